Source: an optimization exercise on an open RTL-to-GDS flow (aim: small area). Production flows keep margins and buffers that such runs may drop.
Where RTL was checked, it was by simulation tests only, not by an equivalence proof against the original.
The runs stand in the order in which they began. Some may have run side by side, so a run need not build on the results above it, and the first need not be the original design.
The series may have gaps, and a smaller design here may also do less where the tests do not look.
For run 4, only the layout was checked, not whether the RTL still works.

==> design/flow/design.v <==
module CORE_FIR(clk, rst_n, sequencing, smpl_in, smpl_out, cff_ptr, cff_out);
parameter NUM_COEFF = 1021;
input clk, rst_n, sequencing;
input signed [15:0] smpl_in;
input signed [15:0] cff_out;
reg inc_smpl, clr_accum;
output reg [9:0] cff_ptr;
reg [31:0] accum;
output reg [15:0] smpl_out;
wire flt_done;
wire signed [31:0] mult;
typedef enum reg [1:0] {IDLE, MAC} state;
state st, nxt_st;
always@(posedge clk, negedge rst_n) 
  if(!rst_n)
    cff_ptr <= 10'h0;
  else 
    if(inc_smpl)
      cff_ptr <= cff_ptr + 1;
    else
      cff_ptr <= 10'h0;  
assign flt_done = (cff_ptr == 1022) ? 1'b1 : 1'b0;
assign mult = cff_out*smpl_in;
always@(posedge clk, negedge rst_n) 
  if(!rst_n) 
    accum <= 32'h0;
  else
    if(clr_accum)
      accum <= 32'h0;
    else if(inc_smpl)
      accum <= accum + mult;
always@(posedge clk, negedge rst_n) 
  if(!rst_n) 
    smpl_out <= 16'h0;
  else if(flt_done) 
    smpl_out <= accum[30:15];
always@(posedge clk, negedge rst_n) 
  if(!rst_n) 
    st <= IDLE;
  else 
    st <= nxt_st;
always_comb begin
  clr_accum = 1'b0;
  inc_smpl = 1'b0;
  nxt_st = IDLE;
  case(st)
    IDLE:
      if(sequencing) begin
        clr_accum = 1'b1;
        inc_smpl = 1'b1;  
        nxt_st = MAC; 
      end else 
        nxt_st = IDLE;
    MAC:
      if(sequencing) begin
        inc_smpl = 1'b1;
        nxt_st = MAC;
      end else
        nxt_st = IDLE;
  endcase
end
endmodule
module ROM_LP(clk,addr,dout);
input clk;				 
input [9:0] addr;		 
output reg [15:0] dout;	 
  reg [15:0] rom[1023:0];
  initial
    $readmemh("Coeff_LP.hex",rom);		 
  always @(posedge clk)
    dout <= rom[addr];
endmodule
module ROM_B1(clk,addr,dout);
input clk;				 
input [9:0] addr;		 
output reg [15:0] dout;	 
  reg [15:0] rom[1023:0];
  initial
    $readmemh("Coeff_B1.hex",rom);		 
  always @(posedge clk)
    dout <= rom[addr];
endmodule
module ROM_B2(clk,addr,dout);
input clk;				 
input [9:0] addr;		 
output reg [15:0] dout;	 
  reg [15:0] rom[1023:0];
  initial
    $readmemh("Coeff_B2.hex",rom);		 
  always @(posedge clk)
    dout <= rom[addr];
endmodule
module ROM_B3(clk,addr,dout);
input clk;				 
input [9:0] addr;		 
output reg [15:0] dout;	 
  reg [15:0] rom[1023:0];
  initial
    $readmemh("Coeff_B3.hex",rom);		 
  always @(posedge clk)
    dout <= rom[addr];
endmodule
module ROM_HP(clk,addr,dout);
input clk;				 
input [9:0] addr;		 
output reg [15:0] dout;	 
  reg [15:0] rom[1023:0];
  initial
    $readmemh("Coeff_HP.hex",rom);		 
  always @(posedge clk)
    dout <= rom[addr];
endmodule
module LP_FIR(clk, rst_n, sequencing, smpl_in, smpl_out);
input clk, rst_n, sequencing;
input signed [15:0] smpl_in;
wire [9:0] cff_ptr;
wire signed [15:0] cff_out;
output wire [15:0] smpl_out;
ROM_LP rom_lp(.clk(clk), .addr(cff_ptr), .dout(cff_out));
CORE_FIR filter(.clk(clk),
                .rst_n(rst_n),
                .sequencing(sequencing),
                .smpl_in(smpl_in),
                .smpl_out(smpl_out),
                .cff_ptr(cff_ptr),
                .cff_out(cff_out)
                );
endmodule
module B1_FIR(clk, rst_n, sequencing, smpl_in, smpl_out);
input clk, rst_n, sequencing;
input signed [15:0] smpl_in;
wire [9:0] cff_ptr;
wire signed [15:0] cff_out;
output wire [15:0] smpl_out;
ROM_B1 rom_b1(.clk(clk), .addr(cff_ptr), .dout(cff_out));
CORE_FIR filter(.clk(clk),
                .rst_n(rst_n),
                .sequencing(sequencing),
                .smpl_in(smpl_in),
                .smpl_out(smpl_out),
                .cff_ptr(cff_ptr),
                .cff_out(cff_out)
                );
endmodule
module B2_FIR(clk, rst_n, sequencing, smpl_in, smpl_out);
input clk, rst_n, sequencing;
input signed [15:0] smpl_in;
wire [9:0] cff_ptr;
wire signed [15:0] cff_out;
output wire [15:0] smpl_out;
ROM_B2 rom_b2(.clk(clk), .addr(cff_ptr), .dout(cff_out));
CORE_FIR filter(.clk(clk),
                .rst_n(rst_n),
                .sequencing(sequencing),
                .smpl_in(smpl_in),
                .smpl_out(smpl_out),
                .cff_ptr(cff_ptr),
                .cff_out(cff_out)
                );
endmodule
module B3_FIR(clk, rst_n, sequencing, smpl_in, smpl_out);
input clk, rst_n, sequencing;
input signed [15:0] smpl_in;
wire [9:0] cff_ptr;
wire signed [15:0] cff_out;
output wire [15:0] smpl_out;
ROM_B3 rom_b3(.clk(clk), .addr(cff_ptr), .dout(cff_out));
CORE_FIR filter(.clk(clk),
                .rst_n(rst_n),
                .sequencing(sequencing),
                .smpl_in(smpl_in),
                .smpl_out(smpl_out),
                .cff_ptr(cff_ptr),
                .cff_out(cff_out)
                );
endmodule
module HP_FIR(clk, rst_n, sequencing, smpl_in, smpl_out);
input clk, rst_n, sequencing;
input signed [15:0] smpl_in;
wire [9:0] cff_ptr;
wire signed [15:0] cff_out;
output wire [15:0] smpl_out;
ROM_HP rom_hp(.clk(clk), .addr(cff_ptr), .dout(cff_out));
CORE_FIR filter(.clk(clk),
                .rst_n(rst_n),
                .sequencing(sequencing),
                .smpl_in(smpl_in),
                .smpl_out(smpl_out),
                .cff_ptr(cff_ptr),
                .cff_out(cff_out)
                );
endmodule
module band_scale(clk, pot, audio, scaled);
input clk;
input [11:0] pot;
input signed [15:0] audio;
output wire [15:0] scaled;
wire [23:0] mult_pot;
reg signed [12:0] signed_mult_pot;
reg signed [28:0] signed_audio_scaled;
wire [3:0] sat_bits;
wire sat_pos, sat_neg;
assign mult_pot = pot*pot;
always@(posedge clk)
  signed_mult_pot <= {1'b0, mult_pot[23:12]};
always@(posedge clk) 
  signed_audio_scaled <= signed_mult_pot*audio;
assign sat_bits = signed_audio_scaled[28:25];
assign sat_pos = ((sat_bits[3] == 1'b0) && (sat_bits[2:0] > 3'b000)) ? 1'b1 : 1'b0;
assign sat_neg = ((sat_bits[3] == 1'b1) && (sat_bits[2:0] < 3'b111)) ? 1'b1 : 1'b0;
assign scaled = (sat_pos == 1'b1) ? 16'h7fff :
                (sat_neg == 1'b1) ? 16'h8000 : signed_audio_scaled[25:10];
endmodule
module band_scale_sum(LP_scl, B1_scl, B2_scl, B3_scl, HP_scl, out);
input signed [15:0] LP_scl, B1_scl, B2_scl, B3_scl, HP_scl;
output wire [15:0] out;
wire signed [18:0] sum_out;
wire [2:0] sat_bits;
wire sat_pos, sat_neg;
assign sum_out = LP_scl + B1_scl + B2_scl + B3_scl + HP_scl;
assign sat_bits = sum_out[18:16];
assign sat_pos = ((sat_bits[2] == 1'b0) && (sat_bits[1:0] > 2'b00)) ? 1'b1 : 1'b0;
assign sat_neg = ((sat_bits[2] == 1'b1) && (sat_bits[1:0] < 2'b11)) ? 1'b1 : 1'b0;
assign out = (sat_pos == 1'b1) ? 16'h7fff :
                (sat_neg == 1'b1) ? 16'h8000 : sum_out[15:0];
endmodule
module vol_scale(clk, pot, audio, scaled);
input clk;
input [11:0] pot;
input signed [15:0] audio;
output wire [15:0] scaled;
wire signed [12:0] signed_pot;
reg signed [28:0] signed_audio_scaled;
assign signed_pot = {1'b0, pot[11:0]};
always@(posedge clk) 
  signed_audio_scaled <= signed_pot*audio;
assign scaled = signed_audio_scaled[27:12];
endmodule
module eq_channel(clk, rst_n, seq_lo, smpl_lo, seq_hi, smpl_hi,
                  LP_pot, B1_pot, B2_pot, B3_pot, HP_pot, VOL_pot, aud_out);
input clk, rst_n;
input seq_lo, seq_hi;                  
input [15:0] smpl_lo, smpl_hi;         
input [11:0] LP_pot, B1_pot, B2_pot, B3_pot, HP_pot, VOL_pot;
output [15:0] aud_out;
wire [15:0] LP_out, B1_out, B2_out, B3_out, HP_out;
wire signed [15:0] LP_scl, B1_scl, B2_scl, B3_scl, HP_scl;
wire [15:0] sum_out;
reg [15:0] sum_out_buf;
LP_FIR iLP(.clk(clk), .rst_n(rst_n), .sequencing(seq_lo), .smpl_in(smpl_lo), .smpl_out(LP_out));
B1_FIR iB1(.clk(clk), .rst_n(rst_n), .sequencing(seq_lo), .smpl_in(smpl_lo), .smpl_out(B1_out));
B2_FIR iB2(.clk(clk), .rst_n(rst_n), .sequencing(seq_lo), .smpl_in(smpl_lo), .smpl_out(B2_out));
B3_FIR iB3(.clk(clk), .rst_n(rst_n), .sequencing(seq_hi), .smpl_in(smpl_hi), .smpl_out(B3_out));
HP_FIR iHP(.clk(clk), .rst_n(rst_n), .sequencing(seq_hi), .smpl_in(smpl_hi), .smpl_out(HP_out));
band_scale scale_LP(.pot(LP_pot), .clk(clk), .audio(LP_out), .scaled(LP_scl));
band_scale scale_B1(.pot(B1_pot), .clk(clk), .audio(B1_out), .scaled(B1_scl));
band_scale scale_B2(.pot(B2_pot), .clk(clk), .audio(B2_out), .scaled(B2_scl));
band_scale scale_B3(.pot(B3_pot), .clk(clk), .audio(B3_out), .scaled(B3_scl));
band_scale scale_HP(.pot(HP_pot), .clk(clk), .audio(HP_out), .scaled(HP_scl));
band_scale_sum sum(.LP_scl(LP_scl), .B1_scl(B1_scl), .B2_scl(B2_scl), .B3_scl(B3_scl),
                   .HP_scl(HP_scl), .out(sum_out));
always@(posedge clk, negedge rst_n)
  if(!rst_n)
    sum_out_buf <= 16'h0;
  else
    sum_out_buf <= sum_out;
vol_scale scale_vol(.pot(VOL_pot), .clk(clk), .audio(sum_out_buf), .scaled(aud_out));
endmodule
==> design/flow/Coeff_B1.hex <==
21C
FB0C
FE42
FF73
FFE3
D
1B
20
21
20
1F
1D
1B
19
17
15
13
10
E
C
9
7
4
1
FFFF
FFFC
FFFA
FFF7
FFF5
FFF2
FFF0
FFED
FFEB
FFE9
FFE6
FFE4
FFE2
FFE0
FFDE
FFDD
FFDB
FFD9
FFD8
FFD7
FFD5
FFD4
FFD3
FFD2
FFD2
FFD1
FFD1
FFD0
FFD0
FFD0
FFD0
FFD0
FFD1
FFD1
FFD2
FFD2
FFD3
FFD4
FFD5
FFD6
FFD7
FFD8
FFDA
FFDB
FFDD
FFDE
FFE0
FFE2
FFE3
FFE5
FFE7
FFE9
FFEB
FFED
FFEE
FFF0
FFF2
FFF4
FFF6
FFF8
FFFA
FFFC
FFFE
FFFF
1
3
4
6
7
9
A
B
C
D
E
F
10
10
11
11
12
12
12
12
12
12
12
11
11
11
F
10
D
E
D
B
B
A
8
7
6
5
3
2
1
0
FFFE
FFFD
FFFB
FFFB
FFFA
FFF8
FFF7
FFF6
FFF5
FFF4
FFF3
FFF3
FFF2
FFF1
FFF0
FFF0
FFF0
FFEF
FFEF
FFEF
FFEF
FFEF
FFEF
FFEF
FFF0
FFF1
FFF2
FFF2
FFF3
FFF4
FFF5
FFF6
FFF7
FFF9
FFFA
FFFC
FFFE
0
2
4
6
8
A
C
E
10
12
14
16
19
1B
1D
1F
21
23
25
27
29
2B
2D
2F
30
32
33
35
36
37
38
39
39
3A
3A
3B
3B
3B
3B
3A
3A
3A
39
38
37
36
35
34
33
31
30
2E
2C
2B
29
27
25
23
21
1F
1D
1B
19
17
15
13
11
F
D
B
9
8
7
5
4
3
2
0
0
FFFF
FFFE
FFFE
FFFE
FFFE
FFFE
FFFE
FFFE
FFFF
FFFF
0
1
2
3
4
6
7
9
B
D
E
10
12
15
17
19
1B
1E
20
22
25
27
29
2B
2D
2F
31
33
35
36
38
39
3A
3B
3C
3D
3D
3E
3E
3E
3D
3D
3C
3B
3A
39
38
36
34
32
2F
2D
2A
27
24
21
1E
1A
17
13
F
B
7
3
FFFE
FFFA
FFF6
FFF1
FFED
FFE9
FFE4
FFE0
FFDC
FFD8
FFD4
FFD0
FFCC
FFC8
FFC5
FFC1
FFBE
FFBB
FFB8
FFB6
FFB3
FFB1
FFAF
FFAD
FFAC
FFAA
FFA9
FFA9
FFA8
FFA8
FFA8
FFA8
FFA9
FFAA
FFAB
FFAC
FFAE
FFAF
FFB1
FFB3
FFB6
FFB8
FFBB
FFBE
FFC1
FFC4
FFC8
FFCB
FFCF
FFD2
FFD6
FFD9
FFDD
FFE0
FFE4
FFE7
FFEB
FFEE
FFF1
FFF4
FFF7
FFF9
FFFC
FFFE
0
2
3
4
5
5
5
5
4
4
2
1
FFFE
FFFC
FFF9
FFF6
FFF2
FFEE
FFEA
FFE5
FFE0
FFDA
FFD5
FFCE
FFC8
FFC1
FFBA
FFB3
FFAB
FFA3
FF9B
FF93
FF8B
FF82
FF7A
FF71
FF68
FF60
FF57
FF4E
FF46
FF3E
FF35
FF2D
FF26
FF1E
FF17
FF10
FF0A
FF03
FEFE
FEF8
FEF4
FEEF
FEEC
FEE9
FEE6
FEE4
FEE3
FEE2
FEE2
FEE3
FEE4
FEE6
FEE9
FEED
FEF1
FEF6
FEFC
FF03
FF0A
FF12
FF1B
FF25
FF2F
FF3A
FF46
FF53
FF60
FF6E
FF7C
FF8B
FF9A
FFAA
FFBB
FFCC
FFDD
FFEF
1
14
26
39
4D
60
73
87
9A
AD
C1
D4
E7
F9
10C
11E
12F
140
151
161
171
180
18F
19C
1A9
1B6
1C1
1CC
1D6
1DF
1E7
1EE
1F5
1FA
1FF
202
204
206
206
206
204
202
1FF
1FA
1F5
1EE
1E7
1DF
1D6
1CC
1C1
1B6
1A9
19C
18F
180
171
161
151
140
12F
11E
10C
F9
E7
D4
C1
AD
9A
87
73
60
4D
39
26
14
1
FFEF
FFDD
FFCC
FFBB
FFAA
FF9A
FF8B
FF7C
FF6E
FF60
FF53
FF46
FF3A
FF2F
FF25
FF1B
FF12
FF0A
FF03
FEFC
FEF6
FEF1
FEED
FEE9
FEE6
FEE4
FEE3
FEE2
FEE2
FEE3
FEE4
FEE6
FEE9
FEEC
FEEF
FEF4
FEF8
FEFE
FF03
FF0A
FF10
FF17
FF1E
FF26
FF2D
FF35
FF3E
FF46
FF4E
FF57
FF60
FF68
FF71
FF7A
FF82
FF8B
FF93
FF9B
FFA3
FFAB
FFB3
FFBA
FFC1
FFC8
FFCE
FFD5
FFDA
FFE0
FFE5
FFEA
FFEE
FFF2
FFF6
FFF9
FFFC
FFFE
1
2
4
4
5
5
5
5
4
3
2
0
FFFE
FFFC
FFF9
FFF7
FFF4
FFF1
FFEE
FFEB
FFE7
FFE4
FFE0
FFDD
FFD9
FFD6
FFD2
FFCF
FFCB
FFC8
FFC4
FFC1
FFBE
FFBB
FFB8
FFB6
FFB3
FFB1
FFAF
FFAE
FFAC
FFAB
FFAA
FFA9
FFA8
FFA8
FFA8
FFA8
FFA9
FFA9
FFAA
FFAC
FFAD
FFAF
FFB1
FFB3
FFB6
FFB8
FFBB
FFBE
FFC1
FFC5
FFC8
FFCC
FFD0
FFD4
FFD8
FFDC
FFE0
FFE4
FFE9
FFED
FFF1
FFF6
FFFA
FFFE
3
7
B
F
13
17
1A
1E
21
24
27
2A
2D
2F
32
34
36
38
39
3A
3B
3C
3D
3D
3E
3E
3E
3D
3D
3C
3B
3A
39
38
36
35
33
31
2F
2D
2B
29
27
25
22
20
1E
1B
19
17
15
12
10
E
D
B
9
7
6
4
3
2
1
0
FFFF
FFFF
FFFE
FFFE
FFFE
FFFE
FFFE
FFFE
FFFE
FFFF
0
0
2
3
4
5
7
8
9
B
D
F
11
13
15
17
19
1B
1D
1F
21
23
25
27
29
2B
2C
2E
30
31
33
34
35
36
37
38
39
3A
3A
3A
3B
3B
3B
3B
3A
3A
39
39
38
37
36
35
33
32
30
2F
2D
2B
29
27
25
23
21
1F
1D
1B
19
16
14
12
10
E
C
A
8
6
4
2
0
FFFE
FFFC
FFFA
FFF9
FFF7
FFF6
FFF5
FFF4
FFF3
FFF2
FFF2
FFF1
FFF0
FFEF
FFEF
FFEF
FFEF
FFEF
FFEF
FFEF
FFF0
FFF0
FFF0
FFF1
FFF2
FFF3
FFF3
FFF4
FFF5
FFF6
FFF7
FFF8
FFFA
FFFB
FFFB
FFFD
FFFE
0
1
2
3
5
6
7
8
A
B
B
D
E
D
10
F
11
11
11
12
12
12
12
12
12
12
11
11
10
10
F
E
D
C
B
A
9
7
6
4
3
1
FFFF
FFFE
FFFC
FFFA
FFF8
FFF6
FFF4
FFF2
FFF0
FFEE
FFED
FFEB
FFE9
FFE7
FFE5
FFE3
FFE2
FFE0
FFDE
FFDD
FFDB
FFDA
FFD8
FFD7
FFD6
FFD5
FFD4
FFD3
FFD2
FFD2
FFD1
FFD1
FFD0
FFD0
FFD0
FFD0
FFD0
FFD1
FFD1
FFD2
FFD2
FFD3
FFD4
FFD5
FFD7
FFD8
FFD9
FFDB
FFDD
FFDE
FFE0
FFE2
FFE4
FFE6
FFE9
FFEB
FFED
FFF0
FFF2
FFF5
FFF7
FFFA
FFFC
FFFF
1
4
7
9
C
E
10
13
15
17
19
1B
1D
1F
20
21
20
1B
D
FFE3
FF73
FE42
FB0C
21C
0
0
0
==> design/flow/Coeff_B2.hex <==
1A7
FDF0
FEE5
FF6F
FFBC
FFE4
FFF8
0
1
FFFD
FFF8
FFF2
FFEC
FFE6
FFE2
FFDF
FFDE
FFDF
FFE1
FFE4
FFE9
FFEE
FFF3
FFF9
FFFE
3
6
9
A
A
9
7
5
1
FFFE
FFFB
FFF8
FFF6
FFF5
FFF5
FFF6
FFF8
FFFB
FFFF
3
8
C
11
15
18
1B
1C
1D
1C
1A
17
14
10
C
9
5
3
1
FFFF
FFFF
0
2
4
7
A
D
10
12
14
15
14
13
11
E
A
5
0
FFFB
FFF7
FFF2
FFEF
FFEC
FFEA
FFEA
FFEA
FFEB
FFED
FFF0
FFF3
FFF6
FFF9
FFFB
FFFD
FFFE
FFFE
FFFE
FFFC
FFF9
FFF6
FFF2
FFEE
FFEA
FFE6
FFE3
FFE1
FFE0
FFE0
FFE1
FFE3
FFE6
FFEA
FFEE
FFF3
FFF8
FFFD
2
5
8
A
A
A
8
6
4
1
FFFE
FFFB
FFF9
FFF8
FFF7
FFF9
FFFA
FFFE
1
6
C
11
16
1B
20
23
25
26
26
24
22
1E
1A
15
10
C
8
5
3
2
2
4
6
9
D
11
15
18
1B
1C
1C
1B
18
15
F
9
3
FFFC
FFF5
FFEE
FFE9
FFE4
FFE1
FFE0
FFDF
FFE1
FFE3
FFE6
FFEA
FFEF
FFF3
FFF7
FFFA
FFFC
FFFD
FFFC
FFFA
FFF7
FFF2
FFED
FFE7
FFE1
FFDB
FFD6
FFD2
FFD0
FFCF
FFD0
FFD2
FFD6
FFDC
FFE3
FFEA
FFF2
FFFA
1
7
C
F
10
10
E
B
7
2
FFFD
FFF9
FFF5
FFF3
FFF2
FFF2
FFF5
FFF9
FFFF
6
E
17
20
28
30
36
3A
3C
3D
3B
37
31
2A
23
1B
13
C
7
3
1
1
3
7
C
13
19
20
26
2B
2E
2F
2E
2B
25
1D
13
8
FFFC
FFF1
FFE6
FFDC
FFD4
FFCE
FFCB
FFCA
FFCC
FFCF
FFD5
FFDC
FFE4
FFEC
FFF3
FFF8
FFFD
FFFF
FFFE
FFFB
FFF6
FFEE
FFE5
FFDB
FFD0
FFC6
FFBC
FFB5
FFAF
FFAD
FFAD
FFB1
FFB7
FFC0
FFCC
FFD8
FFE6
FFF3
0
B
14
1A
1D
1D
1B
15
E
6
FFFD
FFF4
FFEC
FFE7
FFE4
FFE4
FFE7
FFEE
FFF7
4
12
22
32
42
50
5C
64
6A
6B
68
62
59
4D
3F
30
22
15
B
3
FFFE
FFFE
1
7
11
1D
2A
37
43
4E
55
59
58
53
4A
3C
2A
16
0
FFEA
FFD5
FFC1
FFB1
FFA4
FF9C
FF99
FF9B
FFA2
FFAC
FFB9
FFC9
FFD8
FFE7
FFF4
FFFD
2
3
FFFE
FFF4
FFE6
FFD4
FFBF
FFA9
FF93
FF7E
FF6D
FF60
FF58
FF56
FF5B
FF67
FF78
FF8E
FFA7
FFC3
FFE0
FFFB
13
28
36
3F
41
3D
32
23
10
FFFC
FFE7
FFD5
FFC6
FFBD
FFBA
FFBF
FFCB
FFE0
FFFB
1B
40
67
8D
B1
D0
E9
F9
101
FF
F3
DF
C4
A3
80
5C
3A
1D
6
FFF8
FFF4
FFFA
A
23
43
68
8F
B6
D8
F4
105
10A
102
EC
C8
97
5B
18
FFD0
FF88
FF43
FF06
FED3
FEAF
FE9A
FE97
FEA5
FEC2
FEED
FF22
FF5C
FF96
FFCB
FFF6
12
1B
C
FFE5
FFA5
FF4D
FEE0
FE63
FDDB
FD4F
FCC9
FC50
FBEC
FBA5
FB84
FB8C
FBC3
FC29
FCBF
FD82
FE6E
FF7A
9E
1D0
303
42E
542
636
6FF
795
7F2
811
7F2
795
6FF
636
542
42E
303
1D0
9E
FF7A
FE6E
FD82
FCBF
FC29
FBC3
FB8C
FB84
FBA5
FBEC
FC50
FCC9
FD4F
FDDB
FE63
FEE0
FF4D
FFA5
FFE5
C
1B
12
FFF6
FFCB
FF96
FF5C
FF22
FEED
FEC2
FEA5
FE97
FE9A
FEAF
FED3
FF06
FF43
FF88
FFD0
18
5B
97
C8
EC
102
10A
105
F4
D8
B6
8F
68
43
23
A
FFFA
FFF4
FFF8
6
1D
3A
5C
80
A3
C4
DF
F3
FF
101
F9
E9
D0
B1
8D
67
40
1B
FFFB
FFE0
FFCB
FFBF
FFBA
FFBD
FFC6
FFD5
FFE7
FFFC
10
23
32
3D
41
3F
36
28
13
FFFB
FFE0
FFC3
FFA7
FF8E
FF78
FF67
FF5B
FF56
FF58
FF60
FF6D
FF7E
FF93
FFA9
FFBF
FFD4
FFE6
FFF4
FFFE
3
2
FFFD
FFF4
FFE7
FFD8
FFC9
FFB9
FFAC
FFA2
FF9B
FF99
FF9C
FFA4
FFB1
FFC1
FFD5
FFEA
0
16
2A
3C
4A
53
58
59
55
4E
43
37
2A
1D
11
7
1
FFFE
FFFE
3
B
15
22
30
3F
4D
59
62
68
6B
6A
64
5C
50
42
32
22
12
4
FFF7
FFEE
FFE7
FFE4
FFE4
FFE7
FFEC
FFF4
FFFD
6
E
15
1B
1D
1D
1A
14
B
0
FFF3
FFE6
FFD8
FFCC
FFC0
FFB7
FFB1
FFAD
FFAD
FFAF
FFB5
FFBC
FFC6
FFD0
FFDB
FFE5
FFEE
FFF6
FFFB
FFFE
FFFF
FFFD
FFF8
FFF3
FFEC
FFE4
FFDC
FFD5
FFCF
FFCC
FFCA
FFCB
FFCE
FFD4
FFDC
FFE6
FFF1
FFFC
8
13
1D
25
2B
2E
2F
2E
2B
26
20
19
13
C
7
3
1
1
3
7
C
13
1B
23
2A
31
37
3B
3D
3C
3A
36
30
28
20
17
E
6
FFFF
FFF9
FFF5
FFF2
FFF2
FFF3
FFF5
FFF9
FFFD
2
7
B
E
10
10
F
C
7
1
FFFA
FFF2
FFEA
FFE3
FFDC
FFD6
FFD2
FFD0
FFCF
FFD0
FFD2
FFD6
FFDB
FFE1
FFE7
FFED
FFF2
FFF7
FFFA
FFFC
FFFD
FFFC
FFFA
FFF7
FFF3
FFEF
FFEA
FFE6
FFE3
FFE1
FFDF
FFE0
FFE1
FFE4
FFE9
FFEE
FFF5
FFFC
3
9
F
15
18
1B
1C
1C
1B
18
15
11
D
9
6
4
2
2
3
5
8
C
10
15
1A
1E
22
24
26
26
25
23
20
1B
16
11
C
6
1
FFFE
FFFA
FFF9
FFF7
FFF8
FFF9
FFFB
FFFE
1
4
6
8
A
A
A
8
5
2
FFFD
FFF8
FFF3
FFEE
FFEA
FFE6
FFE3
FFE1
FFE0
FFE0
FFE1
FFE3
FFE6
FFEA
FFEE
FFF2
FFF6
FFF9
FFFC
FFFE
FFFE
FFFE
FFFD
FFFB
FFF9
FFF6
FFF3
FFF0
FFED
FFEB
FFEA
FFEA
FFEA
FFEC
FFEF
FFF2
FFF7
FFFB
0
5
A
E
11
13
14
15
14
12
10
D
A
7
4
2
0
FFFF
FFFF
1
3
5
9
C
10
14
17
1A
1C
1D
1C
1B
18
15
11
C
8
3
FFFF
FFFB
FFF8
FFF6
FFF5
FFF5
FFF6
FFF8
FFFB
FFFE
1
5
7
9
A
A
9
6
3
FFFE
FFF9
FFF3
FFEE
FFE9
FFE4
FFE1
FFDF
FFDE
FFDF
FFE2
FFE6
FFEC
FFF2
FFF8
FFFD
1
0
FFF8
FFE4
FFBC
FF6F
FEE5
FDF0
1A7
0
0
0
==> design/flow/Coeff_B3.hex <==
549
FF30
FF50
FF75
FF99
FFB7
FFCC
FFD7
FFD8
FFD0
FFC4
FFB7
FFAD
FFA7
FFA7
FFAB
FFB3
FFBB
FFC2
FFC6
FFC6
FFC3
FFBE
FFBA
FFB7
FFB7
FFBB
FFC2
FFCB
FFD4
FFDC
FFE2
FFE4
FFE4
FFE3
FFE2
FFE2
FFE4
FFE9
FFF0
FFF9
0
6
9
9
7
3
FFFE
FFFB
FFFA
FFFC
FFFF
3
6
8
7
3
FFFD
FFF5
FFEE
FFE9
FFE7
FFE7
FFEA
FFED
FFF1
FFF3
FFF3
FFF0
FFEB
FFE6
FFE2
FFE0
FFE1
FFE5
FFEB
FFF3
FFFA
FFFF
2
2
0
FFFD
FFFB
FFFB
FFFD
2
A
11
18
1C
1D
1B
16
10
A
6
5
7
B
F
12
13
10
A
1
FFF8
FFF0
FFEA
FFE8
FFE9
FFED
FFF2
FFF6
FFF7
FFF6
FFF0
FFED
FFE5
FFDF
FFDE
FFE0
FFE7
FFEF
FFF8
0
6
8
7
3
FFFF
FFFC
FFFC
0
7
10
1A
22
26
25
21
19
11
A
6
6
9
F
15
18
18
13
9
FFFE
FFF2
FFE9
FFE3
FFE2
FFE6
FFEC
FFF3
FFF7
FFF8
FFF5
FFEE
FFE5
FFDD
FFD7
FFD6
FFDB
FFE4
FFF0
FFFC
6
B
C
8
2
FFFC
FFF9
FFFA
1
B
18
24
2D
30
2D
25
1A
F
8
4
7
D
15
1C
20
1D
15
7
FFF8
FFE9
FFDF
FFDA
FFDC
FFE2
FFEC
FFF4
FFF9
FFF9
FFF2
FFE7
FFDB
FFD1
FFCB
FFCD
FFD5
FFE3
FFF3
2
D
11
F
7
FFFE
FFF7
FFF5
FFF9
4
13
24
33
3A
3C
35
28
19
D
5
3
9
13
1F
27
29
23
15
2
FFEE
FFDD
FFD2
FFD0
FFD5
FFE0
FFED
FFF7
FFFB
FFF7
FFEC
FFDC
FFCC
FFC0
FFBC
FFC2
FFD0
FFE4
FFF9
A
15
16
10
4
FFF8
FFF0
FFF0
FFF9
A
20
36
46
4D
4A
3D
2B
17
8
1
4
F
1F
2D
36
35
29
13
FFF9
FFDF
FFCB
FFC1
FFC3
FFCE
FFDF
FFF0
FFFB
FFFC
FFF2
FFE0
FFC9
FFB5
FFA9
FFA8
FFB4
FFCB
FFE7
2
16
1F
1C
F
FFFD
FFEE
FFE6
FFEB
FFFC
17
35
51
62
66
5C
47
2C
13
3
FFFF
9
1C
32
44
4C
44
2E
D
FFE8
FFC7
FFB1
FFAA
FFB3
FFC8
FFE0
FFF5
FFFF
FFFA
FFE7
FFC9
FFAA
FF91
FF85
FF8B
FFA3
FFC7
FFEF
11
27
2C
20
A
FFF0
FFDD
FFD9
FFE7
5
2F
5A
7D
8F
8C
76
53
2D
D
FFFD
0
15
35
55
6B
6E
5A
32
FFFE
FFC9
FF9D
FF86
FF86
FF9C
FFBE
FFE2
FFFC
2
FFF1
FFCC
FF9C
FF6E
FF4E
FF47
FF5B
FF87
FFC2
FFFE
2C
43
3F
24
FFFC
FFD6
FFC0
FFC4
FFE5
1F
65
A7
D6
E6
D5
A8
6A
2E
4
FFF7
A
36
6F
A2
BC
B3
84
35
FFD8
FF80
FF41
FF28
FF38
FF69
FFAA
FFE6
7
1
FFD1
FF81
FF24
FED4
FEA6
FEAA
FEE3
FF44
FFB9
25
6F
88
6B
26
FFD1
FF8B
FF70
FF90
FFEE
7B
118
1A3
1F9
207
1C8
150
BE
3C
FFF0
FFF1
41
CD
16A
1E9
21A
1DF
136
37
FF15
FE0D
FD5C
FD2A
FD7F
FE3D
FF27
FFEB
36
FFCE
FE9F
FCCA
FAA2
F8A0
F749
F713
F84C
FAFE
FEED
39B
85A
C6E
F2E
1027
F2E
C6E
85A
39B
FEED
FAFE
F84C
F713
F749
F8A0
FAA2
FCCA
FE9F
FFCE
36
FFEB
FF27
FE3D
FD7F
FD2A
FD5C
FE0D
FF15
37
136
1DF
21A
1E9
16A
CD
41
FFF1
FFF0
3C
BE
150
1C8
207
1F9
1A3
118
7B
FFEE
FF90
FF70
FF8B
FFD1
26
6B
88
6F
25
FFB9
FF44
FEE3
FEAA
FEA6
FED4
FF24
FF81
FFD1
1
7
FFE6
FFAA
FF69
FF38
FF28
FF41
FF80
FFD8
35
84
B3
BC
A2
6F
36
A
FFF7
4
2E
6A
A8
D5
E6
D6
A7
65
1F
FFE5
FFC4
FFC0
FFD6
FFFC
24
3F
43
2C
FFFE
FFC2
FF87
FF5B
FF47
FF4E
FF6E
FF9C
FFCC
FFF1
2
FFFC
FFE2
FFBE
FF9C
FF86
FF86
FF9D
FFC9
FFFE
32
5A
6E
6B
55
35
15
0
FFFD
D
2D
53
76
8C
8F
7D
5A
2F
5
FFE7
FFD9
FFDD
FFF0
A
20
2C
27
11
FFEF
FFC7
FFA3
FF8B
FF85
FF91
FFAA
FFC9
FFE7
FFFA
FFFF
FFF5
FFE0
FFC8
FFB3
FFAA
FFB1
FFC7
FFE8
D
2E
44
4C
44
32
1C
9
FFFF
3
13
2C
47
5C
66
62
51
35
17
FFFC
FFEB
FFE6
FFEE
FFFD
F
1C
1F
16
2
FFE7
FFCB
FFB4
FFA8
FFA9
FFB5
FFC9
FFE0
FFF2
FFFC
FFFB
FFF0
FFDF
FFCE
FFC3
FFC1
FFCB
FFDF
FFF9
13
29
35
36
2D
1F
F
4
1
8
17
2B
3D
4A
4D
46
36
20
A
FFF9
FFF0
FFF0
FFF8
4
10
16
15
A
FFF9
FFE4
FFD0
FFC2
FFBC
FFC0
FFCC
FFDC
FFEC
FFF7
FFFB
FFF7
FFED
FFE0
FFD5
FFD0
FFD2
FFDD
FFEE
2
15
23
29
27
1F
13
9
3
5
D
19
28
35
3C
3A
33
24
13
4
FFF9
FFF5
FFF7
FFFE
7
F
11
D
2
FFF3
FFE3
FFD5
FFCD
FFCB
FFD1
FFDB
FFE7
FFF2
FFF9
FFF9
FFF4
FFEC
FFE2
FFDC
FFDA
FFDF
FFE9
FFF8
7
15
1D
20
1C
15
D
7
4
8
F
1A
25
2D
30
2D
24
18
B
1
FFFA
FFF9
FFFC
2
8
C
B
6
FFFC
FFF0
FFE4
FFDB
FFD6
FFD7
FFDD
FFE5
FFEE
FFF5
FFF8
FFF7
FFF3
FFEC
FFE6
FFE2
FFE3
FFE9
FFF2
FFFE
9
13
18
18
15
F
9
6
6
A
11
19
21
25
26
22
1A
10
7
0
FFFC
FFFC
FFFF
3
7
8
6
0
FFF8
FFEF
FFE7
FFE0
FFDE
FFDF
FFE5
FFED
FFF0
FFF6
FFF7
FFF6
FFF2
FFED
FFE9
FFE8
FFEA
FFF0
FFF8
1
A
10
13
12
F
B
7
5
6
A
10
16
1B
1D
1C
18
11
A
2
FFFD
FFFB
FFFB
FFFD
0
2
2
FFFF
FFFA
FFF3
FFEB
FFE5
FFE1
FFE0
FFE2
FFE6
FFEB
FFF0
FFF3
FFF3
FFF1
FFED
FFEA
FFE7
FFE7
FFE9
FFEE
FFF5
FFFD
3
7
8
6
3
FFFF
FFFC
FFFA
FFFB
FFFE
3
7
9
9
6
0
FFF9
FFF0
FFE9
FFE4
FFE2
FFE2
FFE3
FFE4
FFE4
FFE2
FFDC
FFD4
FFCB
FFC2
FFBB
FFB7
FFB7
FFBA
FFBE
FFC3
FFC6
FFC6
FFC2
FFBB
FFB3
FFAB
FFA7
FFA7
FFAD
FFB7
FFC4
FFD0
FFD8
FFD7
FFCC
FFB7
FF99
FF75
FF50
FF30
549
0
0
0
==> design/flow/Coeff_HP.hex <==
E1
FFF5
FFF1
FFEA
FFE3
FFDD
FFDA
FFDB
FFDE
FFE4
FFEB
FFF1
FFF5
FFF7
FFF6
FFF4
FFF0
FFED
FFEC
FFED
FFF0
FFF5
FFFA
FFFF
1
1
FFFF
FFFB
FFF7
FFF4
FFF3
FFF4
FFF7
FFFC
1
4
6
6
3
FFFE
FFFA
FFF6
FFF5
FFF6
FFF9
FFFE
3
7
9
8
4
FFFF
FFFA
FFF6
FFF5
FFF7
FFFA
0
5
9
A
9
4
FFFF
FFFA
FFF6
FFF5
FFF7
FFFB
1
6
A
B
9
5
FFFF
FFF9
FFF5
FFF4
FFF6
FFFB
1
7
B
C
A
5
FFFE
FFF8
FFF4
FFF3
FFF6
FFFB
2
8
C
D
A
4
FFFD
FFF7
FFF3
FFF3
FFF6
FFFC
3
9
D
E
A
4
FFFD
FFF6
FFF2
FFF2
FFF5
FFFC
4
B
F
F
B
4
FFFC
FFF5
FFF1
FFF1
FFF5
FFFC
5
C
10
10
B
3
FFFB
FFF4
FFF0
FFF0
FFF5
FFFD
6
D
11
10
B
3
FFFA
FFF2
FFEE
FFEF
FFF5
FFFD
7
E
12
11
B
2
FFF9
FFF1
FFED
FFEE
FFF4
FFFE
8
10
14
12
C
2
FFF7
FFEF
FFEC
FFED
FFF4
FFFF
9
12
15
13
C
1
FFF6
FFEE
FFEA
FFED
FFF4
FFFF
B
13
17
14
C
0
FFF5
FFEC
FFE9
FFEC
FFF4
0
C
15
18
15
C
FFFF
FFF3
FFEA
FFE7
FFEB
FFF4
1
E
17
1A
16
C
FFFE
FFF1
FFE8
FFE5
FFEA
FFF4
2
10
19
1C
17
B
FFFD
FFEF
FFE6
FFE4
FFE9
FFF5
4
12
1B
1D
17
B
FFFC
FFED
FFE4
FFE2
FFE8
FFF5
5
14
1E
1F
18
B
FFFA
FFEB
FFE1
FFE0
FFE7
FFF6
7
17
20
21
19
A
FFF8
FFE8
FFDE
FFDE
FFE6
FFF6
9
19
23
23
1A
9
FFF6
FFE5
FFDC
FFDC
FFE6
FFF7
B
1C
26
26
1B
9
FFF4
FFE2
FFD8
FFD9
FFE5
FFF8
D
20
29
28
1C
8
FFF1
FFDF
FFD5
FFD7
FFE4
FFF9
10
23
2D
2A
1C
6
FFEE
FFDB
FFD1
FFD4
FFE3
FFFA
13
27
31
2D
1D
5
FFEB
FFD7
FFCD
FFD2
FFE3
FFFC
17
2C
35
30
1E
3
FFE7
FFD2
FFC9
FFCE
FFE2
FFFE
1B
31
3A
33
1E
1
FFE3
FFCC
FFC3
FFCB
FFE1
0
20
37
3F
37
1F
FFFE
FFDE
FFC6
FFBE
FFC7
FFE1
3
25
3D
46
3B
20
FFFB
FFD8
FFBF
FFB7
FFC3
FFE0
6
2B
45
4D
3F
20
FFF8
FFD1
FFB6
FFAF
FFBE
FFE0
A
33
4F
55
44
21
FFF3
FFC9
FFAC
FFA6
FFB9
FFDF
F
3C
5A
5F
4B
21
FFEE
FFBE
FFA0
FF9B
FFB2
FFDF
16
48
68
6C
52
22
FFE7
FFB1
FF90
FF8D
FFA9
FFDE
1E
57
79
7B
5C
22
FFDD
FFA0
FF7C
FF7B
FF9E
FFDE
29
6A
91
90
68
22
FFD0
FF89
FF60
FF62
FF90
FFDE
38
86
B2
AE
7A
22
FFBE
FF68
FF38
FF3E
FF7A
FFDD
4F
AF
E4
DB
95
23
FFA1
FF33
FEF8
FF04
FF57
FFDD
75
F5
139
129
C5
23
FF6C
FED1
FE80
FE95
FF12
FFDD
C3
187
1EF
1D3
130
23
FEEC
FDDE
FD4A
FD6A
FE51
FFDD
1BB
375
486
47A
307
23
FC0C
F740
F26C
EE4A
EB83
6A88
EB83
EE4A
F26C
F740
FC0C
23
307
47A
486
375
1BB
FFDD
FE51
FD6A
FD4A
FDDE
FEEC
23
130
1D3
1EF
187
C3
FFDD
FF12
FE95
FE80
FED1
FF6C
23
C5
129
139
F5
75
FFDD
FF57
FF04
FEF8
FF33
FFA1
23
95
DB
E4
AF
4F
FFDD
FF7A
FF3E
FF38
FF68
FFBE
22
7A
AE
B2
86
38
FFDE
FF90
FF62
FF60
FF89
FFD0
22
68
90
91
6A
29
FFDE
FF9E
FF7B
FF7C
FFA0
FFDD
22
5C
7B
79
57
1E
FFDE
FFA9
FF8D
FF90
FFB1
FFE7
22
52
6C
68
48
16
FFDF
FFB2
FF9B
FFA0
FFBE
FFEE
21
4B
5F
5A
3C
F
FFDF
FFB9
FFA6
FFAC
FFC9
FFF3
21
44
55
4F
33
A
FFE0
FFBE
FFAF
FFB6
FFD1
FFF8
20
3F
4D
45
2B
6
FFE0
FFC3
FFB7
FFBF
FFD8
FFFB
20
3B
46
3D
25
3
FFE1
FFC7
FFBE
FFC6
FFDE
FFFE
1F
37
3F
37
20
0
FFE1
FFCB
FFC3
FFCC
FFE3
1
1E
33
3A
31
1B
FFFE
FFE2
FFCE
FFC9
FFD2
FFE7
3
1E
30
35
2C
17
FFFC
FFE3
FFD2
FFCD
FFD7
FFEB
5
1D
2D
31
27
13
FFFA
FFE3
FFD4
FFD1
FFDB
FFEE
6
1C
2A
2D
23
10
FFF9
FFE4
FFD7
FFD5
FFDF
FFF1
8
1C
28
29
20
D
FFF8
FFE5
FFD9
FFD8
FFE2
FFF4
9
1B
26
26
1C
B
FFF7
FFE6
FFDC
FFDC
FFE5
FFF6
9
1A
23
23
19
9
FFF6
FFE6
FFDE
FFDE
FFE8
FFF8
A
19
21
20
17
7
FFF6
FFE7
FFE0
FFE1
FFEB
FFFA
B
18
1F
1E
14
5
FFF5
FFE8
FFE2
FFE4
FFED
FFFC
B
17
1D
1B
12
4
FFF5
FFE9
FFE4
FFE6
FFEF
FFFD
B
17
1C
19
10
2
FFF4
FFEA
FFE5
FFE8
FFF1
FFFE
C
16
1A
17
E
1
FFF4
FFEB
FFE7
FFEA
FFF3
FFFF
C
15
18
15
C
0
FFF4
FFEC
FFE9
FFEC
FFF5
0
C
14
17
13
B
FFFF
FFF4
FFED
FFEA
FFEE
FFF6
1
C
13
15
12
9
FFFF
FFF4
FFED
FFEC
FFEF
FFF7
2
C
12
14
10
8
FFFE
FFF4
FFEE
FFED
FFF1
FFF9
2
B
11
12
E
7
FFFD
FFF5
FFEF
FFEE
FFF2
FFFA
3
B
10
11
D
6
FFFD
FFF5
FFF0
FFF0
FFF4
FFFB
3
B
10
10
C
5
FFFC
FFF5
FFF1
FFF1
FFF5
FFFC
4
B
F
F
B
4
FFFC
FFF5
FFF2
FFF2
FFF6
FFFD
4
A
E
D
9
3
FFFC
FFF6
FFF3
FFF3
FFF7
FFFD
4
A
D
C
8
2
FFFB
FFF6
FFF3
FFF4
FFF8
FFFE
5
A
C
B
7
1
FFFB
FFF6
FFF4
FFF5
FFF9
FFFF
5
9
B
A
6
1
FFFB
FFF7
FFF5
FFF6
FFFA
FFFF
4
9
A
9
5
0
FFFA
FFF7
FFF5
FFF6
FFFA
FFFF
4
8
9
7
3
FFFE
FFF9
FFF6
FFF5
FFF6
FFFA
FFFE
3
6
6
4
1
FFFC
FFF7
FFF4
FFF3
FFF4
FFF7
FFFB
FFFF
1
1
FFFF
FFFA
FFF5
FFF0
FFED
FFEC
FFED
FFF0
FFF4
FFF6
FFF7
FFF5
FFF1
FFEB
FFE4
FFDE
FFDB
FFDA
FFDD
FFE3
FFEA
FFF1
FFF5
E1
0
0
0
==> design/flow/Coeff_LP.hex <==
FA2A
93
8C
86
7F
79
74
6F
69
65
60
5C
58
54
50
4D
4A
47
44
41
3E
3C
3A
37
35
33
32
30
2E
2D
2B
2A
28
27
26
25
24
23
22
21
20
1F
1E
1D
1D
1C
1B
1B
1A
1A
19
19
18
18
17
17
16
16
15
15
15
14
16
13
12
13
13
13
13
12
12
11
11
10
10
10
10
10
10
F
F
F
F
E
E
E
D
D
D
C
C
C
C
C
B
B
B
B
A
A
A
9
9
9
8
8
8
7
7
7
6
6
6
5
5
5
4
4
4
4
3
3
2
2
1
2
1
1
0
0
FFFF
FFFF
FFFF
FFFE
FFFE
FFFD
FFFD
FFFD
FFFC
FFFC
FFFC
FFFB
FFFB
FFFA
FFFA
FFF9
FFF9
FFF9
FFF8
FFF8
FFF7
FFF7
FFF7
FFF6
FFF6
FFF6
FFF5
FFF5
FFF4
FFF4
FFF3
FFF3
FFF2
FFF2
FFF2
FFF1
FFF1
FFF0
FFF0
FFF0
FFEF
FFEF
FFEE
FFEE
FFEE
FFED
FFED
FFEC
FFEC
FFEC
FFEB
FFEB
FFEA
FFEA
FFEA
FFE9
FFE9
FFE9
FFE8
FFE8
FFE8
FFE7
FFE7
FFE7
FFE6
FFE6
FFE6
FFE5
FFE5
FFE5
FFE4
FFE4
FFE4
FFE3
FFE3
FFE3
FFE3
FFE2
FFE2
FFE2
FFE1
FFE1
FFE1
FFE1
FFE1
FFE0
FFE0
FFE0
FFE0
FFE0
FFDF
FFDF
FFDF
FFDF
FFDF
FFDF
FFDE
FFDE
FFDE
FFDE
FFDE
FFDE
FFDE
FFDE
FFDE
FFDE
FFDE
FFDE
FFDE
FFDE
FFDE
FFDE
FFDE
FFDE
FFDE
FFDE
FFDE
FFDE
FFDE
FFDE
FFDE
FFDE
FFDE
FFDE
FFDE
FFDF
FFDF
FFDF
FFDF
FFDF
FFDF
FFE0
FFE0
FFE0
FFE0
FFE1
FFE1
FFE1
FFE1
FFE2
FFE2
FFE2
FFE3
FFE3
FFE3
FFE4
FFE4
FFE4
FFE5
FFE5
FFE6
FFE6
FFE7
FFE7
FFE8
FFE8
FFE9
FFE9
FFEA
FFEA
FFEB
FFEB
FFEC
FFEC
FFED
FFEE
FFEE
FFEF
FFEF
FFF0
FFF1
FFF1
FFF2
FFF3
FFF3
FFF4
FFF5
FFF5
FFF6
FFF7
FFF8
FFF9
FFF9
FFFA
FFFB
FFFC
FFFC
FFFD
FFFE
FFFF
0
1
2
3
3
4
5
6
7
8
9
A
B
C
D
E
F
10
11
12
13
14
15
16
17
19
1A
1B
1C
1D
1E
1F
20
21
23
24
25
26
27
28
2A
2B
2C
2D
2E
2F
31
32
33
34
36
37
38
39
3A
3C
3D
3E
3F
41
42
43
44
46
47
48
49
4A
4C
4D
4E
4F
51
52
53
54
56
57
58
59
5B
5C
5D
5E
5F
61
62
63
64
66
67
68
69
6A
6B
6D
6E
6F
70
71
72
74
75
76
77
78
79
7A
7B
7C
7E
7F
80
81
82
83
84
85
86
87
88
89
8A
8B
8C
8D
8D
8E
8F
90
91
92
93
94
94
95
96
97
98
98
99
9A
9B
9B
9C
9D
9D
9E
9F
9F
A0
A1
A1
A2
A2
A3
A3
A4
A4
A5
A5
A6
A6
A7
A7
A8
A8
A8
A9
A9
A9
AA
AA
AA
AA
AB
AB
AB
AB
AC
AC
AC
AC
AC
AC
AC
AC
AC
AC
AC
AC
AC
AC
AC
AC
AC
AC
AC
AC
AC
AC
AC
AB
AB
AB
AB
AA
AA
AA
AA
A9
A9
A9
A8
A8
A8
A7
A7
A6
A6
A5
A5
A4
A4
A3
A3
A2
A2
A1
A1
A0
9F
9F
9E
9D
9D
9C
9B
9B
9A
99
98
98
97
96
95
94
94
93
92
91
90
8F
8E
8D
8D
8C
8B
8A
89
88
87
86
85
84
83
82
81
80
7F
7E
7C
7B
7A
79
78
77
76
75
74
72
71
70
6F
6E
6D
6B
6A
69
68
67
66
64
63
62
61
5F
5E
5D
5C
5B
59
58
57
56
54
53
52
51
4F
4E
4D
4C
4A
49
48
47
46
44
43
42
41
3F
3E
3D
3C
3A
39
38
37
36
34
33
32
31
2F
2E
2D
2C
2B
2A
28
27
26
25
24
23
21
20
1F
1E
1D
1C
1B
1A
19
17
16
15
14
13
12
11
10
F
E
D
C
B
A
9
8
7
6
5
4
3
3
2
1
0
FFFF
FFFE
FFFD
FFFC
FFFC
FFFB
FFFA
FFF9
FFF9
FFF8
FFF7
FFF6
FFF5
FFF5
FFF4
FFF3
FFF3
FFF2
FFF1
FFF1
FFF0
FFEF
FFEF
FFEE
FFEE
FFED
FFEC
FFEC
FFEB
FFEB
FFEA
FFEA
FFE9
FFE9
FFE8
FFE8
FFE7
FFE7
FFE6
FFE6
FFE5
FFE5
FFE4
FFE4
FFE4
FFE3
FFE3
FFE3
FFE2
FFE2
FFE2
FFE1
FFE1
FFE1
FFE1
FFE0
FFE0
FFE0
FFE0
FFDF
FFDF
FFDF
FFDF
FFDF
FFDF
FFDE
FFDE
FFDE
FFDE
FFDE
FFDE
FFDE
FFDE
FFDE
FFDE
FFDE
FFDE
FFDE
FFDE
FFDE
FFDE
FFDE
FFDE
FFDE
FFDE
FFDE
FFDE
FFDE
FFDE
FFDE
FFDE
FFDE
FFDE
FFDE
FFDF
FFDF
FFDF
FFDF
FFDF
FFDF
FFE0
FFE0
FFE0
FFE0
FFE0
FFE1
FFE1
FFE1
FFE1
FFE1
FFE2
FFE2
FFE2
FFE3
FFE3
FFE3
FFE3
FFE4
FFE4
FFE4
FFE5
FFE5
FFE5
FFE6
FFE6
FFE6
FFE7
FFE7
FFE7
FFE8
FFE8
FFE8
FFE9
FFE9
FFE9
FFEA
FFEA
FFEA
FFEB
FFEB
FFEC
FFEC
FFEC
FFED
FFED
FFEE
FFEE
FFEE
FFEF
FFEF
FFF0
FFF0
FFF0
FFF1
FFF1
FFF2
FFF2
FFF2
FFF3
FFF3
FFF4
FFF4
FFF5
FFF5
FFF6
FFF6
FFF6
FFF7
FFF7
FFF7
FFF8
FFF8
FFF9
FFF9
FFF9
FFFA
FFFA
FFFB
FFFB
FFFC
FFFC
FFFC
FFFD
FFFD
FFFD
FFFE
FFFE
FFFF
FFFF
FFFF
0
0
1
1
2
1
2
2
3
3
4
4
4
4
5
5
5
6
6
6
7
7
7
8
8
8
9
9
9
A
A
A
B
B
B
B
C
C
C
C
C
D
D
D
E
E
E
F
F
F
F
10
10
10
10
10
10
11
11
12
12
13
13
13
13
12
13
16
14
15
15
15
16
16
17
17
18
18
19
19
1A
1A
1B
1B
1C
1D
1D
1E
1F
20
21
22
23
24
25
26
27
28
2A
2B
2D
2E
30
32
33
35
37
3A
3C
3E
41
44
47
4A
4D
50
54
58
5C
60
65
69
6F
74
79
7F
86
8C
93
FA2A
0
0
0
==> design/flow/run.sh <==
#!/bin/bash
# synth_recipe.tcl (not shown) runs the flow's synth.tcl, then flattens the netlist and writes it again
# the make line also repeats each setting of config.mk as NAME=value (left out here)
make -C /OpenROAD-flow-scripts/flow DESIGN_CONFIG=/design/flow/config.mk WORK_HOME=/design/flow/orfs CLKGATE_MAP_FILE= SYNTH_SCRIPT=/design/flow/synth_recipe.tcl finish
==> design/flow/config.mk <==
export PLATFORM = sky130hd
export DESIGN_NAME = eq_channel
export DESIGN_NICKNAME = eq_channel
export VERILOG_FILES = /design/flow/design.v
export SDC_FILE = /design/flow/constraint.sdc
export NUM_CORES = 4
export LEC_CHECK = 0
export CAP_MARGIN = 20
export CORE_MARGIN = 2
export CORE_UTILIZATION = 45
export SLEW_MARGIN = 20
export SYNTH_MEMORY_MAX_BITS = 65536
==> design/flow/constraint.sdc <==
create_clock -name core_clock -period 10.0 [get_ports {clk}]
set_input_delay 2.0000 -clock core_clock [delete_from_list [all_inputs] [get_ports {clk}]]
set_output_delay 2.0000 -clock core_clock [all_outputs]
set_load 0.01 [all_outputs]
==> flow_summary.json, run 1 <==
{
  "hpwlAfterDp_um": 493200,
  "grt_use_total_pct": 35.53,
  "antenna_found_initial": 54,
  "path_common_cell": "sky130_fd_sc_hd__fa_1",
  "dieWidth_um": 606.1,
  "htreeDepth": 3,
  "proportion_of_register_bits_with_asynchronous_set_or_reset_after_synthesis_pct": 56.32,
  "detail_route.wl_per_cell_um": 27.29,
  "first_iter_violations": 17230,
  "worst_setup_path_start_kind": "input port",
  "number_of_enable_type_register_cells_in_the_synthesized_netlist": 0,
  "clock_sinks": 538,
  "maxSlewViolCount": 0,
  "quantity_of_i_o_buffers_inserted_on_ports": 123,
  "clockRootBuffer": "sky130_fd_sc_hd__clkbuf_16",
  "cts_hold_buf": 0,
  "resized_cells_post_cts": 0,
  "synth.cell_area_sq_um": 163100,
  "routed_via_density": 6.112,
  "final_layout_size_suffix_gt1_share_pct": 4.508,
  "nNetsFinal": 23270,
  "detailed_routing_iteration_count_for_the_pre_antenna_repair_pass": 10,
  "slowest_stage_cell_crit_path": "sky130_fd_sc_hd__clkdlybuf4s50_1",
  "grt_pass1_wl_um": 982500,
  "synthesis.area_per_instance_sq_um": 8.233,
  "setup.worst_path.class": "input port to flop",
  "mostFrequentLayoutCell": "sky130_fd_sc_hd__inv_1",
  "die-area_sq_um": 367400,
  "cap_viol_max_count": 0,
  "share_of_the_synthesized_area_in_the_top_cell_type_pct": 34.27,
  "start_util_pct": 45.11,
  "synth.largest_area_cell": "sky130_fd_sc_hd__fa_1",
  "grt_overflow": 0,
  "finalSetupViolCount": 0,
  "finalClockSkew_ns": 0.07350,
  "core_area_sq_um": 361700,
  "clock_tree.buffer_depth": 4,
  "synth.yosys.seq_area_share_pct": 7.531,
  "ys.warnings.count": 9,
  "ys_ff_latch": 538,
  "cp_data_arrival_time_ns": 9.50,
  "finalWirelength_um": 654100,
  "ys.flop_type": "sky130_fd_sc_hd__dfrtp_1",
  "timing.final.crit_period_ns": 8.747,
  "area.growth.synth_to_final_pct": 4.986,
  "timing.critical_path.required_ns": 10.76,
  "netlist_instances": 19820,
  "maximum_number_of_pins_on_one_net_before_global_route_repair": 169,
  "crit_path_max_fanout": 17,
  "insertion_delay_ns": 0.87,
  "netlist_top_cells_area": "sky130_fd_sc_hd__fa_1 34%, sky130_fd_sc_hd__ha_1 9.9%, sky130_fd_sc_hd__inv_1 7.3%",
  "path_category_of_the_worst_min_delay_check": "flop to flop",
  "yosysUniqueCellTypes": 97,
  "post_cts_repair_timing_setup_buffer_count": 0,
  "hold_viol_final": 0,
  "endpoint_kind": "flop",
  "floorplan.io_pins": 124,
  "tritoncts": "built",
  "max_slew.worst_pin.slew_ns": 1.225,
  "cp_cell_sequence": "clkdlybuf4s50_1 -> nand2_1 -> fa_1 -> inv_1 -> fa_1 -> inv_1 -> fa_1 -> fa_1 -> inv_1 -> fa_1 -> fa_1 -> ha_1 -> nand2_1 -> o31ai_1 -> a311oi_2 -> a2111oi_0 -> o31ai_1 -> o21ai_1 -> xnor2_1 -> a22o_1",
  "number_of_filler_instances_in_the_final_layout": 36010,
  "mostFrequentLayoutCells": "3,185 x sky130_fd_sc_hd__inv_1, 2,793 x sky130_fd_sc_hd__fa_1, 2,166 x sky130_fd_sc_hd__nand2_1, 1,301 x sky130_fd_sc_hd__and2_1, 1,292 x sky130_fd_sc_hd__ha_1",
  "cpPeakStageDelay_ns": 1.01,
  "grt_setup_unrepaired": "no",
  "fmax_mhz": 114.3,
  "route.vias.total": 146500,
  "fin_tns_setup_ns": 0,
  "place_congestion": 1.067,
  "clk_transition_reported_paths_ns": 0.07,
  "max-slew-margin-rel_pct": 17.71,
  "final_min_period_over_clock_period_pct": 87.47,
  "cts-buffers-inserted": 84,
  "rows": 221,
  "antenna_violating_nets_post_route": 0,
  "outcome": "timing/DRC/antenna clean",
  "floorplan.die.height_um": 606.1,
  "vias_in_the_first_global_route": 148800,
  "drt_drc_violations_left": 0
}
synth_stat cells, types with 235 or more instances:
cell type,n
sky130_fd_sc_hd__nand2_1,2168
sky130_fd_sc_hd__xnor2_1,328
sky130_fd_sc_hd__nor3_1,302
sky130_fd_sc_hd__nand3_1,288
sky130_fd_sc_hd__clkbuf_1,1003
sky130_fd_sc_hd__dfrtp_1,303
sky130_fd_sc_hd__inv_1,3191
sky130_fd_sc_hd__fa_1,2793
sky130_fd_sc_hd__o21ai_0,1066
sky130_fd_sc_hd__a21oi_1,1182
sky130_fd_sc_hd__dfxtp_1,235
sky130_fd_sc_hd__nor2_1,1032
sky130_fd_sc_hd__and2_1,1303
sky130_fd_sc_hd__ha_1,1294
cells by family (layout without fill, tap and decap cells):
group                      Yosys count  count (layout)  share of synthesized area (%)
adders and majority gates         4088            4088                          44.20
AOI/OAI and AO/OA                 4311            4311                          16.98
other                                0              29                              0
buffers and inverters             4536            3861                          10.55
muxes                              195             195                          1.795
and+or+nand+nor                   5716            5716                          16.62
xor gates and xnor gates           433             433                          2.324
DFF                                538             538                          7.531
final cells by class:
cell class	instances	area, sq um	area share [%]
multi-input combinational	14740	133800	78.09
clock buffer	101	2256	1.317
tap	4794	5998	3.502
sequential	538	12370	7.221
timing repair buffer	504	4210	2.458
antenna	29	72.57	0.04237
inverter	3208	12040	7.032
clock inverter	48	575.6	0.3360
worst paths after layout:
path / from / endpoint / slack [ns] / cells after the start
worst max-delay path: smpl_hi[1] / iHP.filter.accum[30] / 1.25 / 20
worst min-delay path: iHP.filter.accum[10] / iHP.filter.accum[10] / 0.51 / 1
worst max register to register: scale_LP.signed_audio_scaled[28] / sum_out_buf[15] / 2.21 / 25
worst min register to register: iHP.filter.accum[10] / iHP.filter.accum[10] / 0.51 / 1
max in group asynchronous: rst_n / iB2.filter.cff_ptr[4] / 6.90 / 3
min in group asynchronous: rst_n / iB1.filter.cff_ptr[3] / 1.13 / 1
routing by layer:
metal	wire, um	part of all wire, %	vias up	track usage, %
met4	40960	6.3	32	18.48
met2	282400	43	7850	53.82
li1	-	-	63200	-
met1	267100	41	73270	47.53
met3	63400	9.7	2115	7.914
met5	199	0.030	-	0
stage by stage:
stage / utilization, % / area (sq um) / hold WS, ns / cells / setup WS [ns]
after floorplan: - / 163100 / 0.4612 / 19820 / 1.799
after global placement: 46.54 / 168300 / 0.4834 / 23780 / 0.3314
after detailed placement: 46.54 / 168300 / 0.4845 / 23780 / 0.3634
after CTS: 47.32 / 171100 / 0.5008 / 23930 / 1.250
after global routing: 47.35 / 171200 / 0.5282 / 23950 / 0.7673
final: 47.36 / 171300 / 0.5086 / 23970 / 1.253
flip-flops by register name, indices dropped and copies added, names as in the netlist, 14 cells and up:
register,flops
iB3.filter.smpl_out,16
iB1.filter.accum,31
iHP.filter.smpl_out,16
scale_vol.signed_audio_scaled,16
iHP.filter.accum,31
iB3.filter.accum,31
iB2.filter.accum,31
iLP.filter.accum,31
scale_B3.signed_audio_scaled,19
sum_out_buf,16
iB3.rom_b3.dout,14
scale_HP.signed_audio_scaled,19
iB2.filter.smpl_out,16
scale_B1.signed_audio_scaled,19
iLP.filter.smpl_out,16
iB1.filter.smpl_out,16
iHP.rom_hp.dout,15
scale_B2.signed_audio_scaled,19
scale_LP.signed_audio_scaled,19
worst max-delay path, delay by kind of cell:
family          cells  cell delay, ns
fa+ha+maj           7            3.47
xor+xnor            1            0.09
simple gates        2            0.24
compound gates      6            2.50
buf+inv             4            1.18
Power of run 1 is not shown: the default activity estimate is doubtful for this run.
==> run 2: too many edits to list; what changed since run 1 <==
design/flow/design.v: 268 -> 12051 lines; modules unchanged: 0
  eq_channel: edited, 30 -> 12051 lines, shown in part
  removed: CORE_FIR, ROM_LP, ROM_B1, ROM_B2, ROM_B3, ROM_HP, LP_FIR, B1_FIR, B2_FIR, B3_FIR, HP_FIR, band_scale, band_scale_sum, vol_scale
==> module eq_channel, changes in run 2, first 33 of 12075 lines <==
@@ -2,29 +2,12050 @@
                   LP_pot, B1_pot, B2_pot, B3_pot, HP_pot, VOL_pot, aud_out);
 input clk, rst_n;
-input seq_lo, seq_hi;                  
-input [15:0] smpl_lo, smpl_hi;         
+input seq_lo, seq_hi;
+input [15:0] smpl_lo, smpl_hi;
 input [11:0] LP_pot, B1_pot, B2_pot, B3_pot, HP_pot, VOL_pot;
 output [15:0] aud_out;
-wire [15:0] LP_out, B1_out, B2_out, B3_out, HP_out;
-wire signed [15:0] LP_scl, B1_scl, B2_scl, B3_scl, HP_scl;
-wire [15:0] sum_out;
-reg [15:0] sum_out_buf;
-LP_FIR iLP(.clk(clk), .rst_n(rst_n), .sequencing(seq_lo), .smpl_in(smpl_lo), .smpl_out(LP_out));
-B1_FIR iB1(.clk(clk), .rst_n(rst_n), .sequencing(seq_lo), .smpl_in(smpl_lo), .smpl_out(B1_out));
-B2_FIR iB2(.clk(clk), .rst_n(rst_n), .sequencing(seq_lo), .smpl_in(smpl_lo), .smpl_out(B2_out));
-B3_FIR iB3(.clk(clk), .rst_n(rst_n), .sequencing(seq_hi), .smpl_in(smpl_hi), .smpl_out(B3_out));
-HP_FIR iHP(.clk(clk), .rst_n(rst_n), .sequencing(seq_hi), .smpl_in(smpl_hi), .smpl_out(HP_out));
-band_scale scale_LP(.pot(LP_pot), .clk(clk), .audio(LP_out), .scaled(LP_scl));
-band_scale scale_B1(.pot(B1_pot), .clk(clk), .audio(B1_out), .scaled(B1_scl));
-band_scale scale_B2(.pot(B2_pot), .clk(clk), .audio(B2_out), .scaled(B2_scl));
-band_scale scale_B3(.pot(B3_pot), .clk(clk), .audio(B3_out), .scaled(B3_scl));
-band_scale scale_HP(.pot(HP_pot), .clk(clk), .audio(HP_out), .scaled(HP_scl));
-band_scale_sum sum(.LP_scl(LP_scl), .B1_scl(B1_scl), .B2_scl(B2_scl), .B3_scl(B3_scl),
-                   .HP_scl(HP_scl), .out(sum_out));
-always@(posedge clk, negedge rst_n)
-  if(!rst_n)
-    sum_out_buf <= 16'h0;
-  else
-    sum_out_buf <= sum_out;
-vol_scale scale_vol(.pot(VOL_pot), .clk(clk), .audio(sum_out_buf), .scaled(aud_out));
+reg st_lo;
+always @(posedge clk, negedge rst_n)
removed: design/flow/Coeff_B1.hex
removed: design/flow/Coeff_B2.hex
removed: design/flow/Coeff_B3.hex
removed: design/flow/Coeff_HP.hex
removed: design/flow/Coeff_LP.hex
==> run 2 against run 1 <==
  * Non-clock buffer count decreased by 86
  * Critical path depth unchanged
  * Hold slack got worse by 0.0072 ns
  * Critical endpoint is now acc_LP[19]
  * Largest cell class unchanged
  * Highest routed layer unchanged
==> flow_summary.json, run 2 <==
{
  "outcome": "timing/DRC/antenna clean",
  "ys.flop_type": "sky130_fd_sc_hd__dfxtp_1",
  "cp_cell_sequence": "clkdlybuf4s50_1 -> and2_1 -> fa_1 -> fa_1 -> inv_1 -> fa_1 -> fa_1 -> inv_1 -> fa_1 -> ha_1 -> fa_1 -> fa_1 -> fa_1 -> fa_1 -> fa_1 -> fa_1 -> fa_1 -> fa_1 -> fa_1 -> and2_1",
  "place_congestion": 1.050,
  "finalClockSkew_ns": 0.03651,
  "floorplan.io_pins": 124,
  "quantity_of_i_o_buffers_inserted_on_ports": 123,
  "number_of_enable_type_register_cells_in_the_synthesized_netlist": 0,
  "cpPeakStageDelay_ns": 0.59,
  "worst_hold_startpoint": "d_B3[0]",
  "synth.cell_area_sq_um": 111700,
  "start_util_pct": 45.35,
  "routed_via_density": 5.764,
  "nNetsFinal": 15360,
  "mostFrequentLayoutCell": "sky130_fd_sc_hd__inv_1",
  "cts-buffers-inserted": 79,
  "proportion_of_register_bits_with_asynchronous_set_or_reset_after_synthesis_pct": 14.70,
  "synth.yosys.seq_area_share_pct": 10.36,
  "setup.worst_path.class": "input port to flop",
  "maxSlewViolCount": 0,
  "timing.critical_path.required_ns": 10.63,
  "regToRegStartpoint": "c_HP[6]",
  "resized_cells_post_cts": 0,
  "netlist_top_cells_area": "sky130_fd_sc_hd__fa_1 41%, sky130_fd_sc_hd__and2_1 9.3%, sky130_fd_sc_hd__dfxtp_1 8.5%",
  "core_area_sq_um": 246400,
  "insertion_delay_ns": 0.75,
  "fmax_mhz": 106.2,
  "timing.final.crit_period_ns": 9.421,
  "max-slew-margin-rel_pct": 11.19,
  "ys.warnings.count": 1,
  "synthMostInstantiatedCell": "sky130_fd_sc_hd__inv_1",
  "tritoncts": "built",
  "crit_path_start": "smpl_lo[1]",
  "vias_in_the_first_global_route": 98700,
  "htreeDepth": 3,
  "clock_tree.buffer_depth": 3,
  "area.growth.synth_to_final_pct": 7.062,
  "hold_viol_final": 0,
  "path_common_cell": "sky130_fd_sc_hd__fa_1",
  "netlist_instances": 12600,
  "grt_use_total_pct": 33.37,
  "clk_transition_reported_paths_ns": 0.05,
  "crit_path_max_fanout": 4,
  "dpl-instance-area_sq_um": 116800,
  "detail_route.wl_per_cell_um": 26.19,
  "dieWidth_um": 502.3,
  "grt_pass1_wl_um": 630000,
  "ys_ff_latch": 558,
  "final_layout_size_suffix_gt1_share_pct": 5.132,
  "post-route-util_pct": 48.56,
  "synthesis.area_per_instance_sq_um": 8.866,
  "final_cell_area_sq_um": 119600,
  "max_slew.worst_pin.slew_ns": 1.326,
  "clock_sinks": 558,
  "maximum_number_of_pins_on_one_net_before_global_route_repair": 126,
  "endpoint_kind": "flop",
  "mostFrequentLayoutCells": "2,369 x sky130_fd_sc_hd__inv_1, 2,265 x sky130_fd_sc_hd__fa_1, 1,668 x sky130_fd_sc_hd__and2_1, 1,306 x sky130_fd_sc_hd__nand2_1, 634 x sky130_fd_sc_hd__ha_1",
  "antenna_found_initial": 28,
  "detailed_routing_iteration_count_for_the_pre_antenna_repair_pass": 8,
  "share_of_the_synthesized_area_in_the_top_cell_type_pct": 40.58,
  "cap_viol_max_count": 0,
  "grt_setup_unrepaired": "no",
  "first_iter_violations": 8059,
  "antenna_violating_nets_post_route": 0,
  "route.vias.total": 90770,
  "finalSetupViolCount": 0,
  "final_min_period_over_clock_period_pct": 94.21,
  "fin_tns_setup_ns": 0,
  "finalWirelength_um": 412400,
  "synth.cells.most_frequent": "2,370 x sky130_fd_sc_hd__inv_1, 2,265 x sky130_fd_sc_hd__fa_1, 1,668 x sky130_fd_sc_hd__and2_1, 1,306 x sky130_fd_sc_hd__nand2_1, 636 x sky130_fd_sc_hd__ha_1",
  "slowest_stage_cell_crit_path": "sky130_fd_sc_hd__clkdlybuf4s50_1",
  "drt_drc_violations_left": 0,
  "rows": 182,
  "yosysUniqueCellTypes": 112,
  "synth.largest_area_cell": "sky130_fd_sc_hd__fa_1",
  "cp_data_arrival_time_ns": 10.05,
  "post_cts_repair_timing_setup_buffer_count": 0,
  "die-area_sq_um": 252300,
  "cts_hold_buf": 0,
  "hpwlAfterDp_um": 311900,
  "worst_setup_path_start_kind": "input port",
  "floorplan.die.height_um": 502.3,
  "path_category_of_the_worst_min_delay_check": "flop to flop",
  "grt_overflow": 0,
  "clockRootBuffer": "sky130_fd_sc_hd__clkbuf_16"
}
[run 2: final timing paths]
check / endpoint / slack (ns) / cells past startpoint
hold / removal: c_B3[0] / 0.50 / 2
hold reg to reg: c_B3[0] / 0.50 / 2
max in group asynchronous: r_LP[10] / 7.50 / 2
setup / recovery: acc_LP[19] / 0.58 / 20
setup reg to reg: acc_HP[19] / 1.57 / 22
min in group asynchronous: r_HP[0] / 1.20 / 1
[run 2: metal layers]
metal  GRT usage (%)  vias to the layer above  share of wire, %
li1                -                    38590                 -
met1           43.56                    46950                40
met2           52.39                     4099                45
met3           6.901                     1114               8.6
met4           17.27                       18               6.0
met5               0                        -             0.031
[run 2: kinds of logic after synthesis]
family,count (synthesis),share of synthesized area [%]
mux,80,0.7994
xor+xnor,193,1.519
simple gates,4008,18.47
fa+ha+maj,2901,47.70
buf+inv,3134,10.73
flops,558,10.36
compound gates,1730,10.42
[run 2: worst max-delay path: cells and delay by family]
| kind | cells | cell delay [ns] |
|---|---|---|
| simple gates | 2 | 0.41 |
| fa+ha+maj | 15 | 6.92 |
| buf+inv | 3 | 0.71 |
[run 2: cell type report]
class | count | area (sq um)
tap | 3312 | 4144
clock inverter | 42 | 554.3
fill | 23580 | 126800
inverter | 2378 | 8931
clock buffer | 105 | 2230
multi-input combinational | 8912 | 88510
timing repair buffer | 418 | 3633
antenna | 23 | 57.56
sequential | 558 | 11580
[run 2: metrics by stage]
step                hold slack (ns)  instances  setup slack [ns]
finish                       0.5014      15750            0.5795
global route                 0.5193      15730            0.3064
CTS                          0.5058      15720            0.6044
detailed placement           0.4929      15580           -0.2036
global placement             0.4931      15580           -0.1646
floorplan                    0.4650      12600            0.2012
Power of run 2 is left out: the tool's default activity adds up to more than one toggle a clock period on the data nets, which glitch-free logic cannot reach.
==> run 3: too many edits to list; what changed since run 2 <==
design/flow/design.v: 12051 -> 9131 lines; modules unchanged: 0
  eq_channel: edited, 12051 -> 9123 lines, shown in part
  FA: new, 4 lines
  HA: new, 4 lines
==> module eq_channel, changes in run 3, first 44 of 20318 lines <==
@@ -18,4 +18,112 @@
   else if (a_lo == 9'd510) dn_lo <= 1'b1;
   else a_lo <= a_lo + 9'd1;
+wire x3lo_1 = smpl_lo[1] & smpl_lo[0];
+wire x3lo_2 = smpl_lo[1] ^ smpl_lo[0];
+wire x3lo_3 = smpl_lo[2] & smpl_lo[1];
+wire x3lo_4 = smpl_lo[2] ^ smpl_lo[1];
+wire x3lo_5 = smpl_lo[3] & smpl_lo[2];
+wire x3lo_6 = smpl_lo[3] ^ smpl_lo[2];
+wire x3lo_7 = smpl_lo[4] & smpl_lo[3];
+wire x3lo_8 = smpl_lo[4] ^ smpl_lo[3];
+wire x3lo_9 = smpl_lo[5] & smpl_lo[4];
+wire x3lo_10 = smpl_lo[5] ^ smpl_lo[4];
+wire x3lo_11 = smpl_lo[6] & smpl_lo[5];
+wire x3lo_12 = smpl_lo[6] ^ smpl_lo[5];
+wire x3lo_13 = smpl_lo[7] & smpl_lo[6];
+wire x3lo_14 = smpl_lo[7] ^ smpl_lo[6];
+wire x3lo_15 = smpl_lo[8] & smpl_lo[7];
+wire x3lo_16 = smpl_lo[8] ^ smpl_lo[7];
+wire x3lo_17 = smpl_lo[9] & smpl_lo[8];
+wire x3lo_18 = smpl_lo[9] ^ smpl_lo[8];
+wire x3lo_19 = smpl_lo[10] & smpl_lo[9];
+wire x3lo_20 = smpl_lo[10] ^ smpl_lo[9];
+wire x3lo_21 = smpl_lo[11] & smpl_lo[10];
+wire x3lo_22 = smpl_lo[11] ^ smpl_lo[10];
+wire x3lo_23 = smpl_lo[12] & smpl_lo[11];
+wire x3lo_24 = smpl_lo[12] ^ smpl_lo[11];
+wire x3lo_25 = smpl_lo[13] & smpl_lo[12];
+wire x3lo_26 = smpl_lo[13] ^ smpl_lo[12];
+wire x3lo_27 = smpl_lo[14] & smpl_lo[13];
+wire x3lo_28 = smpl_lo[14] ^ smpl_lo[13];
+wire x3lo_29 = smpl_lo[15] & smpl_lo[14];
+wire x3lo_30 = smpl_lo[15] ^ smpl_lo[14];
+wire x3lo_31 = smpl_lo[15] & smpl_lo[15];
+wire x3lo_32 = smpl_lo[15] ^ smpl_lo[15];
+wire x3lo_33 = smpl_lo[15] & smpl_lo[15];
+wire x3lo_34 = smpl_lo[15] ^ smpl_lo[15];
+wire x3lo_35 = x3lo_2 & smpl_lo[0];
+wire x3lo_36 = x3lo_5 | (x3lo_6 & x3lo_3);
+wire x3lo_37 = x3lo_6 & x3lo_4;
+wire x3lo_38 = x3lo_9 | (x3lo_10 & x3lo_7);
+wire x3lo_39 = x3lo_10 & x3lo_8;
+wire x3lo_40 = x3lo_13 | (x3lo_14 & x3lo_11);
+wire x3lo_41 = x3lo_14 & x3lo_12;
==> module FA as of run 3 <==
module FA(input a, input b, input c, output s, output co);
assign s = a ^ b ^ c;
assign co = (a & b) | (a & c) | (b & c);
endmodule
==> module HA as of run 3 <==
module HA(input a, input b, output s, output co);
assign s = a ^ b;
assign co = a & b;
endmodule
--- a/design/flow/config.mk
+++ b/design/flow/config.mk
@@ -6,7 +6,9 @@
 export NUM_CORES = 4
 export LEC_CHECK = 0
+export ABC_AREA = 1
 export CAP_MARGIN = 20
 export CORE_MARGIN = 2
 export CORE_UTILIZATION = 45
 export SLEW_MARGIN = 20
+export SYNTH_HIERARCHICAL = 1
 export SYNTH_MEMORY_MAX_BITS = 65536
==> run 3 against run 2 <==
  * Synthesized cell count fell by 11%
  * Die area fell by 18%
  * Global-route usage rose by 1.5 points
  * Core utilization rose by 0.73 points
  * Sequential share of layout area rose by 1.0 points
  * First-iteration DRC count rose by 29%
  * Clock skew rose by 0.033 ns
  * Critical path depth rose by 11
  * Maximum frequency fell by 3.9%
  * Cell area fell by 17%
  * Register-to-register slack got worse by 1.4 ns
  * Count of clock-buffer cells in the layout fell by 15
==> flow_summary.json, run 3 <==
{
  "antenna_found_initial": 10,
  "number_of_enable_type_register_cells_in_the_synthesized_netlist": 0,
  "core_area_sq_um": 202300,
  "crit_path_max_fanout": 12,
  "min_path_cells": 3,
  "area.growth.synth_to_final_pct": 8.866,
  "detailed_routing_iteration_count_for_the_pre_antenna_repair_pass": 8,
  "path_common_cell": "sky130_fd_sc_hd__fa_1",
  "place_congestion": 1.108,
  "ys_ff_latch": 511,
  "ys.flop_type": "sky130_fd_sc_hd__dfxtp_1",
  "cts-buffers-inserted": 70,
  "synth_simple_gate_area_share_pct": 18.44,
  "clock_sinks": 511,
  "floorplan.die.height_um": 455.1,
  "max_slew.worst_pin.slew_ns": 1.205,
  "synth_top_family_by_area": "adder cells",
  "finalWirelength_um": 362400,
  "synth.yosys.seq_area_share_pct": 11.62,
  "die-area_sq_um": 207200,
  "max-slew-margin-rel_pct": 19.39,
  "clockRootBuffer": "sky130_fd_sc_hd__clkbuf_16",
  "final_min_period_over_clock_period_pct": 98.03,
  "dieWidth_um": 455.1,
  "number_of_filler_instances_in_the_final_layout": 19720,
  "grt_pass1_wl_um": 551000,
  "cpPeakStageDelay_ns": 0.84,
  "grt_overflow": 0,
  "timing.critical_path.required_ns": 10.60,
  "finalClockSkew_ns": 0.06939,
  "start_util_pct": 45.27,
  "floorplan.io_pins": 124,
  "worst-r2r-cell-count": 31,
  "hold_viol_final": 0,
  "mostFrequentLayoutCell": "sky130_fd_sc_hd__nand2_1",
  "detailedPlace.worstSlack_ns": -0.4547,
  "nNetsFinal": 13640,
  "synth.cell_area_sq_um": 91590,
  "quantity_of_i_o_buffers_inserted_on_ports": 123,
  "fmax_mhz": 102.0,
  "drt_drc_violations_left": 0,
  "ys.warnings.count": 7,
  "maxSlewViolCount": 0,
  "final_layout_size_suffix_gt1_share_pct": 5.810,
  "proportion_of_register_bits_with_asynchronous_set_or_reset_after_synthesis_pct": 16.05,
  "post_cts_repair_timing_setup_buffer_count": 0,
  "cts_hold_buf": 0,
  "cap_viol_max_count": 0,
  "detail_route.wl_per_cell_um": 25.91,
  "synth-adder-area-share_pct": 44.66,
  "hpwlAfterDp_um": 276600,
  "multi_input_comb_area_sq_um": 72910,
  "synthesis.area_per_instance_sq_um": 8.180,
  "maximum_number_of_pins_on_one_net_before_global_route_repair": 82,
  "htreeDepth": 3,
  "clock_tree.buffer_depth": 3,
  "routed_via_density": 6.135,
  "synth.largest_area_cell": "sky130_fd_sc_hd__fa_1",
  "path_category_of_the_worst_min_delay_check": "flop to flop",
  "endpoint_kind": "flop",
  "yosysUniqueCellTypes": 55,
  "post_synth_mux_area_share_pct": 0.06148,
  "slowest_stage_cell_crit_path": "sky130_fd_sc_hd__ha_1",
  "netlist_instances": 11200,
  "xor_and_xnor_area_share_after_synthesis_pct": 1.081,
  "share_of_the_synthesized_area_in_the_top_cell_type_pct": 36.15,
  "grt_use_total_pct": 34.87,
  "synth-compound-area-share_pct": 15.29,
  "finalSetupViolCount": 0,
  "cp_data_arrival_time_ns": 10.40,
  "synthMostInstantiatedCell": "sky130_fd_sc_hd__nand2_1",
  "sequential_cell_area_sq_um": 10650,
  "synth.cells.most_frequent": "2,870 x sky130_fd_sc_hd__nand2_1, 1,654 x sky130_fd_sc_hd__fa_1, 1,464 x sky130_fd_sc_hd__inv_1, 915 x sky130_fd_sc_hd__o221ai_1, 674 x sky130_fd_sc_hd__nor2_1",
  "tritoncts": "built",
  "antenna_violating_nets_post_route": 0,
  "post-route-util_pct": 49.28,
  "clk_transition_reported_paths_ns": 0.06,
  "route.vias.total": 85820,
  "setup.worst_path.class": "flop to flop",
  "timing.final.crit_period_ns": 9.803,
  "vias_in_the_first_global_route": 88160,
  "grt_setup_unrepaired": "no",
  "netlist_top_cells_area": "sky130_fd_sc_hd__fa_1 36%, sky130_fd_sc_hd__nand2_1 12%, sky130_fd_sc_hd__dfxtp_1 9.4%",
  "rows": 165,
  "insertion_delay_ns": 0.73,
  "first_iter_violations": 10420,
  "mostFrequentLayoutCells": "2,868 x sky130_fd_sc_hd__nand2_1, 1,654 x sky130_fd_sc_hd__fa_1, 1,463 x sky130_fd_sc_hd__inv_1, 915 x sky130_fd_sc_hd__o221ai_1, 672 x sky130_fd_sc_hd__nor2_1",
  "outcome": "timing/DRC/antenna clean",
  "worst_setup_path_start_kind": "flop",
  "worst_setup_slack_final_ns": 0.1969
}
[run 3: worst paths after layout]
path                            from        end  slack [ns]
hold reg to reg            acc_B2[0]  acc_B2[0]        0.56
setup reg to reg             a_hi[0]   c_HP[15]        0.20
setup / recovery             a_hi[0]   c_HP[15]        0.20
min in group asynchronous      rst_n      st_lo        1.23
hold / removal             acc_B2[0]  acc_B2[0]        0.56
max in group asynchronous      rst_n   r_B3[11]        7.60
[run 3: worst max-delay path, delay by kind of cell, from the launching register on]
family,cells,cell delay (ns)
AOI/OAI and AO/OA,2,0.37
adders and majority gates,17,7.50
buffers and inverters,2,0.31
DFF,1,0.36
and+or+nand+nor,10,1.16
[run 3: cell type report]
cell class,count,share of cell area (%)
Antenna cell,9,0.02259
Clock buffer,90,1.912
Clock inverter,40,0.5471
Inverter,1534,5.776
Multi-Input combinational cell,8582,73.13
Sequential cell,511,10.68
Tap cell,2672,3.353
Timing Repair Buffer,551,4.583
[run 3: layer usage]
| layer | global-route usage [%] | share of wire, % | vias up |
|---|---|---|---|
| met5 | 0 | 0.0077 | - |
| met4 | 18.56 | 6.3 | 4 |
| met3 | 6.053 | 9.7 | 1328 |
| met2 | 54.67 | 45 | 5286 |
| met1 | 46.11 | 39 | 42120 |
| li1 | - | - | 37080 |
[run 3: kinds of logic after synthesis]
| group | count (synthesis) |
|---|---|
| AOI/OAI and AO/OA | 1961 |
| xor gates and xnor gates | 113 |
| adders and majority gates | 2277 |
| buffers and inverters | 2111 |
| DFF | 511 |
| muxes | 5 |
| other | 2 |
| and+or+nand+nor | 4217 |
[run 3: stage by stage]
stage               hold slack, ns  instances  cell area, sq um  setup TNS, ns
floorplan                   0.5070      11200             91610              0
global placement            0.5393      13850             97210         -2.882
detailed placement          0.5484      13850             97210         -2.122
CTS                         0.5629      13980             99660              0
global route                0.5778      13990             99700              0
finish                      0.5551      13990             99710              0
[run 3: per-module statistics from Yosys (local to each module, per instance)]
module | cells | cell area [sq um] | flops+latches
FA | 1 | 20.02 | 0
eq_channel | 9330 | 56790 | 511
HA | 1 | 12.51 | 0
[run 3: timing repair]
action | CTS | global route
hold endpoints to repair | 0 | 0
endpoints found under the setup margin | 0 | 5
gates resized for setup | 0 | 4
Power of run 3 is left out for the same reason.
## Run 4: large edit since run 3, in outline
design/flow/design.v: 9131 -> 8934 lines; modules unchanged: 2
  eq_channel: edited, 9123 -> 8926 lines, shown in part
==> module eq_channel, changes in run 4, first 12 of 6997 lines <==
@@ -253,238 +253,227 @@
 wire rom_LP_n148, rom_LP_n149, rom_LP_n150, rom_LP_n151, rom_LP_n152, rom_LP_n153, rom_LP_n154, rom_LP_n155, rom_LP_n156, rom_LP_n157, rom_LP_n158, rom_LP_n159;
 wire rom_LP_n160, rom_LP_n161, rom_LP_n162, rom_LP_n163, rom_LP_n164, rom_LP_n165, rom_LP_n166, rom_LP_n167, rom_LP_n168, rom_LP_n169, rom_LP_n170, rom_LP_n171;
-wire rom_LP_n172, rom_LP_n173, rom_LP_n174, rom_LP_n175, rom_LP_n176, rom_LP_n177, rom_LP_n178, rom_LP_n180, rom_LP_n181, rom_LP_n182, rom_LP_n183, rom_LP_n184;
-wire rom_LP_n185, rom_LP_n186, rom_LP_n187, rom_LP_n188, rom_LP_n189, rom_LP_n190, rom_LP_n191, rom_LP_n192, rom_LP_n193, rom_LP_n194, rom_LP_n195, rom_LP_n196;
-wire rom_LP_n197, rom_LP_n198, rom_LP_n200, rom_LP_n201, rom_LP_n202, rom_LP_n203, rom_LP_n204, rom_LP_n205, rom_LP_n206, rom_LP_n207, rom_LP_n209, rom_LP_n211;
-wire rom_LP_n212, rom_LP_n22, rom_LP_n23, rom_LP_n24, rom_LP_n25, rom_LP_n26, rom_LP_n27, rom_LP_n28, rom_LP_n29, rom_LP_n30, rom_LP_n31, rom_LP_n32;
-wire rom_LP_n33, rom_LP_n34, rom_LP_n35, rom_LP_n36, rom_LP_n37, rom_LP_n38, rom_LP_n39, rom_LP_n40, rom_LP_n41, rom_LP_n42, rom_LP_n43, rom_LP_n44;
-wire rom_LP_n45, rom_LP_n46, rom_LP_n47, rom_LP_n48, rom_LP_n49, rom_LP_n50, rom_LP_n51, rom_LP_n52, rom_LP_n53, rom_LP_n54, rom_LP_n55, rom_LP_n56;
-wire rom_LP_n57, rom_LP_n58, rom_LP_n59, rom_LP_n60, rom_LP_n61, rom_LP_n62, rom_LP_n63, rom_LP_n64, rom_LP_n65, rom_LP_n66, rom_LP_n67, rom_LP_n68;
-wire rom_LP_n69, rom_LP_n70, rom_LP_n71, rom_LP_n72, rom_LP_n73, rom_LP_n74, rom_LP_n75, rom_LP_n76, rom_LP_n77, rom_LP_n78, rom_LP_n79, rom_LP_n80;
-wire rom_LP_n81, rom_LP_n82, rom_LP_n83, rom_LP_n84, rom_LP_n85, rom_LP_n86, rom_LP_n87, rom_LP_n88, rom_LP_n89, rom_LP_n90, rom_LP_n91, rom_LP_n92;
--- a/design/flow/config.mk
+++ b/design/flow/config.mk
@@ -7,8 +7,9 @@
 export LEC_CHECK = 0
 export ABC_AREA = 1
-export CAP_MARGIN = 20
+export CAP_MARGIN = 0
 export CORE_MARGIN = 2
 export CORE_UTILIZATION = 45
-export SLEW_MARGIN = 20
+export CTS_BUF_LIST = sky130_fd_sc_hd__clkbuf_4 sky130_fd_sc_hd__clkbuf_8
+export SLEW_MARGIN = 0
 export SYNTH_HIERARCHICAL = 1
 export SYNTH_MEMORY_MAX_BITS = 65536
==> run 4 against run 3 <==
  * Global-route usage up 1.8 points
  * Non-clock buffer count up 123
  * Worst setup slack better by 0.17 ns
  * Critical path type unchanged
  * Maximum frequency up 1.7%
  * Highest routed layer unchanged
  * Critical endpoint unchanged
  * Sequential share of layout area down 0.11 points
  * Core utilization up 0.52 points
  * Final cell count up 0.71%
  * Cell area up 1.1%
==> flow_summary.json, run 4 <==
{
  "first_iter_violations": 10060,
  "max-slew-margin-rel_pct": 5.859,
  "htreeDepth": 3,
  "resized_cells_post_cts": 0,
  "timing.critical_path.required_ns": 10.75,
  "cp_data_arrival_time_ns": 10.39,
  "area.growth.synth_to_final_pct": 10.02,
  "cts-buffers-inserted": 108,
  "ys.warnings.count": 7,
  "antenna_found_initial": 15,
  "outcome": "timing/DRC/antenna clean",
  "number_of_enable_type_register_cells_in_the_synthesized_netlist": 0,
  "path_common_cell": "sky130_fd_sc_hd__fa_1",
  "mostFrequentLayoutCells": "2,663 x sky130_fd_sc_hd__nand2_1, 1,652 x sky130_fd_sc_hd__fa_1, 1,502 x sky130_fd_sc_hd__inv_1, 915 x sky130_fd_sc_hd__o221ai_1, 704 x sky130_fd_sc_hd__nor2_1",
  "whs_ns": 0.5606,
  "cts_hold_buf": 0,
  "clockRootBuffer": "sky130_fd_sc_hd__clkbuf_8",
  "worstPathBufferInverterCount": 2,
  "fmax_mhz": 103.8,
  "clk_transition_reported_paths_ns": 0.06,
  "crit_path_max_fanout": 5,
  "cap_viol_max_count": 0,
  "floorplan.io_pins": 124,
  "synth.cells.most_frequent": "2,666 x sky130_fd_sc_hd__nand2_1, 1,652 x sky130_fd_sc_hd__fa_1, 1,503 x sky130_fd_sc_hd__inv_1, 915 x sky130_fd_sc_hd__o221ai_1, 707 x sky130_fd_sc_hd__nor2_1",
  "synth.yosys.seq_area_share_pct": 11.62,
  "rows": 165,
  "hold_viol_final": 0,
  "timing.final.crit_period_ns": 9.636,
  "finalWirelength_um": 378500,
  "drt_drc_violations_left": 0,
  "nNetsFinal": 13720,
  "routed_via_density": 6.109,
  "vias_in_the_first_global_route": 89120,
  "antenna_violating_nets_post_route": 0,
  "mostFrequentLayoutCell": "sky130_fd_sc_hd__nand2_1",
  "grt_overflow": 0,
  "grt_pass1_wl_um": 573000,
  "cpPeakStageDelay_ns": 0.48,
  "grt_use_total_pct": 36.67,
  "insertion_delay_ns": 0.91,
  "synth.largest_area_cell": "sky130_fd_sc_hd__fa_1",
  "quantity_of_i_o_buffers_inserted_on_ports": 123,
  "hpwlAfterDp_um": 294000,
  "setup.reg_to_reg.worst_slack_ns": 0.36,
  "die-area_sq_um": 207200,
  "clock_sinks": 511,
  "worst-r2r-cell-count": 32,
  "synthMostInstantiatedCell": "sky130_fd_sc_hd__nand2_1",
  "depth_of_the_critical_timing_path_with_buffers_and_inverters_included": 32,
  "min_path_cells": 3,
  "worst_setup_path_start_kind": "flop",
  "detailed_routing_iteration_count_for_the_pre_antenna_repair_pass": 7,
  "share_of_the_synthesized_area_in_the_top_cell_type_pct": 36.11,
  "start_util_pct": 45.27,
  "path_category_of_the_worst_min_delay_check": "flop to flop",
  "netlist_instances": 11110,
  "endpoint_kind": "flop",
  "place_congestion": 1.061,
  "synthesis.area_per_instance_sq_um": 8.247,
  "tritoncts": "built",
  "maximum_number_of_pins_on_one_net_before_global_route_repair": 76,
  "setup.worst_path.class": "flop to flop",
  "final_layout_size_suffix_gt1_share_pct": 7.615,
  "post_cts_repair_timing_setup_buffer_count": 0,
  "dieWidth_um": 455.2,
  "maxSlewViolCount": 0,
  "floorplan.die.height_um": 455.2,
  "clock_tree.buffer_depth": 3,
  "core_area_sq_um": 202300,
  "detail_route.wl_per_cell_um": 26.86,
  "ys_ff_latch": 511,
  "post-route-util_pct": 49.81,
  "timing.critical_path.max_delay_family": "adder cells",
  "grt_setup_unrepaired": "no",
  "final_min_period_over_clock_period_pct": 96.36,
  "ys.flop_type": "sky130_fd_sc_hd__dfxtp_1",
  "finalClockSkew_ns": 0.1236,
  "synth.cell_area_sq_um": 91590,
  "slowest_stage_cell_crit_path": "sky130_fd_sc_hd__fa_1",
  "finalSetupViolCount": 0,
  "route.vias.total": 86070,
  "yosysUniqueCellTypes": 64,
  "proportion_of_register_bits_with_asynchronous_set_or_reset_after_synthesis_pct": 16.05,
  "max_slew.worst_pin.slew_ns": 1.407,
  "netlist_top_cells_area": "sky130_fd_sc_hd__fa_1 36%, sky130_fd_sc_hd__nand2_1 11%, sky130_fd_sc_hd__dfxtp_1 9.4%"
}
run 4: changes by cell type after synthesis, sizes merged, moves of 22 or more:
cell / before / now
o211ai: 138 / 87
o21bai: 3 / 30
a21oi: 366 / 336
nand4: 80 / 48
inv: 1480 / 1513
nor2: 686 / 722
ha: 623 / 645
o21ai: 373 / 401
nand2: 2881 / 2684
run 4: final timing paths:
check	start	to
min in group asynchronous	rst_n	st_lo
max in group asynchronous	rst_n	r_HP[5]
setup reg to reg	a_hi[1]	c_HP[15]
hold reg to reg	acc_B1[0]	acc_B1[0]
hold / removal	acc_B1[0]	acc_B1[0]
setup / recovery	a_hi[1]	c_HP[15]
run 4: logic make-up (layout without fill, tap and decap cells):
family | Yosys count | after routing | synth area share (%)
adder cells (fa/ha/maj) | 2297 | 2297 | 44.92
flip-flops | 511 | 511 | 11.62
multiplexers | 5 | 5 | 0.06147
buffers and inverters | 2147 | 2446 | 9.052
AND/OR/NAND/NOR | 4063 | 4063 | 17.90
other | 2 | 14 | 0.008199
AO/OA/AOI/OAI | 1962 | 1962 | 15.30
XOR/XNOR | 119 | 119 | 1.138
run 4: layout make-up:
cell class	instances	area, sq um
fillers	19600	101600
multi-input cells	8455	72730
flip-flops and latches	511	10650
inverters	1569	5898
repair buffers	674	5555
well taps	2672	3343
clock buffers	162	2098
clock inverters	41	478.0
diodes	5	12.51
run 4: worst reg2reg max path, delay by kind of cell (launching register included):
kind | cells | cell delay (ns)
buf+inv | 2 | 0.36
fa+ha+maj | 17 | 6.63
simple gates | 12 | 1.87
flops | 1 | 0.45
compound gates | 1 | 0.27
run 4: Yosys stat by module, one instance, submodules excluded:
module	flip-flops and latches	cells	area (sq um)	times used
HA	0	1	12.51	344
eq_channel	511	9239	56800	1
FA	0	1	20.02	1523
run 4: metal layers:
metal | up-vias | wire length, um | global-route usage, %
met2 | 5284 | 165200 | 55.75
met5 | - | 89 | 0
met4 | 12 | 17510 | 14.18
met3 | 1104 | 40730 | 8.606
met1 | 42590 | 154900 | 50.64
li1 | 37080 | - | -
run 4: stage by stage:
stage / TNS (ns) / instances / worst slack [ns] / cell area (sq um)
6_report: 0 / 14090 / 0.3637 / 100800
5_1_grt: 0 / 14090 / 0.02422 / 100800
4_1_cts: 0 / 14080 / 0.2963 / 100700
3_5_place_dp: -4.197 / 13880 / -0.4695 / 98160
3_3_place_gp: -2.994 / 13880 / -0.4122 / 98160
2_1_floorplan: 0 / 11110 / 0.4366 / 91620
Power of run 4 is left out for the same reason.
==> run 5: too many edits to list; what changed since run 4 <==
design/flow/design.v: 8934 -> 8798 lines; modules unchanged: 2
  eq_channel: edited, 8926 -> 8790 lines, shown in part
==> module eq_channel, changes in run 5, first 37 of 1967 lines <==
@@ -586,197 +586,172 @@
 wire mac_LP_104 = (mac_LP_85 & smpl_lo[15]) | (mac_LP_86 & smpl_lo[15]) | (mac_LP_87 & x3_lo[16]);
 wire mac_LP_105 = (mac_LP_85 & smpl_lo[15]) | (mac_LP_86 & smpl_lo[15]) | (mac_LP_87 & x3_lo[17]);
-wire mac_LP_106 = c_LP[10] & smpl_lo[0];
-wire mac_LP_107 = c_LP[10] & smpl_lo[1];
-wire mac_LP_108 = c_LP[10] & smpl_lo[2];
-wire mac_LP_109 = c_LP[10] & smpl_lo[3];
-wire mac_LP_110 = c_LP[10] & smpl_lo[4];
-wire mac_LP_111 = c_LP[10] & smpl_lo[5];
-wire mac_LP_112 = c_LP[10] & smpl_lo[6];
-wire mac_LP_113 = c_LP[10] & smpl_lo[7];
-wire mac_LP_114 = c_LP[10] & smpl_lo[8];
-wire mac_LP_115 = c_LP[10] & smpl_lo[9];
-wire mac_LP_116 = c_LP[10] & smpl_lo[10];
-wire mac_LP_117 = c_LP[10] & smpl_lo[11];
-wire mac_LP_118 = c_LP[10] & smpl_lo[12];
-wire mac_LP_119 = c_LP[10] & smpl_lo[13];
-wire mac_LP_120 = c_LP[10] & smpl_lo[14];
-wire mac_LP_121 = c_LP[10] & smpl_lo[15];
-wire mac_LP_122 = c_LP[11] & smpl_lo[0];
-wire mac_LP_123 = c_LP[11] & smpl_lo[1];
-wire mac_LP_124 = c_LP[11] & smpl_lo[2];
-wire mac_LP_125 = c_LP[11] & smpl_lo[3];
-wire mac_LP_126 = c_LP[11] & smpl_lo[4];
-wire mac_LP_127 = c_LP[11] & smpl_lo[5];
-wire mac_LP_128 = c_LP[11] & smpl_lo[6];
-wire mac_LP_129 = c_LP[11] & smpl_lo[7];
-wire mac_LP_130 = c_LP[11] & smpl_lo[8];
-wire mac_LP_131 = c_LP[11] & smpl_lo[9];
-wire mac_LP_132 = c_LP[11] & smpl_lo[10];
-wire mac_LP_133 = c_LP[11] & smpl_lo[11];
-wire mac_LP_134 = c_LP[11] & smpl_lo[12];
-wire mac_LP_135 = c_LP[11] & smpl_lo[13];
-wire mac_LP_136 = c_LP[11] & smpl_lo[14];
-wire mac_LP_137 = c_LP[11] & smpl_lo[15];
-wire mac_LP_138s, mac_LP_138c; HA u_mac_LP_138 (cy_LP[0], acc_LP[8], mac_LP_138s, mac_LP_138c);
-wire mac_LP_139s, mac_LP_139c; HA u_mac_LP_139 (acc_LP[9], mac_LP_89, mac_LP_139s, mac_LP_139c);
--- a/design/flow/config.mk
+++ b/design/flow/config.mk
@@ -7,9 +7,8 @@
 export LEC_CHECK = 0
 export ABC_AREA = 1
-export CAP_MARGIN = 0
+export CAP_MARGIN = 20
 export CORE_MARGIN = 2
 export CORE_UTILIZATION = 45
-export CTS_BUF_LIST = sky130_fd_sc_hd__clkbuf_4 sky130_fd_sc_hd__clkbuf_8
-export SLEW_MARGIN = 0
+export SLEW_MARGIN = 20
 export SYNTH_HIERARCHICAL = 1
 export SYNTH_MEMORY_MAX_BITS = 65536
==> run 5 against run 4 <==
  * Register-to-register slack about the same
  * Core utilization up 0.074 points
  * Maximum frequency down 0.10%
  * Non-clock buffer count down 22
  * Critical path depth down 5
  * Global-route usage down 0.78 points
  * Sequential cell count unchanged
  * Critical endpoint is now acc_B2[23]
  * Highest routed layer unchanged
==> flow_summary.json, run 5 <==
{
  "outcome": "timing/DRC/antenna clean",
  "timing.critical_path.max_delay_family": "adder cells",
  "final_min_period_over_clock_period_pct": 96.46,
  "cts-buffers-inserted": 72,
  "max_slew.worst_pin.slew_ns": 1.047,
  "antenna_violating_nets_post_route": 0,
  "final_cell_count_no_fill": 13780,
  "rr_endpoint": "s_HP[2]",
  "routed_via_density": 6.131,
  "dpl.cell_count": 13640,
  "detail_route.wl_per_cell_um": 26.44,
  "synth.cell_area_sq_um": 89640,
  "mostFrequentLayoutCells": "2,585 x sky130_fd_sc_hd__nand2_1, 1,582 x sky130_fd_sc_hd__fa_1, 1,449 x sky130_fd_sc_hd__inv_1, 971 x sky130_fd_sc_hd__o221ai_1, 719 x sky130_fd_sc_hd__nor2_1",
  "regToRegStartpoint": "r_HP[3]",
  "clock_sinks": 511,
  "finalWirelength_um": 364200,
  "ys.flop_type": "sky130_fd_sc_hd__dfxtp_1",
  "grt_setup_unrepaired": "no",
  "insertion_delay_ns": 0.74,
  "floorplan.io_pins": 124,
  "cp_data_arrival_time_ns": 10.30,
  "mostFrequentLayoutCell": "sky130_fd_sc_hd__nand2_1",
  "clk_transition_reported_paths_ns": 0.06,
  "yosysUniqueCellTypes": 60,
  "timing.final.crit_period_ns": 9.646,
  "share_of_the_synthesized_area_in_the_top_cell_type_pct": 35.33,
  "antenna_found_initial": 13,
  "die-area_sq_um": 202800,
  "endpoint_kind": "flop",
  "path_category_of_the_worst_min_delay_check": "flop to flop",
  "finalSetupViolCount": 0,
  "place_congestion": 1.040,
  "quantity_of_i_o_buffers_inserted_on_ports": 123,
  "post_cts_repair_timing_setup_buffer_count": 0,
  "maxSlewViolCount": 0,
  "floorplan.die.height_um": 450.3,
  "final_layout_size_suffix_gt1_share_pct": 6.677,
  "netlist_instances": 10910,
  "synthesis.area_per_instance_sq_um": 8.218,
  "fmax_mhz": 103.7,
  "clockRootBuffer": "sky130_fd_sc_hd__clkbuf_16",
  "ys.warnings.count": 7,
  "synth.largest_area_cell": "sky130_fd_sc_hd__fa_1",
  "grt_use_total_pct": 35.89,
  "min_path_cells": 3,
  "area.growth.synth_to_final_pct": 9.969,
  "proportion_of_register_bits_with_asynchronous_set_or_reset_after_synthesis_pct": 16.05,
  "dieWidth_um": 450.3,
  "max-slew-margin-rel_pct": 29.55,
  "synth.yosys.seq_area_share_pct": 11.87,
  "core_area_sq_um": 197600,
  "tritoncts": "built",
  "cpPeakStageDelay_ns": 0.58,
  "crit_path_max_fanout": 4,
  "synthMostInstantiatedCell": "sky130_fd_sc_hd__nand2_1",
  "maximum_number_of_pins_on_one_net_before_global_route_repair": 79,
  "rows": 163,
  "worst_setup_path_start_kind": "input port",
  "hpwlAfterDp_um": 285900,
  "drt_drc_violations_left": 0,
  "worstPathBufferInverterCount": 4,
  "clock_tree.buffer_depth": 3,
  "detailed_routing_iteration_count_for_the_pre_antenna_repair_pass": 7,
  "hold_path_end": "acc_HP[0]",
  "slowest_stage_cell_crit_path": "sky130_fd_sc_hd__fa_1",
  "synth.cells.most_frequent": "2,589 x sky130_fd_sc_hd__nand2_1, 1,582 x sky130_fd_sc_hd__fa_1, 1,450 x sky130_fd_sc_hd__inv_1, 971 x sky130_fd_sc_hd__o221ai_1, 722 x sky130_fd_sc_hd__nor2_1",
  "path_common_cell": "sky130_fd_sc_hd__fa_1",
  "ys_ff_latch": 511,
  "grt_overflow": 0,
  "first_iter_violations": 9752,
  "finalClockSkew_ns": 0.04360,
  "post-route-util_pct": 49.88,
  "cap_viol_max_count": 0,
  "worst_hold_startpoint": "acc_HP[0]",
  "vias_in_the_first_global_route": 86700,
  "nNetsFinal": 13390,
  "worst-r2r-cell-count": 33,
  "hold_viol_final": 0,
  "htreeDepth": 3,
  "timing.critical_path.required_ns": 10.66,
  "netlist_top_cells_area": "sky130_fd_sc_hd__fa_1 35%, sky130_fd_sc_hd__nand2_1 11%, sky130_fd_sc_hd__dfxtp_1 9.6%",
  "route.vias.total": 84460,
  "start_util_pct": 45.36,
  "number_of_enable_type_register_cells_in_the_synthesized_netlist": 0,
  "grt_pass1_wl_um": 557800,
  "setup.reg_to_reg.worst_slack_ns": 0.36,
  "cts_hold_buf": 0,
  "setup.worst_path.class": "input port to flop"
}
-- run 5: cell count changes in the layout (fill, tap and decap cells not counted), sizes merged, moves of 6 or more --
| cell | previous run | this run |
|---|---|---|
| a221oi | 14 | 20 |
| buf | 554 | 531 |
| clkbuf | 162 | 94 |
| fa | 1652 | 1582 |
| ha | 645 | 631 |
| inv | 1519 | 1472 |
| nand2 | 2684 | 2599 |
| nand3 | 488 | 435 |
| nand3b | 17 | 8 |
| nor2 | 722 | 732 |
| o211ai | 87 | 95 |
| o21ai | 401 | 395 |
| o221ai | 915 | 971 |
| o22ai | 20 | 31 |
-- run 5: timing repair --
| item | in CTS | in global routing |
|---|---|---|
| endpoints found under the hold margin | 0 | 0 |
| gates resized for setup | 0 | 5 |
| setup endpoints to repair | 0 | 24 |
-- run 5: worst max path at each step --
| stage | start | endpoint | slack (ns) | depth (start not counted) |
|---|---|---|---|---|
| 6_report | smpl_lo[2] | acc_B2[23] | 0.35 | 27 |
| 5_1_grt | r_HP[3] | s_HP[2] | 0.03 | 33 |
| 4_1_cts | r_HP[3] | s_HP[9] | 0.31 | 34 |
| 3_5_place_dp | smpl_lo[2] | acc_B2[23] | -0.30 | 27 |
| 3_3_place_gp | smpl_lo[2] | acc_B2[23] | -0.23 | 27 |
| 2_1_floorplan | a_hi[0] | c_HP[15] | 0.32 | 41 |
-- run 5: area by class of cell --
type / count / area (sq um)
clock buffer: 94 / 1976
tap: 2640 / 3303
timing repair buffer: 652 / 5283
sequential: 511 / 10650
inverter: 1521 / 5709
clock inverter: 37 / 523.0
antenna: 8 / 20.02
multi-input combinational: 8312 / 71110
fill: 19140 / 99050
-- run 5: routing by layer --
| layer | part of all wire (%) | global-route usage (%) | vias up |
|---|---|---|---|
| met5 | 0.011 | 0 | - |
| met4 | 5.0 | 14.87 | 6 |
| met3 | 9.1 | 6.278 | 961 |
| met2 | 45 | 55.73 | 4824 |
| met1 | 41 | 49.48 | 42100 |
| li1 | - | - | 36570 |
-- run 5: per-stage QoR --
stage                     hold WS [ns]  setup TNS [ns]  worst slack [ns]  instance area (sq um)
final                           0.5622               0            0.3539                  98570
after global routing            0.6000               0           0.02889                  98560
after CTS                       0.5678               0            0.3128                  98540
after detailed placement        0.5549          -1.335           -0.3003                  96040
after global placement          0.5411         -0.9997           -0.2303                  96040
after floorplan                 0.5070               0            0.3160                  89660
-- run 5: logic make-up (layout without fill, tap and decap cells) --
group	after synthesis	after routing	synth area share (%)
adder cells (fa/ha/maj)	2213	2213	44.14
AO/OA/AOI/OAI	2042	2042	16.37
buffers and inverters	2091	2304	8.869
multiplexers	5	5	0.06281
other	1	15	0.004184
XOR/XNOR	119	119	1.163
flip-flops	511	511	11.87
AND/OR/NAND/NOR	3926	3926	17.52
-- run 5: worst register-to-register path: cells and delay by family (launching register included) --
family          cells  cell delay (ns)
flops               1             0.50
buf+inv             4             0.27
xor+xnor            2             0.69
fa+ha+maj          15             5.84
compound gates      5             1.39
simple gates        7             0.81
-- run 5: modules after synthesis, one instance, submodules excluded --
module	times used	cells inside
FA	1453	1
eq_channel	1	9125
HA	330	1
Power of run 5 is left out for the same reason.
==> inputs of run 6 (changes only) <==
--- a/design/flow/config.mk
+++ b/design/flow/config.mk
@@ -10,4 +10,5 @@
 export CORE_MARGIN = 2
 export CORE_UTILIZATION = 45
+export GPL_TIMING_DRIVEN = 0
 export SLEW_MARGIN = 20
 export SYNTH_HIERARCHICAL = 1
==> run 6 against run 5 <==
  * Now fails the layout checks on negative setup slack
  * Die area did not move
  * Global-route usage rose by 3.6 points
  * Via count rose by 2.9%
  * First-iteration DRC count rose by 20%
  * Worst setup slack got worse by 0.36 ns
  * Hold slack got worse by 0.0021 ns
  * Routed wire length rose by 11%
  * Count of clock-buffer cells in the layout fell by 9
==> flow_summary.json, run 6 <==
{
  "netlist_instances": 10910,
  "path_category_of_the_worst_min_delay_check": "flop to flop",
  "place_congestion": 1.078,
  "detailed_routing_iteration_count_for_the_pre_antenna_repair_pass": 9,
  "maximum_number_of_pins_on_one_net_before_global_route_repair": 57,
  "max_slew.worst_pin.slew_ns": 1.271,
  "outcome": "complete, but fails checks",
  "fmax_mhz": 99.94,
  "final_min_period_over_clock_period_pct": 100.1,
  "vias_in_the_first_global_route": 88250,
  "hold_viol_final": 0,
  "ys.flop_type": "sky130_fd_sc_hd__dfxtp_1",
  "cts-buffers-inserted": 70,
  "proportion_of_register_bits_with_asynchronous_set_or_reset_after_synthesis_pct": 16.05,
  "antenna_violating_nets_post_route": 0,
  "synthMostInstantiatedCell": "sky130_fd_sc_hd__nand2_1",
  "synth.cell_area_sq_um": 89640,
  "clockRootBuffer": "sky130_fd_sc_hd__clkbuf_16",
  "floorplan.die.height_um": 450.3,
  "htreeDepth": 3,
  "insertion_delay_ns": 0.76,
  "ys_ff_latch": 511,
  "synthesis.area_per_instance_sq_um": 8.218,
  "cpPeakStageDelay_ns": 0.93,
  "checkFailReasons": "negative setup slack",
  "mostFrequentLayoutCells": "2,579 x sky130_fd_sc_hd__nand2_1, 1,572 x sky130_fd_sc_hd__fa_1, 1,439 x sky130_fd_sc_hd__inv_1, 970 x sky130_fd_sc_hd__o221ai_1, 711 x sky130_fd_sc_hd__nor2_1",
  "first_iter_violations": 11710,
  "timing.final.crit_period_ns": 10.01,
  "final_layout_size_suffix_gt1_share_pct": 4.146,
  "setup.worst_path.class": "flop to flop",
  "hpwlAfterDp_um": 319000,
  "depth_of_the_critical_timing_path_with_buffers_and_inverters_included": 28,
  "mostFrequentLayoutCell": "sky130_fd_sc_hd__nand2_1",
  "crit_path_max_fanout": 10,
  "max-slew-margin-rel_pct": 14.95,
  "min_path_cells": 3,
  "die-area_sq_um": 202800,
  "rows": 163,
  "synth_top_family_by_area": "adder cells",
  "dieWidth_um": 450.3,
  "worst_setup_slack_final_ns": -0.006266,
  "xor_and_xnor_area_share_after_synthesis_pct": 1.163,
  "timing.critical_path.max_delay_family": "adder cells",
  "cap_viol_max_count": 0,
  "yosysUniqueCellTypes": 60,
  "maxSlewViolCount": 0,
  "antenna_found_initial": 14,
  "core_area_sq_um": 197600,
  "synth-compound-area-share_pct": 16.37,
  "nNetsFinal": 13450,
  "floorplan.io_pins": 124,
  "synth-adder-area-share_pct": 44.14,
  "quantity_of_i_o_buffers_inserted_on_ports": 123,
  "netlist_top_cells_area": "sky130_fd_sc_hd__fa_1 35%, sky130_fd_sc_hd__nand2_1 11%, sky130_fd_sc_hd__dfxtp_1 9.6%",
  "ys.warnings.count": 7,
  "cts_hold_buf": 0,
  "clk_transition_reported_paths_ns": 0.07,
  "clock_sinks": 511,
  "synth.largest_area_cell": "sky130_fd_sc_hd__fa_1",
  "cp_data_arrival_time_ns": 10.66,
  "timing.critical_path.required_ns": 10.65,
  "start_util_pct": 45.36,
  "final_cell_count_no_fill": 13840,
  "slowest_stage_cell_crit_path": "sky130_fd_sc_hd__clkdlybuf4s15_1",
  "worst_setup_path_start_kind": "flop",
  "dpl.cell_count": 13680,
  "share_of_the_synthesized_area_in_the_top_cell_type_pct": 35.33,
  "route.vias.total": 86880,
  "grt_setup_unrepaired": "yes",
  "detail_route.wl_per_cell_um": 29.14,
  "area.growth.synth_to_final_pct": 9.231,
  "number_of_enable_type_register_cells_in_the_synthesized_netlist": 0,
  "grt_pass1_wl_um": 596200,
  "clock_tree.buffer_depth": 3,
  "synth.cells.most_frequent": "2,589 x sky130_fd_sc_hd__nand2_1, 1,582 x sky130_fd_sc_hd__fa_1, 1,450 x sky130_fd_sc_hd__inv_1, 971 x sky130_fd_sc_hd__o221ai_1, 722 x sky130_fd_sc_hd__nor2_1",
  "number_of_filler_instances_in_the_final_layout": 19230,
  "worstPathBufferInverterCount": 4,
  "tritoncts": "built",
  "drt_drc_violations_left": 0,
  "path_common_cell": "sky130_fd_sc_hd__fa_1",
  "grt_use_total_pct": 39.48,
  "grt_overflow": 0,
  "post_synth_mux_area_share_pct": 0.06281,
  "routed_via_density": 6.277,
  "endpoint_kind": "flop",
  "finalWirelength_um": 403400,
  "synth_simple_gate_area_share_pct": 17.52,
  "finalSetupViolCount": 1,
  "finalClockSkew_ns": 0.05271,
  "synth.yosys.seq_area_share_pct": 11.87,
  "worst-r2r-cell-count": 28
}
-- run 6: kinds of logic after synthesis --
group | Yosys count
AOI/OAI and AO/OA | 2042
xor gates and xnor gates | 119
adders and majority gates | 2213
buffers and inverters | 2091
DFF | 511
muxes | 5
other | 1
and+or+nand+nor | 3926
-- run 6: through the flow --
step | hold slack, ns | instance area, sq um | TNS [ns] | worst slack, ns | util (%)
after floorplan | 0.5070 | 89660 | 0 | 0.3160 | -
after global placement | 0.5407 | 94190 | -62.71 | -3.293 | 47.66
after detailed placement | 0.5488 | 94310 | -55.31 | -2.419 | 47.72
after CTS | 0.5640 | 97430 | -0.02747 | -0.02747 | 49.30
after global routing | 0.5926 | 97890 | -0.09381 | -0.07541 | 49.53
final | 0.5600 | 97910 | -0.006266 | -0.006266 | 49.54
-- run 6: layer usage --
metal / part of all wire, % / GRT usage (%)
met1: 40 / 54.38
met2: 43 / 58.53
met3: 11 / 9.713
met4: 5.6 / 17.97
met5: 0.020 / 0
-- run 6: final timing paths --
check / from / end / slack (ns)
worst min register to register: acc_LP[0] / acc_LP[0] / 0.56
worst max register to register: a_hi[4] / c_B3[13] / -0.006
min in group asynchronous: rst_n / r_HP[6] / 1.15
worst min-delay path: acc_LP[0] / acc_LP[0] / 0.56
max in group asynchronous: rst_n / r_B2[3] / 8.17
worst max-delay path: a_hi[4] / c_B3[13] / -0.006
-- run 6: final cells by class --
| class | instances | area [sq um] | share of cell area, % |
|---|---|---|---|
| diodes | 10 | 25.02 | 0.02556 |
| multi-input cells | 8312 | 71630 | 73.16 |
| inverters | 1521 | 5764 | 5.887 |
| plain buffers | 554 | 2376 | 2.427 |
| clock buffers | 85 | 1878 | 1.918 |
| well taps | 2640 | 3303 | 3.374 |
| repair buffers | 163 | 1603 | 1.637 |
| flip-flops and latches | 511 | 10660 | 10.89 |
| clock inverters | 45 | 670.6 | 0.6849 |
-- run 6: modules after synthesis (local to each module, per instance) --
module	flops+latches	cells	cell area [sq um]
HA	0	1	12.51
FA	0	1	20.02
eq_channel	511	9125	56420
-- run 6: worst reg2reg max path: cells and delay by family, from the launching register on --
kind,cells,cell delay (ns)
adder cells (fa/ha/maj),14,5.78
AND/OR/NAND/NOR,9,1.77
buffers and inverters,4,1.53
AO/OA/AOI/OAI,1,0.47
flip-flops,1,0.41
-- run 6: what timing repair did --
action / in CTS / in global routing
resized for setup: 148 / 125
setup endpoints to repair: 55 / 77
setup buffers: 17 / 16
pin swaps: 4 / 6
Power of run 6 is left out for the same reason.
==> inputs of run 7 (changes only) <==
--- a/design/flow/design.v
+++ b/design/flow/design.v
@@ -5379,13 +5379,40 @@
 wire cu_B3_19s, cu_B3_19c; FA u_cu_B3_19 (c_B3[6], cu_B3_8, cu_B3_18c, cu_B3_19s, cu_B3_19c);
 wire cu_B3_20s, cu_B3_20c; FA u_cu_B3_20 (c_B3[7], cu_B3_9, cu_B3_19c, cu_B3_20s, cu_B3_20c);
-wire cu_B3_21s, cu_B3_21c; FA u_cu_B3_21 (c_B3[8], cu_B3_10, cu_B3_20c, cu_B3_21s, cu_B3_21c);
-wire cu_B3_22s, cu_B3_22c; FA u_cu_B3_22 (c_B3[9], cu_B3_11, cu_B3_21c, cu_B3_22s, cu_B3_22c);
-wire cu_B3_23s, cu_B3_23c; FA u_cu_B3_23 (c_B3[10], cu_B3_12, cu_B3_22c, cu_B3_23s, cu_B3_23c);
-wire cu_B3_24s, cu_B3_24c; FA u_cu_B3_24 (c_B3[11], cu_B3_1, cu_B3_23c, cu_B3_24s, cu_B3_24c);
-wire cu_B3_25s, cu_B3_25c; FA u_cu_B3_25 (c_B3[12], cu_B3_1, cu_B3_24c, cu_B3_25s, cu_B3_25c);
-wire cu_B3_26s, cu_B3_26c; FA u_cu_B3_26 (c_B3[13], cu_B3_1, cu_B3_25c, cu_B3_26s, cu_B3_26c);
+wire cu_B3_21 = c_B3[8] & cu_B3_10;
+wire cu_B3_22 = c_B3[8] ^ cu_B3_10;
+wire cu_B3_23 = c_B3[9] & cu_B3_11;
+wire cu_B3_24 = c_B3[9] ^ cu_B3_11;
+wire cu_B3_25 = c_B3[10] & cu_B3_12;
+wire cu_B3_26 = c_B3[10] ^ cu_B3_12;
+wire cu_B3_27 = c_B3[11] & cu_B3_1;
+wire cu_B3_28 = c_B3[11] ^ cu_B3_1;
+wire cu_B3_29 = c_B3[12] & cu_B3_1;
+wire cu_B3_30 = c_B3[12] ^ cu_B3_1;
+wire cu_B3_31 = c_B3[13] & cu_B3_1;
+wire cu_B3_32 = c_B3[13] ^ cu_B3_1;
+wire cu_B3_33 = cu_B3_21 | (cu_B3_22 & cu_B3_20c);
+wire cu_B3_34 = cu_B3_23 | (cu_B3_24 & cu_B3_33);
+wire cu_B3_35 = cu_B3_24 & cu_B3_22;
+wire cu_B3_36 = cu_B3_27 | (cu_B3_28 & cu_B3_25);
+wire cu_B3_37 = cu_B3_28 & cu_B3_26;
+wire cu_B3_38 = cu_B3_31 | (cu_B3_32 & cu_B3_29);
+wire cu_B3_39 = cu_B3_32 & cu_B3_30;
+wire cu_B3_40 = cu_B3_36 | (cu_B3_37 & cu_B3_34);
+wire cu_B3_41 = cu_B3_37 & cu_B3_35;
+wire cu_B3_42 = cu_B3_38 | (cu_B3_39 & cu_B3_40);
+wire cu_B3_43 = cu_B3_39 & cu_B3_41;
+wire cu_B3_44 = cu_B3_25 | (cu_B3_26 & cu_B3_34);
+wire cu_B3_45 = cu_B3_26 & cu_B3_35;
+wire cu_B3_46 = cu_B3_29 | (cu_B3_30 & cu_B3_40);
+wire cu_B3_47 = cu_B3_30 & cu_B3_41;
+wire cu_B3_48 = cu_B3_22 ^ cu_B3_20c;
+wire cu_B3_49 = cu_B3_24 ^ cu_B3_33;
+wire cu_B3_50 = cu_B3_26 ^ cu_B3_34;
+wire cu_B3_51 = cu_B3_28 ^ cu_B3_44;
+wire cu_B3_52 = cu_B3_30 ^ cu_B3_40;
+wire cu_B3_53 = cu_B3_32 ^ cu_B3_46;
 always @(posedge clk)
   if (start_hi) c_B3 <= 14'h549;
-  else c_B3 <= {cu_B3_26s, cu_B3_25s, cu_B3_24s, cu_B3_23s, cu_B3_22s, cu_B3_21s, cu_B3_20s, cu_B3_19s, cu_B3_18s, cu_B3_17s, cu_B3_16s, cu_B3_15s, cu_B3_14s, cu_B3_13s};
+  else c_B3 <= {cu_B3_53, cu_B3_52, cu_B3_51, cu_B3_50, cu_B3_49, cu_B3_48, cu_B3_20s, cu_B3_19s, cu_B3_18s, cu_B3_17s, cu_B3_16s, cu_B3_15s, cu_B3_14s, cu_B3_13s};
 reg [30:0] acc_B3;
 reg [2:0] cy_B3;
@@ -7272,15 +7299,54 @@
 wire cu_HP_23s, cu_HP_23c; FA u_cu_HP_23 (c_HP[6], cu_HP_8, cu_HP_22c, cu_HP_23s, cu_HP_23c);
 wire cu_HP_24s, cu_HP_24c; FA u_cu_HP_24 (c_HP[7], cu_HP_9, cu_HP_23c, cu_HP_24s, cu_HP_24c);
-wire cu_HP_25s, cu_HP_25c; FA u_cu_HP_25 (c_HP[8], cu_HP_10, cu_HP_24c, cu_HP_25s, cu_HP_25c);
-wire cu_HP_26s, cu_HP_26c; FA u_cu_HP_26 (c_HP[9], cu_HP_11, cu_HP_25c, cu_HP_26s, cu_HP_26c);
-wire cu_HP_27s, cu_HP_27c; FA u_cu_HP_27 (c_HP[10], cu_HP_12, cu_HP_26c, cu_HP_27s, cu_HP_27c);
-wire cu_HP_28s, cu_HP_28c; FA u_cu_HP_28 (c_HP[11], cu_HP_13, cu_HP_27c, cu_HP_28s, cu_HP_28c);
-wire cu_HP_29s, cu_HP_29c; FA u_cu_HP_29 (c_HP[12], cu_HP_14, cu_HP_28c, cu_HP_29s, cu_HP_29c);
-wire cu_HP_30s, cu_HP_30c; FA u_cu_HP_30 (c_HP[13], cu_HP_15, cu_HP_29c, cu_HP_30s, cu_HP_30c);
-wire cu_HP_31s, cu_HP_31c; FA u_cu_HP_31 (c_HP[14], cu_HP_16, cu_HP_30c, cu_HP_31s, cu_HP_31c);
-wire cu_HP_32s, cu_HP_32c; FA u_cu_HP_32 (c_HP[15], cu_HP_1, cu_HP_31c, cu_HP_32s, cu_HP_32c);
+wire cu_HP_25 = c_HP[8] & cu_HP_10;
+wire cu_HP_26 = c_HP[8] ^ cu_HP_10;
+wire cu_HP_27 = c_HP[9] & cu_HP_11;
+wire cu_HP_28 = c_HP[9] ^ cu_HP_11;
+wire cu_HP_29 = c_HP[10] & cu_HP_12;
+wire cu_HP_30 = c_HP[10] ^ cu_HP_12;
+wire cu_HP_31 = c_HP[11] & cu_HP_13;
+wire cu_HP_32 = c_HP[11] ^ cu_HP_13;
+wire cu_HP_33 = c_HP[12] & cu_HP_14;
+wire cu_HP_34 = c_HP[12] ^ cu_HP_14;
+wire cu_HP_35 = c_HP[13] & cu_HP_15;
+wire cu_HP_36 = c_HP[13] ^ cu_HP_15;
+wire cu_HP_37 = c_HP[14] & cu_HP_16;
+wire cu_HP_38 = c_HP[14] ^ cu_HP_16;
+wire cu_HP_39 = c_HP[15] & cu_HP_1;
+wire cu_HP_40 = c_HP[15] ^ cu_HP_1;
+wire cu_HP_41 = cu_HP_25 | (cu_HP_26 & cu_HP_24c);
+wire cu_HP_42 = cu_HP_27 | (cu_HP_28 & cu_HP_41);
+wire cu_HP_43 = cu_HP_28 & cu_HP_26;
+wire cu_HP_44 = cu_HP_31 | (cu_HP_32 & cu_HP_29);
+wire cu_HP_45 = cu_HP_32 & cu_HP_30;
+wire cu_HP_46 = cu_HP_35 | (cu_HP_36 & cu_HP_33);
+wire cu_HP_47 = cu_HP_36 & cu_HP_34;
+wire cu_HP_48 = cu_HP_39 | (cu_HP_40 & cu_HP_37);
+wire cu_HP_49 = cu_HP_40 & cu_HP_38;
+wire cu_HP_50 = cu_HP_44 | (cu_HP_45 & cu_HP_42);
+wire cu_HP_51 = cu_HP_45 & cu_HP_43;
+wire cu_HP_52 = cu_HP_48 | (cu_HP_49 & cu_HP_46);
+wire cu_HP_53 = cu_HP_49 & cu_HP_47;
+wire cu_HP_54 = cu_HP_52 | (cu_HP_53 & cu_HP_50);
+wire cu_HP_55 = cu_HP_53 & cu_HP_51;
+wire cu_HP_56 = cu_HP_46 | (cu_HP_47 & cu_HP_50);
+wire cu_HP_57 = cu_HP_47 & cu_HP_51;
+wire cu_HP_58 = cu_HP_29 | (cu_HP_30 & cu_HP_42);
+wire cu_HP_59 = cu_HP_30 & cu_HP_43;
+wire cu_HP_60 = cu_HP_33 | (cu_HP_34 & cu_HP_50);
+wire cu_HP_61 = cu_HP_34 & cu_HP_51;
+wire cu_HP_62 = cu_HP_37 | (cu_HP_38 & cu_HP_56);
+wire cu_HP_63 = cu_HP_38 & cu_HP_57;
+wire cu_HP_64 = cu_HP_26 ^ cu_HP_24c;
+wire cu_HP_65 = cu_HP_28 ^ cu_HP_41;
+wire cu_HP_66 = cu_HP_30 ^ cu_HP_42;
+wire cu_HP_67 = cu_HP_32 ^ cu_HP_58;
+wire cu_HP_68 = cu_HP_34 ^ cu_HP_50;
+wire cu_HP_69 = cu_HP_36 ^ cu_HP_60;
+wire cu_HP_70 = cu_HP_38 ^ cu_HP_56;
+wire cu_HP_71 = cu_HP_40 ^ cu_HP_62;
 always @(posedge clk)
   if (start_hi) c_HP <= 16'he1;
-  else c_HP <= {cu_HP_32s, cu_HP_31s, cu_HP_30s, cu_HP_29s, cu_HP_28s, cu_HP_27s, cu_HP_26s, cu_HP_25s, cu_HP_24s, cu_HP_23s, cu_HP_22s, cu_HP_21s, cu_HP_20s, cu_HP_19s, cu_HP_18s, cu_HP_17s};
+  else c_HP <= {cu_HP_71, cu_HP_70, cu_HP_69, cu_HP_68, cu_HP_67, cu_HP_66, cu_HP_65, cu_HP_64, cu_HP_24s, cu_HP_23s, cu_HP_22s, cu_HP_21s, cu_HP_20s, cu_HP_19s, cu_HP_18s, cu_HP_17s};
 reg [30:0] acc_HP;
 reg [2:0] cy_HP;
@@ -8696,95 +8762,119 @@
 wire vm_306s, vm_306c; FA u_vm_306 (vm_281s, vm_280c, vm_305c, vm_306s, vm_306c);
 wire vm_307s, vm_307c; FA u_vm_307 (vm_282s, vm_281c, vm_306c, vm_307s, vm_307c);
-wire vm_308s, vm_308c; FA u_vm_308 (vm_283s, vm_282c, vm_307c, vm_308s, vm_308c);
-wire vm_309s, vm_309c; FA u_vm_309 (vm_284s, vm_283c, vm_308c, vm_309s, vm_309c);
-wire vm_310s, vm_310c; FA u_vm_310 (vm_285s, vm_284c, vm_309c, vm_310s, vm_310c);
-wire vm_311s, vm_311c; FA u_vm_311 (vm_286s, vm_285c, vm_310c, vm_311s, vm_311c);
-wire vm_312 = vm_287s & vm_286c;
-wire vm_313 = vm_287s ^ vm_286c;
-wire vm_314 = vm_288s & vm_287c;
-wire vm_315 = vm_288s ^ vm_287c;
-wire vm_316 = vm_289s & vm_288c;
-wire vm_317 = vm_289s ^ vm_288c;
-wire vm_318 = vm_290s & vm_289c;
-wire vm_319 = vm_290s ^ vm_289c;
-wire vm_320 = vm_291s & vm_290c;
-wire vm_321 = vm_291s ^ vm_290c;
-wire vm_322 = vm_292s & vm_291c;
-wire vm_323 = vm_292s ^ vm_291c;
-wire vm_324 = vm_293s & vm_292c;
-wire vm_325 = vm_293s ^ vm_292c;
-wire vm_326 = vm_294s & vm_293c;
-wire vm_327 = vm_294s ^ vm_293c;
-wire vm_328 = vm_295s & vm_294c;
-wire vm_329 = vm_295s ^ vm_294c;
-wire vm_330 = vm_296s & vm_295c;
-wire vm_331 = vm_296s ^ vm_295c;
-wire vm_332 = vm_297s & vm_296c;
-wire vm_333 = vm_297s ^ vm_296c;
-wire vm_334 = vm_298s & vm_297c;
-wire vm_335 = vm_298s ^ vm_297c;
-wire vm_336 = vm_299s & vm_298c;
-wire vm_337 = vm_299s ^ vm_298c;
-wire vm_338 = (~vm_220) & vm_299c;
-wire vm_339 = (~vm_220) ^ vm_299c;
-wire vm_340 = vm_312 | (vm_313 & vm_311c);
-wire vm_341 = vm_314 | (vm_315 & vm_340);
-wire vm_342 = vm_315 & vm_313;
-wire vm_343 = vm_318 | (vm_319 & vm_316);
-wire vm_344 = vm_319 & vm_317;
-wire vm_345 = vm_322 | (vm_323 & vm_320);
-wire vm_346 = vm_323 & vm_321;
-wire vm_347 = vm_326 | (vm_327 & vm_324);
-wire vm_348 = vm_327 & vm_325;
-wire vm_349 = vm_330 | (vm_331 & vm_328);
-wire vm_350 = vm_331 & vm_329;
-wire vm_351 = vm_334 | (vm_335 & vm_332);
-wire vm_352 = vm_335 & vm_333;
-wire vm_353 = vm_338 | (vm_339 & vm_336);
-wire vm_354 = vm_339 & vm_337;
-wire vm_355 = vm_343 | (vm_344 & vm_341);
-wire vm_356 = vm_344 & vm_342;
-wire vm_357 = vm_347 | (vm_348 & vm_345);
-wire vm_358 = vm_348 & vm_346;
-wire vm_359 = vm_351 | (vm_352 & vm_349);
-wire vm_360 = vm_352 & vm_350;
-wire vm_361 = vm_357 | (vm_358 & vm_355);
-wire vm_362 = vm_358 & vm_356;
-wire vm_363 = vm_359 | (vm_360 & vm_361);
-wire vm_364 = vm_360 & vm_362;
-wire vm_365 = vm_345 | (vm_346 & vm_355);
-wire vm_366 = vm_346 & vm_356;
-wire vm_367 = vm_349 | (vm_350 & vm_361);
-wire vm_368 = vm_350 & vm_362;
-wire vm_369 = vm_353 | (vm_354 & vm_363);
-wire vm_370 = vm_354 & vm_364;
-wire vm_371 = vm_316 | (vm_317 & vm_341);
-wire vm_372 = vm_317 & vm_342;
-wire vm_373 = vm_320 | (vm_321 & vm_355);
-wire vm_374 = vm_321 & vm_356;
-wire vm_375 = vm_324 | (vm_325 & vm_365);
-wire vm_376 = vm_325 & vm_366;
-wire vm_377 = vm_328 | (vm_329 & vm_361);
-wire vm_378 = vm_329 & vm_362;
-wire vm_379 = vm_332 | (vm_333 & vm_367);
-wire vm_380 = vm_333 & vm_368;
-wire vm_381 = vm_336 | (vm_337 & vm_363);
-wire vm_382 = vm_337 & vm_364;
-wire vm_383 = vm_313 ^ vm_311c;
-wire vm_384 = vm_315 ^ vm_340;
-wire vm_385 = vm_317 ^ vm_341;
-wire vm_386 = vm_319 ^ vm_371;
-wire vm_387 = vm_321 ^ vm_355;
-wire vm_388 = vm_323 ^ vm_373;
-wire vm_389 = vm_325 ^ vm_365;
-wire vm_390 = vm_327 ^ vm_375;
-wire vm_391 = vm_329 ^ vm_361;
-wire vm_392 = vm_331 ^ vm_377;
-wire vm_393 = vm_333 ^ vm_367;
-wire vm_394 = vm_335 ^ vm_379;
-wire vm_395 = vm_337 ^ vm_363;
-wire vm_396 = vm_339 ^ vm_381;
+wire vm_308 = vm_283s & vm_282c;
+wire vm_309 = vm_283s ^ vm_282c;
+wire vm_310 = vm_284s & vm_283c;
+wire vm_311 = vm_284s ^ vm_283c;
+wire vm_312 = vm_285s & vm_284c;
+wire vm_313 = vm_285s ^ vm_284c;
+wire vm_314 = vm_286s & vm_285c;
+wire vm_315 = vm_286s ^ vm_285c;
+wire vm_316 = vm_287s & vm_286c;
+wire vm_317 = vm_287s ^ vm_286c;
+wire vm_318 = vm_288s & vm_287c;
+wire vm_319 = vm_288s ^ vm_287c;
+wire vm_320 = vm_289s & vm_288c;
+wire vm_321 = vm_289s ^ vm_288c;
+wire vm_322 = vm_290s & vm_289c;
+wire vm_323 = vm_290s ^ vm_289c;
+wire vm_324 = vm_291s & vm_290c;
+wire vm_325 = vm_291s ^ vm_290c;
+wire vm_326 = vm_292s & vm_291c;
+wire vm_327 = vm_292s ^ vm_291c;
+wire vm_328 = vm_293s & vm_292c;
+wire vm_329 = vm_293s ^ vm_292c;
+wire vm_330 = vm_294s & vm_293c;
+wire vm_331 = vm_294s ^ vm_293c;
+wire vm_332 = vm_295s & vm_294c;
+wire vm_333 = vm_295s ^ vm_294c;
+wire vm_334 = vm_296s & vm_295c;
+wire vm_335 = vm_296s ^ vm_295c;
+wire vm_336 = vm_297s & vm_296c;
+wire vm_337 = vm_297s ^ vm_296c;
+wire vm_338 = vm_298s & vm_297c;
+wire vm_339 = vm_298s ^ vm_297c;
+wire vm_340 = vm_299s & vm_298c;
+wire vm_341 = vm_299s ^ vm_298c;
+wire vm_342 = (~vm_220) & vm_299c;
+wire vm_343 = (~vm_220) ^ vm_299c;
+wire vm_344 = vm_308 | (vm_309 & vm_307c);
+wire vm_345 = vm_310 | (vm_311 & vm_344);
+wire vm_346 = vm_311 & vm_309;
+wire vm_347 = vm_314 | (vm_315 & vm_312);
+wire vm_348 = vm_315 & vm_313;
+wire vm_349 = vm_318 | (vm_319 & vm_316);
+wire vm_350 = vm_319 & vm_317;
+wire vm_351 = vm_322 | (vm_323 & vm_320);
+wire vm_352 = vm_323 & vm_321;
+wire vm_353 = vm_326 | (vm_327 & vm_324);
+wire vm_354 = vm_327 & vm_325;
+wire vm_355 = vm_330 | (vm_331 & vm_328);
+wire vm_356 = vm_331 & vm_329;
+wire vm_357 = vm_334 | (vm_335 & vm_332);
+wire vm_358 = vm_335 & vm_333;
+wire vm_359 = vm_338 | (vm_339 & vm_336);
+wire vm_360 = vm_339 & vm_337;
+wire vm_361 = vm_342 | (vm_343 & vm_340);
+wire vm_362 = vm_343 & vm_341;
+wire vm_363 = vm_347 | (vm_348 & vm_345);
+wire vm_364 = vm_348 & vm_346;
+wire vm_365 = vm_351 | (vm_352 & vm_349);
+wire vm_366 = vm_352 & vm_350;
+wire vm_367 = vm_355 | (vm_356 & vm_353);
+wire vm_368 = vm_356 & vm_354;
+wire vm_369 = vm_359 | (vm_360 & vm_357);
+wire vm_370 = vm_360 & vm_358;
+wire vm_371 = vm_365 | (vm_366 & vm_363);
+wire vm_372 = vm_366 & vm_364;
+wire vm_373 = vm_369 | (vm_370 & vm_367);
+wire vm_374 = vm_370 & vm_368;
+wire vm_375 = vm_373 | (vm_374 & vm_371);
+wire vm_376 = vm_374 & vm_372;
+wire vm_377 = vm_367 | (vm_368 & vm_371);
+wire vm_378 = vm_368 & vm_372;
+wire vm_379 = vm_349 | (vm_350 & vm_363);
+wire vm_380 = vm_350 & vm_364;
+wire vm_381 = vm_353 | (vm_354 & vm_371);
+wire vm_382 = vm_354 & vm_372;
+wire vm_383 = vm_357 | (vm_358 & vm_377);
+wire vm_384 = vm_358 & vm_378;
+wire vm_385 = vm_361 | (vm_362 & vm_375);
+wire vm_386 = vm_362 & vm_376;
+wire vm_387 = vm_312 | (vm_313 & vm_345);
+wire vm_388 = vm_313 & vm_346;
+wire vm_389 = vm_316 | (vm_317 & vm_363);
+wire vm_390 = vm_317 & vm_364;
+wire vm_391 = vm_320 | (vm_321 & vm_379);
+wire vm_392 = vm_321 & vm_380;
+wire vm_393 = vm_324 | (vm_325 & vm_371);
+wire vm_394 = vm_325 & vm_372;
+wire vm_395 = vm_328 | (vm_329 & vm_381);
+wire vm_396 = vm_329 & vm_382;
+wire vm_397 = vm_332 | (vm_333 & vm_377);
+wire vm_398 = vm_333 & vm_378;
+wire vm_399 = vm_336 | (vm_337 & vm_383);
+wire vm_400 = vm_337 & vm_384;
+wire vm_401 = vm_340 | (vm_341 & vm_375);
+wire vm_402 = vm_341 & vm_376;
+wire vm_403 = vm_309 ^ vm_307c;
+wire vm_404 = vm_311 ^ vm_344;
+wire vm_405 = vm_313 ^ vm_345;
+wire vm_406 = vm_315 ^ vm_387;
+wire vm_407 = vm_317 ^ vm_363;
+wire vm_408 = vm_319 ^ vm_389;
+wire vm_409 = vm_321 ^ vm_379;
+wire vm_410 = vm_323 ^ vm_391;
+wire vm_411 = vm_325 ^ vm_371;
+wire vm_412 = vm_327 ^ vm_393;
+wire vm_413 = vm_329 ^ vm_381;
+wire vm_414 = vm_331 ^ vm_395;
+wire vm_415 = vm_333 ^ vm_377;
+wire vm_416 = vm_335 ^ vm_397;
+wire vm_417 = vm_337 ^ vm_383;
+wire vm_418 = vm_339 ^ vm_399;
+wire vm_419 = vm_341 ^ vm_375;
+wire vm_420 = vm_343 ^ vm_401;
 reg [15:0] vol_q;
-always @(posedge clk) vol_q <= {vm_396, vm_395, vm_394, vm_393, vm_392, vm_391, vm_390, vm_389, vm_388, vm_387, vm_386, vm_385, vm_384, vm_383, vm_311s, vm_310s};
+always @(posedge clk) vol_q <= {vm_420, vm_419, vm_418, vm_417, vm_416, vm_415, vm_414, vm_413, vm_412, vm_411, vm_410, vm_409, vm_408, vm_407, vm_406, vm_405};
 assign aud_out = vol_q;
 endmodule
--- a/design/flow/config.mk
+++ b/design/flow/config.mk
@@ -10,5 +10,4 @@
 export CORE_MARGIN = 2
 export CORE_UTILIZATION = 45
-export GPL_TIMING_DRIVEN = 0
 export SLEW_MARGIN = 20
 export SYNTH_HIERARCHICAL = 1
==> run 7 against run 6 <==
  * Hold slack got worse by 0.0028 ns
  * The run now finishes clean
  * Count of clock-buffer cells in the layout increased by 13
  * Critical endpoint is now acc_HP[23]
  * Non-clock buffer count decreased by 137
  * Final cell count decreased by 1.6%
  * Critical path depth decreased by 1
  * Worst setup slack improved by 0.33 ns
  * Highest routed layer unchanged
==> flow_summary.json, run 7 <==
{
  "outcome": "timing/DRC/antenna clean",
  "die-area_sq_um": 202800,
  "rr_endpoint": "s_B2[2]",
  "dieWidth_um": 450.3,
  "tritoncts": "built",
  "post_cts_repair_timing_setup_buffer_count": 0,
  "timing.critical_path.required_ns": 10.64,
  "endpoint_kind": "flop",
  "setup.reg_to_reg.worst_slack_ns": 0.56,
  "core_area_sq_um": 197600,
  "crit_path_max_fanout": 4,
  "ys_ff_latch": 511,
  "final_min_period_over_clock_period_pct": 96.79,
  "setup.worst_path.class": "input port to flop",
  "antenna_violating_nets_post_route": 0,
  "finalSetupViolCount": 0,
  "netlist_instances": 10830,
  "ys.flop_type": "sky130_fd_sc_hd__dfxtp_1",
  "worst_setup_path_start_kind": "input port",
  "cap_viol_max_count": 0,
  "number_of_enable_type_register_cells_in_the_synthesized_netlist": 0,
  "regToRegStartpoint": "r_B2[3]",
  "post-route-util_pct": 49.59,
  "start_util_pct": 45.35,
  "proportion_of_register_bits_with_asynchronous_set_or_reset_after_synthesis_pct": 16.05,
  "synth.largest_area_cell": "sky130_fd_sc_hd__fa_1",
  "mostFrequentLayoutCells": "2,592 x sky130_fd_sc_hd__nand2_1, 1,573 x sky130_fd_sc_hd__fa_1, 1,360 x sky130_fd_sc_hd__inv_1, 971 x sky130_fd_sc_hd__o221ai_1, 705 x sky130_fd_sc_hd__nor2_1",
  "fmax_mhz": 103.3,
  "crit_path_start": "smpl_hi[2]",
  "mostFrequentLayoutCell": "sky130_fd_sc_hd__nand2_1",
  "finalWirelength_um": 370600,
  "hold_path_end": "acc_B2[0]",
  "htreeDepth": 3,
  "max_slew.worst_pin.slew_ns": 1.150,
  "grt_overflow": 0,
  "floorplan.die.height_um": 450.3,
  "antenna_found_initial": 11,
  "route.vias.total": 84420,
  "vias_in_the_first_global_route": 86680,
  "clock_tree.buffer_depth": 3,
  "first_iter_violations": 9292,
  "area.growth.synth_to_final_pct": 9.348,
  "insertion_delay_ns": 0.71,
  "cts_hold_buf": 0,
  "finalClockSkew_ns": 0.03224,
  "worst_hold_startpoint": "acc_B2[0]",
  "maximum_number_of_pins_on_one_net_before_global_route_repair": 80,
  "whs_ns": 0.5572,
  "synth.cell_area_sq_um": 89630,
  "cp_data_arrival_time_ns": 10.31,
  "drt_drc_violations_left": 0,
  "nNetsFinal": 13250,
  "max-slew-margin-rel_pct": 23.03,
  "rows": 163,
  "netlist_top_cells_area": "sky130_fd_sc_hd__fa_1 35%, sky130_fd_sc_hd__nand2_1 11%, sky130_fd_sc_hd__dfxtp_1 9.6%",
  "worst-r2r-cell-count": 34,
  "share_of_the_synthesized_area_in_the_top_cell_type_pct": 35.13,
  "resized_cells_post_cts": 0,
  "clock_sinks": 511,
  "min_path_cells": 3,
  "detail_route.wl_per_cell_um": 27.20,
  "floorplan.io_pins": 124,
  "routed_via_density": 6.196,
  "hold_viol_final": 0,
  "grt_setup_unrepaired": "no",
  "synthesis.area_per_instance_sq_um": 8.276,
  "detailed_routing_iteration_count_for_the_pre_antenna_repair_pass": 7,
  "path_category_of_the_worst_min_delay_check": "flop to flop",
  "cts-buffers-inserted": 72,
  "final_layout_size_suffix_gt1_share_pct": 6.273,
  "synth.cells.most_frequent": "2,594 x sky130_fd_sc_hd__nand2_1, 1,573 x sky130_fd_sc_hd__fa_1, 1,360 x sky130_fd_sc_hd__inv_1, 971 x sky130_fd_sc_hd__o221ai_1, 711 x sky130_fd_sc_hd__nor2_1",
  "hpwlAfterDp_um": 288300,
  "maxSlewViolCount": 0,
  "grt_use_total_pct": 36.30,
  "synthMostInstantiatedCell": "sky130_fd_sc_hd__nand2_1",
  "clockRootBuffer": "sky130_fd_sc_hd__clkbuf_16",
  "grt_pass1_wl_um": 561300,
  "quantity_of_i_o_buffers_inserted_on_ports": 123,
  "synth.yosys.seq_area_share_pct": 11.87,
  "yosysUniqueCellTypes": 62,
  "place_congestion": 1.042,
  "ys.warnings.count": 7,
  "clk_transition_reported_paths_ns": 0.06,
  "timing.final.crit_period_ns": 9.679
}
==> run 7: changes by cell type after synthesis, moves of 22 or more <==
cell	delta
sky130_fd_sc_hd__buf_2	+24
sky130_fd_sc_hd__clkbuf_1	-31
sky130_fd_sc_hd__clkinv_1	-22
sky130_fd_sc_hd__inv_1	-90
sky130_fd_sc_hd__nand3_1	+35
sky130_fd_sc_hd__o21ai_0	-52
sky130_fd_sc_hd__xnor2_1	-32
sky130_fd_sc_hd__xor2_1	+52
==> run 7: kinds of logic after synthesis <==
group | Yosys count | synth area share, %
flops | 511 | 11.87
simple gates | 3959 | 17.75
other cells | 1 | 0.004184
mux | 5 | 0.06282
xor+xnor | 139 | 1.358
compound gates | 2023 | 16.35
fa+ha+maj | 2215 | 44.10
buf+inv | 1977 | 8.503
==> run 7: layer usage <==
layer	vias to the layer above	track usage [%]	wire, um
li1	36410	-	-
met1	41730	48.41	148500
met2	5067	56.48	165100
met3	1212	7.000	34570
met4	8	17.86	22360
met5	-	0	58
==> run 7: through the flow <==
| stage | std cells | instance area [sq um] | TNS (ns) | setup slack [ns] |
|---|---|---|---|---|
| after floorplan | 10840 | 89650 | 0 | 0.5733 |
| after global placement | 13490 | 95450 | -0.4746 | -0.1896 |
| after detailed placement | 13490 | 95450 | -0.9755 | -0.2770 |
| after CTS | 13620 | 97980 | 0 | 0.4612 |
| after global routing | 13630 | 98000 | 0 | 0.007733 |
| final | 13630 | 98010 | 0 | 0.3208 |
==> run 7: critical path, cell delays in order <==
cell                              delay, ns
sky130_fd_sc_hd__clkdlybuf4s50_1       0.47
sky130_fd_sc_hd__ha_1                  0.36
sky130_fd_sc_hd__a21oi_1               0.16
sky130_fd_sc_hd__nand2_1               0.11
sky130_fd_sc_hd__a221oi_1              0.27
sky130_fd_sc_hd__buf_4                 0.18
sky130_fd_sc_hd__inv_1                 0.04
sky130_fd_sc_hd__a21oi_1               0.15
sky130_fd_sc_hd__buf_4                 0.16
sky130_fd_sc_hd__o21ai_0               0.10
sky130_fd_sc_hd__fa_1                  0.39
sky130_fd_sc_hd__xnor2_1               0.40
sky130_fd_sc_hd__o221ai_1              0.22
sky130_fd_sc_hd__fa_1                  0.54
sky130_fd_sc_hd__fa_1                  0.48
sky130_fd_sc_hd__fa_1                  0.57
sky130_fd_sc_hd__fa_1                  0.42
sky130_fd_sc_hd__ha_1                  0.23
sky130_fd_sc_hd__fa_1                  0.38
sky130_fd_sc_hd__fa_1                  0.42
sky130_fd_sc_hd__fa_1                  0.41
sky130_fd_sc_hd__fa_1                  0.42
sky130_fd_sc_hd__fa_1                  0.40
sky130_fd_sc_hd__fa_1                  0.39
sky130_fd_sc_hd__fa_1                  0.49
sky130_fd_sc_hd__inv_1                 0.04
sky130_fd_sc_hd__nor2_1                0.08
==> run 7: worst max path at each step <==
stage                      end  slack (ns)  cells after the start
finish              acc_HP[23]        0.32                     27
global route        acc_HP[23]       0.008                     27
CTS                 acc_HP[23]        0.46                     27
detailed placement  acc_HP[23]       -0.28                     27
global placement    acc_HP[23]       -0.19                     27
floorplan           acc_HP[23]        0.57                     25
==> run 7: cell type report <==
class	instances	area, sq um
fillers	19070	99620
multi-input cells	8348	71430
flip-flops and latches	511	10650
inverters	1411	5299
repair buffers	580	4785
well taps	2640	3303
clock buffers	98	2095
clock inverters	35	435.4
diodes	3	7.507
==> run 7: per-module statistics from Yosys, one instance, submodules excluded <==
module / copies in the design / area, sq um / flops+latches
FA: 1435 / 20.02 / 0
HA: 330 / 12.51 / 0
eq_channel: 1 / 56770 / 511
Power of run 7 is left out for the same reason.
==> run 8: too many edits to list; what changed since run 7 <==
design/flow/design.v: 8888 -> 8998 lines; modules unchanged: 2
  eq_channel: edited, 8880 -> 8990 lines, shown in part
==> module eq_channel, changes in run 8, first 22 of 2244 lines <==
@@ -480,5 +480,5 @@
   else c_LP <= {cu_LP_24s, cu_LP_23s, cu_LP_22s, cu_LP_21s, cu_LP_20s, cu_LP_19s, cu_LP_18s, cu_LP_17s, cu_LP_16s, cu_LP_15s, cu_LP_14s, cu_LP_13s};
 reg [30:0] acc_LP;
-reg [2:0] cy_LP;
+reg [3:0] cy_LP;
 wire mac_LP_1 = ~c_LP[1] & c_LP[0];
 wire mac_LP_2 = c_LP[1] & ~c_LP[0];
@@ -607,120 +607,120 @@
 wire mac_LP_125 = (mac_LP_106 & smpl_lo[15]) | (mac_LP_107 & ~smpl_lo[15]) | (mac_LP_108 & ~smpl_lo[15]);
 wire mac_LP_126 = (mac_LP_106 & smpl_lo[15]) | (mac_LP_107 & ~smpl_lo[15]) | (mac_LP_108 & ~smpl_lo[15]);
-wire mac_LP_127s, mac_LP_127c; HA u_mac_LP_127 (cy_LP[0], acc_LP[8], mac_LP_127s, mac_LP_127c);
-wire mac_LP_128s, mac_LP_128c; HA u_mac_LP_128 (acc_LP[9], mac_LP_89, mac_LP_128s, mac_LP_128c);
-wire mac_LP_129s, mac_LP_129c; FA u_mac_LP_129 (acc_LP[10], c_LP[11], mac_LP_109, mac_LP_129s, mac_LP_129c);
-wire mac_LP_130s, mac_LP_130c; HA u_mac_LP_130 (mac_LP_90, mac_LP_71, mac_LP_130s, mac_LP_130c);
-wire mac_LP_131s, mac_LP_131c; FA u_mac_LP_131 (acc_LP[11], mac_LP_110, mac_LP_91, mac_LP_131s, mac_LP_131c);
-wire mac_LP_132s, mac_LP_132c; HA u_mac_LP_132 (mac_LP_72, mac_LP_53, mac_LP_132s, mac_LP_132c);
-wire mac_LP_133s, mac_LP_133c; FA u_mac_LP_133 (acc_LP[12], mac_LP_111, mac_LP_92, mac_LP_133s, mac_LP_133c);
-wire mac_LP_134s, mac_LP_134c; HA u_mac_LP_134 (mac_LP_73, mac_LP_54, mac_LP_134s, mac_LP_134c);
-wire mac_LP_135s, mac_LP_135c; FA u_mac_LP_135 (acc_LP[13], mac_LP_112, mac_LP_93, mac_LP_135s, mac_LP_135c);
-wire mac_LP_136s, mac_LP_136c; HA u_mac_LP_136 (mac_LP_74, mac_LP_55, mac_LP_136s, mac_LP_136c);
-wire mac_LP_137s, mac_LP_137c; FA u_mac_LP_137 (acc_LP[14], mac_LP_113, mac_LP_94, mac_LP_137s, mac_LP_137c);
-wire mac_LP_138s, mac_LP_138c; HA u_mac_LP_138 (mac_LP_75, mac_LP_56, mac_LP_138s, mac_LP_138c);
--- a/design/flow/config.mk
+++ b/design/flow/config.mk
@@ -9,5 +9,7 @@
 export CAP_MARGIN = 20
 export CORE_MARGIN = 2
-export CORE_UTILIZATION = 45
+export CORE_UTILIZATION = 55
+export CTS_CLUSTER_DIAMETER = 100
+export CTS_CLUSTER_SIZE = 30
 export SLEW_MARGIN = 20
 export SYNTH_HIERARCHICAL = 1
==> run 8 against run 7 <==
  * Still clean on timing, DRC and antenna
  * Core utilization rose by 9.1 points
  * Non-clock buffer count decreased by 168
  * Critical path depth increased by 6
  * Final cell count decreased by 4.6%
  * Register-to-register slack got worse by 0.09 ns
  * Sequential cell count up 5
  * Worst setup slack better by 0.14 ns
  * Critical path type is now flop to flop
==> flow_summary.json, run 8 <==
{
  "worst_setup_slack_final_ns": 0.4653,
  "clock_tree.buffer_depth": 3,
  "grt_use_total_pct": 43.51,
  "synth.cell_area_sq_um": 89870,
  "proportion_of_register_bits_with_asynchronous_set_or_reset_after_synthesis_pct": 15.89,
  "hold_viol_final": 0,
  "final_min_period_over_clock_period_pct": 95.35,
  "netlist_instances": 10890,
  "vias_in_the_first_global_route": 88000,
  "maximum_number_of_pins_on_one_net_before_global_route_repair": 97,
  "floorplan.io_pins": 124,
  "hpwlAfterDp_um": 282500,
  "dpl.cell_count": 12920,
  "cap_viol_max_count": 0,
  "grt_overflow": 0,
  "fin_tns_setup_ns": 0,
  "post_cts_repair_timing_setup_buffer_count": 0,
  "sequential_cell_area_sq_um": 10740,
  "quantity_of_i_o_buffers_inserted_on_ports": 123,
  "dpl-instance-area_sq_um": 93850,
  "netlist_top_cells_area": "sky130_fd_sc_hd__fa_1 35%, sky130_fd_sc_hd__nand2_1 11%, sky130_fd_sc_hd__dfxtp_1 9.7%",
  "area.growth.synth_to_final_pct": 6.246,
  "detail_route.wl_per_cell_um": 28.16,
  "cp_data_arrival_time_ns": 10.09,
  "fmax_mhz": 104.9,
  "cts-buffers-inserted": 40,
  "ys_ff_latch": 516,
  "die-area_sq_um": 166600,
  "drt_drc_violations_left": 0,
  "yosysUniqueCellTypes": 60,
  "grt_pass1_wl_um": 554900,
  "timing.final.crit_period_ns": 9.535,
  "nNetsFinal": 13120,
  "start_util_pct": 55.27,
  "number_of_enable_type_register_cells_in_the_synthesized_netlist": 0,
  "final_cell_count_no_fill": 12990,
  "tritoncts": "built",
  "multi_input_comb_area_sq_um": 71600,
  "number_of_filler_instances_in_the_final_layout": 14330,
  "ys.warnings.count": 7,
  "route.vias.total": 86600,
  "setup.worst_path.class": "flop to flop",
  "finalSetupViolCount": 0,
  "grt_setup_unrepaired": "no",
  "synth.yosys.seq_area_share_pct": 11.95,
  "core_area_sq_um": 162600,
  "synthesis.area_per_instance_sq_um": 8.255,
  "outcome": "timing/DRC/antenna clean",
  "worst_hold_startpoint": "s_LP[0]",
  "clockRootBuffer": "sky130_fd_sc_hd__clkbuf_16",
  "detailed_routing_iteration_count_for_the_pre_antenna_repair_pass": 10,
  "endpoint_kind": "flop",
  "share_of_the_synthesized_area_in_the_top_cell_type_pct": 34.93,
  "final_cell_area_sq_um": 95480,
  "synthMostInstantiatedCell": "sky130_fd_sc_hd__nand2_1",
  "maxSlewViolCount": 0,
  "synth.cells.most_frequent": "2,575 x sky130_fd_sc_hd__nand2_1, 1,568 x sky130_fd_sc_hd__fa_1, 1,379 x sky130_fd_sc_hd__inv_1, 970 x sky130_fd_sc_hd__o221ai_1, 716 x sky130_fd_sc_hd__nor2_1",
  "dieWidth_um": 408.2,
  "worst_setup_path_start_kind": "flop",
  "rows": 148,
  "max_slew.worst_pin.slew_ns": 1.208,
  "finalWirelength_um": 365900,
  "synth.largest_area_cell": "sky130_fd_sc_hd__fa_1",
  "antenna_violating_nets_post_route": 0,
  "crit_path_start": "r_B3[0]",
  "cpPeakStageDelay_ns": 0.81,
  "detailedPlace.worstSlack_ns": 0.1349,
  "slowest_stage_cell_crit_path": "sky130_fd_sc_hd__nor2_1",
  "first_iter_violations": 12200,
  "antenna_found_initial": 14,
  "floorplan.die.height_um": 408.2,
  "ys.flop_type": "sky130_fd_sc_hd__dfxtp_1",
  "final_layout_size_suffix_gt1_share_pct": 4.336,
  "timing.critical_path.required_ns": 10.55,
  "finalClockSkew_ns": 0.03752,
  "crit_path_max_fanout": 15,
  "htreeDepth": 2,
  "regToRegStartpoint": "r_B3[0]",
  "insertion_delay_ns": 0.72,
  "path_category_of_the_worst_min_delay_check": "flop to flop",
  "path_common_cell": "sky130_fd_sc_hd__fa_1",
  "mostFrequentLayoutCells": "2,573 x sky130_fd_sc_hd__nand2_1, 1,568 x sky130_fd_sc_hd__fa_1, 1,379 x sky130_fd_sc_hd__inv_1, 970 x sky130_fd_sc_hd__o221ai_1, 709 x sky130_fd_sc_hd__nor2_1",
  "routed_via_density": 6.665,
  "clk_transition_reported_paths_ns": 0.10,
  "clock_sinks": 516,
  "max-slew-margin-rel_pct": 19.18,
  "mostFrequentLayoutCell": "sky130_fd_sc_hd__nand2_1",
  "place_congestion": 1.094
}
## run 8: cell types whose count changed after synthesis, moves of 6 or more
cell | previous run | this run
sky130_fd_sc_hd__buf_2 | 69 | 47
sky130_fd_sc_hd__o21ai_1 | 11 | 33
sky130_fd_sc_hd__inv_1 | 1360 | 1379
sky130_fd_sc_hd__nand2_1 | 2594 | 2575
sky130_fd_sc_hd__buf_1 | 30 | 48
sky130_fd_sc_hd__a21oi_1 | 350 | 366
sky130_fd_sc_hd__ha_1 | 642 | 657
sky130_fd_sc_hd__clkbuf_1 | 447 | 460
sky130_fd_sc_hd__inv_2 | 12 | 21
sky130_fd_sc_hd__o21bai_1 | 26 | 35
sky130_fd_sc_hd__xnor2_1 | 33 | 42
sky130_fd_sc_hd__buf_4 | 11 | 4
sky130_fd_sc_hd__nor3_1 | 46 | 40
sky130_fd_sc_hd__o31ai_1 | 19 | 13
## run 8: cells by family (layout without fill, tap and decap cells)
logic type	count (synthesis)	count (layout)	synth area share, %
and+or+nand+nor	3941	3941	17.59
adders and majority gates	2225	2225	44.08
AOI/OAI and AO/OA	2046	2046	16.39
buffers and inverters	2004	1927	8.469
DFF	516	516	11.95
xor gates and xnor gates	149	149	1.452
muxes	5	5	0.06265
other	1	9	0.004173
## run 8: metal layers
| layer | routed length (um) | GRT usage [%] | up-vias |
|---|---|---|---|
| met5 | 180 | 0 | - |
| met2 | 158300 | 65.77 | 6578 |
| met3 | 46290 | 12.72 | 1564 |
| met1 | 138100 | 57.21 | 42290 |
| li1 | - | - | 36140 |
| met4 | 23050 | 21.27 | 18 |
## run 8: through the flow
stage,hold WS (ns),util (%)
6_report,0.5864,58.73
5_1_grt,0.6312,58.72
3_3_place_gp,0.5398,57.72
3_5_place_dp,0.5605,57.73
2_1_floorplan,0.5070,-
4_1_cts,0.5884,58.70
## run 8: layout make-up
class	count	area share, %
multi-input cells	8373	74.99
flip-flops and latches	516	11.25
inverters	1443	5.673
repair buffers	412	3.580
well taps	2175	2.850
clock buffers	43	1.103
clock inverters	29	0.5478
diodes	2	0.005242
## run 8: final timing paths
kind	endpoint	slack, ns	cells past startpoint
min in group asynchronous	r_B3[13]	1.23	1
worst max-delay path	s_B3[7]	0.47	33
worst max register to register	s_B3[7]	0.47	33
worst min-delay path	sum2[0]	0.59	3
max in group asynchronous	r_B2[1]	7.51	2
worst min register to register	sum2[0]	0.59	3
## run 8: critical path, delay by kind of cell, from the launching register on
family / cells / cell delay [ns]
buffers and inverters: 4 / 0.40
adder cells (fa/ha/maj): 17 / 6.22
flip-flops: 1 / 0.60
AO/OA/AOI/OAI: 3 / 0.57
AND/OR/NAND/NOR: 8 / 1.42
XOR/XNOR: 1 / 0.17
## run 8: what timing repair did
item,in CTS,in global routing
endpoints found under the setup margin,0,29
resized for setup,0,2
hold buffers,0,0
## run 8: modules after synthesis (local to each module, per instance)
| module | cell area (sq um) | cells | flip-flops and latches | times used |
|---|---|---|---|---|
| eq_channel | 57370 | 9142 | 516 | 1 |
| FA | 20.02 | 1 | 0 | 1420 |
| HA | 12.51 | 1 | 0 | 325 |
Power of run 8 is left out for the same reason.
==> inputs of run 9 (changes only) <==
--- a/design/flow/config.mk
+++ b/design/flow/config.mk
@@ -9,7 +9,8 @@
 export CAP_MARGIN = 20
 export CORE_MARGIN = 2
-export CORE_UTILIZATION = 55
+export CORE_UTILIZATION = 50
 export CTS_CLUSTER_DIAMETER = 100
 export CTS_CLUSTER_SIZE = 30
+export GPL_TIMING_DRIVEN = 0
 export SLEW_MARGIN = 20
 export SYNTH_HIERARCHICAL = 1
==> run 9 against run 8 <==
  * Now fails the layout checks on negative setup slack
  * First-iteration DRC count is 3.3% higher
  * Die area increased by 9.9%
  * Synthesized area unchanged
  * Non-clock buffer count rose by 274
==> flow_summary.json, run 9 <==
{
  "synth.cell_area_sq_um": 89870,
  "max_slew.worst_pin.slew_ns": 1.376,
  "ys.flop_type": "sky130_fd_sc_hd__dfxtp_1",
  "netlist_instances": 10890,
  "finalSetupViolCount": 2,
  "tritoncts": "built",
  "maxSlewViolCount": 0,
  "hold_path_end": "r_HP[0]",
  "finalClockSkew_ns": 0.1018,
  "finalWirelength_um": 403300,
  "final_layout_size_suffix_gt1_share_pct": 2.724,
  "detail_route.wl_per_cell_um": 29.98,
  "insertion_delay_ns": 0.73,
  "yosysUniqueCellTypes": 60,
  "ys_ff_latch": 516,
  "cp_cell_sequence": "clkdlybuf4s50_1 -> ha_1 -> a21o_1 -> a21boi_0 -> and2_1 -> o31ai_1 -> fa_1 -> xnor2_2 -> clkbuf_1 -> o221ai_1 -> fa_1 -> fa_1 -> fa_1 -> fa_1 -> ha_1 -> fa_1 -> fa_1 -> fa_1 -> fa_1 -> fa_1 -> inv_1 -> nor2_1",
  "vias_in_the_first_global_route": 88980,
  "proportion_of_register_bits_with_asynchronous_set_or_reset_after_synthesis_pct": 15.89,
  "nNetsFinal": 13390,
  "route.vias.total": 88370,
  "setup.worst_path.class": "input port to flop",
  "antenna_found_initial": 23,
  "cts_hold_buf": 0,
  "endpoint_kind": "flop",
  "number_of_filler_instances_in_the_final_layout": 16620,
  "floorplan.io_pins": 124,
  "area.growth.synth_to_final_pct": 6.882,
  "cap_viol_max_count": 0,
  "worst_setup_path_start_kind": "input port",
  "mostFrequentLayoutCells": "2,572 x sky130_fd_sc_hd__nand2_1, 1,568 x sky130_fd_sc_hd__fa_1, 1,378 x sky130_fd_sc_hd__inv_1, 970 x sky130_fd_sc_hd__o221ai_1, 708 x sky130_fd_sc_hd__nor2_1",
  "timing.critical_path.required_ns": 10.68,
  "start_util_pct": 50.37,
  "synth.largest_area_cell": "sky130_fd_sc_hd__fa_1",
  "routed_via_density": 6.568,
  "final_cell_area_sq_um": 96050,
  "synthMostInstantiatedCell": "sky130_fd_sc_hd__nand2_1",
  "rows": 155,
  "min_path_cells": 1,
  "crit_path_max_fanout": 10,
  "post-route-util_pct": 53.83,
  "number_of_enable_type_register_cells_in_the_synthesized_netlist": 0,
  "core_area_sq_um": 178400,
  "dieWidth_um": 428.0,
  "cp_data_arrival_time_ns": 10.78,
  "synth.cells.most_frequent": "2,575 x sky130_fd_sc_hd__nand2_1, 1,568 x sky130_fd_sc_hd__fa_1, 1,379 x sky130_fd_sc_hd__inv_1, 970 x sky130_fd_sc_hd__o221ai_1, 716 x sky130_fd_sc_hd__nor2_1",
  "final_min_period_over_clock_period_pct": 101.0,
  "place_congestion": 1.089,
  "outcome": "complete, but fails checks",
  "grt_pass1_wl_um": 592200,
  "worst-r2r-cell-count": 30,
  "ys.warnings.count": 7,
  "slowest_stage_cell_crit_path": "sky130_fd_sc_hd__clkdlybuf4s50_1",
  "first_iter_violations": 12600,
  "mostFrequentLayoutCell": "sky130_fd_sc_hd__nand2_1",
  "maximum_number_of_pins_on_one_net_before_global_route_repair": 52,
  "grt_overflow": 0,
  "cts-buffers-inserted": 38,
  "hpwlAfterDp_um": 320900,
  "netlist_top_cells_area": "sky130_fd_sc_hd__fa_1 35%, sky130_fd_sc_hd__nand2_1 11%, sky130_fd_sc_hd__dfxtp_1 9.7%",
  "clock_tree.buffer_depth": 3,
  "worst_hold_startpoint": "r_HP[0]",
  "antenna_violating_nets_post_route": 0,
  "cpPeakStageDelay_ns": 0.86,
  "max-slew-margin-rel_pct": 8.255,
  "rr_endpoint": "c_B2[12]",
  "synth.yosys.seq_area_share_pct": 11.95,
  "dpl-instance-area_sq_um": 94150,
  "share_of_the_synthesized_area_in_the_top_cell_type_pct": 34.93,
  "hold_viol_final": 0,
  "path_category_of_the_worst_min_delay_check": "flop to flop",
  "die-area_sq_um": 183100,
  "setup.reg_to_reg.worst_slack_ns": 0.07,
  "grt_use_total_pct": 43.33,
  "timing.final.crit_period_ns": 10.10,
  "regToRegStartpoint": "a_lo[3]",
  "htreeDepth": 2,
  "whs_ns": 0.5692,
  "detailed_routing_iteration_count_for_the_pre_antenna_repair_pass": 7,
  "floorplan.die.height_um": 428.0,
  "clock_sinks": 516,
  "drt_drc_violations_left": 0,
  "checkFailReasons": "negative setup slack",
  "clockRootBuffer": "sky130_fd_sc_hd__clkbuf_16",
  "clk_transition_reported_paths_ns": 0.10,
  "fmax_mhz": 98.97,
  "path_common_cell": "sky130_fd_sc_hd__fa_1",
  "quantity_of_i_o_buffers_inserted_on_ports": 123,
  "synthesis.area_per_instance_sq_um": 8.255,
  "worst_setup_slack_final_ns": -0.1044
}
[run 9: cell counts after synthesis]
Identical to the previous run, type by type.
[run 9: worst max path at each step]
stage                       endpoint  cells after the start        from
after CTS                 acc_HP[30]                     25  smpl_hi[3]
after detailed placement    c_HP[15]                     37     a_hi[1]
after floorplan           acc_HP[30]                     24  smpl_hi[2]
final                     acc_B2[23]                     22  smpl_lo[4]
after global placement      c_HP[15]                     37     a_hi[1]
after global routing      acc_B2[30]                     25  smpl_lo[4]
[run 9: per-layer routing]
layer | vias to the layer above | routed length (um) | global-route usage, %
met4 | 14 | 25950 | 22.06
met3 | 1550 | 53340 | 14.47
met5 | - | 93 | 0
li1 | 36740 | - | -
met2 | 6585 | 169700 | 63.81
met1 | 43480 | 154300 | 56.84
[run 9: critical path: cells and delay by family]
family,cells,cell delay [ns]
fa+ha+maj,12,5.20
buf+inv,3,1.63
compound gates,4,0.92
xor+xnor,1,0.55
simple gates,2,0.47
[run 9: cells by family (layout without fill, tap and decap cells)]
group | count (synthesis) | count (layout) | synth area share, %
mux | 5 | 5 | 0.06265
simple gates | 3941 | 3941 | 17.59
fa+ha+maj | 2225 | 2225 | 44.08
xor+xnor | 149 | 149 | 1.452
buf+inv | 2004 | 2198 | 8.469
other cells | 1 | 19 | 0.004173
compound gates | 2046 | 2046 | 16.39
flops | 516 | 516 | 11.95
[run 9: layout make-up]
type	count	area [sq um]	share of cell area, %
multi-input cells	8373	71750	74.70
flip-flops and latches	516	10760	11.20
inverters	1443	5436	5.660
well taps	2355	2947	3.068
plain buffers	554	2237	2.329
repair buffers	132	1339	1.394
clock buffers	40	1001	1.042
clock inverters	29	554.3	0.5771
diodes	12	30.03	0.03126
[run 9: through the flow]
step           cells   TNS, ns  setup slack, ns
2_1_floorplan  10890         0            1.232
3_3_place_gp   13370    -18.93           -1.398
3_5_place_dp   13380    -20.51           -1.341
4_1_cts        13440         0         0.003578
5_1_grt        13440  -0.04541         -0.01914
6_report       13450   -0.1472          -0.1044
[run 9: repair_timing]
action | 4_1_cts | 5_1_grt
pin swaps | 0 | 1
setup buffers | 0 | 5
setup endpoints to repair | 27 | 64
resized for setup | 23 | 85
hold endpoints to repair | 0 | 0
[run 9: modules after synthesis (local to each module, per instance)]
module / copies in the design / area (sq um) / flops+latches
FA: 1420 / 20.02 / 0
eq_channel: 1 / 57370 / 516
HA: 325 / 12.51 / 0
Power of run 9 is left out for the same reason.
==> inputs of run 10 (changes only) <==
--- a/design/flow/config.mk
+++ b/design/flow/config.mk
@@ -9,8 +9,7 @@
 export CAP_MARGIN = 20
 export CORE_MARGIN = 2
-export CORE_UTILIZATION = 50
+export CORE_UTILIZATION = 45
 export CTS_CLUSTER_DIAMETER = 100
 export CTS_CLUSTER_SIZE = 30
-export GPL_TIMING_DRIVEN = 0
 export SLEW_MARGIN = 20
 export SYNTH_HIERARCHICAL = 1
==> run 10 against run 9 <==
  * Now clean on timing, DRC and antenna
  * Count of clock-buffer cells in the layout rose by 6
  * Maximum frequency increased by 7.0%
  * Global-route usage decreased by 6.6 points
  * Hold slack got worse by 0.00051 ns
  * Routed wire length is 6.6% lower
  * Core utilization fell by 5.3 points
  * Synthesized cell count is the same
  * Register-to-register slack improved by 0.49 ns
  * Cell area rose by 0.49%
  * Sequential cell count unchanged
  * Largest cell class unchanged
==> flow_summary.json, run 10 <==
{
  "outcome": "timing/DRC/antenna clean",
  "clock_tree.buffer_depth": 3,
  "antenna_violating_nets_post_route": 0,
  "crit_path_max_fanout": 15,
  "detail_route.wl_per_cell_um": 27.85,
  "grt_pass1_wl_um": 568600,
  "maxSlewViolCount": 0,
  "core_area_sq_um": 199000,
  "timing.final.crit_period_ns": 9.442,
  "vias_in_the_first_global_route": 86380,
  "ys.flop_type": "sky130_fd_sc_hd__dfxtp_1",
  "worst_setup_slack_final_ns": 0.5581,
  "die-area_sq_um": 203300,
  "finalWirelength_um": 376600,
  "insertion_delay_ns": 0.72,
  "hold_viol_final": 0,
  "cts_hold_buf": 0,
  "endpoint_kind": "flop",
  "grt_setup_unrepaired": "no",
  "nNetsFinal": 13160,
  "first_iter_violations": 10660,
  "clk_transition_reported_paths_ns": 0.10,
  "quantity_of_i_o_buffers_inserted_on_ports": 123,
  "cpPeakStageDelay_ns": 0.58,
  "htreeDepth": 2,
  "met3RoutedLength_um": 36480,
  "synth.yosys.seq_area_share_pct": 11.95,
  "synth.cell_area_sq_um": 89870,
  "number_of_filler_instances_in_the_final_layout": 19490,
  "synth.cells.most_frequent": "2,575 x sky130_fd_sc_hd__nand2_1, 1,568 x sky130_fd_sc_hd__fa_1, 1,379 x sky130_fd_sc_hd__inv_1, 970 x sky130_fd_sc_hd__o221ai_1, 716 x sky130_fd_sc_hd__nor2_1",
  "synthMostInstantiatedCell": "sky130_fd_sc_hd__nand2_1",
  "final_layout_size_suffix_gt1_share_pct": 4.703,
  "highest-signal-layer": "met5",
  "ys.warnings.count": 7,
  "hpwlAfterDp_um": 289000,
  "dieWidth_um": 450.9,
  "slowest_stage_cell_crit_path": "sky130_fd_sc_hd__dfrtp_1",
  "setup.reg_to_reg.worst_slack_ns": 0.56,
  "timing.critical_path.required_ns": 10.54,
  "routed_via_density": 6.243,
  "timing.critical_path.max_delay_family": "adder cells",
  "resized_cells_post_cts": 0,
  "dpl.cell_count": 13440,
  "grt_use_total_pct": 36.77,
  "cts-buffers-inserted": 44,
  "netlist_top_cells_area": "sky130_fd_sc_hd__fa_1 35%, sky130_fd_sc_hd__nand2_1 11%, sky130_fd_sc_hd__dfxtp_1 9.7%",
  "wl_on_met1_um": 154000,
  "finalSetupViolCount": 0,
  "final_min_period_over_clock_period_pct": 94.42,
  "floorplan.die.height_um": 450.9,
  "tritoncts": "built",
  "detailed_routing_iteration_count_for_the_pre_antenna_repair_pass": 7,
  "antenna_found_initial": 7,
  "detailedPlace.worstSlack_ns": 0.4084,
  "dpl-instance-area_sq_um": 94780,
  "fin_tns_setup_ns": 0,
  "mostFrequentLayoutCells": "2,573 x sky130_fd_sc_hd__nand2_1, 1,568 x sky130_fd_sc_hd__fa_1, 1,379 x sky130_fd_sc_hd__inv_1, 970 x sky130_fd_sc_hd__o221ai_1, 713 x sky130_fd_sc_hd__nor2_1",
  "fmax_mhz": 105.9,
  "place_congestion": 1.060,
  "cp_data_arrival_time_ns": 9.99,
  "mostFrequentLayoutCell": "sky130_fd_sc_hd__nand2_1",
  "drt_drc_violations_left": 0,
  "yosysUniqueCellTypes": 60,
  "detailroute.wirelength.met2_um": 164700,
  "share_of_the_synthesized_area_in_the_top_cell_type_pct": 34.93,
  "number_of_enable_type_register_cells_in_the_synthesized_netlist": 0,
  "netlist_instances": 10890,
  "finalClockSkew_ns": 0.04953,
  "worstPathBufferInverterCount": 2,
  "synth.largest_area_cell": "sky130_fd_sc_hd__fa_1",
  "synthesis.area_per_instance_sq_um": 8.255,
  "grt_overflow": 0,
  "worst_setup_path_start_kind": "flop",
  "final_cell_count_no_fill": 13520,
  "route.vias.total": 84430,
  "proportion_of_register_bits_with_asynchronous_set_or_reset_after_synthesis_pct": 15.89,
  "ys_ff_latch": 516,
  "clockRootBuffer": "sky130_fd_sc_hd__clkbuf_16",
  "rows": 164,
  "post_cts_repair_timing_setup_buffer_count": 0,
  "max_slew.worst_pin.slew_ns": 1.207,
  "start_util_pct": 45.15,
  "area.growth.synth_to_final_pct": 7.404,
  "floorplan.io_pins": 124,
  "path_common_cell": "sky130_fd_sc_hd__fa_1",
  "setup.worst_path.class": "flop to flop",
  "clock_sinks": 516,
  "max-slew-margin-rel_pct": 19.27,
  "path_category_of_the_worst_min_delay_check": "flop to flop",
  "cap_viol_max_count": 0,
  "maximum_number_of_pins_on_one_net_before_global_route_repair": 146,
  "final_cell_area_sq_um": 96520
}
-- run 10: final cells by class --
type	count	area (sq um)	share of cell area [%]
antenna	3	7.507	0.007778
clock buffer	46	1151	1.193
clock inverter	36	584.3	0.6054
inverter	1443	5416	5.612
multi-input combinational	8373	71570	74.15
sequential	516	10740	11.13
tap	2656	3323	3.443
timing repair buffer	451	3729	3.863
-- run 10: stage by stage --
stage	hold slack [ns]	util [%]
final	0.5687	48.49
after global routing	0.6160	48.49
after CTS	0.5744	48.49
after detailed placement	0.5484	47.62
after global placement	0.5417	47.62
after floorplan	0.5070	-
-- run 10: final timing paths --
path | startpoint | end | cells after the start
setup / recovery | r_B1[3] | s_B1[13] | 34
hold / removal | acc_HP[0] | acc_HP[0] | 3
setup reg to reg | r_B1[3] | s_B1[13] | 34
hold reg to reg | acc_HP[0] | acc_HP[0] | 3
max in group asynchronous | rst_n | r_B3[1] | 2
min in group asynchronous | rst_n | st_lo | 1
-- run 10: worst reg2reg max path: cells and delay by family (launching register included) --
kind,cells,cell delay [ns]
AND/OR/NAND/NOR,11,1.30
buffers and inverters,2,0.13
XOR/XNOR,2,0.68
adder cells (fa/ha/maj),15,5.91
AO/OA/AOI/OAI,4,0.69
flip-flops,1,0.58
-- run 10: cells by family after synthesis --
| family | synth area share [%] |
|---|---|
| muxes | 0.06265 |
| AOI/OAI and AO/OA | 16.39 |
| DFF | 11.95 |
| buffers and inverters | 8.469 |
| and+or+nand+nor | 17.59 |
| adders and majority gates | 44.08 |
| xor gates and xnor gates | 1.452 |
| other | 0.004173 |
-- run 10: routing by layer --
layer	vias to the layer above	global-route usage [%]
met5	-	0
li1	36250	-
met2	5110	56.27
met3	1186	7.260
met4	2	17.08
met1	41880	50.16
-- run 10: modules after synthesis, one instance, submodules excluded --
module,flops+latches,cell area [sq um],cells inside,times used
HA,0,12.51,1,325
FA,0,20.02,1,1420
eq_channel,516,57370,9142,1
Power of run 10 is left out for the same reason.

-- afterwards: timing with drivers on the ports --
The flow's constraints put no driver on any port. The routed layouts listed below were extracted and timed again, unchanged, in two steps.
Step 1: set_driving_cell puts a clkbuf_16 on clk and a buf_2 on each other input, an assumption about the parent block.
Step 2, shift: input delay + t, output delay - t, t = (earliest + latest rising clock arrival at the registers) / 2. This alone moves slack from input paths to output paths.
a / b / c = no drivers / after step 1 / after step 2; a / b = the first two.
| run | t (ns) | setup slack, ns | worst setup path at the end |
|---|---|---|---|
| run 1 | 0.954 | 1.253 / 1.345 / 0.391 | input to register |
| run 2 | 0.824 | 0.579 / 0.639 / -0.185 | input to register |
| run 3 | 0.787 | 0.197 / 0.197 / -0.306 | input to register |
| run 4 | 0.937 | 0.364 / 0.364 / -0.413 | input to register |
| run 5 | 0.800 | 0.354 / 0.362 / -0.394 | input to register |
| run 6 | 0.803 | -0.006 / -0.006 / -0.737 | input to register |
| run 7 | 0.782 | 0.321 / 0.372 / -0.410 | input to register |
| run 8 | 0.782 | 0.465 / 0.465 / -0.032 | input to register |
| run 9 | 0.778 | -0.104 / -0.052 / -0.830 | input to register |
| run 10 | 0.775 | 0.558 / 0.558 / 0.385 | input to register |
With both steps, setup timing fails in 6 of these runs, where it was met with ideal ports. The setup slack of run 1, which loses most, moves by +0.092 ns with the drivers and by -0.862 ns with both steps.
